Source: an optimization exercise on an open RTL-to-GDS flow (aim: small area). Production flows keep margins and buffers that such runs may drop. In this exercise RTL edits were held to simulation tests only and were not proved equivalent to the original. Runs are listed by start time; runs that overlapped did not see each other's results, and the first one shown may already differ from the original design. The series may have gaps, and a smaller design here may also do less where the tests do not look.

`flow/config.mk`:
```
export PLATFORM = sky130hd
export DESIGN_NAME = mst_fifo_top
export DESIGN_NICKNAME = mst_fifo_top
export VERILOG_FILES = /design/flow/design.v
export SDC_FILE = /design/flow/constraint.sdc
export NUM_CORES = 4
export LEC_CHECK = 0
export CAP_MARGIN = 20
export CORE_MARGIN = 2
export CORE_UTILIZATION = 40
export SLEW_MARGIN = 20
```
`flow/constraint.sdc`:
```
create_clock -name core_clock -period 10.0 [get_ports {CLK}]
set_input_delay 2.0000 -clock core_clock [delete_from_list [all_inputs] [get_ports {CLK}]]
set_output_delay 2.0000 -clock core_clock [all_outputs]
set_load 0.01 [all_outputs]
```
`flow/design.v`:
```
module mst_fifo_io (
  input wire HRST_N,
  input wire SRST_N,
  input wire MLTCN,  
  input wire STREN,  
  input wire ERDIS,  
  input wire [3:0] MST_RD_N,	 
  input wire [3:0] MST_WR_N,    
  input wire R_OOB,
  input wire W_OOB, 
  input wire CLK,
  input wire [31:0] DATA_I,
  input wire [3:0]  BE_I,
  output wire [31:0] DATA_O,
  output wire [3:0]  BE_O,
  output wire DT_OE_N,
  output wire BE_OE_N,
  input wire RXF_N,   	 
  input wire TXE_N,
  output wire WR_N,     
  output wire SIWU_N,
  output wire RD_N,
  output wire OE_N,
  output wire [3:0] debug_sig,
  output wire [3:0] seq_err, 
  input wire [31:0] tp_data,
  input wire [3:0]  tp_be,
  input wire tp_dt_oe_n,
  input wire tp_be_oe_n,
  input wire tp_siwu_n,
  input wire tp_wr_n,      
  input wire tp_rd_n,
  input wire tp_oe_n,
  input wire [3:0] tp_debug_sig,  
  input wire [3:0] tp_seq_err, 
  output wire [31:0] tc_data,
  output wire [3:0]  tc_be,
  output wire tc_rst_n,
  output wire tc_clk,
  output wire tc_txe_n,
  output wire tc_rxf_n,
  output wire tc_mltcn,
  output wire tc_stren,
  output wire tc_erdis,  
  output wire tc_r_oob,
  output wire tc_w_oob,  
  output wire [3:0] tc_mst_rd_n,
  output wire [3:0] tc_mst_wr_n
);
  assign tc_clk 	= CLK; 
  assign tc_data  	= DATA_I;
  assign tc_be  	= BE_I;
  assign DATA_O 	= tp_data;
  assign BE_O 		= tp_be;
  assign DT_OE_N	= tp_dt_oe_n;
  assign BE_OE_N	= tp_be_oe_n;
  assign tc_txe_n 	= TXE_N;
  assign tc_rxf_n 	= RXF_N;
  assign SIWU_N  	= tp_siwu_n;
  assign WR_N 		= tp_wr_n;
  assign RD_N    	= tp_rd_n;
  assign OE_N    	= tp_oe_n;
  assign tc_rst_n 		= SRST_N & HRST_N; 
  assign tc_mltcn		= MLTCN;
  assign tc_stren		= STREN;
  assign tc_erdis		= ERDIS;  
  assign tc_r_oob		= R_OOB; 
  assign tc_w_oob		= W_OOB; 
  assign tc_mst_rd_n		= MST_RD_N;
  assign tc_mst_wr_n		= MST_WR_N;
  assign debug_sig		= tp_debug_sig;	
  assign seq_err		= tp_seq_err;
endmodule 
module mst_fifo_fsm (
  input  rst_n,
  input  clk,
  input  txe_n,
  input  rxf_n,
  input  [31:0] idata,
  input  [3:0]  ibe,
  input  mltcn,
  input  stren,
  input  r_oob,
  input  w_oob,  
  input  [3:0] mst_rd_n,
  input  [3:0] mst_wr_n,
  output  reg [31:0] odata,
  output  reg [3:0]  obe,
  output  reg dt_oe_n,
  output  reg be_oe_n,
  output  wire siwu_n,
  output  reg wr_n,    
  output  reg rd_n,
  output  reg oe_n,
  output  [3:0] tp_debug_sig,  
  output  ch0_vld,
  output  ch1_vld,
  output  ch2_vld,
  output  ch3_vld,
  output  [31:0] chk_data,
  input	  [3:0] chk_err,  
  input  [3:0] ififoafull,  
  input  [3:0] ififonempt, 
  output  ififowr,
  output  [ 1:0] ififowrid,
  output  [35:0] ififo_wdat,
  output wire prefena,
  output wire prefreq,
  output wire prefmod,
  output wire [1:0] prefchn,
  input [ 3:0]  prefnempt, 
  input [35:0]  prefdout
);
  localparam IDLE	= 4'b0001;
  localparam MTRD	= 4'b0010;
  localparam MDLE	= 4'b0100;
  localparam MTWR	= 4'b1000;
  reg [3:0] nxt_state, cur_stap1, cur_stap2, cur_stap3, cur_stap4;
  wire [3:0] cur_state;  
  assign tp_debug_sig[3:0] 	= 4'b1010; 
  assign siwu_n		= 1'b1;
  wire [3:0] imst_rd_n;
  wire [3:0] imst_wr_n;
  reg  [3:0] mst_rd_n_p1;
  reg  [3:0] mst_wr_n_p1;
  reg  [3:0] mst_rd_n_p2;
  reg  [3:0] mst_wr_n_p2;
  reg        mst_wr_n_p3;
  reg        mst_wr_n_p4;
  wire [3:0] ibuf_ful;
  wire [3:0] ibuf_nep;
  reg  [1:0] ichannel;
  reg  [36:0] remain[3:0]; 
  reg  [31:0] odata_p1;
  reg  [31:0] odata_p2;
  reg  [3:0]  obe_p1;
  reg  [3:0]  obe_p2;
  reg  rxf_n_p1;
  reg  rxf_n_p2;
  reg  txe_n_p1; 
  reg  w_oob_p1;
  reg  w_oob_p2;
  reg  r_oob_p1;
  reg  r_oob_p2;
  reg  r_oob_p3;
  reg  w_1byte;
  reg  w_1flag; 
  assign imst_rd_n = mst_rd_n_p2;
  assign imst_wr_n = mst_wr_n_p2;
  assign ibuf_ful  = ififoafull; 
  assign ibuf_nep  = ififonempt | prefnempt | {remain[3][36],remain[2][36],remain[1][36],remain[0][36]};
  reg [3:0] irxf_n;
  reg [3:0] itxe_n;
  always @ (posedge clk or negedge rst_n)
  begin
    if (~rst_n)
    begin 
      irxf_n	<=	4'hf;
      itxe_n 	<=	4'hf;
    end 
    else if (((cur_stap2 == IDLE) || (cur_stap2 == MDLE)) && (!txe_n) && wr_n)
      begin
        irxf_n    <= mltcn ? idata[15:12] : {3'b111,rxf_n}; 
        itxe_n    <= mltcn ? idata[11:8]  : {3'b111,txe_n}; 
      end
  end
  always @ (posedge clk or negedge rst_n)
  begin
    if (~rst_n)
      w_1byte <= 1'b0;
    else if (r_oob_p2 & (!r_oob_p3))
      w_1byte <= 1'b1;
    else if (w_1byte && (cur_stap1 == IDLE) && (cur_stap2 == MTWR))
      w_1byte <= 1'b0;
    else if (!r_oob_p2)
      w_1byte <= 1'b0; 
  end 
  always @ (posedge clk or negedge rst_n)
  begin
    if (~rst_n)
      w_1flag <= 1'b0;
    else if (!r_oob_p2) 
      w_1flag <= 1'b0;
    else if (w_1byte & (cur_stap2 == MTWR))
      w_1flag <= 1'b1;
  end 
  reg [3:0] ifsm_cond;
  wire r_oobe;
  assign r_oobe = r_oob_p2 | ((!mltcn) & (!wr_n) & (obe != 4'hF)); 
  always @ (posedge clk or negedge rst_n)
  begin
    if (~rst_n)
      ifsm_cond <= 4'h0;
    else if (!mltcn)
    begin
      ifsm_cond[0] <= (cur_stap1 == IDLE) & (!imst_rd_n[0]) & (!rxf_n)& (!ibuf_ful[0]); 
      ifsm_cond[1] <= (cur_state == MTRD) & ( imst_rd_n[0]  | (rxf_n  & (!rxf_n_p1))  | ibuf_ful[0]) ; 
      ifsm_cond[2] <= (cur_state == MDLE) & (!imst_wr_n[0]) & (!txe_n)& (ibuf_nep[0]  | stren | w_1byte) & (!w_1flag);
      ifsm_cond[3] <= (cur_stap3 == MTWR) & ( imst_wr_n[0]  | (txe_n  & (!txe_n_p1))  | r_oobe |
		                            ((!ififonempt[0]) & (!stren) & (!prefnempt[0]))) ; 
    end 
    else 
    begin 
      ifsm_cond[0] <= (!imst_rd_n[ichannel]) & (!irxf_n[ichannel])  & (!ibuf_ful[ichannel]) & (cur_stap3 == IDLE); 
      ifsm_cond[1] <= ( imst_rd_n[ichannel]  | (rxf_n & (!rxf_n_p1))|   ibuf_ful[ichannel]) & (cur_state == MTRD); 
      ifsm_cond[2] <= (!imst_wr_n[ichannel]) & (!itxe_n[ichannel])  & (ibuf_nep[ichannel] | stren) & (cur_stap3 == MDLE);
      ifsm_cond[3] <= ( imst_wr_n[ichannel]  | (rxf_n & (!rxf_n_p1))| 
			((!ififonempt[ichannel]) & (!stren) & (!prefnempt[ichannel]))) & (cur_stap3 == MTWR); 
    end 
  end 
  always @ (posedge clk, negedge rst_n)
  begin
    if (~rst_n) begin
      cur_stap1 <= IDLE;
      cur_stap2 <= IDLE;
      cur_stap3 <= IDLE;
      cur_stap4 <= IDLE;
    end
    else begin
      cur_stap1 <= cur_state;
      cur_stap2 <= cur_stap1; 
      cur_stap3 <= cur_stap2; 
      cur_stap4 <= cur_stap3; 
    end
  end
  assign cur_state = nxt_state;
  always @ (posedge clk, negedge rst_n) 
  begin
    if (~rst_n)
      nxt_state <= IDLE;
    else if (chk_err != 4'b0000)
      nxt_state <= MDLE;
    else 
      case (cur_state)
        IDLE : nxt_state <= ifsm_cond[0] ? MTRD : (((cur_stap4 == IDLE) & (cur_stap3 == IDLE)  & 
                                                 (cur_stap2 == IDLE) & (cur_stap1 == IDLE)) ? MDLE : IDLE); 
        MTRD : nxt_state <= ifsm_cond[1] ? MDLE : MTRD;
        MDLE : nxt_state <= ifsm_cond[2] ? MTWR : (((cur_stap4 == MDLE) & (cur_stap3 == MDLE)  & 
                                                 (cur_stap2 == MDLE) & (cur_stap1 == MDLE)) ? IDLE : MDLE); 
        MTWR : nxt_state <= (ifsm_cond[3] | (r_oobe & (!wr_n))) ? IDLE : MTWR; 
      endcase
  end
  always @ (posedge clk or negedge rst_n)
  begin 
    if (~rst_n) 
      ichannel <= 2'b00;
    else if (!mltcn)
      ichannel <= 2'b00;
    else if ((cur_stap1 == IDLE) & (cur_stap2 != IDLE))
      ichannel <= ichannel + 1'b1; 
  end 
reg  [31:0] rdata;
reg  [3:0] rbe; 
reg  rvalid;
wire [31:0] wdata;
wire [3:0] wbe; 
  always @ (posedge clk or negedge rst_n)
  begin
    if (~rst_n)
    begin 
      odata	<= 32'hFFFF_FFFF;
      obe	<=  4'hF;
    end
    else if ((cur_state == MTWR) || (cur_stap1 == MTWR)) 
      if (!mltcn) 
      begin
        odata <= r_oobe ? 32'h0000_0036 : (remain[0][36] ? remain[0][31:0]  : wdata[31:0]);
        obe   <= r_oobe ? 4'h1          : (remain[0][36] ? remain[0][35:32] : wbe);
      end 
      else 
      begin 
        if ((cur_stap1 != MTWR) | (cur_stap2 != MTWR))
        begin 
          odata[31:16] <= 16'hffff; 
          odata[15:8]  <= odata[15:8];
          odata[7:0]   <= {6'b000000,ichannel} + 1'b1; 
          obe          <= 4'h1;
        end 
        else 
        begin
          odata <= remain[ichannel][36] ? remain[ichannel][31:0]  : wdata[31:0];
          obe   <= remain[ichannel][36] ? remain[ichannel][35:32] : wbe;
        end 
      end 
    else if ((cur_state == MTRD) & mltcn)
      begin 
        odata[31:16] <= 16'hffff; 
        odata[15:8]  <= odata[15:8];
        odata[7:0]   <= {6'b000000,ichannel} + 1'b1; 
        obe	     <= 4'h0;
      end  
    else if ((cur_stap2 == IDLE) | (cur_stap2 == MDLE)) 
    begin 
      odata	<= 32'hFFFF_FFFF;
      obe	<=  4'hF;
    end
  end
  always @ (posedge clk or negedge rst_n)
  begin
    if (~rst_n)
    begin 
      rdata     <= 'b0;
      rbe	<= 'b0; 
      rvalid    <= 'b0; 
    end
    else if (cur_stap1 == MTRD)
    begin
      rdata 	<= idata;
      rbe	<= ibe;
      if (mltcn)
        rvalid	<= (rxf_n | wr_n) ? 1'b0 : 1'b1;
      else    
        rvalid 	<= (rxf_n | rd_n) ? 1'b0 : (!w_oob_p2);   
    end  
    else 
    begin 
      rdata     <= 'b0;
      rbe	<= 'b0; 
      rvalid    <= 'b0; 
    end
  end 
  always @ (posedge clk or negedge rst_n)
  begin
    if (~rst_n)
    begin 
      dt_oe_n	<= 'b1;
      be_oe_n 	<= 'b1;
      wr_n	<= 'b1;     
      rd_n	<= 'b1; 
      oe_n	<= 'b1;
    end
    else
    begin  
      if ((cur_state == IDLE) || (cur_state == MDLE)) 
      begin 
        dt_oe_n	<= mltcn; 
        be_oe_n	<= 'b0;
        wr_n	<= 'b1;     
        rd_n	<= 'b1; 
        oe_n	<= 'b1;
      end
      else if (cur_state == MTRD)
        if (!mltcn) 
        begin
          dt_oe_n 	<= 'b1;
          be_oe_n 	<= 'b1;
          wr_n		<= 'b1;     
          rd_n		<= (rxf_n_p1 | oe_n) ? 1'b1 : 1'b0; 
          oe_n		<=  rxf_n_p1         ? 1'b1 : 1'b0; 
        end
        else
        begin
          be_oe_n 	<= !(cur_stap1 == IDLE);  
          wr_n		<= (rxf_n_p1 & (!rxf_n_p2)) ? 1'b1 : ((cur_stap1 == IDLE)?  1'b0 : wr_n); 
          rd_n		<= 1'b1; 
          oe_n		<= 1'b1;  
        end
      else if (cur_state == MTWR) 
        if (!mltcn) 
        begin
      	  dt_oe_n	<= 1'b0; 
      	  be_oe_n 	<= 1'b0;
          if ((cur_stap3 == MTWR) && (cur_stap4 == MDLE)) 
            wr_n        <= 1'b0; 
          else if (((!prefnempt[0]) & (!stren)) | r_oobe | txe_n)
	    wr_n 	<= 1'b1;
      	  rd_n		<= 'b1; 
      	  oe_n		<= 'b1;
        end 
        else 
        begin 
          dt_oe_n	<= wr_n;  
          be_oe_n 	<= 1'b0;
          if (rxf_n_p1 & (!rxf_n_p2))
            wr_n	<= 1'b1;
          else if (cur_stap1 == MDLE)
            wr_n	<= 1'b0;
          else if ((!rxf_n_p1) & (((!stren) & (!prefnempt[ichannel])) | ifsm_cond[3])) 
            wr_n	<= 1'b1;
          rd_n		<= 1'b1; 
          oe_n		<= 1'b1; 
        end 
    end 
  end
  wire readburst;
  reg  readburst_p1; 
  wire rd245;
  wire rd600; 
  wire rema600;
  assign rd245 = (!mltcn) && (!txe_n) && (prefnempt[0] | stren) && (!r_oobe) && (cur_stap3 == MTWR) 
                          && (!remain[0][36]) && (!mst_wr_n_p4) && prefena;  
  assign rd600 =   mltcn  && (!wr_n) && (prefnempt[ichannel] | stren) && (cur_stap3 == MTWR); 
  assign rema600 = (!remain[ichannel][36]) & (cur_stap2 == MTWR) & (cur_stap3 != MTWR) & mltcn;
  assign readburst  = rd245 | rd600;
  always @ (posedge clk or negedge rst_n)
  begin
    if (~rst_n)
      begin
        remain[0] <= 37'd0;
        remain[1] <= 37'd0;
        remain[2] <= 37'd0;
        remain[3] <= 37'd0;
      end
    else if ((cur_stap3 == MTWR) && (cur_stap4 == MDLE) && (!mltcn))
      remain[ichannel] <= 37'd0;
    else if ((cur_stap2 == MTWR) && (cur_stap3 == MDLE) && mltcn)
      remain[ichannel] <= 37'd0;
    else if ((!wr_n & txe_n    & readburst_p1 & !mltcn)  |
             ( wr_n & rxf_n_p1 & readburst_p1 & mltcn )  | 
             (!wr_n & rxf_n_p1 & readburst_p1 & mltcn )) 
      remain[ichannel] <= {1'b1,obe_p2,odata_p2};
    else if ((!wr_n & !rxf_n_p1 & !readburst    & mltcn) |
             ( wr_n & !rxf_n_p1 &  readburst_p1 & mltcn))
      remain[ichannel] <= {1'b1,obe,odata};
  end
  always @ (posedge clk or negedge rst_n)
  begin 
    if (~rst_n) 
    begin 
      readburst_p1<= 1'b0;
      rxf_n_p1	  <= 1'b1;
      rxf_n_p2    <= 1'b1;
      txe_n_p1	  <= 1'b1;
      w_oob_p1    <= 1'b0;
      w_oob_p2    <= 1'b0;
      r_oob_p1    <= 1'b0;
      r_oob_p2    <= 1'b0;
      r_oob_p3    <= 1'b0;
      odata_p1    <= 32'h0;
      odata_p2    <= 32'h0;
      obe_p1      <= 4'h0;
      obe_p2      <= 4'h0;
      mst_rd_n_p1 <= 4'hF;
      mst_wr_n_p1 <= 4'hF;
      mst_rd_n_p2 <= 4'hF;
      mst_wr_n_p2 <= 4'hF;
      mst_wr_n_p3 <= 1'b1;
      mst_wr_n_p4 <= 1'b1;
    end 
    else
    begin 
      readburst_p1<= readburst;
      rxf_n_p1    <= rxf_n; 
      rxf_n_p2    <= rxf_n_p1;
      txe_n_p1    <= txe_n; 
      w_oob_p1    <= w_oob;		
      w_oob_p2    <= w_oob_p1;
      r_oob_p1    <= r_oob;		
      r_oob_p2    <= r_oob_p1;
      r_oob_p3    <= r_oob_p2;
      odata_p1    <= odata;
      odata_p2    <= odata_p1;
      obe_p1      <= obe;
      obe_p2      <= obe_p1;
      mst_rd_n_p1 <= mst_rd_n;
      mst_wr_n_p1 <= mst_wr_n;
      mst_rd_n_p2 <= mst_rd_n_p1;
      mst_wr_n_p2 <= mst_wr_n_p1;
      mst_wr_n_p3 <= mst_wr_n_p2[0];
      mst_wr_n_p4 <= mst_wr_n_p3;
    end 
  end
assign ch0_vld = rvalid & stren & (ichannel == 2'b00);
assign ch1_vld = rvalid & stren & (ichannel == 2'b01) & mltcn;
assign ch2_vld = rvalid & stren & (ichannel == 2'b10) & mltcn;
assign ch3_vld = rvalid & stren & (ichannel == 2'b11) & mltcn;
assign chk_data= rdata;
assign prefena = (cur_state == MTWR);
assign prefreq = readburst | rema600;
assign prefmod = stren;
assign prefchn = ichannel;
assign wdata   = prefdout[31:0];
assign wbe     = prefdout[35:32];
assign ififowr  	= rvalid & (!stren);
assign ififowrid 	= ichannel;
assign ififo_wdat 	= {rbe,rdata}; 
endmodule 
module mst_fifo_ctl #(
  parameter CAW = 3,           
  parameter AW  = CAW + 2      
  ) ( 
  input  clk,
  input  rst_n,
  input  mltcn, 
  input  fiford,    
  input  [1:0] fifordid,  
  input  fifowr,
  input  [1:0] fifowrid,     
  output reg [3:0] fifoafull,  
  output wire [3:0] fifonempt,  
  input  [35:0] fifo_din,
  output wire [35:0] fifo_dout, 
  output  wire mem_we,           
  output  wire [AW-1:0] mem_a,     
  output  wire [35:0] mem_d,	 
  input   wire [35:0] mem_q	 
  );
wire mem_re;
reg [AW-1:0] wrcnt0;
reg [CAW-1:0] wrcnt1;
reg [CAW-1:0] wrcnt2;
reg [CAW-1:0] wrcnt3;
reg [CAW-1:0] wrcnt;
reg [AW-1:0] rdcnt0;
reg [CAW-1:0] rdcnt1;
reg [CAW-1:0] rdcnt2;
reg [CAW-1:0] rdcnt3;
reg [CAW-1:0] rdcnt;
wire [AW-1:0] mem_wa;
assign      mem_wa = mltcn ? {fifowrid,wrcnt} : wrcnt0;
wire [AW-1:0] mem_ra;
assign      mem_ra = mltcn ? {fifordid,rdcnt} : rdcnt0;
always @ (*)  
  begin 
  case (fifowrid)
    2'b00: wrcnt = wrcnt0[CAW-1:0];
    2'b01: wrcnt = wrcnt1;
    2'b10: wrcnt = wrcnt2;
    2'b11: wrcnt = wrcnt3;
  endcase
  end  
always @ (*)  
  begin 
  case (fifordid)
    2'b00: rdcnt = rdcnt0[CAW-1:0];
    2'b01: rdcnt = rdcnt1;
    2'b10: rdcnt = rdcnt2;
    2'b11: rdcnt = rdcnt3;
  endcase
  end 
assign mem_a = mem_we ? mem_wa : mem_ra;
assign mem_d = fifo_din;
assign fifo_dout = mem_q; 
always @(posedge clk or negedge rst_n)
  begin
  if(!rst_n)
    wrcnt0 <= {AW{1'b0}};   
  else if (mem_we & (fifowrid == 2'b00)) 
    wrcnt0 <= wrcnt0 + 1'b1;
  end
always @(posedge clk or negedge rst_n)
  begin
  if(!rst_n)
    wrcnt1 <= {CAW{1'b0}};   
  else if (mem_we & (fifowrid == 2'b01)) 
    wrcnt1 <= wrcnt1 + 1'b1;
  end
always @(posedge clk or negedge rst_n)
  begin
  if(!rst_n)
    wrcnt2 <= {CAW{1'b0}};   
  else if (mem_we & (fifowrid == 2'b10)) 
    wrcnt2 <= wrcnt2 + 1'b1;
  end
always @(posedge clk or negedge rst_n)
  begin
  if(!rst_n)
    wrcnt3 <= {CAW{1'b0}};   
  else if (mem_we & (fifowrid == 2'b11)) 
    wrcnt3 <= wrcnt3 + 1'b1;
  end
always @(posedge clk or negedge rst_n)
  begin
  if(!rst_n)
    rdcnt0 <= {AW{1'b0}};   
  else if (mem_re & (fifordid == 2'b00)) 
    rdcnt0 <= rdcnt0 + 1'b1;
  end
always @(posedge clk or negedge rst_n)
  begin
  if(!rst_n)
    rdcnt1 <= {CAW{1'b0}};   
  else if (mem_re & (fifordid == 2'b01)) 
    rdcnt1 <= rdcnt1 + 1'b1;
  end
always @(posedge clk or negedge rst_n)
  begin
  if(!rst_n)
    rdcnt2 <= {CAW{1'b0}};   
  else if (mem_re & (fifordid == 2'b10)) 
    rdcnt2 <= rdcnt2 + 1'b1;
  end
always @(posedge clk or negedge rst_n)
  begin
  if(!rst_n)
    rdcnt3 <= {CAW{1'b0}};   
  else if (mem_re & (fifordid == 2'b11)) 
    rdcnt3 <= rdcnt3 + 1'b1;
  end
wire [3:0] fifofull;
wire full;
assign full  =   fifofull[fifowrid];
wire notempty;
assign notempty    =   fifonempt[fifordid];
assign mem_we      =   fifowr & (!full);
assign mem_re      =   fiford & (notempty);
reg [AW:0] fifolen0;
reg [CAW:0] fifolen1;
reg [CAW:0] fifolen2;
reg [CAW:0] fifolen3;
assign fifonempt[0] = |fifolen0;
assign fifonempt[1] = |fifolen1;
assign fifonempt[2] = |fifolen2;
assign fifonempt[3] = |fifolen3; 
assign fifofull[0] = mltcn ? fifolen0[CAW] : fifolen0[AW];
assign fifofull[1] = mltcn ? fifolen1[CAW] : 1'b0;
assign fifofull[2] = mltcn ? fifolen2[CAW] : 1'b0; 
assign fifofull[3] = mltcn ? fifolen3[CAW] : 1'b0; 
always @ (posedge clk or negedge rst_n)
  begin 
    if (!rst_n) 
      fifolen0 <= {(AW+1){1'b0}};
    else if (mem_we & (fifowrid == 2'b00))
      fifolen0 <= fifolen0 + 1'b1;
    else if (mem_re & (fifordid == 2'b00))
      fifolen0 <= fifolen0 - 1'b1;
  end 
always @ (posedge clk or negedge rst_n)
  begin 
    if (!rst_n) 
      fifolen1 <= {(CAW+1){1'b0}};
    else if (mem_we & (fifowrid == 2'b01))
      fifolen1 <= fifolen1 + 1'b1;
    else if (mem_re & (fifordid == 2'b01))
      fifolen1 <= fifolen1 - 1'b1;
  end 
always @ (posedge clk or negedge rst_n)
  begin 
    if (!rst_n) 
      fifolen2 <= {(CAW+1){1'b0}};
    else if (mem_we & (fifowrid == 2'b10))
      fifolen2 <= fifolen2 + 1'b1;
    else if (mem_re & (fifordid == 2'b10))
      fifolen2 <= fifolen2 - 1'b1;
  end 
always @ (posedge clk or negedge rst_n)
  begin 
    if (!rst_n) 
      fifolen3 <= {(CAW+1){1'b0}};
    else if (mem_we & (fifowrid == 2'b11))
      fifolen3 <= fifolen3 + 1'b1;
    else if (mem_re & (fifordid == 2'b11))
      fifolen3 <= fifolen3 - 1'b1;
  end 
always @ (posedge clk or negedge rst_n)
  begin 
    if (!rst_n)
      fifoafull <= 4'h0;
    else if (mltcn) 
      begin
      fifoafull[0] <= (fifolen0 >= (1 << CAW) - 5);
      fifoafull[1] <= (fifolen1 >= (1 << CAW) - 5);
      fifoafull[2] <= (fifolen2 >= (1 << CAW) - 5);
      fifoafull[3] <= (fifolen3 >= (1 << CAW) - 5);
      end
    else  
      begin
      fifoafull[0] <= (fifolen0 >= (1 << AW) - 5);
      fifoafull[1] <= 1'b0;
      fifoafull[2] <= 1'b0; 
      fifoafull[3] <= 1'b0;
      end
  end 
endmodule
module mst_sp_ram #(
  parameter AW = 5,
  parameter DW = 36
  ) (
  input  wire [AW-1:0] address,
  input  wire          clock,
  input  wire [DW-1:0] data,
  input  wire          wren,
  output wire [DW-1:0] q
);
  reg [DW-1:0] mem [0:(1<<AW)-1];
  reg [AW-1:0] addr_r;
  always @(posedge clock)
  begin
    if (wren)
      mem[address] <= data;
    addr_r <= address;
  end
  assign q = mem[addr_r];
endmodule
module mst_data_gen (
  input rst_n, 
  input clk,
  input bus16,
  input ch0_req,
  input ch1_req,
  input ch2_req,
  input ch3_req,
  output reg [31:0] ch0_dat,
  output reg [31:0] ch1_dat,
  output reg [31:0] ch2_dat,
  output reg [31:0] ch3_dat 
);
  always @ (posedge clk or negedge rst_n)
  begin
    if (!rst_n)
        ch0_dat <= 32'hFFFF_FFFF;
    else if (ch0_req)  
      if (bus16) 
            ch0_dat <= (&ch0_dat[15:0]) ? 32'h0000_0000 : {16'h0000,ch0_dat[15:0] + 1'b1};
      else  
            ch0_dat <= (&ch0_dat) ? 32'h0000_0000 : ch0_dat + 1'b1;
  end 
  always @ (posedge clk or negedge rst_n)
  begin
    if (!rst_n)
        ch1_dat <= 32'hFFFF_FFFF;
    else if (ch1_req)  
      if (bus16) 
            ch1_dat <= (&ch1_dat[15:0]) ? 32'h0000_0000 : {16'h0000,ch1_dat[15:0] + 1'b1};
      else  
            ch1_dat <= (&ch1_dat) ? 32'h0000_0000 : ch1_dat + 1'b1;
  end 
  always @ (posedge clk or negedge rst_n)
  begin
    if (!rst_n)
        ch2_dat <= 32'hFFFF_FFFF;
    else if (ch2_req)  
      if (bus16) 
            ch2_dat <= (&ch2_dat[15:0]) ? 32'h0000_0000 : {16'h0000,ch2_dat[15:0] + 1'b1};
      else  
            ch2_dat <= (&ch2_dat) ? 32'h0000_0000 : ch2_dat + 1'b1;
  end 
  always @ (posedge clk or negedge rst_n)
  begin
    if (!rst_n)
        ch3_dat <= 32'hFFFF_FFFF;
    else if (ch3_req)  
      if (bus16) 
            ch3_dat <= (&ch3_dat[15:0]) ? 32'h0000_0000 : {16'h0000,ch3_dat[15:0] + 1'b1};
      else  
            ch3_dat <= (&ch3_dat) ? 32'h0000_0000 : ch3_dat + 1'b1;
  end
endmodule 
module mst_data_chk (
  input  rst_n, 
  input  clk,
  input  bus16,
  input  erdis, 
  input  ch0_vld,
  input  ch1_vld,
  input  ch2_vld,
  input  ch3_vld,
  input  [31:0] rdata,
  output wire [3:0] seq_err 
);
  reg [31:0] cmp0_dat;
  reg [31:0] cmp1_dat;
  reg [31:0] cmp2_dat;
  reg [31:0] cmp3_dat;
  reg cmp0_err;
  reg cmp1_err;
  reg cmp2_err;
  reg cmp3_err;
  assign seq_err = {cmp3_err,cmp2_err,cmp1_err,cmp0_err} & {4{!erdis}};
  always @ (posedge clk or negedge rst_n)
  begin
    if (!rst_n)
      begin 
        cmp0_dat <= 32'h0000_0000;
        cmp0_err <= 1'b0;
      end 
    else if (ch0_vld & (!cmp0_err) & (!erdis))
      if (bus16) 
        if (rdata[15:0] == cmp0_dat[15:0])
          begin  
            cmp0_dat <= (&cmp0_dat[15:0]) ? 32'h0000_0000 : {16'h0000,cmp0_dat[15:0] + 1'b1};
            cmp0_err <= 1'b0;
          end 
        else
          begin 
            cmp0_dat <= cmp0_dat;
            cmp0_err <= 1'b1;
          end 
      else  
        if (rdata == cmp0_dat)
          begin  
            cmp0_dat <= (&cmp0_dat) ? 32'h0000_0000 : cmp0_dat + 1'b1;
            cmp0_err <= 1'b0;
          end 
        else
          begin 
            cmp0_dat <= cmp0_dat;
            cmp0_err <= 1'b1;
          end
  end 
  always @ (posedge clk or negedge rst_n)
  begin
    if (!rst_n)
      begin 
        cmp1_dat <= 32'h0000_0000;
        cmp1_err <= 1'b0;
      end 
    else if (ch1_vld & (!cmp1_err) & (!erdis)) 
      if (bus16) 
        if (rdata[15:0] == cmp1_dat[15:0])
          begin  
            cmp1_dat <= (&cmp1_dat[15:0]) ? 32'h0000_0000 : {16'h0000,cmp1_dat[15:0] + 1'b1};
            cmp1_err <= 1'b0;
          end 
        else
          begin 
            cmp1_dat <= cmp1_dat;
            cmp1_err <= 1'b1;
          end 
      else  
        if (rdata == cmp1_dat)
          begin  
            cmp1_dat <= (&cmp1_dat) ? 32'h0000_0000 : cmp1_dat + 1'b1;
            cmp1_err <= 1'b0;
          end 
        else
          begin 
            cmp1_dat <= cmp1_dat;
            cmp1_err <= 1'b1;
          end
  end 
  always @ (posedge clk or negedge rst_n)
  begin
    if (!rst_n)
      begin 
        cmp2_dat <= 32'h0000_0000;
        cmp2_err <= 1'b0;
      end 
    else if (ch2_vld & (!cmp2_err) & (!erdis)) 
      if (bus16) 
        if (rdata[15:0] == cmp2_dat[15:0])
          begin  
            cmp2_dat <= (&cmp2_dat[15:0]) ? 32'h0000_0000 : {16'h0000,cmp2_dat[15:0] + 1'b1};
            cmp2_err <= 1'b0;
          end 
        else
          begin 
            cmp2_dat <= cmp2_dat;
            cmp2_err <= 1'b1;
          end 
      else  
        if (rdata == cmp2_dat)
          begin  
            cmp2_dat <= (&cmp2_dat) ? 32'h0000_0000 : cmp2_dat + 1'b1;
            cmp2_err <= 1'b0;
          end 
        else
          begin 
            cmp2_dat <= cmp2_dat;
            cmp2_err <= 1'b1;
          end
  end 
  always @ (posedge clk or negedge rst_n)
  begin
    if (!rst_n)
      begin 
        cmp3_dat <= 32'h0000_0000;
        cmp3_err <= 1'b0;
      end 
    else if (ch3_vld & (!cmp3_err) & (!erdis)) 
      if (bus16) 
        if (rdata[15:0] == cmp3_dat[15:0])
          begin  
            cmp3_dat <= (&cmp3_dat[15:0]) ? 32'h0000_0000 : {16'h0000,cmp3_dat[15:0] + 1'b1};
            cmp3_err <= 1'b0;
          end 
        else
          begin 
            cmp3_dat <= cmp3_dat;
            cmp3_err <= 1'b1;
          end 
      else  
        if (rdata == cmp3_dat)
          begin  
            cmp3_dat <= (&cmp3_dat) ? 32'h0000_0000 : cmp3_dat + 1'b1;
            cmp3_err <= 1'b0;
          end 
        else
          begin 
            cmp3_dat <= cmp3_dat;
            cmp3_err <= 1'b1;
          end
  end 
endmodule 
module mst_pre_fet 
    (
     clk,
     rst_n,
     rxf_n,
     mltcn,
     wr_n,
     prefena,        
     prefreq,        
     prefmod,	     
     prefchn,	     
     prefnempt,      
     prefdout,       
     ififord,        
     ifnempt,        
     ififodat,       
     gen0req,         
     gen1req,         
     gen2req,         
     gen3req,         
     gen0dat,         
     gen1dat,         
     gen2dat,         
     gen3dat          
     );
parameter ADDRBIT = 2;
parameter LENGTH  = 4;
parameter WIDTH   = 36;
input clk;
input rst_n;
input rxf_n;
input mltcn;
input wr_n;
input prefena;      
input prefreq;      
input prefmod;	    
input [1:0]  prefchn;
output[3:0]  prefnempt;      
output[WIDTH -1:0]  prefdout;      
output ififord;
input [3:0] ifnempt;
input [WIDTH -1:0] ififodat; 
output gen0req;
output gen1req;
output gen2req;
output gen3req;
input[WIDTH-5:0]  gen0dat; 
input[WIDTH-5:0]  gen1dat; 
input[WIDTH-5:0]  gen2dat; 
input[WIDTH-5:0]  gen3dat; 
reg     [WIDTH-1:0]     pref_dat0 [LENGTH-1:0];
reg     [WIDTH-1:0]     pref_dat1 [LENGTH-1:0];
reg     [WIDTH-1:0]     pref_dat2 [LENGTH-1:0];
reg     [WIDTH-1:0]     pref_dat3 [LENGTH-1:0];
reg     [ADDRBIT:0]     pref_len0;
reg     [ADDRBIT:0]     pref_len1;
reg     [ADDRBIT:0]     pref_len2;
reg     [ADDRBIT:0]     pref_len3;
reg     [ADDRBIT-1:0]   wrcnt0;
reg     [ADDRBIT-1:0]   wrcnt1;
reg     [ADDRBIT-1:0]   wrcnt2;
reg     [ADDRBIT-1:0]   wrcnt3;
wire    [3:0] prefnempt; 
assign  prefnempt[0]    =   (pref_len0!={1'b0,{ADDRBIT{1'b0}}});
assign  prefnempt[1]    =   (pref_len1!={1'b0,{ADDRBIT{1'b0}}});
assign  prefnempt[2]    =   (pref_len2!={1'b0,{ADDRBIT{1'b0}}});
assign  prefnempt[3]    =   (pref_len3!={1'b0,{ADDRBIT{1'b0}}});
wire    [3:0] preffull;
assign  preffull[0]    =   (pref_len0[ADDRBIT]);
assign  preffull[1]    =   (pref_len1[ADDRBIT]);
assign  preffull[2]    =   (pref_len2[ADDRBIT]);
assign  preffull[3]    =   (pref_len3[ADDRBIT]);
wire    prefwr; 
wire    write;
assign  write       =   (prefwr & !preffull[prefchn]);
reg wr_n_p1;
always @(posedge clk or negedge rst_n)
begin
  if (~rst_n)
    wr_n_p1	<= 1'b0;
  else
    wr_n_p1 <= wr_n;
end
reg wr_start;
always @(posedge clk or negedge rst_n)
begin
  if (~rst_n)
    wr_start <= 1'b0;
  else if (!wr_n && wr_n_p1)
    wr_start <= 1'b1;
  else
    wr_start <= 1'b0;
end
wire    rd245;
wire    rd600;
assign  rd245       =   prefreq & prefnempt[prefchn];
assign  rd600       =   (!rxf_n | (wr_start & prefreq)) & prefnempt[prefchn];
wire    [ADDRBIT-1:0]   rdcnt0;
wire    [ADDRBIT-1:0]   rdcnt1;
wire    [ADDRBIT-1:0]   rdcnt2;
wire    [ADDRBIT-1:0]   rdcnt3;
assign  rdcnt0       =   wrcnt0 - pref_len0[ADDRBIT-1:0];
assign  rdcnt1       =   wrcnt1 - pref_len1[ADDRBIT-1:0];
assign  rdcnt2       =   wrcnt2 - pref_len2[ADDRBIT-1:0];
assign  rdcnt3       =   wrcnt3 - pref_len3[ADDRBIT-1:0];
integer     i;
reg [WIDTH-1:0] prefdat0 [LENGTH-1:0];
reg [WIDTH-1:0] prefdat1 [LENGTH-1:0];
reg [WIDTH-1:0] prefdat2 [LENGTH-1:0];
reg [WIDTH-1:0] prefdat3 [LENGTH-1:0];
reg [WIDTH-1:0] prefdin; 
always @(posedge clk or negedge rst_n)
begin
  if(!rst_n) 
    for(i=0; i<LENGTH; i=i+1)
    begin 
      prefdat0[i]      <= {WIDTH{1'b0}};
      prefdat1[i]      <= {WIDTH{1'b0}};
      prefdat2[i]      <= {WIDTH{1'b0}};
      prefdat3[i]      <= {WIDTH{1'b0}};
    end 
  else if(write)
    case (prefchn) 
      2'b00 :  prefdat0[wrcnt0] <= prefdin;
      2'b01 :  prefdat1[wrcnt1] <= prefdin;
      2'b10 :  prefdat2[wrcnt2] <= prefdin;
      2'b11 :  prefdat3[wrcnt3] <= prefdin;
    endcase 
end
always @(posedge clk or negedge rst_n)
begin
  if(!rst_n) 
  begin
    wrcnt0 <= {ADDRBIT{1'b0}};
    wrcnt1 <= {ADDRBIT{1'b0}};
    wrcnt2 <= {ADDRBIT{1'b0}};
    wrcnt3 <= {ADDRBIT{1'b0}};
  end 
  else if(write)
    case (prefchn)
      2'b00:  wrcnt0 <= wrcnt0 + 1'b1;
      2'b01:  wrcnt1 <= wrcnt1 + 1'b1;
      2'b10:  wrcnt2 <= wrcnt2 + 1'b1;
      2'b11:  wrcnt3 <= wrcnt3 + 1'b1;
    endcase
end  
always @(posedge clk or negedge rst_n)
begin
  if(!rst_n) pref_len0  <= {1'b0,{ADDRBIT{1'b0}}};
  else if ((prefchn == 2'b00) && !mltcn)
    case({rd245,write})
      2'b01:   pref_len0 <= pref_len0 + 1'b1;
      2'b10:   pref_len0 <= pref_len0 - 1'b1;
      default: pref_len0 <= pref_len0;
    endcase
  else if (prefchn == 2'b00)
    case({rd600,write})
      2'b01:   pref_len0 <= pref_len0 + 1'b1;
      2'b10:   pref_len0 <= pref_len0 - 1'b1;
      default: pref_len0 <= pref_len0;
    endcase
end
always @(posedge clk or negedge rst_n)
begin
  if(!rst_n) pref_len1  <= {1'b0,{ADDRBIT{1'b0}}};
  else if ((prefchn == 2'b01) && !mltcn)
    case({rd245,write})
      2'b01:   pref_len1 <= pref_len1 + 1'b1;
      2'b10:   pref_len1 <= pref_len1 - 1'b1;
      default: pref_len1 <= pref_len1;
    endcase
  else if (prefchn == 2'b01)
    case({rd600,write})
      2'b01:   pref_len1 <= pref_len1 + 1'b1;
      2'b10:   pref_len1 <= pref_len1 - 1'b1;
      default: pref_len1 <= pref_len1;
    endcase
end
always @(posedge clk or negedge rst_n)
begin
  if(!rst_n) pref_len2  <= {1'b0,{ADDRBIT{1'b0}}};
  else if ((prefchn == 2'b10) && !mltcn)
    case({rd245,write})
      2'b01:   pref_len2 <= pref_len2 + 1'b1;
      2'b10:   pref_len2 <= pref_len2 - 1'b1;
      default: pref_len2 <= pref_len2;
    endcase
  else if (prefchn == 2'b10)
    case({rd600,write})
      2'b01:   pref_len2 <= pref_len2 + 1'b1;
      2'b10:   pref_len2 <= pref_len2 - 1'b1;
      default: pref_len2 <= pref_len2;
    endcase
end
always @(posedge clk or negedge rst_n)
begin
  if(!rst_n) pref_len3  <= {1'b0,{ADDRBIT{1'b0}}};
  else if ((prefchn == 2'b11) && !mltcn)
    case({rd245,write})
      2'b01:   pref_len3 <= pref_len3 + 1'b1;
      2'b10:   pref_len3 <= pref_len3 - 1'b1;
      default: pref_len3 <= pref_len3;
    endcase
  else if (prefchn == 2'b11)
    case({rd600,write})
      2'b01:   pref_len3 <= pref_len3 + 1'b1;
      2'b10:   pref_len3 <= pref_len3 - 1'b1;
      default: pref_len3 <= pref_len3;
    endcase
end
wire [WIDTH-1:0] pref_dout[3:0];
assign pref_dout[0] = prefdat0[rdcnt0]; 
assign pref_dout[1] = prefdat1[rdcnt1]; 
assign pref_dout[2] = prefdat2[rdcnt2]; 
assign pref_dout[3] = prefdat3[rdcnt3];
wire [WIDTH-1:0] prefdout;  
assign prefdout = pref_dout[prefchn];
wire[3:0] prenotful; 
assign prenotful[0] = (pref_len0 < 3);
assign prenotful[1] = (pref_len1 < 3);
assign prenotful[2] = (pref_len2 < 3);
assign prenotful[3] = (pref_len3 < 3);
wire datareq;
wire ififord;  
assign datareq = prefena && prenotful[prefchn] && (ifnempt[prefchn] | prefmod) ;
assign ififord = datareq && (!prefmod);  
reg datareq_p1;
always @(posedge clk or negedge rst_n)
begin
  if(!rst_n) 
    datareq_p1 <= 1'b0;
  else
    datareq_p1 <= datareq; 
end
assign prefwr = datareq_p1;
always @(*)  
begin 
  if (!prefmod)
    prefdin = ififodat; 
  else 
    case (prefchn)
      2'b00: prefdin = {4'hf,gen0dat};
      2'b01: prefdin = {4'hf,gen1dat}; 
      2'b10: prefdin = {4'hf,gen2dat}; 
      2'b11: prefdin = {4'hf,gen3dat}; 
    endcase 
end 
wire gen0req;
wire gen1req;
wire gen2req;
wire gen3req;
assign gen0req = datareq & (prefchn == 2'b00) & prefmod; 
assign gen1req = datareq & (prefchn == 2'b01) & prefmod; 
assign gen2req = datareq & (prefchn == 2'b10) & prefmod; 
assign gen3req = datareq & (prefchn == 2'b11) & prefmod;
endmodule 
module mst_fifo_top (
  input wire HRST_N,
  input wire MLTCN,  
  input wire STREN,  
  input wire ERDIS,  
  input wire R_OOB,
  input wire W_OOB,  
  input wire WAKEUP_N, 
  input wire CLK,
  input wire [31:0] DATA_I,   
  input wire [3:0]  BE_I,
  output wire [31:0] DATA_O,  
  output wire [3:0]  BE_O,
  output wire DT_OE_N,        
  output wire BE_OE_N,        
  input wire RXF_N,     
  input wire TXE_N,
  output wire WR_N,     
  output wire SIWU_N,
  output wire RD_N,
  output wire OE_N,
  output wire [3:0] debug_sig,
  output wire [3:0] STRER
);
  assign debug_sig[0]   = WAKEUP_N; 
  assign debug_sig[3:1] = 3'b101;
  wire [31:0] tp_data;
  wire [3:0]  tp_be;
  wire tp_dt_oe_n;
  wire tp_be_oe_n;
  wire tp_siwu_n;
  wire tp_wr_n;      
  wire tp_rd_n;
  wire tp_oe_n;
  wire [3:0] tp_debug_sig;
  wire [3:0] tp_seq_err;
  wire [31:0] tc_data;
  wire [3:0]  tc_be;
  wire tc_rst_n;
  wire tc_clk;
  wire tc_txe_n;
  wire tc_rxf_n;
  wire tc_mltcn;
  wire tc_stren;
  wire tc_bus16;
  wire tc_erdis;
  wire tc_r_oob;
  wire tc_w_oob;
  wire [3:0] tc_mst_rd_n;
  wire [3:0] tc_mst_wr_n; 
  mst_fifo_io i0_io (
    .HRST_N	(HRST_N),
    .SRST_N	(1'b1),
    .MLTCN	(MLTCN), 
    .STREN	(STREN), 
    .ERDIS	(ERDIS), 
    .MST_RD_N	(4'h0),   
    .MST_WR_N	(4'h0), 
    .R_OOB	(R_OOB), 
    .W_OOB	(W_OOB), 
    .CLK		(CLK),
    .DATA_I	(DATA_I),
    .BE_I	(BE_I),
    .DATA_O	(DATA_O),
    .BE_O	(BE_O),
    .DT_OE_N	(DT_OE_N),
    .BE_OE_N	(BE_OE_N),
    .RXF_N	(RXF_N),   
    .TXE_N	(TXE_N),
    .WR_N	(WR_N),
    .SIWU_N	(SIWU_N),
    .RD_N	(RD_N),
    .OE_N	(OE_N),
    .debug_sig	(),  
    .seq_err	(STRER),
    .tp_data	(tp_data),
    .tp_be	(tp_be),
    .tp_dt_oe_n	(tp_dt_oe_n),
    .tp_be_oe_n	(tp_be_oe_n),
    .tp_siwu_n	(tp_siwu_n),
    .tp_wr_n	(tp_wr_n),   
    .tp_rd_n	(tp_rd_n),
    .tp_oe_n	(tp_oe_n),
    .tp_debug_sig(tp_debug_sig),
    .tp_seq_err	(tp_seq_err),
    .tc_data	(tc_data),
    .tc_be	(tc_be),
    .tc_rst_n	(tc_rst_n),
    .tc_clk	(tc_clk),
    .tc_txe_n	(tc_txe_n),
    .tc_rxf_n	(tc_rxf_n),
    .tc_mltcn	(tc_mltcn),
    .tc_stren	(tc_stren),
    .tc_erdis	(tc_erdis),
    .tc_r_oob	(tc_r_oob),
    .tc_w_oob	(tc_w_oob),
    .tc_mst_rd_n(tc_mst_rd_n),
    .tc_mst_wr_n(tc_mst_wr_n) 
  );
  wire ch0_vld;
  wire ch1_vld;
  wire ch2_vld;
  wire ch3_vld;
  wire [31:0] chk_data;
  wire ch0_req;
  wire ch1_req;
  wire ch2_req;
  wire ch3_req;
  wire [31:0] ch0_dat;
  wire [31:0] ch1_dat;
  wire [31:0] ch2_dat;
  wire [31:0] ch3_dat;
  wire ififord;
  wire ififowr;
  wire [1:0] ififowrid;
  wire [3:0] ififoafull;
  wire [3:0] ififonempt;
  wire [35:0] ififo_wdat;
  wire [35:0] ififo_rdat;
  wire prefena;
  wire prefreq;
  wire prefmod;
  wire[ 1:0]  prefchn;
  wire[ 3:0]  prefnempt;
  wire[35:0]  prefdout; 
  mst_fifo_fsm i1_fsm (
    .rst_n	(tc_rst_n),
    .clk		(tc_clk),
    .txe_n	(tc_txe_n),
    .rxf_n	(tc_rxf_n),
    .idata	(tc_data),
    .ibe		(tc_be),
    .mltcn	(tc_mltcn),
    .stren	(tc_stren),
    .r_oob	(tc_r_oob),
    .w_oob	(tc_w_oob),
    .mst_rd_n	(tc_mst_rd_n),
    .mst_wr_n	(tc_mst_wr_n), 
    .odata	(tp_data),
    .obe		(tp_be),
    .dt_oe_n(tp_dt_oe_n),
    .be_oe_n(tp_be_oe_n),
    .siwu_n	(tp_siwu_n),
    .wr_n	(tp_wr_n),
    .rd_n	(tp_rd_n),
    .oe_n	(tp_oe_n),
    .tp_debug_sig(tp_debug_sig),
    .ch0_vld	(ch0_vld),
    .ch1_vld	(ch1_vld),
    .ch2_vld	(ch2_vld),
    .ch3_vld	(ch3_vld),
    .chk_data	(chk_data),
    .chk_err	(tp_seq_err),
    .ififoafull	(ififoafull),
    .ififonempt	(ififonempt),
    .ififowr	(ififowr),
    .ififowrid	(ififowrid),
    .ififo_wdat	(ififo_wdat),
    .prefena   (prefena),
    .prefreq   (prefreq),
    .prefmod   (prefmod),
    .prefchn   (prefchn),
    .prefnempt (prefnempt),
    .prefdout  (prefdout)
  );
   mst_pre_fet i2_pref (
    .clk      (tc_clk),
    .rst_n    (tc_rst_n),
    .rxf_n    (tc_rxf_n),
    .mltcn    (tc_mltcn),
    .wr_n     (tp_wr_n),
    .prefena  (prefena),    
    .prefreq  (prefreq),    
    .prefmod  (prefmod),
    .prefchn  (prefchn),       
    .prefnempt(prefnempt),     
    .prefdout (prefdout),     
    .ififord  (ififord),
    .ifnempt  (ififonempt),    
    .ififodat (ififo_rdat),  
    .gen0req  (ch0_req),  
    .gen1req  (ch1_req), 
    .gen2req  (ch2_req),
    .gen3req  (ch3_req),
    .gen0dat  (ch0_dat),
    .gen1dat  (ch1_dat),
    .gen2dat  (ch2_dat),
    .gen3dat  (ch3_dat) 
     );
  wire chk_rst_n;
  assign chk_rst_n = (!tc_w_oob) & tc_rst_n;
  assign tc_bus16  = 1'b0;
  mst_data_chk i3_chk(
    .rst_n	(chk_rst_n),
    .clk	(tc_clk),
    .bus16	(tc_bus16),
    .erdis 	(tc_erdis), 
    .ch0_vld	(ch0_vld),
    .ch1_vld	(ch1_vld),
    .ch2_vld	(ch2_vld),
    .ch3_vld	(ch3_vld),
    .rdata	(chk_data),
    .seq_err	(tp_seq_err) 
  );
  wire gen_rst_n;
  assign gen_rst_n = (!tc_r_oob) & tc_rst_n;
  mst_data_gen i4_gen(
    .rst_n	(gen_rst_n),
    .clk	(tc_clk),
    .bus16	(tc_bus16),
    .ch0_req	(ch0_req),
    .ch1_req	(ch1_req),
    .ch2_req	(ch2_req),
    .ch3_req	(ch3_req),
    .ch0_dat	(ch0_dat),
    .ch1_dat	(ch1_dat),
    .ch2_dat	(ch2_dat),
    .ch3_dat	(ch3_dat)
  ); 
  wire mem_w;       
  wire [4:0] mem_a;
  wire [35:0] mem_d;   
  wire [35:0] mem_q; 
  mst_fifo_ctl i5_ctl(
    .clk	(tc_clk),
    .rst_n	(tc_rst_n),
    .mltcn	(tc_mltcn),
    .fiford	(ififord),
    .fifordid	(prefchn),
    .fifowr	(ififowr),
    .fifowrid	(ififowrid),
    .fifoafull	(ififoafull),
    .fifonempt	(ififonempt),
    .fifo_din	(ififo_wdat),
    .fifo_dout	(ififo_rdat), 
    .mem_we	(mem_w),
    .mem_a	(mem_a),
    .mem_d	(mem_d),
    .mem_q	(mem_q) 
    );
  mst_sp_ram i6_ram (
    .address	(mem_a),
    .clock	(tc_clk),
    .data	(mem_d),
    .wren	(mem_w),
    .q		(mem_q) 
  );
endmodule 
```
`flow/run.sh`:
```
#!/bin/bash
# synth_recipe.tcl (not shown) runs the flow's synth.tcl, then flattens the netlist and writes it again
# the make line also repeats each setting of config.mk as NAME=value (left out here)
make -C /OpenROAD-flow-scripts/flow DESIGN_CONFIG=/design/flow/config.mk WORK_HOME=/design/flow/orfs CLKGATE_MAP_FILE= SYNTH_SCRIPT=/design/flow/synth_recipe.tcl finish
```
==> results of run 1 <==
[cell type report]
class	count	area, sq um
antenna	8	20.02
clock buffer	328	6701
clock inverter	123	1277
fill	22640	140200
inverter	71	267.8
multi-input combinational	4735	35270
sequential	2413	66380
tap	3384	4234
timing repair buffer	299	2570
[flip-flops by register name (all words and copies together), names as in the netlist, 144 cells and up, named ones only]
register	count
i2_pref.prefdat1	144
i1_fsm.remain	148
i2_pref.prefdat2	144
i6_ram.mem	1152
i2_pref.prefdat0	144
i2_pref.prefdat3	144
[layer usage]
metal | routed length (microns) | GRT usage
met1 | 127600 | 0.3222
met2 | 140800 | 0.3598
met3 | 23250 | 0.03821
met4 | 8689 | 0.06626
met5 | 13 | 0
[logic make-up (layout without fill, tap and decap cells)]
family | after synthesis | in the layout | share of synthesized area
buf+inv | 564 | 821 | 0.02203
fa+ha+maj | 69 | 69 | 0.008644
compound gates | 1557 | 1557 | 0.09445
xor+xnor | 385 | 385 | 0.03352
flops | 2413 | 2413 | 0.6421
mux | 590 | 590 | 0.1060
simple gates | 2129 | 2129 | 0.09319
other cells | 2 | 13 | 0.00007266
[per-stage QoR]
| stage | instances | instance area [sq um] |
|---|---|---|
| final | 11360 | 116700 |
| after CTS | 11350 | 116700 |
| after global placement | 10900 | 108600 |
| after global routing | 11350 | 116700 |
| after detailed placement | 10900 | 108700 |
| after floorplan | 7712 | 103400 |
[Yosys cell counts (all sizes together), types with 107 or more instances]
library cell	n	share of area
dfstp	189	0.048
mux4	402	0.088
xor2	145	0.012
mux2i	169	0.016
nand2	1116	0.041
a21oi	226	0.011
xnor2	234	0.020
nand3	151	0.0073
nand4	107	0.0065
buf	136	0.0064
dfrtp	1067	0.26
nor2	327	0.012
o21ai	783	0.038
edfxtp	1152	0.33
a22o	148	0.013
clkbuf	357	0.013
[worst min path at each step]
stage | slack [ns] | end | start | cells after the start
floorplan | 0.33 | i1_fsm.obe_p2[0] | i1_fsm.obe_p1[0] | 0
global placement | 0.33 | i1_fsm.odata_p2[22] | i1_fsm.odata_p1[22] | 0
detailed placement | 0.33 | i1_fsm.odata_p2[13] | i1_fsm.odata_p1[13] | 0
CTS | 0.33 | i1_fsm.odata_p2[0] | i1_fsm.odata_p1[0] | 0
global route | 0.34 | i1_fsm.odata_p2[0] | i1_fsm.odata_p1[0] | 0
finish | 0.34 | i1_fsm.odata_p2[0] | i1_fsm.odata_p1[0] | 0
[layout by cell type (no fill, tap or decap), types with 59 or more instances in the layout]
| master | instances |
|---|---|
| sky130_fd_sc_hd__a22o_1 | 148 |
| sky130_fd_sc_hd__edfxtp_1 | 1152 |
| sky130_fd_sc_hd__nand3_1 | 151 |
| sky130_fd_sc_hd__clkdlybuf4s50_1 | 86 |
| sky130_fd_sc_hd__nor3_1 | 71 |
| sky130_fd_sc_hd__nand4_1 | 107 |
| sky130_fd_sc_hd__buf_4 | 202 |
| sky130_fd_sc_hd__dfrtp_1 | 1063 |
| sky130_fd_sc_hd__xnor2_1 | 232 |
| sky130_fd_sc_hd__nor4_1 | 69 |
| sky130_fd_sc_hd__mux4_2 | 402 |
| sky130_fd_sc_hd__a21oi_1 | 225 |
| sky130_fd_sc_hd__dfstp_2 | 189 |
| sky130_fd_sc_hd__nand2_1 | 1098 |
| sky130_fd_sc_hd__mux2i_1 | 169 |
| sky130_fd_sc_hd__xor2_1 | 144 |
| sky130_fd_sc_hd__inv_1 | 69 |
| sky130_fd_sc_hd__nor2_1 | 289 |
| sky130_fd_sc_hd__a222oi_1 | 75 |
| sky130_fd_sc_hd__clkbuf_16 | 244 |
| sky130_fd_sc_hd__and2_1 | 59 |
| sky130_fd_sc_hd__ha_1 | 60 |
| sky130_fd_sc_hd__o21ai_0 | 770 |
[critical path: stages]
cell and delay (ns):
sky130_fd_sc_hd__buf_2 0.39, sky130_fd_sc_hd__mux2i_1 0.24, sky130_fd_sc_hd__o21ai_0 0.17, sky130_fd_sc_hd__a2111oi_4 0.38
sky130_fd_sc_hd__buf_4 0.38, sky130_fd_sc_hd__mux2i_1 0.12, sky130_fd_sc_hd__o21ai_0 0.63, sky130_fd_sc_hd__nand2_1 0.70
sky130_fd_sc_hd__nor2_4 0.75, sky130_fd_sc_hd__buf_16 0.25
==> run summary, run 1 <==
Routing:
- The final routed wirelength across all metal layers is 300.3 mm.
- The number of DRC markers in iteration 0 is 7349.
- For this run, design rule violations remaining after detail routing come to 0.
- Detailed routing inserted a total of 66290 vias.
- The remaining number of nets flagged by the antenna check after routing is 0.
- Dividing the detail-routed via count by the number of cells gives 5.835.
- After detailed routing, the average wire length per cell comes to 26.43 microns.
- The first detailed-routing pass ran for 8 iterations.

Run status:
- The run finished with no timing, DRC or antenna violations.

Worst setup path:
- STA classifies the critical path endpoint as a flip-flop.
- The critical path startpoint category is a primary input.
- The capturing instance or port of the critical path is i6_ram.mem[31][2].
- The setup slack of the worst register-to-register path is 5.02 ns.
- Along the worst path, the maximum fanout reaches 28.
- In this run the critical register-to-register path is captured at i2_pref.pref_len1[2].
- The start-to-end type of the worst setup path is in2reg.
- The depth of the most critical reg-to-reg path is 16.
- Data arrives at the worst endpoint at 6.07 ns.
- The critical path launch point is MLTCN.
- The startpoint of the worst register-to-register path is i1_fsm.ichannel[0].
- The required time of the critical path is 10.57 ns.

Global route:
- The first global-routing pass estimated 447.3 mm of wire.
- The number of global-route vias before repair was 65870.
- For this run, the total global-route usage over all layers was measured as 0.2273.
- Entering global routing, the biggest net connects 177 pins.
- The number of antenna violations at the first check in global routing is 12.
- The remaining global-route overflow is 0.

STA:
- For the final routed database, the setup TNS stands at 0 ns.
- The setup violation total in the final timing report is 0.
- For this run, the top clock speed supported by timing is 181.8 MHz.
- At the pin with the least slew margin, the transition time is 1.132 ns.
- The number of pins exceeding their max-slew limit in the final report is 0.
- The final-layout worst hold slack is 0.3376 ns.
- The final-report hold violation count is 0.
- The clock arrives with 0.05227 ns of skew.
- The post-route clock period utilization is 0.5500.
- Headroom to the max-slew limit came out at 0.2382.
- Setup repair after global routing left no endpoint under its margin.
- The worst path needs 5.500 ns of the cycle, external delays included.
- The setup slack after layout is 4.500 ns.

Synth:
- In the synthesized netlist the async set-or-reset flop fraction comes to 0.5205.
- The number of unique standard cell types used by synthesis is 93.
- After synthesis, the mean cell area works out to 13.41 sq um.
- The total standard cell area after synthesis is 103400 sq um.
- The register bit count reported by yosys is 2413.
- The number of synthesized flops with an enable pin is 1152.
- In the synthesized netlist the dominant register cell turns out to be sky130_fd_sc_hd__edfxtp_1.
- The number of synthesis warnings is 11.
- The number of standard cells after synthesis is 7709.
- For this run, the register share of the synthesized area comes to 0.6421.

Cells and area:
- The utilization after layout is 0.4543.
- In the final layout, the share of cells above drive strength 1 is 0.1663.
- The final net count is 7872.
- The area added between synthesis and finish is 12.93%.

CTS:
- The cts-stage hold buffer count is 0.
- The clock latency at the later pin of the worst-skew pair is 0.89 ns.
- The number of buffers created by CTS is 237.
- The clock-pin slew reported for the worst setup and hold paths after clock tree synthesis is 0.07 ns.
- The maximum clock insertion buffer count is 3.
- The number of levels in the clock H-tree is 4.
- Gates resized during post-CTS repair numbered 0.
- The number of post-CTS setup repair buffers is 0.
- Clock tree synthesis selected as its root buffer the cell sky130_fd_sc_hd__clkbuf_16.
- The number of sinks handled by clock tree synthesis is 2413.
- TritonCTS built the clock tree.

Place:
- The count of buffers inserted at the top-level ports is 89.
- At the end of routability-driven placement, the weighted congestion stood at 0.8661.
- After legalization and detailed placement, the total HPWL measured 186.3 mm.
- The setup slack at placement is 3.547 ns.

Hold path:
- The worst hold-check path type is reg2reg.

Flow run:
- Max-cap violations in this run came to 0.

Floorplan:
- In this run the core area contains 186 standard-cell rows.
- The die covers 262500 sq um.
- The initial core utilization is 0.4023.
- Pin placement for this block handled 96 I/O pins.
- The core region is 256900 sq um.
- The height of the die is 512.3 microns.
- The width of the die is 512.3 microns.
Power of run 1 is not shown: the default activity estimate is doubtful for this run.
==> inputs of run 2 (changes only) <==
==> flow/design.v (replaced) <==
module mst_fifo_io (
  input wire HRST_N,
  input wire SRST_N,
  input wire MLTCN,  
  input wire STREN,  
  input wire ERDIS,  
  input wire [3:0] MST_RD_N,	 
  input wire [3:0] MST_WR_N,    
  input wire R_OOB,
  input wire W_OOB, 
  input wire CLK,
  input wire [31:0] DATA_I,
  input wire [3:0]  BE_I,
  output wire [31:0] DATA_O,
  output wire [3:0]  BE_O,
  output wire DT_OE_N,
  output wire BE_OE_N,
  input wire RXF_N,   	 
  input wire TXE_N,
  output wire WR_N,     
  output wire SIWU_N,
  output wire RD_N,
  output wire OE_N,
  output wire [3:0] debug_sig,
  output wire [3:0] seq_err, 
  input wire [31:0] tp_data,
  input wire [3:0]  tp_be,
  input wire tp_dt_oe_n,
  input wire tp_be_oe_n,
  input wire tp_siwu_n,
  input wire tp_wr_n,      
  input wire tp_rd_n,
  input wire tp_oe_n,
  input wire [3:0] tp_debug_sig,  
  input wire [3:0] tp_seq_err, 
  output wire [31:0] tc_data,
  output wire [3:0]  tc_be,
  output wire tc_rst_n,
  output wire tc_clk,
  output wire tc_txe_n,
  output wire tc_rxf_n,
  output wire tc_mltcn,
  output wire tc_stren,
  output wire tc_erdis,  
  output wire tc_r_oob,
  output wire tc_w_oob,  
  output wire [3:0] tc_mst_rd_n,
  output wire [3:0] tc_mst_wr_n
);
  assign tc_clk 	= CLK; 
  assign tc_data  	= DATA_I;
  assign tc_be  	= BE_I;
  assign DATA_O 	= tp_data;
  assign BE_O 		= tp_be;
  assign DT_OE_N	= tp_dt_oe_n;
  assign BE_OE_N	= tp_be_oe_n;
  assign tc_txe_n 	= TXE_N;
  assign tc_rxf_n 	= RXF_N;
  assign SIWU_N  	= tp_siwu_n;
  assign WR_N 		= tp_wr_n;
  assign RD_N    	= tp_rd_n;
  assign OE_N    	= tp_oe_n;
  assign tc_rst_n 		= SRST_N & HRST_N; 
  assign tc_mltcn		= MLTCN;
  assign tc_stren		= STREN;
  assign tc_erdis		= ERDIS;  
  assign tc_r_oob		= R_OOB; 
  assign tc_w_oob		= W_OOB; 
  assign tc_mst_rd_n		= MST_RD_N;
  assign tc_mst_wr_n		= MST_WR_N;
  assign debug_sig		= tp_debug_sig;	
  assign seq_err		= tp_seq_err;
endmodule 
module mst_fifo_fsm (
  input  rst_n,
  input  clk,
  input  txe_n,
  input  rxf_n,
  input  [31:0] idata,
  input  [3:0]  ibe,
  input  mltcn,
  input  stren,
  input  r_oob,
  input  w_oob,
  output  reg [31:0] odata,
  output  reg [3:0]  obe,
  output  reg dt_oe_n,
  output  reg be_oe_n,
  output  reg wr_n,
  output  reg rd_n,
  output  reg oe_n,
  output  rvalid_o,
  output  [1:0] chan,
  output  [31:0] chk_data,
  input	  [3:0] chk_err,
  input  [3:0] ififoafull,
  input  [3:0] ififonempt,
  output  ififowr,
  output  [35:0] ififo_wdat,
  output wire prefena,
  output wire prefreq,
  input [ 3:0]  prefnempt,
  input [35:0]  prefdout
);
  localparam IDLE	= 2'd0;
  localparam MTRD	= 2'd1;
  localparam MDLE	= 2'd2;
  localparam MTWR	= 2'd3;
  reg [1:0] nxt_state, cur_stap1, cur_stap2, cur_stap3, cur_stap4;
  wire [1:0] cur_state;
  reg  mst_p1, mst_p2, mst_p3, mst_p4;
  wire [3:0] imst_rd_n;
  wire [3:0] imst_wr_n;
  wire       mst_wr_n_p4;
  wire [3:0] ibuf_ful;
  wire [3:0] ibuf_nep;
  reg  [1:0] ichannel;
  reg  [3:0]  rem_v;
  reg  [35:0] rem_d [3:0];
  reg  [31:0] odata_p1;
  reg  [31:0] odata_p2;
  reg  [3:0]  obe_p1;
  reg  [3:0]  obe_p2;
  reg  rxf_n_p1;
  reg  rxf_n_p2;
  reg  txe_n_p1;
  reg  w_oob_p1;
  reg  w_oob_p2;
  reg  r_oob_p1;
  reg  r_oob_p2;
  reg  r_oob_p3;
  reg  w_1byte;
  reg  w_1flag;
  assign imst_rd_n = {4{mst_p2}};
  assign imst_wr_n = {4{mst_p2}};
  assign mst_wr_n_p4 = mst_p4;
  assign ibuf_ful  = ififoafull;
  assign ibuf_nep  = ififonempt | prefnempt | rem_v;
  reg [3:0] irxf_n;
  reg [3:0] itxe_n;
  always @ (posedge clk or negedge rst_n)
  begin
    if (~rst_n)
    begin
      irxf_n	<=	4'hf;
      itxe_n 	<=	4'hf;
    end
    else if (((cur_stap2 == IDLE) || (cur_stap2 == MDLE)) && (!txe_n) && wr_n)
      begin
        irxf_n    <= mltcn ? idata[15:12] : {3'b111,rxf_n};
        itxe_n    <= mltcn ? idata[11:8]  : {3'b111,txe_n};
      end
  end
  always @ (posedge clk or negedge rst_n)
  begin
    if (~rst_n)
      w_1byte <= 1'b0;
    else if (r_oob_p2 & (!r_oob_p3))
      w_1byte <= 1'b1;
    else if (w_1byte && (cur_stap1 == IDLE) && (cur_stap2 == MTWR))
      w_1byte <= 1'b0;
    else if (!r_oob_p2)
      w_1byte <= 1'b0;
  end
  always @ (posedge clk or negedge rst_n)
  begin
    if (~rst_n)
      w_1flag <= 1'b0;
    else if (!r_oob_p2)
      w_1flag <= 1'b0;
    else if (w_1byte & (cur_stap2 == MTWR))
      w_1flag <= 1'b1;
  end
  reg [3:0] ifsm_cond;
  wire r_oobe;
  assign r_oobe = r_oob_p2 | ((!mltcn) & (!wr_n) & (obe != 4'hF));
  always @ (posedge clk or negedge rst_n)
  begin
    if (~rst_n)
      ifsm_cond <= 4'h0;
    else if (!mltcn)
    begin
      ifsm_cond[0] <= (cur_stap1 == IDLE) & (!imst_rd_n[0]) & (!rxf_n)& (!ibuf_ful[0]);
      ifsm_cond[1] <= (cur_state == MTRD) & ( imst_rd_n[0]  | (rxf_n  & (!rxf_n_p1))  | ibuf_ful[0]) ;
      ifsm_cond[2] <= (cur_state == MDLE) & (!imst_wr_n[0]) & (!txe_n)& (ibuf_nep[0]  | stren | w_1byte) & (!w_1flag);
      ifsm_cond[3] <= (cur_stap3 == MTWR) & ( imst_wr_n[0]  | (txe_n  & (!txe_n_p1))  | r_oobe |
		                            ((!ififonempt[0]) & (!stren) & (!prefnempt[0]))) ;
    end
    else
    begin
      ifsm_cond[0] <= (!imst_rd_n[ichannel]) & (!irxf_n[ichannel])  & (!ibuf_ful[ichannel]) & (cur_stap3 == IDLE);
      ifsm_cond[1] <= ( imst_rd_n[ichannel]  | (rxf_n & (!rxf_n_p1))|   ibuf_ful[ichannel]) & (cur_state == MTRD);
      ifsm_cond[2] <= (!imst_wr_n[ichannel]) & (!itxe_n[ichannel])  & (ibuf_nep[ichannel] | stren) & (cur_stap3 == MDLE);
      ifsm_cond[3] <= ( imst_wr_n[ichannel]  | (rxf_n & (!rxf_n_p1))|
			((!ififonempt[ichannel]) & (!stren) & (!prefnempt[ichannel]))) & (cur_stap3 == MTWR);
    end
  end
  always @ (posedge clk, negedge rst_n)
  begin
    if (~rst_n) begin
      cur_stap1 <= IDLE;
      cur_stap2 <= IDLE;
      cur_stap3 <= IDLE;
      cur_stap4 <= IDLE;
    end
    else begin
      cur_stap1 <= cur_state;
      cur_stap2 <= cur_stap1;
      cur_stap3 <= cur_stap2;
      cur_stap4 <= cur_stap3;
    end
  end
  assign cur_state = nxt_state;
  always @ (posedge clk, negedge rst_n)
  begin
    if (~rst_n)
      nxt_state <= IDLE;
    else if (chk_err != 4'b0000)
      nxt_state <= MDLE;
    else
      case (cur_state)
        IDLE : nxt_state <= ifsm_cond[0] ? MTRD : (((cur_stap4 == IDLE) & (cur_stap3 == IDLE)  &
                                                 (cur_stap2 == IDLE) & (cur_stap1 == IDLE)) ? MDLE : IDLE);
        MTRD : nxt_state <= ifsm_cond[1] ? MDLE : MTRD;
        MDLE : nxt_state <= ifsm_cond[2] ? MTWR : (((cur_stap4 == MDLE) & (cur_stap3 == MDLE)  &
                                                 (cur_stap2 == MDLE) & (cur_stap1 == MDLE)) ? IDLE : MDLE);
        MTWR : nxt_state <= (ifsm_cond[3] | (r_oobe & (!wr_n))) ? IDLE : MTWR;
      endcase
  end
  always @ (posedge clk or negedge rst_n)
  begin
    if (~rst_n)
      ichannel <= 2'b00;
    else if (!mltcn)
      ichannel <= 2'b00;
    else if ((cur_stap1 == IDLE) & (cur_stap2 != IDLE))
      ichannel <= ichannel + 1'b1;
  end
reg  [31:0] rdata;
reg  [3:0] rbe;
reg  rvalid;
wire [31:0] wdata;
wire [3:0] wbe;
wire [36:0] remain_c = {rem_v[ichannel], rem_d[ichannel]};
  always @ (posedge clk or negedge rst_n)
  begin
    if (~rst_n)
    begin
      odata	<= 32'hFFFF_FFFF;
      obe	<=  4'hF;
    end
    else if ((cur_state == MTWR) || (cur_stap1 == MTWR))
      if (!mltcn)
      begin
        odata <= r_oobe ? 32'h0000_0036 : (remain_c[36] ? remain_c[31:0]  : wdata[31:0]);
        obe   <= r_oobe ? 4'h1          : (remain_c[36] ? remain_c[35:32] : wbe);
      end
      else
      begin
        if ((cur_stap1 != MTWR) | (cur_stap2 != MTWR))
        begin
          odata[31:16] <= 16'hffff;
          odata[15:8]  <= odata[15:8];
          odata[7:0]   <= {6'b000000,ichannel} + 1'b1;
          obe          <= 4'h1;
        end
        else
        begin
          odata <= remain_c[36] ? remain_c[31:0]  : wdata[31:0];
          obe   <= remain_c[36] ? remain_c[35:32] : wbe;
        end
      end
    else if ((cur_state == MTRD) & mltcn)
      begin
        odata[31:16] <= 16'hffff;
        odata[15:8]  <= odata[15:8];
        odata[7:0]   <= {6'b000000,ichannel} + 1'b1;
        obe	     <= 4'h0;
      end
    else if ((cur_stap2 == IDLE) | (cur_stap2 == MDLE))
    begin
      odata	<= 32'hFFFF_FFFF;
      obe	<=  4'hF;
    end
  end
  always @ (posedge clk)
  begin
    rdata <= idata;
    rbe   <= ibe;
  end
  always @ (posedge clk or negedge rst_n)
  begin
    if (~rst_n)
      rvalid    <= 'b0;
    else if (cur_stap1 == MTRD)
    begin
      if (mltcn)
        rvalid	<= (rxf_n | wr_n) ? 1'b0 : 1'b1;
      else
        rvalid 	<= (rxf_n | rd_n) ? 1'b0 : (!w_oob_p2);
    end
    else
      rvalid    <= 'b0;
  end
  always @ (posedge clk or negedge rst_n)
  begin
    if (~rst_n)
    begin
      dt_oe_n	<= 'b1;
      be_oe_n 	<= 'b1;
      wr_n	<= 'b1;
      rd_n	<= 'b1;
      oe_n	<= 'b1;
    end
    else
    begin
      if ((cur_state == IDLE) || (cur_state == MDLE))
      begin
        dt_oe_n	<= mltcn;
        be_oe_n	<= 'b0;
        wr_n	<= 'b1;
        rd_n	<= 'b1;
        oe_n	<= 'b1;
      end
      else if (cur_state == MTRD)
        if (!mltcn)
        begin
          dt_oe_n 	<= 'b1;
          be_oe_n 	<= 'b1;
          wr_n		<= 'b1;
          rd_n		<= (rxf_n_p1 | oe_n) ? 1'b1 : 1'b0;
          oe_n		<=  rxf_n_p1         ? 1'b1 : 1'b0;
        end
        else
        begin
          be_oe_n 	<= !(cur_stap1 == IDLE);
          wr_n		<= (rxf_n_p1 & (!rxf_n_p2)) ? 1'b1 : ((cur_stap1 == IDLE)?  1'b0 : wr_n);
          rd_n		<= 1'b1;
          oe_n		<= 1'b1;
        end
      else if (cur_state == MTWR)
        if (!mltcn)
        begin
      	  dt_oe_n	<= 1'b0;
      	  be_oe_n 	<= 1'b0;
          if ((cur_stap3 == MTWR) && (cur_stap4 == MDLE))
            wr_n        <= 1'b0;
          else if (((!prefnempt[0]) & (!stren)) | r_oobe | txe_n)
	    wr_n 	<= 1'b1;
      	  rd_n		<= 'b1;
      	  oe_n		<= 'b1;
        end
        else
        begin
          dt_oe_n	<= wr_n;
          be_oe_n 	<= 1'b0;
          if (rxf_n_p1 & (!rxf_n_p2))
            wr_n	<= 1'b1;
          else if (cur_stap1 == MDLE)
            wr_n	<= 1'b0;
          else if ((!rxf_n_p1) & (((!stren) & (!prefnempt[ichannel])) | ifsm_cond[3]))
            wr_n	<= 1'b1;
          rd_n		<= 1'b1;
          oe_n		<= 1'b1;
        end
    end
  end
  wire readburst;
  reg  readburst_p1;
  wire rd245;
  wire rd600;
  wire rema600;
  assign rd245 = (!mltcn) && (!txe_n) && (prefnempt[0] | stren) && (!r_oobe) && (cur_stap3 == MTWR)
                          && (!rem_v[0]) && (!mst_wr_n_p4) && prefena;
  assign rd600 =   mltcn  && (!wr_n) && (prefnempt[ichannel] | stren) && (cur_stap3 == MTWR);
  assign rema600 = (!remain_c[36]) & (cur_stap2 == MTWR) & (cur_stap3 != MTWR) & mltcn;
  assign readburst  = rd245 | rd600;
  wire rem_clr = ((cur_stap3 == MTWR) && (cur_stap4 == MDLE) && (!mltcn)) ||
                 ((cur_stap2 == MTWR) && (cur_stap3 == MDLE) && mltcn);
  wire rem_ld2 = (!wr_n & txe_n    & readburst_p1 & !mltcn)  |
                 ( wr_n & rxf_n_p1 & readburst_p1 & mltcn )  |
                 (!wr_n & rxf_n_p1 & readburst_p1 & mltcn );
  wire rem_ld1 = (!wr_n & !rxf_n_p1 & !readburst    & mltcn) |
                 ( wr_n & !rxf_n_p1 &  readburst_p1 & mltcn);
  always @ (posedge clk or negedge rst_n)
  begin
    if (~rst_n)
      rem_v <= 4'd0;
    else if (rem_clr)
      rem_v[ichannel] <= 1'b0;
    else if (rem_ld2 | rem_ld1)
      rem_v[ichannel] <= 1'b1;
  end
  always @ (posedge clk)
  begin
    if (!rem_clr & (rem_ld2 | rem_ld1))
      rem_d[ichannel] <= rem_ld2 ? {obe_p2,odata_p2} : {obe,odata};
  end
  always @ (posedge clk or negedge rst_n)
  begin
    if (~rst_n)
    begin
      readburst_p1<= 1'b0;
      rxf_n_p1	  <= 1'b1;
      rxf_n_p2    <= 1'b1;
      txe_n_p1	  <= 1'b1;
      w_oob_p1    <= 1'b0;
      w_oob_p2    <= 1'b0;
      r_oob_p1    <= 1'b0;
      r_oob_p2    <= 1'b0;
      r_oob_p3    <= 1'b0;
      mst_p1      <= 1'b1;
      mst_p2      <= 1'b1;
      mst_p3      <= 1'b1;
      mst_p4      <= 1'b1;
    end
    else
    begin
      readburst_p1<= readburst;
      rxf_n_p1    <= rxf_n;
      rxf_n_p2    <= rxf_n_p1;
      txe_n_p1    <= txe_n;
      w_oob_p1    <= w_oob;
      w_oob_p2    <= w_oob_p1;
      r_oob_p1    <= r_oob;
      r_oob_p2    <= r_oob_p1;
      r_oob_p3    <= r_oob_p2;
      mst_p1      <= 1'b0;
      mst_p2      <= mst_p1;
      mst_p3      <= mst_p2;
      mst_p4      <= mst_p3;
    end
  end
  always @ (posedge clk)
  begin
    odata_p1    <= odata;
    odata_p2    <= odata_p1;
    obe_p1      <= obe;
    obe_p2      <= obe_p1;
  end
assign rvalid_o = rvalid;
assign chan     = ichannel;
assign chk_data = rdata;
assign prefena = (cur_state == MTWR);
assign prefreq = readburst | rema600;
assign wdata   = prefdout[31:0];
assign wbe     = prefdout[35:32];
assign ififowr  	= rvalid & (!stren);
assign ififo_wdat 	= {rbe,rdata};
endmodule
module mst_fifo_ctl #(
  parameter CAW = 3,           
  parameter AW  = CAW + 2      
  ) ( 
  input  clk,
  input  rst_n,
  input  mltcn, 
  input  fiford,    
  input  [1:0] fifordid,  
  input  fifowr,
  input  [1:0] fifowrid,     
  output reg [3:0] fifoafull,  
  output wire [3:0] fifonempt,  
  input  [35:0] fifo_din,
  output wire [35:0] fifo_dout, 
  output  wire mem_we,           
  output  wire [AW-1:0] mem_a,     
  output  wire [35:0] mem_d,	 
  input   wire [35:0] mem_q	 
  );
wire mem_re;
reg [AW-1:0] wrcnt0;
reg [CAW-1:0] wrcnt1;
reg [CAW-1:0] wrcnt2;
reg [CAW-1:0] wrcnt3;
reg [CAW-1:0] wrcnt;
reg [AW-1:0] rdcnt0;
reg [CAW-1:0] rdcnt1;
reg [CAW-1:0] rdcnt2;
reg [CAW-1:0] rdcnt3;
reg [CAW-1:0] rdcnt;
wire [AW-1:0] mem_wa;
assign      mem_wa = mltcn ? {fifowrid,wrcnt} : wrcnt0;
wire [AW-1:0] mem_ra;
assign      mem_ra = mltcn ? {fifordid,rdcnt} : rdcnt0;
always @ (*)  
  begin 
  case (fifowrid)
    2'b00: wrcnt = wrcnt0[CAW-1:0];
    2'b01: wrcnt = wrcnt1;
    2'b10: wrcnt = wrcnt2;
    2'b11: wrcnt = wrcnt3;
  endcase
  end  
always @ (*)  
  begin 
  case (fifordid)
    2'b00: rdcnt = rdcnt0[CAW-1:0];
    2'b01: rdcnt = rdcnt1;
    2'b10: rdcnt = rdcnt2;
    2'b11: rdcnt = rdcnt3;
  endcase
  end 
assign mem_a = mem_we ? mem_wa : mem_ra;
assign mem_d = fifo_din;
assign fifo_dout = mem_q; 
always @(posedge clk or negedge rst_n)
  begin
  if(!rst_n)
    wrcnt0 <= {AW{1'b0}};   
  else if (mem_we & (fifowrid == 2'b00)) 
    wrcnt0 <= wrcnt0 + 1'b1;
  end
always @(posedge clk or negedge rst_n)
  begin
  if(!rst_n)
    wrcnt1 <= {CAW{1'b0}};   
  else if (mem_we & (fifowrid == 2'b01)) 
    wrcnt1 <= wrcnt1 + 1'b1;
  end
always @(posedge clk or negedge rst_n)
  begin
  if(!rst_n)
    wrcnt2 <= {CAW{1'b0}};   
  else if (mem_we & (fifowrid == 2'b10)) 
    wrcnt2 <= wrcnt2 + 1'b1;
  end
always @(posedge clk or negedge rst_n)
  begin
  if(!rst_n)
    wrcnt3 <= {CAW{1'b0}};   
  else if (mem_we & (fifowrid == 2'b11)) 
    wrcnt3 <= wrcnt3 + 1'b1;
  end
always @(posedge clk or negedge rst_n)
  begin
  if(!rst_n)
    rdcnt0 <= {AW{1'b0}};   
  else if (mem_re & (fifordid == 2'b00)) 
    rdcnt0 <= rdcnt0 + 1'b1;
  end
always @(posedge clk or negedge rst_n)
  begin
  if(!rst_n)
    rdcnt1 <= {CAW{1'b0}};   
  else if (mem_re & (fifordid == 2'b01)) 
    rdcnt1 <= rdcnt1 + 1'b1;
  end
always @(posedge clk or negedge rst_n)
  begin
  if(!rst_n)
    rdcnt2 <= {CAW{1'b0}};   
  else if (mem_re & (fifordid == 2'b10)) 
    rdcnt2 <= rdcnt2 + 1'b1;
  end
always @(posedge clk or negedge rst_n)
  begin
  if(!rst_n)
    rdcnt3 <= {CAW{1'b0}};   
  else if (mem_re & (fifordid == 2'b11)) 
    rdcnt3 <= rdcnt3 + 1'b1;
  end
wire [3:0] fifofull;
wire full;
assign full  =   fifofull[fifowrid];
wire notempty;
assign notempty    =   fifonempt[fifordid];
assign mem_we      =   fifowr & (!full);
assign mem_re      =   fiford & (notempty);
reg [AW:0] fifolen0;
reg [CAW:0] fifolen1;
reg [CAW:0] fifolen2;
reg [CAW:0] fifolen3;
assign fifonempt[0] = |fifolen0;
assign fifonempt[1] = |fifolen1;
assign fifonempt[2] = |fifolen2;
assign fifonempt[3] = |fifolen3; 
assign fifofull[0] = mltcn ? fifolen0[CAW] : fifolen0[AW];
assign fifofull[1] = mltcn ? fifolen1[CAW] : 1'b0;
assign fifofull[2] = mltcn ? fifolen2[CAW] : 1'b0; 
assign fifofull[3] = mltcn ? fifolen3[CAW] : 1'b0; 
always @ (posedge clk or negedge rst_n)
  begin 
    if (!rst_n) 
      fifolen0 <= {(AW+1){1'b0}};
    else if (mem_we & (fifowrid == 2'b00))
      fifolen0 <= fifolen0 + 1'b1;
    else if (mem_re & (fifordid == 2'b00))
      fifolen0 <= fifolen0 - 1'b1;
  end 
always @ (posedge clk or negedge rst_n)
  begin 
    if (!rst_n) 
      fifolen1 <= {(CAW+1){1'b0}};
    else if (mem_we & (fifowrid == 2'b01))
      fifolen1 <= fifolen1 + 1'b1;
    else if (mem_re & (fifordid == 2'b01))
      fifolen1 <= fifolen1 - 1'b1;
  end 
always @ (posedge clk or negedge rst_n)
  begin 
    if (!rst_n) 
      fifolen2 <= {(CAW+1){1'b0}};
    else if (mem_we & (fifowrid == 2'b10))
      fifolen2 <= fifolen2 + 1'b1;
    else if (mem_re & (fifordid == 2'b10))
      fifolen2 <= fifolen2 - 1'b1;
  end 
always @ (posedge clk or negedge rst_n)
  begin 
    if (!rst_n) 
      fifolen3 <= {(CAW+1){1'b0}};
    else if (mem_we & (fifowrid == 2'b11))
      fifolen3 <= fifolen3 + 1'b1;
    else if (mem_re & (fifordid == 2'b11))
      fifolen3 <= fifolen3 - 1'b1;
  end 
always @ (posedge clk or negedge rst_n)
  begin 
    if (!rst_n)
      fifoafull <= 4'h0;
    else if (mltcn) 
      begin
      fifoafull[0] <= (fifolen0 >= (1 << CAW) - 5);
      fifoafull[1] <= (fifolen1 >= (1 << CAW) - 5);
      fifoafull[2] <= (fifolen2 >= (1 << CAW) - 5);
      fifoafull[3] <= (fifolen3 >= (1 << CAW) - 5);
      end
    else  
      begin
      fifoafull[0] <= (fifolen0 >= (1 << AW) - 5);
      fifoafull[1] <= 1'b0;
      fifoafull[2] <= 1'b0; 
      fifoafull[3] <= 1'b0;
      end
  end 
endmodule
module mst_sp_ram #(
  parameter AW = 5,
  parameter DW = 36
  ) (
  input  wire [AW-1:0] address,
  input  wire          clock,
  input  wire [DW-1:0] data,
  input  wire          wren,
  output wire [DW-1:0] q,
  input  wire          stren,
  input  wire [1:0]    chan,
  input  wire          gen_we,
  input  wire [31:0]   gen_d,
  input  wire          chk_we,
  input  wire [31:0]   chk_d,
  output wire [31:0]   hi_q
);
  reg [DW-1:0] mem [0:(1<<AW)-1];
  reg [AW-1:0] addr_r;
  wire [3:0]    wa    = stren ? {2'b00, chan} : address[3:0];
  wire          we_lo = stren ? gen_we : (wren & !address[4]);
  wire          we_hi = stren ? chk_we : (wren &  address[4]);
  wire [DW-1:0] d_lo  = stren ? {data[DW-1:32], gen_d} : data;
  wire [DW-1:0] d_hi  = stren ? {data[DW-1:32], chk_d} : data;
  integer r;
  always @(posedge clock)
  begin
    for (r = 0; r < 16; r = r + 1)
    begin
      if (we_lo && (wa == r))
        mem[r] <= d_lo;
      if (we_hi && (wa == r))
        mem[r+16] <= d_hi;
    end
    addr_r <= address;
  end
  wire [3:0]    ra   = stren ? {2'b00, chan} : addr_r[3:0];
  wire [DW-1:0] lo_w = mem[{1'b0, ra}];
  wire [DW-1:0] hi_w = mem[{1'b1, ra}];
  assign q    = (addr_r[4] & !stren) ? hi_w : lo_w;
  assign hi_q = hi_w[31:0];
endmodule
module mst_data_gen (
  input rst_n,
  input clk,
  input req,               
  input [1:0] chan,
  input [31:0] row,        
  output [31:0] gen_val,   
  output [31:0] gen_nxt    
);
  reg [3:0] vld;
  assign gen_val = row | {32{~vld[chan]}};
  assign gen_nxt = gen_val + 1'b1;
  always @ (posedge clk or negedge rst_n)
  begin
    if (!rst_n)
      vld <= 4'h0;
    else if (req)
      vld[chan] <= 1'b1;
  end
endmodule
module mst_data_chk (
  input  rst_n,
  input  clk,
  input  erdis,
  input  vld,               
  input  [1:0] chan,
  input  [31:0] rdata,
  input  [31:0] row,        
  output upd,               
  output [31:0] cmp_nxt,
  output wire [3:0] seq_err
);
  reg [3:0] cvld;
  reg [3:0] cmp_err;
  wire [31:0] cmp_val = row & {32{cvld[chan]}};
  wire        go      = vld & !cmp_err[chan] & !erdis;
  wire        match   = (rdata == cmp_val);
  assign cmp_nxt = cmp_val + 1'b1;
  assign upd     = go & match;
  assign seq_err = cmp_err & {4{!erdis}};
  always @ (posedge clk or negedge rst_n)
  begin
    if (!rst_n)
    begin
      cvld    <= 4'h0;
      cmp_err <= 4'h0;
    end
    else if (go)
    begin
      if (match)
        cvld[chan] <= 1'b1;
      else
        cmp_err[chan] <= 1'b1;
    end
  end
endmodule
module mst_pre_fet
    (
     input clk,
     input rst_n,
     input rxf_n,
     input mltcn,
     input wr_n,
     input prefena,             
     input prefreq,             
     input prefmod,             
     input [1:0] prefchn,       
     output [3:0] prefnempt,    
     output [35:0] prefdout,    
     output ififord,            
     input [3:0] ifnempt,       
     input [35:0] prefdin,      
     output genreq              
     );
reg     [35:0]  pref_dat [15:0];
reg     [2:0]   pref_len [3:0];
reg     [1:0]   wrcnt    [3:0];
reg     [3:0]   wrapped;
wire [2:0] len_c   = pref_len[prefchn];
wire [1:0] wrcnt_c = wrcnt[prefchn];
assign  prefnempt[0]    =   (pref_len[0] != 3'd0);
assign  prefnempt[1]    =   (pref_len[1] != 3'd0);
assign  prefnempt[2]    =   (pref_len[2] != 3'd0);
assign  prefnempt[3]    =   (pref_len[3] != 3'd0);
wire    nempt_c  = (len_c != 3'd0);
wire    full_c   = len_c[2];
reg     datareq_p1;
wire    write;
assign  write       =   (datareq_p1 & !full_c);
reg wr_n_p1;
always @(posedge clk or negedge rst_n)
begin
  if (~rst_n)
    wr_n_p1	<= 1'b0;
  else
    wr_n_p1 <= wr_n;
end
reg wr_start;
always @(posedge clk or negedge rst_n)
begin
  if (~rst_n)
    wr_start <= 1'b0;
  else if (!wr_n && wr_n_p1)
    wr_start <= 1'b1;
  else
    wr_start <= 1'b0;
end
wire    rd245;
wire    rd600;
assign  rd245       =   prefreq & nempt_c;
assign  rd600       =   (!rxf_n | (wr_start & prefreq)) & nempt_c;
wire    rd          =   mltcn ? rd600 : rd245;
always @(posedge clk)
begin
  if (write)
    pref_dat[{prefchn, wrcnt_c}] <= prefdin;
end
integer i;
always @(posedge clk or negedge rst_n)
begin
  if(!rst_n)
  begin
    for (i = 0; i < 4; i = i + 1)
    begin
      wrcnt[i]    <= 2'b00;
      pref_len[i] <= 3'b000;
    end
    wrapped <= 4'h0;
  end
  else
  begin
    if (write)
    begin
      wrcnt[prefchn] <= wrcnt_c + 1'b1;
      if (wrcnt_c == 2'b11)
        wrapped[prefchn] <= 1'b1;
    end
    case ({rd, write})
      2'b01:   pref_len[prefchn] <= len_c + 1'b1;
      2'b10:   pref_len[prefchn] <= len_c - 1'b1;
      default: ;
    endcase
  end
end
wire [1:0] rdcnt_c = wrcnt_c - len_c[1:0];
assign prefdout = pref_dat[{prefchn, rdcnt_c}] & {36{wrapped[prefchn] | nempt_c}};
wire prenotful_c = (len_c < 3'd3);
wire datareq;
assign datareq = prefena && prenotful_c && (ifnempt[prefchn] | prefmod) ;
assign ififord = datareq && (!prefmod);
always @(posedge clk or negedge rst_n)
begin
  if(!rst_n)
    datareq_p1 <= 1'b0;
  else
    datareq_p1 <= datareq;
end
assign genreq = datareq & prefmod;
endmodule
module mst_fifo_top (
  input wire HRST_N,
  input wire MLTCN,  
  input wire STREN,  
  input wire ERDIS,  
  input wire R_OOB,
  input wire W_OOB,  
  input wire WAKEUP_N, 
  input wire CLK,
  input wire [31:0] DATA_I,   
  input wire [3:0]  BE_I,
  output wire [31:0] DATA_O,  
  output wire [3:0]  BE_O,
  output wire DT_OE_N,        
  output wire BE_OE_N,        
  input wire RXF_N,     
  input wire TXE_N,
  output wire WR_N,     
  output wire SIWU_N,
  output wire RD_N,
  output wire OE_N,
  output wire [3:0] debug_sig,
  output wire [3:0] STRER
);
  assign debug_sig[0]   = WAKEUP_N; 
  assign debug_sig[3:1] = 3'b101;
  wire [31:0] tp_data;
  wire [3:0]  tp_be;
  wire tp_dt_oe_n;
  wire tp_be_oe_n;
  wire tp_siwu_n;
  wire tp_wr_n;      
  wire tp_rd_n;
  wire tp_oe_n;
  wire [3:0] tp_debug_sig;
  wire [3:0] tp_seq_err;
  wire [31:0] tc_data;
  wire [3:0]  tc_be;
  wire tc_rst_n;
  wire tc_clk;
  wire tc_txe_n;
  wire tc_rxf_n;
  wire tc_mltcn;
  wire tc_stren;
  wire tc_bus16;
  wire tc_erdis;
  wire tc_r_oob;
  wire tc_w_oob;
  wire [3:0] tc_mst_rd_n;
  wire [3:0] tc_mst_wr_n; 
  mst_fifo_io i0_io (
    .HRST_N	(HRST_N),
    .SRST_N	(1'b1),
    .MLTCN	(MLTCN), 
    .STREN	(STREN), 
    .ERDIS	(ERDIS), 
    .MST_RD_N	(4'h0),   
    .MST_WR_N	(4'h0), 
    .R_OOB	(R_OOB), 
    .W_OOB	(W_OOB), 
    .CLK		(CLK),
    .DATA_I	(DATA_I),
    .BE_I	(BE_I),
    .DATA_O	(DATA_O),
    .BE_O	(BE_O),
    .DT_OE_N	(DT_OE_N),
    .BE_OE_N	(BE_OE_N),
    .RXF_N	(RXF_N),   
    .TXE_N	(TXE_N),
    .WR_N	(WR_N),
    .SIWU_N	(SIWU_N),
    .RD_N	(RD_N),
    .OE_N	(OE_N),
    .debug_sig	(),  
    .seq_err	(STRER),
    .tp_data	(tp_data),
    .tp_be	(tp_be),
    .tp_dt_oe_n	(tp_dt_oe_n),
    .tp_be_oe_n	(tp_be_oe_n),
    .tp_siwu_n	(tp_siwu_n),
    .tp_wr_n	(tp_wr_n),   
    .tp_rd_n	(tp_rd_n),
    .tp_oe_n	(tp_oe_n),
    .tp_debug_sig(tp_debug_sig),
    .tp_seq_err	(tp_seq_err),
    .tc_data	(tc_data),
    .tc_be	(tc_be),
    .tc_rst_n	(tc_rst_n),
    .tc_clk	(tc_clk),
    .tc_txe_n	(tc_txe_n),
    .tc_rxf_n	(tc_rxf_n),
    .tc_mltcn	(tc_mltcn),
    .tc_stren	(tc_stren),
    .tc_erdis	(tc_erdis),
    .tc_r_oob	(tc_r_oob),
    .tc_w_oob	(tc_w_oob),
    .tc_mst_rd_n(tc_mst_rd_n),
    .tc_mst_wr_n(tc_mst_wr_n) 
  );
  wire rvalid;
  wire [1:0] chan;
  wire [31:0] chk_data;
  wire ififord;
  wire ififowr;
  wire [3:0] ififoafull;
  wire [3:0] ififonempt;
  wire [35:0] ififo_wdat;
  wire [35:0] ififo_rdat;
  wire prefena;
  wire prefreq;
  wire[ 3:0]  prefnempt;
  wire[35:0]  prefdout;
  wire[35:0]  prefdin;
  wire        genreq;
  mst_fifo_fsm i1_fsm (
    .rst_n	(tc_rst_n),
    .clk		(tc_clk),
    .txe_n	(tc_txe_n),
    .rxf_n	(tc_rxf_n),
    .idata	(tc_data),
    .ibe		(tc_be),
    .mltcn	(tc_mltcn),
    .stren	(tc_stren),
    .r_oob	(tc_r_oob),
    .w_oob	(tc_w_oob),
    .odata	(tp_data),
    .obe		(tp_be),
    .dt_oe_n(tp_dt_oe_n),
    .be_oe_n(tp_be_oe_n),
    .wr_n	(tp_wr_n),
    .rd_n	(tp_rd_n),
    .oe_n	(tp_oe_n),
    .rvalid_o	(rvalid),
    .chan	(chan),
    .chk_data	(chk_data),
    .chk_err	(tp_seq_err),
    .ififoafull	(ififoafull),
    .ififonempt	(ififonempt),
    .ififowr	(ififowr),
    .ififo_wdat	(ififo_wdat),
    .prefena   (prefena),
    .prefreq   (prefreq),
    .prefnempt (prefnempt),
    .prefdout  (prefdout)
  );
  assign tp_siwu_n    = 1'b1;
  assign tp_debug_sig = 4'b1010;
   mst_pre_fet i2_pref (
    .clk      (tc_clk),
    .rst_n    (tc_rst_n),
    .rxf_n    (tc_rxf_n),
    .mltcn    (tc_mltcn),
    .wr_n     (tp_wr_n),
    .prefena  (prefena),
    .prefreq  (prefreq),
    .prefmod  (tc_stren),
    .prefchn  (chan),
    .prefnempt(prefnempt),
    .prefdout (prefdout),
    .ififord  (ififord),
    .ifnempt  (ififonempt),
    .prefdin  (prefdin),
    .genreq   (genreq)
     );
  wire chk_rst_n;
  assign chk_rst_n = (!tc_w_oob) & tc_rst_n;
  wire chk_upd;
  wire [31:0] chk_nxt;
  wire [31:0] chk_row;
  mst_data_chk i3_chk(
    .rst_n	(chk_rst_n),
    .clk	(tc_clk),
    .erdis 	(tc_erdis),
    .vld	(rvalid & tc_stren),
    .chan	(chan),
    .rdata	(chk_data),
    .row	(chk_row),
    .upd	(chk_upd),
    .cmp_nxt	(chk_nxt),
    .seq_err	(tp_seq_err)
  );
  wire gen_rst_n;
  assign gen_rst_n = (!tc_r_oob) & tc_rst_n;
  wire [31:0] gen_val;
  wire [31:0] gen_nxt;
  mst_data_gen i4_gen(
    .rst_n	(gen_rst_n),
    .clk	(tc_clk),
    .req	(genreq),
    .chan	(chan),
    .row	(ififo_rdat[31:0]),
    .gen_val	(gen_val),
    .gen_nxt	(gen_nxt)
  );
  assign prefdin = tc_stren ? {4'hf, gen_val} : ififo_rdat;
  wire mem_w;
  wire [4:0] mem_a;
  wire [35:0] mem_d;
  wire [35:0] mem_q;
  mst_fifo_ctl i5_ctl(
    .clk	(tc_clk),
    .rst_n	(tc_rst_n),
    .mltcn	(tc_mltcn),
    .fiford	(ififord),
    .fifordid	(chan),
    .fifowr	(ififowr),
    .fifowrid	(chan),
    .fifoafull	(ififoafull),
    .fifonempt	(ififonempt),
    .fifo_din	(ififo_wdat),
    .fifo_dout	(ififo_rdat),
    .mem_we	(mem_w),
    .mem_a	(mem_a),
    .mem_d	(mem_d),
    .mem_q	(mem_q)
    );
  mst_sp_ram i6_ram (
    .address	(mem_a),
    .clock	(tc_clk),
    .data	(mem_d),
    .wren	(mem_w),
    .q		(mem_q),
    .stren	(tc_stren),
    .chan	(chan),
    .gen_we	(genreq),
    .gen_d	(gen_nxt),
    .chk_we	(chk_upd),
    .chk_d	(chk_nxt),
    .hi_q	(chk_row)
  );
endmodule 
==> run 2 against run 1 <==
Still clean. Cell area shrank 15%. Register-to-register slack got worse by 2.2 ns. Worst setup slack got worse by 2.3 ns. Non-clock buffer count grew 13. Global-route usage up 3.1 points. Clock skew grew 0.037 ns. Die area down 16%. Fmax fell by 30%. Utilization is 0.69 points higher. Critical endpoint is now i6_ram.mem[21][24]. Largest cell class unchanged. Highest routed layer unchanged.
==> run summary, run 2 <==
CTS:
- The cell chosen for the clock root is sky130_fd_sc_hd__clkbuf_16.
- The number of levels in the clock H-tree is 4.
- In this run the post-CTS setup repair buffer count came out at 0.
- The clock latency at the later pin of the worst-skew pair is 0.91 ns.
- The number of cells upsized or downsized after cts is 0.
- In this run the deepest clock path goes through 3 buffers.
- For this design, the sink count on the clock tree is 2159.
- After clock tree synthesis, the flow added hold-fix buffers numbering 0.
- The number of clock buffers added by TritonCTS is 219.
- After clock tree synthesis, the clock-pin slew on the worst setup and hold paths is 0.07 ns.
- The TritonCTS clock tree is done.

Global route:
- Across every metal layer, demand over resource in global routing totals 0.2581.
- In the global route stage, met2 resource usage came out at 0.4053.
- The remaining global-route overflow is 0.
- The layer flagged by global routing as most heavily used is met2.
- The largest net degree at the start of global routing is 106.
- The first-pass GRT wire length is 399.7 mm.
- For this run, global-route usage on met1 was measured as 0.3331.
- For this run, global-route usage on met3 was measured as 0.05784.
- The number of global-route vias before repair is 51200.
- The number of antenna violations at the first check in global routing is 18.

Cells and area:
- More flip-flops sit in one register than any other, and that register is i6_ram.mem.
- The final layout contains 5537 nets.
- The most common cell after layout, fill and taps aside is sky130_fd_sc_hd__edfxtp_1.
- The area added between synthesis and finish is 14.60%.
- The finished layout holds 8486 standard cells, fillers aside.
- The number of flip-flops under the largest register name is 1152.
- The top cell types in the final layout, fill and taps aside, are 1872 x sky130_fd_sc_hd__edfxtp_1, 250 x sky130_fd_sc_hd__nand2_1, 224 x sky130_fd_sc_hd__mux4_2.
- Of the cells placed in the final design, the portion with a size suffix greater than 1 is 0.1956.
- The total non-filler cell area in the finished layout is 99090 sq um.
- The largest registers in the layout are i6_ram.mem (1152), i2_pref.pref_dat (576), i1_fsm.rem_d (144).
- The number of fill cells in the layout is 18310.

Routing:
- The DRC violation count after routing is 0.
- The remaining number of nets flagged by the antenna check after routing is 0.
- In the routed layout, each cell is associated on average with a via count of 6.223.
- Wires add up to 287.5 mm.
- The count of vias placed by the detailed router is 52810.
- The number of DRC markers in iteration 0 is 7678.
- The detailed-router iteration count before antenna repair is 9.
- The wire length per cell after detailed routing is 33.88 microns.

Hold path:
- The worst hold path begins at i1_fsm.w_oob_p1.
- The worst min-delay path endpoint is i1_fsm.w_oob_p2.
- Along the worst hold path, the cell count comes to 0.
- The path class of the tightest hold or removal check is reg2reg.

STA:
- In the finished design, the share of the clock period the worst path needs comes to 0.7806.
- Setup repair after global routing left no endpoint under its margin.
- The worst path in the final design needs a cycle of 7.806 ns, including I/O delays and setup.
- The relative slew slack is 0.1498.
- The final-report hold violation count is 0.
- The number of pins exceeding their max-slew limit in the final report came to 0.
- The maximum frequency from static timing analysis is 128.1 MHz.
- Setup violations remaining at the end of the flow were counted as 0.
- The transition at the pin with the smallest max-transition slack is 1.262 ns.
- Setup total negative slack on the finished layout was measured at 0 ns.
- The final-layout worst hold slack is 0.3165 ns.
- For the final database, setup skew stands at 0.08952 ns.

Synth:
- The commonest cells after synthesis are 1872 x sky130_fd_sc_hd__edfxtp_1, 252 x sky130_fd_sc_hd__nand2_1, 225 x sky130_fd_sc_hd__nor2_1.
- The compound-cell area share of the yosys netlist came to 0.09070.
- Counting flops with an async set or reset pin after synthesis yields a share of 0.08059.
- In the post-synthesis netlist, the cell with the most instances is sky130_fd_sc_hd__edfxtp_1.
- The cell count after synthesis came out at 5238.
- The share of the synthesized area in the top cell type is 0.6502.
- Synthesis instantiated 118 different standard cells from the library.
- The largest area contributor in the synthesized netlist is sky130_fd_sc_hd__edfxtp_1.
- The combinational family with the most area after synthesis is compound AO/OA/AOI/OAI gates.
- Of the total synthesized cell area, the portion taken by AND, OR, NAND and NOR gates is 0.06657.
- The fraction of the mapped netlist area in adder cells is 0.005644.
- The multiplexer area fraction after synthesis is 0.07978.
- After synthesis, the mean cell area works out to 16.51 sq um.
- For this run, the number of Yosys warnings is 9.
- For this run, the leading register cell type out of synthesis is sky130_fd_sc_hd__edfxtp_1.
- In this run, synthesis inferred 1872 flip-flops with an integrated enable.
- Ranked by total cell area, the synthesized netlist is headed by sky130_fd_sc_hd__edfxtp_1 65%, sky130_fd_sc_hd__mux4_2 5.8%, sky130_fd_sc_hd__dfrtp_1 3.4%, sky130_fd_sc_hd__dfxtp_1 2.6%, sky130_fd_sc_hd__dfstp_2 1.7%.
- Of the total synthesized cell area, the portion taken by XOR and XNOR cells is 0.009319.
- The synthesized netlist occupies a cell area of 86460 sq um.
- Of the synthesized area, sequential elements account for 0.7275.
- After synthesis the netlist holds a flip-flop and latch count of 2159.

Run status:
- The run finished with no timing, DRC or antenna violations.

Floorplan:
- The initial core utilization is 0.4025.
- The I/O pin count is 96.
- The die covers 219900 sq um.
- The area of the core is 214800 sq um.
- The floorplan has 170 rows.
- The width of the die is 468.9 microns.
- The die is 468.9 microns tall.

Worst setup path:
- The worst setup path is launched from a primary input.
- The start-to-end type of the worst setup path is in2reg.
- The critical path goes through clkbuf_8 -> or3b_1 -> nor3_4 -> a222oi_1 -> nor4b_2 -> nor2_1 -> xor2_1 -> nor4_1 -> nand4_1 -> nor4_4 -> a21oi_4 -> nor3_2 -> buf_4.
- STA classifies the critical path endpoint as a flip-flop.
- The startpoint of the worst register-to-register path is i6_ram.addr_r[1].
- Together, buffers and inverters on the worst path number 2.
- The longest individual stage delay on the worst path is 1.02 ns.
- STA puts the critical path data required time at 10.48 ns.
- The family of cells with the greatest summed delay on the critical path is simple AND/OR/NAND/NOR gates.
- The setup slack of the worst register-to-register path is 2.77 ns.
- For the worst setup path, the data arrival time is 8.29 ns.
- The largest fanout of any net on the critical path is 64.
- The endpoint identified for the worst register-to-register timing path is i6_ram.mem[21][24].
- Counting cells, the worst reg-to-reg path comes to 14.
- The largest individual stage delay along the critical path comes from the cell sky130_fd_sc_hd__a222oi_1.

Place:
- The weighted congestion reported at the end of routability-driven placement is 0.9794.
- The cell count after placement is 8070.
- The detailed-placement wirelength estimate is 179.1 mm.
- The post-place instance area is 91720 sq um.
- The count of buffers inserted at the top-level ports is 89.

Flow run:
- Across the run, the number of max-cap violations was 0.
-- run 2: cell count changes after synthesis, sizes merged, moves of 133 or more --
cell / delta
dfrtp: -949
nand2: -858
edfxtp: +720
o21ai: -572
clkbuf: -200
a22oi: +189
mux4: -178
xnor2: -173
dfstp: -133
-- run 2: worst max-delay path by stage --
| stage | endpoint | slack, ns | cells past startpoint | from |
|---|---|---|---|---|
| finish | i6_ram.mem[21][24] | 2.19 | 13 | STREN |
| global route | i6_ram.mem[20][21] | 2.19 | 13 | STREN |
| CTS | i6_ram.mem[23][13] | 2.78 | 13 | STREN |
| detailed placement | i6_ram.mem[23][27] | 1.89 | 13 | STREN |
| global placement | i6_ram.mem[23][27] | 1.45 | 13 | STREN |
| floorplan | i6_ram.mem[19][0] | 2.28 | 14 | STREN |
-- run 2: final cells by class --
cell class	instances	area, sq um	area share
Clock inverter	133	1421	0.01434
Multi-Input combinational cell	2702	22430	0.2264
Tap cell	2838	3551	0.03584
Clock buffer	277	5821	0.05874
Antenna cell	4	10.01	0.0001010
Sequential cell	2159	62930	0.6351
Inverter	61	230.2	0.002323
Timing Repair Buffer	312	2695	0.02720
-- run 2: cells by family (layout without fill, tap and decap cells) --
logic type,count (synthesis),count (layout)
fa+ha+maj,36,36
other cells,2,9
xor+xnor,92,92
buf+inv,380,783
flops,2159,2159
compound gates,1087,1087
mux,399,399
simple gates,1083,1083
-- run 2: per-stage QoR --
| step | utilization | setup WS [ns] |
|---|---|---|
| after floorplan | - | 2.281 |
| after global placement | 0.4266 | 1.445 |
| after detailed placement | 0.4270 | 1.889 |
| after CTS | 0.4607 | 2.779 |
| after global routing | 0.4612 | 2.194 |
| final | 0.4612 | 2.194 |
-- run 2: routing by layer --
layer | vias to the layer above | part of all wire
li1 | 21530 | -
met1 | 27370 | 0.37
met2 | 3216 | 0.46
met3 | 692 | 0.10
met4 | 8 | 0.062
met5 | - | 0.00022
Power of run 2 is not shown: the default activity estimate is doubtful for this run.
==> inputs of run 3 (changes only) <==
--- a/flow/design.v
+++ b/flow/design.v
@@ -383,12 +383,18 @@
   wire rem_ld1 = (!wr_n & !rxf_n_p1 & !readburst    & mltcn) |
                  ( wr_n & !rxf_n_p1 &  readburst_p1 & mltcn);
+  integer k;
   always @ (posedge clk or negedge rst_n)
   begin
     if (~rst_n)
       rem_v <= 4'd0;
-    else if (rem_clr)
-      rem_v[ichannel] <= 1'b0;
-    else if (rem_ld2 | rem_ld1)
-      rem_v[ichannel] <= 1'b1;
+    else
+      for (k = 0; k < 4; k = k + 1)
+        if (ichannel == k)
+        begin
+          if (rem_clr)
+            rem_v[k] <= 1'b0;
+          else if (rem_ld2 | rem_ld1)
+            rem_v[k] <= 1'b1;
+        end
   end
   always @ (posedge clk)
@@ -452,16 +458,16 @@
   parameter CAW = 3,           
   parameter AW  = CAW + 2      
-  ) ( 
+  ) (
   input  clk,
   input  rst_n,
-  input  mltcn, 
-  input  fiford,    
-  input  [1:0] fifordid,  
+  input  mltcn,
+  input  fiford,
+  input  [1:0] fifordid,
   input  fifowr,
-  input  [1:0] fifowrid,     
+  input  [1:0] fifowrid,
   output reg [3:0] fifoafull,  
   output wire [3:0] fifonempt,  
   input  [35:0] fifo_din,
-  output wire [35:0] fifo_dout, 
+  output wire [35:0] fifo_dout,
   output  wire mem_we,           
   output  wire [AW-1:0] mem_a,     
@@ -474,40 +480,32 @@
 reg [CAW-1:0] wrcnt2;
 reg [CAW-1:0] wrcnt3;
-reg [CAW-1:0] wrcnt;
-reg [AW-1:0] rdcnt0;
-reg [CAW-1:0] rdcnt1;
-reg [CAW-1:0] rdcnt2;
-reg [CAW-1:0] rdcnt3;
-reg [CAW-1:0] rdcnt;
-wire [AW-1:0] mem_wa;
-assign      mem_wa = mltcn ? {fifowrid,wrcnt} : wrcnt0;
-wire [AW-1:0] mem_ra;
-assign      mem_ra = mltcn ? {fifordid,rdcnt} : rdcnt0;
-always @ (*)  
-  begin 
+reg [AW:0] fifolen0;
+reg [CAW:0] fifolen1;
+reg [CAW:0] fifolen2;
+reg [CAW:0] fifolen3;
+reg [AW-1:0] wrsel;
+reg [AW-1:0] lensel;
+always @ (*)
+  begin
   case (fifowrid)
-    2'b00: wrcnt = wrcnt0[CAW-1:0];
-    2'b01: wrcnt = wrcnt1;
-    2'b10: wrcnt = wrcnt2;
-    2'b11: wrcnt = wrcnt3;
-  endcase
-  end  
-always @ (*)  
-  begin 
-  case (fifordid)
-    2'b00: rdcnt = rdcnt0[CAW-1:0];
-    2'b01: rdcnt = rdcnt1;
-    2'b10: rdcnt = rdcnt2;
-    2'b11: rdcnt = rdcnt3;
+    2'b00: begin wrsel = wrcnt0;                 lensel = fifolen0[AW-1:0];         end
+    2'b01: begin wrsel = {{(AW-CAW){1'b0}}, wrcnt1}; lensel = {{(AW-CAW-1){1'b0}}, fifolen1}; end
+    2'b10: begin wrsel = {{(AW-CAW){1'b0}}, wrcnt2}; lensel = {{(AW-CAW-1){1'b0}}, fifolen2}; end
+    2'b11: begin wrsel = {{(AW-CAW){1'b0}}, wrcnt3}; lensel = {{(AW-CAW-1){1'b0}}, fifolen3}; end
   endcase
-  end 
+  end
+wire [AW-1:0] rdsel = wrsel - lensel;
+wire [AW-1:0] mem_wa;
+assign      mem_wa = mltcn ? {fifowrid,wrsel[CAW-1:0]} : wrsel;
+wire [AW-1:0] mem_ra;
+assign      mem_ra = mltcn ? {fifordid,rdsel[CAW-1:0]} : rdsel;
 assign mem_a = mem_we ? mem_wa : mem_ra;
 assign mem_d = fifo_din;
-assign fifo_dout = mem_q; 
+assign fifo_dout = mem_q;
 always @(posedge clk or negedge rst_n)
   begin
   if(!rst_n)
-    wrcnt0 <= {AW{1'b0}};   
-  else if (mem_we & (fifowrid == 2'b00)) 
+    wrcnt0 <= {AW{1'b0}};
+  else if (mem_we & (fifowrid == 2'b00))
     wrcnt0 <= wrcnt0 + 1'b1;
   end
@@ -515,6 +513,6 @@
   begin
   if(!rst_n)
-    wrcnt1 <= {CAW{1'b0}};   
-  else if (mem_we & (fifowrid == 2'b01)) 
+    wrcnt1 <= {CAW{1'b0}};
+  else if (mem_we & (fifowrid == 2'b01))
     wrcnt1 <= wrcnt1 + 1'b1;
   end
@@ -522,6 +520,6 @@
   begin
   if(!rst_n)
-    wrcnt2 <= {CAW{1'b0}};   
-  else if (mem_we & (fifowrid == 2'b10)) 
+    wrcnt2 <= {CAW{1'b0}};
+  else if (mem_we & (fifowrid == 2'b10))
     wrcnt2 <= wrcnt2 + 1'b1;
   end
@@ -529,36 +527,8 @@
   begin
   if(!rst_n)
-    wrcnt3 <= {CAW{1'b0}};   
-  else if (mem_we & (fifowrid == 2'b11)) 
+    wrcnt3 <= {CAW{1'b0}};
+  else if (mem_we & (fifowrid == 2'b11))
     wrcnt3 <= wrcnt3 + 1'b1;
   end
-always @(posedge clk or negedge rst_n)
-  begin
-  if(!rst_n)
-    rdcnt0 <= {AW{1'b0}};   
-  else if (mem_re & (fifordid == 2'b00)) 
-    rdcnt0 <= rdcnt0 + 1'b1;
-  end
-always @(posedge clk or negedge rst_n)
-  begin
-  if(!rst_n)
-    rdcnt1 <= {CAW{1'b0}};   
-  else if (mem_re & (fifordid == 2'b01)) 
-    rdcnt1 <= rdcnt1 + 1'b1;
-  end
-always @(posedge clk or negedge rst_n)
-  begin
-  if(!rst_n)
-    rdcnt2 <= {CAW{1'b0}};   
-  else if (mem_re & (fifordid == 2'b10)) 
-    rdcnt2 <= rdcnt2 + 1'b1;
-  end
-always @(posedge clk or negedge rst_n)
-  begin
-  if(!rst_n)
-    rdcnt3 <= {CAW{1'b0}};   
-  else if (mem_re & (fifordid == 2'b11)) 
-    rdcnt3 <= rdcnt3 + 1'b1;
-  end
 wire [3:0] fifofull;
 wire full;
@@ -568,19 +538,15 @@
 assign mem_we      =   fifowr & (!full);
 assign mem_re      =   fiford & (notempty);
-reg [AW:0] fifolen0;
-reg [CAW:0] fifolen1;
-reg [CAW:0] fifolen2;
-reg [CAW:0] fifolen3;
 assign fifonempt[0] = |fifolen0;
 assign fifonempt[1] = |fifolen1;
 assign fifonempt[2] = |fifolen2;
-assign fifonempt[3] = |fifolen3; 
+assign fifonempt[3] = |fifolen3;
 assign fifofull[0] = mltcn ? fifolen0[CAW] : fifolen0[AW];
 assign fifofull[1] = mltcn ? fifolen1[CAW] : 1'b0;
-assign fifofull[2] = mltcn ? fifolen2[CAW] : 1'b0; 
-assign fifofull[3] = mltcn ? fifolen3[CAW] : 1'b0; 
+assign fifofull[2] = mltcn ? fifolen2[CAW] : 1'b0;
+assign fifofull[3] = mltcn ? fifolen3[CAW] : 1'b0;
 always @ (posedge clk or negedge rst_n)
-  begin 
-    if (!rst_n) 
+  begin
+    if (!rst_n)
       fifolen0 <= {(AW+1){1'b0}};
     else if (mem_we & (fifowrid == 2'b00))
@@ -588,8 +554,8 @@
     else if (mem_re & (fifordid == 2'b00))
       fifolen0 <= fifolen0 - 1'b1;
-  end 
+  end
 always @ (posedge clk or negedge rst_n)
-  begin 
-    if (!rst_n) 
+  begin
+    if (!rst_n)
       fifolen1 <= {(CAW+1){1'b0}};
     else if (mem_we & (fifowrid == 2'b01))
@@ -597,8 +563,8 @@
     else if (mem_re & (fifordid == 2'b01))
       fifolen1 <= fifolen1 - 1'b1;
-  end 
+  end
 always @ (posedge clk or negedge rst_n)
-  begin 
-    if (!rst_n) 
+  begin
+    if (!rst_n)
       fifolen2 <= {(CAW+1){1'b0}};
     else if (mem_we & (fifowrid == 2'b10))
@@ -606,8 +572,8 @@
     else if (mem_re & (fifordid == 2'b10))
       fifolen2 <= fifolen2 - 1'b1;
-  end 
+  end
 always @ (posedge clk or negedge rst_n)
-  begin 
-    if (!rst_n) 
+  begin
+    if (!rst_n)
       fifolen3 <= {(CAW+1){1'b0}};
     else if (mem_we & (fifowrid == 2'b11))
@@ -615,10 +581,10 @@
     else if (mem_re & (fifordid == 2'b11))
       fifolen3 <= fifolen3 - 1'b1;
-  end 
+  end
 always @ (posedge clk or negedge rst_n)
-  begin 
+  begin
     if (!rst_n)
       fifoafull <= 4'h0;
-    else if (mltcn) 
+    else if (mltcn)
       begin
       fifoafull[0] <= (fifolen0 >= (1 << CAW) - 5);
@@ -627,12 +593,12 @@
       fifoafull[3] <= (fifolen3 >= (1 << CAW) - 5);
       end
-    else  
+    else
       begin
       fifoafull[0] <= (fifolen0 >= (1 << AW) - 5);
       fifoafull[1] <= 1'b0;
-      fifoafull[2] <= 1'b0; 
+      fifoafull[2] <= 1'b0;
       fifoafull[3] <= 1'b0;
       end
-  end 
+  end
 endmodule
 module mst_sp_ram #(
@@ -648,7 +614,7 @@
   input  wire [1:0]    chan,
   input  wire          gen_we,
-  input  wire [31:0]   gen_d,
+  input  wire          gen_sel,    
+  input  wire [31:0]   gen_src,
   input  wire          chk_we,
-  input  wire [31:0]   chk_d,
   output wire [31:0]   hi_q
 );
@@ -658,6 +624,6 @@
   wire          we_lo = stren ? gen_we : (wren & !address[4]);
   wire          we_hi = stren ? chk_we : (wren &  address[4]);
-  wire [DW-1:0] d_lo  = stren ? {data[DW-1:32], gen_d} : data;
-  wire [DW-1:0] d_hi  = stren ? {data[DW-1:32], chk_d} : data;
+  wire [31:0]   base  = gen_sel ? gen_src : data[31:0];
+  wire [DW-1:0] d_w   = {data[DW-1:32], base + {31'd0, stren}};
   integer r;
   always @(posedge clock)
@@ -666,7 +632,7 @@
     begin
       if (we_lo && (wa == r))
-        mem[r] <= d_lo;
+        mem[r] <= d_w;
       if (we_hi && (wa == r))
-        mem[r+16] <= d_hi;
+        mem[r+16] <= d_w;
     end
     addr_r <= address;
@@ -683,11 +649,8 @@
   input req,               
   input [1:0] chan,
-  input [31:0] row,        
-  output [31:0] gen_val,   
-  output [31:0] gen_nxt    
+  output vld_c             
 );
   reg [3:0] vld;
-  assign gen_val = row | {32{~vld[chan]}};
-  assign gen_nxt = gen_val + 1'b1;
+  assign vld_c   = vld[chan];
   always @ (posedge clk or negedge rst_n)
   begin
@@ -707,5 +670,4 @@
   input  [31:0] row,        
   output upd,               
-  output [31:0] cmp_nxt,
   output wire [3:0] seq_err
 );
@@ -715,5 +677,4 @@
   wire        go      = vld & !cmp_err[chan] & !erdis;
   wire        match   = (rdata == cmp_val);
-  assign cmp_nxt = cmp_val + 1'b1;
   assign upd     = go & match;
   assign seq_err = cmp_err & {4{!erdis}};
@@ -823,5 +784,14 @@
 end
 wire [1:0] rdcnt_c = wrcnt_c - len_c[1:0];
-assign prefdout = pref_dat[{prefchn, rdcnt_c}] & {36{wrapped[prefchn] | nempt_c}};
+wire [3:0] rsel = {prefchn, rdcnt_c};
+wire gate = wrapped[prefchn] | nempt_c;
+reg [35:0] pd_or;
+integer k;
+always @(*) begin
+  pd_or = 36'd0;
+  for (k = 0; k < 16; k = k + 1)
+    pd_or = pd_or | (pref_dat[k] & {36{(rsel == k) & gate}});
+end
+assign prefdout = pd_or;
 wire prenotful_c = (len_c < 3'd3);
 wire datareq;
@@ -1004,5 +974,4 @@
   assign chk_rst_n = (!tc_w_oob) & tc_rst_n;
   wire chk_upd;
-  wire [31:0] chk_nxt;
   wire [31:0] chk_row;
   mst_data_chk i3_chk(
@@ -1015,11 +984,9 @@
     .row	(chk_row),
     .upd	(chk_upd),
-    .cmp_nxt	(chk_nxt),
     .seq_err	(tp_seq_err)
   );
   wire gen_rst_n;
   assign gen_rst_n = (!tc_r_oob) & tc_rst_n;
-  wire [31:0] gen_val;
-  wire [31:0] gen_nxt;
+  wire        gen_vld;
   mst_data_gen i4_gen(
     .rst_n	(gen_rst_n),
@@ -1027,9 +994,8 @@
     .req	(genreq),
     .chan	(chan),
-    .row	(ififo_rdat[31:0]),
-    .gen_val	(gen_val),
-    .gen_nxt	(gen_nxt)
+    .vld_c	(gen_vld)
   );
-  assign prefdin = tc_stren ? {4'hf, gen_val} : ififo_rdat;
+  assign prefdin = {ififo_rdat[35:32] | {4{tc_stren}},
+                    ififo_rdat[31:0]  | {32{tc_stren & !gen_vld}}};
   wire mem_w;
   wire [4:0] mem_a;
@@ -1062,7 +1028,7 @@
     .chan	(chan),
     .gen_we	(genreq),
-    .gen_d	(gen_nxt),
+    .gen_sel	(tc_stren & !rvalid),
+    .gen_src	(prefdin[31:0]),
     .chk_we	(chk_upd),
-    .chk_d	(chk_nxt),
     .hi_q	(chk_row)
   );
==> flow/flow/run.sh (new file) <==
#!/bin/bash
# Layout flow: the standard flow (standard.sh) with these changes.
#  - Synthesis is the standard flow's own script (synth_recipe.tcl) with an area-oriented
#    ABC mapping script (flow/area.abc) in place of ORFS's speed script.
#    Everything else, and every register, is as in the standard synthesis.
#  - Clock tree synthesis uses clkbuf_8 cells in clusters of up to 14 sinks
#    and 50 um, and inserts no dummy loads.
#  - Every input and output port still gets its buffer, a buf_1.
# Each tool's full output goes to a log file in this folder.
set -euo pipefail
W=$(pwd)
cat > "$W/own_synth.tcl" <<EOT
proc abc {args} {
  set i [lsearch -exact \$args -script]
  if {\$i >= 0} { set args [lreplace \$args [expr {\$i+1}] [expr {\$i+1}] $W/flow/area.abc] }
  puts "own_synth: abc \$args"
  yosys abc {*}\$args
}
source $W/synth_recipe.tcl
EOT
CTS="-sink_clustering_enable -repair_clock_nets -buf_list sky130_fd_sc_hd__clkbuf_8 -sink_clustering_size 14 -sink_clustering_max_diameter 50 -dont_use_dummy_load"
bash "$W/standard.sh" "SYNTH_SCRIPT=$W/own_synth.tcl" "CTS_ARGS=$CTS" "BUFFER_PORTS_ARGS=-buffer_cell sky130_fd_sc_hd__buf_1" finish > "$W/standard_flow.log" 2>&1
# keep the tools' own logs beside this flow's log
cp -r "$W/orfs/logs" "$W/orfs_logs" 2>/dev/null || true
==> flow/flow/area.abc (new file) <==
strash
&get -n
&fraig -x
&put
scorr
dc2
strash
dc2
strash
&get -n
&dch -f
&nf -R 1000
&put
&get -n
&dch -f
&nf -R 1000
&put
==> flow/standard.sh (new file) <==
#!/bin/bash
# synth_recipe.tcl (not shown) runs the flow's synth.tcl, then flattens the netlist and writes it again
# the make line also repeats each setting of config.mk as NAME=value (left out here)
make -C /OpenROAD-flow-scripts/flow DESIGN_CONFIG=/design/flow/config.mk WORK_HOME=/design/flow/orfs CLKGATE_MAP_FILE= SYNTH_SCRIPT=/design/flow/synth_recipe.tcl "${@:-finish}"
--- a/flow/config.mk
+++ b/flow/config.mk
@@ -8,4 +8,4 @@
 export CAP_MARGIN = 20
 export CORE_MARGIN = 2
-export CORE_UTILIZATION = 40
+export CORE_UTILIZATION = 65
 export SLEW_MARGIN = 20
removed: flow/run.sh
==> run 3 against run 2 <==
Still clean on timing, DRC and antenna. Critical path depth increased by 10. Clock skew down 0.011 ns. Wire length decreased by 21%. Cell area is 15% lower. Synthesized cell count shrank 20%. Count of clock-buffer cells in the layout fell by 95. Non-clock buffer count down 28. First-iteration DRC count grew 8.7%.
==> run summary, run 3 <==
Run status:
- The run finished with no timing, DRC or antenna violations.

Synth:
- In the synthesized netlist the async set-or-reset flop fraction comes to 0.07459.
- In the post-synthesis netlist, the biggest area contributors are sky130_fd_sc_hd__edfxtp_1 73%, sky130_fd_sc_hd__a222oi_1 5.2%, sky130_fd_sc_hd__dfrtp_1 3.4%, sky130_fd_sc_hd__dfxtp_1 2.9%, sky130_fd_sc_hd__dfstp_2 1.9%.
- The number of synthesized flops with an enable pin is 1872.
- The post-synthesis sequential area ratio is 0.8069.
- The most used flip-flop cell after synthesis is sky130_fd_sc_hd__edfxtp_1.
- The library cell with the highest instance count after synthesis is sky130_fd_sc_hd__edfxtp_1.
- After synthesis, the most frequently instantiated cells are 1872 x sky130_fd_sc_hd__edfxtp_1, 405 x sky130_fd_sc_hd__a222oi_1, 249 x sky130_fd_sc_hd__nand2_1.
- The combinational family with the most area after synthesis is compound AO/OA/AOI/OAI gates.
- The compound-cell area share of the yosys netlist is 0.1040.
- The largest area contributor in the synthesized netlist is sky130_fd_sc_hd__edfxtp_1.
- The portion of synthesized area spent on multiplexers is 0.02302.
- Yosys printed 9 warnings.
- Dividing the synthesized area by the synthesized cell count gives 18.50 sq um.
- Of the total synthesized cell area, the portion taken by AND, OR, NAND and NOR gates is 0.04650.
- The netlist uses 60 different library cells.
- Of the total synthesized cell area, the portion taken by XOR and XNOR cells is 0.009830.
- The number of standard cells after synthesis is 4191.
- In this run the cell area of the synthesized design comes to 77510 sq um.
- The fraction of the mapped netlist area in adder cells is 0.006941.
- The synthesized design contains 2145 register bits.
- The share of the synthesized area in the top cell type is 0.7252.

Cells and area:
- The fraction of layout instances using a drive strength above 1 is 0.1276.
- The area growth from synthesis to layout is 9.275%.
- In the layout the commonest cells are 1872 x sky130_fd_sc_hd__edfxtp_1, 405 x sky130_fd_sc_hd__a222oi_1, 248 x sky130_fd_sc_hd__nand2_1.
- The largest register by flop count is i6_ram.mem.
- In the final layout, the registers with the most flip-flops are i6_ram.mem (1152), i2_pref.pref_dat (576), i1_fsm.rem_d (144).
- The most common cell after layout, fill and taps aside is sky130_fd_sc_hd__edfxtp_1.
- The net count of the finished layout is 4743.
- The register with the most flip-flops in the layout has 1152 of them.

CTS:
- The number of buffers created by CTS is 182.
- The TritonCTS clock tree is done.
- The maximum clock insertion buffer count is 3.
- Post-CTS repair changed the size of 0 cells.
- The cell chosen for the clock root is sky130_fd_sc_hd__clkbuf_8.
- The H-tree generated during clock tree synthesis spans 4 levels.
- Once the clock tree was built, the setup fixing pass inserted 0 buffers.
- After clock tree synthesis, the clock-pin slew on the worst setup and hold paths is 0.08 ns.
- The clock net in this run drives a total of 2145 sinks.
- The cts-stage hold buffer count is 0.
- The clock latency at the later pin of the worst-skew pair is 0.95 ns.

Place:
- The count of buffers inserted at the top-level ports is 89.
- The weighted congestion reported at the end of routability-driven placement is 0.8871.
- The wire-length estimate of the detail-placed layout is 131.7 mm.
- Before CTS, the worst setup slack after placement is 0.8443 ns.

Routing:
- The detailed-router iteration count before antenna repair is 10.
- After the first detailed-routing iteration, the DRC count stood at 8349.
- The detail-routed via count per cell is 7.482.
- The count of vias placed by the detailed router is 46380.
- After detailed routing, the total wire length is 227.4 mm.
- The wire length per cell after detailed routing is 36.68 microns.
- For this run, design rule violations remaining after detail routing come to 0.
- The remaining number of nets flagged by the antenna check after routing is 0.

Floorplan:
- The floorplan step defined a die boundary enclosing 122000 sq um.
- The width of the die is 349.3 microns.
- The initial core utilization is 0.6556.
- The floorplan has 126 rows.
- The die is 349.3 microns tall.
- The I/O pin count is 96.
- The area of the core is 118200 sq um.

STA:
- In the final timing run, aggregate negative setup slack is 0 ns.
- The relative slew slack is 0.1946.
- Setup repair after global routing left no endpoint under its margin.
- The maximum frequency from static timing analysis is 118.3 MHz.
- Setup violations remaining at the end of the flow were counted as 0.
- The post-route clock period utilization is 0.8452.
- The setup slack after layout is 1.548 ns.
- The final-report hold violation count is 0.
- The worst clock skew on the final layout is 0.07860 ns.
- For the finished layout, the period the worst path requires is 8.452 ns.
- The number of pins exceeding their max-slew limit in the final report is 0.
- The transition at the pin with the smallest max-transition slack is 1.208 ns.

Global route:
- For this run the aggregate overflow at the end of global routing stands at 0.
- The total track usage is 0.3761.
- The first global-routing pass estimated 322.4 mm of wire.
- The number of antenna violations at the first check in global routing came to 8.
- The number of global-route vias before repair is 44740.
- Entering global routing, the biggest net connects 60 pins.

Worst setup path:
- Data on the critical path arrives at its endpoint at 9.07 ns.
- The startpoint of the worst register-to-register path is i1_fsm.ichannel[1].
- The worst setup path is launched from a primary input.
- STA classifies the critical path endpoint as a flip-flop.
- At the worst endpoint, the required time is 10.61 ns.
- The worst register-to-register path ends at i6_ram.mem[28][2].
- The setup slack of the worst register-to-register path is 1.96 ns.
- In this run the worst path has a maximum fanout of 34.
- Following the worst setup path forward leads to its endpoint at i6_ram.mem[28][2].
- The worst register-to-register path has a depth of 23.
- The worst setup path is of the in2reg kind.
- The critical path launch point is STREN.

Hold path:
- The worst hold-check path type is reg2reg.

Flow run:
- The max-cap check violation count is 0.
[run 3: final cells by class]
| cell class | count | area [sq um] |
|---|---|---|
| antenna | 8 | 20.02 |
| clock buffer | 182 | 2505 |
| fill | 7351 | 33530 |
| inverter | 45 | 168.9 |
| multi-input combinational | 1999 | 15520 |
| sequential | 2145 | 62560 |
| tap | 1536 | 1922 |
| timing repair buffer | 284 | 2012 |
[run 3: worst max-delay path, cell delays in order]
cell and delay (ns):
sky130_fd_sc_hd__buf_1 0.14, sky130_fd_sc_hd__buf_4 0.23, sky130_fd_sc_hd__clkinv_1 0.28, sky130_fd_sc_hd__nand3_1 0.38, sky130_fd_sc_hd__nor2_4 0.63, sky130_fd_sc_hd__buf_4 0.64
sky130_fd_sc_hd__buf_4 0.50, sky130_fd_sc_hd__a22oi_1 0.12, sky130_fd_sc_hd__nand2_1 0.10, sky130_fd_sc_hd__a221oi_1 0.05, sky130_fd_sc_hd__and3_1 0.23, sky130_fd_sc_hd__nand3_1 0.12
sky130_fd_sc_hd__nand2_1 0.08, sky130_fd_sc_hd__xor2_1 0.17, sky130_fd_sc_hd__nand4_1 0.29, sky130_fd_sc_hd__nor4_1 0.48, sky130_fd_sc_hd__o2111ai_1 0.63, sky130_fd_sc_hd__nor4_1 0.37
sky130_fd_sc_hd__buf_4 0.22, sky130_fd_sc_hd__a21oi_4 0.04, sky130_fd_sc_hd__buf_4 0.28, sky130_fd_sc_hd__nor2_4 0.70, sky130_fd_sc_hd__buf_12 0.28
[run 3: cells by family (layout without fill, tap and decap cells)]
group,count (synthesis),in the layout
xor gates and xnor gates,87,87
and+or+nand+nor,765,765
DFF,2145,2145
other,2,13
AOI/OAI and AO/OA,982,982
adders and majority gates,40,40
muxes,120,120
buffers and inverters,50,511
[run 3: worst min path at each step]
stage	slack [ns]	endpoint	from	cells after the start
6_report	0.33	i1_fsm.odata_p2[11]	i1_fsm.odata_p1[11]	0
5_1_grt	0.34	i1_fsm.odata_p2[11]	i1_fsm.odata_p1[11]	0
4_1_cts	0.33	i1_fsm.odata_p2[17]	i1_fsm.odata_p1[17]	0
3_5_place_dp	0.31	i1_fsm.odata_p2[23]	i1_fsm.odata_p1[23]	0
3_3_place_gp	0.31	i1_fsm.odata_p2[24]	i1_fsm.odata_p1[24]	0
2_1_floorplan	0.31	i1_fsm.obe_p2[0]	i1_fsm.obe_p1[0]	0
[run 3: metrics by stage]
stage / std cells / utilization / hold WS [ns] / instance area (sq um)
global route: 6196 / 0.7163 / 0.3359 / 84700
global placement: 6003 / 0.6939 / 0.3096 / 82040
floorplan: 4194 / - / 0.3096 / 77550
finish: 6199 / 0.7164 / 0.3309 / 84700
detailed placement: 6009 / 0.6949 / 0.3121 / 82160
CTS: 6191 / 0.7161 / 0.3312 / 84670
[run 3: routing by layer]
layer | global-route usage | share of wire | vias to the layer above
li1 | - | - | 18720
met1 | 0.5192 | 0.36 | 23340
met2 | 0.6004 | 0.47 | 3661
met3 | 0.07080 | 0.12 | 661
met4 | 0.1559 | 0.046 | 4
met5 | 0 | 0.00012 | -
Power of run 3 is not shown: the default activity estimate is doubtful for this run.
==> inputs of run 4 (changes only) <==
==> flow/run.sh (new file) <==
#!/bin/bash
# synth_recipe.tcl (not shown) runs the flow's synth.tcl, then flattens the netlist and writes it again
# the make line also repeats each setting of config.mk as NAME=value (left out here)
make -C /OpenROAD-flow-scripts/flow DESIGN_CONFIG=/design/flow/config.mk WORK_HOME=/design/flow/orfs CLKGATE_MAP_FILE= SYNTH_SCRIPT=/design/flow/synth_recipe.tcl finish
--- a/flow/config.mk
+++ b/flow/config.mk
@@ -9,3 +9,6 @@
 export CORE_MARGIN = 2
 export CORE_UTILIZATION = 65
+export CTS_BUF_LIST = sky130_fd_sc_hd__clkbuf_8
+export CTS_CLUSTER_DIAMETER = 60
+export CTS_CLUSTER_SIZE = 12
 export SLEW_MARGIN = 20
removed: flow/flow/run.sh
removed: flow/flow/area.abc
removed: flow/standard.sh
==> run 4 against run 3 <==
Global-route usage up 4.7 points. Critical path type unchanged. Sequential share of layout area down 5.4 points. Synthesized area up 8.2%. Die area up 8.1%. Register-to-register slack better by 1.0 ns. Synthesized cell count up 25%. Cell area up 7.9%. Critical path depth down 9. Utilization down 0.15 points. Largest cell class unchanged. Non-clock buffer count up 37.
==> run summary, run 4 <==
Run status:
- The run finished with no timing, DRC or antenna violations.

Global route:
- The remaining global-route overflow is 0.
- The largest net degree at the start of global routing is 86.
- The total track usage is 0.4236.
- The number of antenna violations at the first check in global routing is 16.
- The number of global-route vias before repair is 51450.
- The first global-routing pass estimated 387.8 mm of wire.

CTS:
- The clock-pin slew reported for the worst setup and hold paths after clock tree synthesis is 0.09 ns.
- The maximum clock insertion buffer count is 3.
- In this run the post-CTS setup repair buffer count came out at 0.
- The number of buffers created by CTS is 200.
- TritonCTS built the clock tree.
- The later pin in the worst-skew pair is clocked with a latency of 1.01 ns.
- The cts-stage hold buffer count is 0.
- The cell chosen for the clock root is sky130_fd_sc_hd__clkbuf_8.
- The number of sinks handled by clock tree synthesis is 2145.
- The number of cells upsized or downsized after cts is 0.
- The H-tree was split into 4 levels.

Synth:
- Dividing the synthesized area by the synthesized cell count gives 16.06 sq um.
- Among all flip-flop cells after synthesis, the most frequent one is sky130_fd_sc_hd__edfxtp_1.
- The number of unique standard cell types used by synthesis is 118.
- Of all flip-flops after synthesis, the portion carrying an async set or reset was 0.07459.
- sky130_fd_sc_hd__edfxtp_1 takes more of the synthesized area than any other cell.
- Among all cell types in the netlist, the one instantiated most often is sky130_fd_sc_hd__edfxtp_1.
- The number of standard cells after synthesis is 5224.
- The number of synthesized flops with an enable pin is 1872.
- The commonest cells after synthesis are 1872 x sky130_fd_sc_hd__edfxtp_1, 290 x sky130_fd_sc_hd__a22oi_1, 244 x sky130_fd_sc_hd__o21ai_0.
- The number of synthesis warnings is 9.
- Ranked by total cell area, the synthesized netlist is headed by sky130_fd_sc_hd__edfxtp_1 67%, sky130_fd_sc_hd__dfrtp_1 3.1%, sky130_fd_sc_hd__dfxtp_1 2.7%, sky130_fd_sc_hd__a22oi_1 2.6%, sky130_fd_sc_hd__dfstp_2 1.8%.
- After synthesis the netlist holds a flip-flop and latch count of 2145.
- The total standard cell area after synthesis is 83900 sq um.
- The share of the Yosys chip area taken by registers is 0.7456.
- The share of the synthesized area in the top cell type is 0.6700.

Floorplan:
- The width of the die is 363.3 microns.
- The height of the die is 363.3 microns.
- The die covers 132000 sq um.
- The site row count is 131.
- The initial core utilization is 0.6562.
- In this run the standard cell core region covers 127800 sq um.
- The I/O pin count is 96.

STA:
- Adding up every negative setup slack in the final design gives 0 ns.
- Setup violations remaining at the end of the flow were counted as 0.
- The number of pins exceeding their max-slew limit in the final report was 0.
- Setup repair after global routing left no endpoint under its margin.
- The post-route clock period utilization is 0.7182.
- Derived from the worst setup path, the maximum achievable clock frequency is 139.2 MHz.
- The transition at the pin with the smallest max-transition slack is 1.229 ns.
- Clock skew on the completed layout was measured at 0.06143 ns.
- The shortest period the worst path allows is 7.182 ns.
- Measured against its own limit, the worst slew margin works out to 0.1796.
- The final-report hold violation count is 0.

Routing:
- Using the TritonRoute via totals, the vias-per-cell ratio works out to 7.541.
- Summed over all layers, the routed wires come to 278.7 mm.
- The count of vias placed by the detailed router is 54520.
- The remaining number of nets flagged by the antenna check after routing is 0.
- The number of DRC markers in iteration 0 is 9182.
- The wire length per cell after detailed routing is 38.54 microns.
- After detailed routing, the number of remaining DRC violations is 0.
- The detailed-router iteration count before antenna repair is 10.

Place:
- The weighted congestion reported at the end of routability-driven placement is 0.9939.
- The detailed-placement wirelength estimate is 170.2 mm.
- During placement, the flow inserted port buffers numbering 89.

Cells and area:
- The fraction of layout instances using a drive strength above 1 is 0.1559.
- From synthesis to final layout, the design area changed by 8.945%.
- The final net count is 5505.
- The library cell used most frequently in the layout, excluding fill and tap cells, is sky130_fd_sc_hd__edfxtp_1.
- Counting flops per register, the top entry is i6_ram.mem.
- In the layout the commonest cells are 1872 x sky130_fd_sc_hd__edfxtp_1, 290 x sky130_fd_sc_hd__a22oi_1, 238 x sky130_fd_sc_hd__o21ai_0.
- The largest registers in the layout are i6_ram.mem (1152), i2_pref.pref_dat (576), i1_fsm.rem_d (144).
- After filler insertion, the fill cell instance count of the layout stands at 8235.
- The number of flip-flops under the largest register name is 1152.

Hold path:
- The cell depth of the worst min-delay path is 0.
- In this run the most critical hold path is launched from i1_fsm.obe_p1[1].
- The worst hold-check path type is reg2reg.
- The worst min-delay path endpoint is i1_fsm.obe_p2[1].

Worst setup path:
- The cell family contributing the most delay on the critical path is compound AO/OA/AOI/OAI gates.
- The capture point of the worst reg-to-reg path is i6_ram.mem[4][24].
- The most numerous cell on the critical path is sky130_fd_sc_hd__buf_4.
- The depth of the most critical reg-to-reg path is 13.
- Traced cell by cell, the critical path runs through buf_4 -> buf_4 -> nor3b_1 -> buf_4 -> and3_1 -> a2111oi_0 -> nand4_1 -> mux2_2 -> o22ai_1 -> o21ai_0 -> a211oi_2 -> a41oi_4 -> nor3_2 -> buf_4.
- STA classifies the critical path startpoint as a primary input.
- The slowest stage of the critical path belongs to the cell sky130_fd_sc_hd__a2111oi_0.
- Along the worst path, the maximum fanout reaches 51.
- The worst register-to-register path begins at i6_ram.addr_r[2].
- The capturing element type of the critical path is a flip-flop.
- Setup slack on the worst reg-to-reg path comes out at 2.96 ns.
- The buffers plus inverters on the worst setup path is 4.
- The required time of the critical path is 10.62 ns.
- The longest individual stage delay on the worst path is 0.87 ns.
- At the worst endpoint, the arrival time is 7.80 ns.
- The worst setup path is of the in2reg kind.

Flow run:
- The max-cap check violation count is 0.
## run 4: per-layer routing
metal,vias to the layer above,share of wire,global-route usage
met5,-,0.00033,0.001089
li1,21450,-,-
met4,14,0.077,0.2648
met3,1130,0.15,0.1225
met2,4936,0.43,0.6169
met1,26990,0.34,0.5681
## run 4: cells by family (layout without fill, tap and decap cells)
kind of cell / Yosys count / in the layout / share of synthesized area
mux: 198 / 198 / 0.03118
buf+inv: 382 / 717 / 0.02173
flops: 2145 / 2145 / 0.7456
fa+ha+maj: 40 / 40 / 0.006413
other cells: 2 / 11 / 0.00008951
simple gates: 990 / 990 / 0.06398
compound gates: 1390 / 1390 / 0.1230
xor+xnor: 77 / 77 / 0.008038
## run 4: final cells by class
type	count	area (sq um)	share of cell area
sequential	2145	62570	0.6846
multi-input combinational	2700	20320	0.2224
clock buffer	200	2753	0.03012
timing repair buffer	321	2731	0.02988
tap	1662	2079	0.02275
clock inverter	145	733.2	0.008022
inverter	51	191.4	0.002094
antenna	6	15.01	0.0001643
## run 4: how the worst max path moves through the flow
stage | startpoint | endpoint | slack [ns] | cells after the start
after floorplan | STREN | i6_ram.mem[24][0] | 2.39 | 14
after global placement | STREN | i6_ram.mem[29][13] | 2.27 | 12
after detailed placement | STREN | i6_ram.mem[20][13] | 2.15 | 12
after CTS | STREN | i6_ram.mem[25][13] | 3.23 | 12
after global routing | STREN | i6_ram.mem[31][1] | 2.88 | 14
final | STREN | i6_ram.mem[31][1] | 2.82 | 14
## run 4: per-stage QoR
stage	worst slack, ns	instance area, sq um	util	instances	hold slack, ns
after CTS	3.228	91350	0.7145	7221	0.3251
final	2.818	91400	0.7149	7230	0.3308
after global routing	2.881	91390	0.7148	7226	0.3355
after global placement	2.272	87760	0.6864	6873	0.3099
after detailed placement	2.146	87860	0.6872	6876	0.3121
after floorplan	2.391	83910	-	5227	0.3096
Power of run 4 is not shown: the default activity estimate is doubtful for this run.
==> inputs of run 5 (changes only) <==
--- a/flow/design.v
+++ b/flow/design.v
@@ -101,5 +101,8 @@
   output wire prefreq,
   input [ 3:0]  prefnempt,
-  input [35:0]  prefdout
+  input [35:0]  prefdout,     
+  output [3:0]  rem_valid,
+  output [3:0]  rem_we,
+  output [35:0] rem_din
 );
   localparam IDLE	= 2'd0;
@@ -117,5 +120,4 @@
   reg  [1:0] ichannel;
   reg  [3:0]  rem_v;
-  reg  [35:0] rem_d [3:0];
   reg  [31:0] odata_p1;
   reg  [31:0] odata_p2;
@@ -242,5 +244,5 @@
 wire [31:0] wdata;
 wire [3:0] wbe;
-wire [36:0] remain_c = {rem_v[ichannel], rem_d[ichannel]};
+wire        remain_v = rem_v[ichannel];
   always @ (posedge clk or negedge rst_n)
   begin
@@ -253,6 +255,6 @@
       if (!mltcn)
       begin
-        odata <= r_oobe ? 32'h0000_0036 : (remain_c[36] ? remain_c[31:0]  : wdata[31:0]);
-        obe   <= r_oobe ? 4'h1          : (remain_c[36] ? remain_c[35:32] : wbe);
+        odata <= r_oobe ? 32'h0000_0036 : wdata[31:0];
+        obe   <= r_oobe ? 4'h1          : wbe;
       end
       else
@@ -267,6 +269,6 @@
         else
         begin
-          odata <= remain_c[36] ? remain_c[31:0]  : wdata[31:0];
-          obe   <= remain_c[36] ? remain_c[35:32] : wbe;
+          odata <= wdata[31:0];
+          obe   <= wbe;
         end
       end
@@ -374,5 +376,5 @@
                           && (!rem_v[0]) && (!mst_wr_n_p4) && prefena;
   assign rd600 =   mltcn  && (!wr_n) && (prefnempt[ichannel] | stren) && (cur_stap3 == MTWR);
-  assign rema600 = (!remain_c[36]) & (cur_stap2 == MTWR) & (cur_stap3 != MTWR) & mltcn;
+  assign rema600 = (!remain_v) & (cur_stap2 == MTWR) & (cur_stap3 != MTWR) & mltcn;
   assign readburst  = rd245 | rd600;
   wire rem_clr = ((cur_stap3 == MTWR) && (cur_stap4 == MDLE) && (!mltcn)) ||
@@ -398,9 +400,13 @@
         end
   end
-  always @ (posedge clk)
-  begin
-    if (!rem_clr & (rem_ld2 | rem_ld1))
-      rem_d[ichannel] <= rem_ld2 ? {obe_p2,odata_p2} : {obe,odata};
-  end
+  genvar g;
+  generate
+    for (g = 0; g < 4; g = g + 1)
+    begin : g_rem_we
+      assign rem_we[g] = !rem_clr & (rem_ld2 | rem_ld1) & (ichannel == g);
+    end
+  endgenerate
+  assign rem_din   = rem_ld2 ? {obe_p2,odata_p2} : {obe,odata};
+  assign rem_valid = rem_v;
   always @ (posedge clk or negedge rst_n)
   begin
@@ -711,5 +717,8 @@
      input [3:0] ifnempt,       
      input [35:0] prefdin,      
-     output genreq              
+     output genreq,             
+     input [3:0]  rem_v,        
+     input [3:0]  rem_we,       
+     input [35:0] rem_din
      );
 reg     [35:0]  pref_dat [15:0];
@@ -785,5 +794,13 @@
 wire [1:0] rdcnt_c = wrcnt_c - len_c[1:0];
 wire [3:0] rsel = {prefchn, rdcnt_c};
-wire gate = wrapped[prefchn] | nempt_c;
+reg [35:0] rem_d [3:0];
+integer j;
+always @(posedge clk)
+begin
+  for (j = 0; j < 4; j = j + 1)
+    if (rem_we[j])
+      rem_d[j] <= rem_din;
+end
+wire gate = (wrapped[prefchn] | nempt_c) & !rem_v[prefchn];
 reg [35:0] pd_or;
 integer k;
@@ -792,4 +809,6 @@
   for (k = 0; k < 16; k = k + 1)
     pd_or = pd_or | (pref_dat[k] & {36{(rsel == k) & gate}});
+  for (k = 0; k < 4; k = k + 1)
+    pd_or = pd_or | (rem_d[k] & {36{(prefchn == k) & rem_v[k]}});
 end
 assign prefdout = pd_or;
@@ -921,4 +940,7 @@
   wire[35:0]  prefdin;
   wire        genreq;
+  wire [3:0]  rem_valid;
+  wire [3:0]  rem_we;
+  wire [35:0] rem_din;
   mst_fifo_fsm i1_fsm (
     .rst_n	(tc_rst_n),
@@ -950,5 +972,8 @@
     .prefreq   (prefreq),
     .prefnempt (prefnempt),
-    .prefdout  (prefdout)
+    .prefdout  (prefdout),
+    .rem_valid (rem_valid),
+    .rem_we    (rem_we),
+    .rem_din   (rem_din)
   );
   assign tp_siwu_n    = 1'b1;
@@ -969,5 +994,8 @@
     .ifnempt  (ififonempt),
     .prefdin  (prefdin),
-    .genreq   (genreq)
+    .genreq   (genreq),
+    .rem_v    (rem_valid),
+    .rem_we   (rem_we),
+    .rem_din  (rem_din)
      );
   wire chk_rst_n;
==> flow/flow/run.sh (new file) <==
#!/bin/bash
# Layout flow: the standard flow (standard.sh) with these changes.
#  - Synthesis is the standard flow's own script (synth_recipe.tcl) with an area-oriented
#    ABC mapping script (flow/area.abc) in place of ORFS's speed script.
#    Everything else, and every register, is as in the standard synthesis.
#  - Clock tree synthesis uses clkbuf_8 cells in clusters of up to 14 sinks
#    and 50 um, and inserts no dummy loads.
#  - Every input and output port still gets its buffer, a buf_1.
# Each tool's full output goes to a log file in this folder.
set -euo pipefail
W=$(pwd)
cat > "$W/own_synth.tcl" <<EOT
proc abc {args} {
  set i [lsearch -exact \$args -script]
  if {\$i >= 0} { set args [lreplace \$args [expr {\$i+1}] [expr {\$i+1}] $W/flow/area.abc] }
  puts "own_synth: abc \$args"
  yosys abc {*}\$args
}
source $W/synth_recipe.tcl
EOT
CTS="-sink_clustering_enable -repair_clock_nets -buf_list sky130_fd_sc_hd__clkbuf_8 -sink_clustering_size 14 -sink_clustering_max_diameter 50 -dont_use_dummy_load"
bash "$W/standard.sh" "SYNTH_SCRIPT=$W/own_synth.tcl" "CTS_ARGS=$CTS" "BUFFER_PORTS_ARGS=-buffer_cell sky130_fd_sc_hd__buf_1" finish > "$W/standard_flow.log" 2>&1
# keep the tools' own logs beside this flow's log
cp -r "$W/orfs/logs" "$W/orfs_logs" 2>/dev/null || true
==> flow/flow/area.abc (new file) <==
strash
&get -n
&fraig -x
&put
scorr
dc2
strash
dc2
strash
&get -n
&dch -f
&nf -R 1000
&put
&get -n
&dch -f
&nf -R 1000
&put
==> flow/standard.sh (new file) <==
#!/bin/bash
# synth_recipe.tcl (not shown) runs the flow's synth.tcl, then flattens the netlist and writes it again
# the make line also repeats each setting of config.mk as NAME=value (left out here)
make -C /OpenROAD-flow-scripts/flow DESIGN_CONFIG=/design/flow/config.mk WORK_HOME=/design/flow/orfs CLKGATE_MAP_FILE= SYNTH_SCRIPT=/design/flow/synth_recipe.tcl "${@:-finish}"
--- a/flow/config.mk
+++ b/flow/config.mk
@@ -9,6 +9,3 @@
 export CORE_MARGIN = 2
 export CORE_UTILIZATION = 65
-export CTS_BUF_LIST = sky130_fd_sc_hd__clkbuf_8
-export CTS_CLUSTER_DIAMETER = 60
-export CTS_CLUSTER_SIZE = 12
 export SLEW_MARGIN = 20
removed: flow/run.sh
==> run 5 against run 4 <==
Still clean on timing, DRC and antenna. Die area down 7.9%. Critical path depth up 15. Clock skew up 0.019 ns. Final cell count down 14%. Critical endpoint is now i6_ram.mem[6][30]. Wire length down 15%. Worst setup slack worse by 1.8 ns. Count of clock-buffer cells in the layout down 18. Global-route usage down 3.0 points. Hold slack worse by 0.047 ns. Cell area down 7.4%. First-iteration DRC count down 4.9%. Critical path type unchanged.
==> run summary, run 5 <==
Synth:
- Sorting the synthesized cells by area gives the leading types as sky130_fd_sc_hd__edfxtp_1 73%, sky130_fd_sc_hd__a222oi_1 5.4%, sky130_fd_sc_hd__dfrtp_1 3.4%, sky130_fd_sc_hd__dfxtp_1 2.9%, sky130_fd_sc_hd__dfstp_2 1.9%.
- Sorting the synthesized cells by how often they occur yields 1872 x sky130_fd_sc_hd__edfxtp_1, 418 x sky130_fd_sc_hd__a222oi_1, 231 x sky130_fd_sc_hd__nand2_1.
- The fraction of registers with async set or reset after synthesis is 0.07459.
- Yosys mapped a number of flops with a built-in enable equal to 1872.
- The register bit count reported by yosys is 2145.
- For this run, the register share of the synthesized area comes to 0.8106.
- The total standard cell area after synthesis is 77170 sq um.
- The mean instance size in the synthesized netlist is 18.46 sq um.
- In the synthesized netlist, the number of instances is 4181.
- The largest area contributor in the synthesized netlist is sky130_fd_sc_hd__edfxtp_1.
- The netlist uses 59 different library cells.
- Among all cell types in the netlist, the one instantiated most often is sky130_fd_sc_hd__edfxtp_1.
- For this run, the number of Yosys warnings is 10.
- The most used flip-flop cell after synthesis is sky130_fd_sc_hd__edfxtp_1.
- The share of the synthesized area in the top cell type is 0.7285.

Hold path:
- The min-delay analysis places its worst path in the category reg2reg.
- The worst hold path passes through 0 cells.
- The worst hold path terminates at i1_fsm.odata_p2[0].
- The worst hold path startpoint is i1_fsm.odata_p1[0].

Place:
- At the end of routability-driven placement, the weighted congestion stood at 0.9144.
- The detailed-placement wirelength estimate is 135.1 mm.
- Buffers placed on the I/O ports in this run total 89.

Worst setup path:
- The critical path startpoint category is a primary input.
- The depth of the most critical reg-to-reg path is 30.
- In this run the critical register-to-register path is launched from i1_fsm.ichannel[1].
- Setup slack on the worst reg-to-reg path comes out at 1.42 ns.
- The most numerous cell on the critical path is sky130_fd_sc_hd__nand2_1.
- The cell type of the slowest stage on the worst timing path is sky130_fd_sc_hd__xnor2_4.
- Of all nets on the critical path, the largest fanout is 32.
- The endpoint arrival time on the critical path is 9.64 ns.
- For this run, the slowest stage of the critical path takes 0.62 ns.
- The start-to-end type of the worst setup path is in2reg.
- The required time of the critical path is 10.64 ns.
- The endpoint identified for the worst register-to-register timing path is i6_ram.mem[6][30].
- The worst setup path is captured at a flip-flop.

STA:
- Across all hold checks on the routed design, the worst slack comes to 0.2838 ns.
- The worst clock skew on the final layout is 0.08062 ns.
- The setup violation total in the final timing report is 0.
- At the pin with the least slew margin, the transition time is 1.104 ns.
- The maximum frequency from static timing analysis is 111.1 MHz.
- The final-report hold violation count came to 0.
- The number of pins exceeding their max-slew limit in the final report is 0.
- In the finished design, the share of the clock period the worst path needs comes to 0.9005.
- The relative slew slack is 0.2627.
- Setup repair after global routing left no endpoint under its margin.
- The shortest period the worst path allows is 9.005 ns.

Routing:
- In this run, the number of DRC markers left after iteration 0 of detailed routing was 8735.
- Using the TritonRoute via totals, the vias-per-cell ratio works out to 7.588.
- The count of vias placed by the detailed router is 47170.
- The first detailed-routing pass ran for 10 iterations.
- For this run, design rule violations remaining after detail routing come to 0.
- The detail route stage leaves a number of antenna-violating nets equal to 0.
- The wire length per cell after detailed routing is 38.15 microns.
- Summed over all layers, the routed wires come to 237.1 mm.

Cells and area:
- The final net count is 4766.
- The number of flip-flops under the largest register name is 1152.
- Leaving out fill and tap cells, the most frequent cells in the layout are 1872 x sky130_fd_sc_hd__edfxtp_1, 418 x sky130_fd_sc_hd__a222oi_1, 230 x sky130_fd_sc_hd__nand2_1.
- The multi-input combinational cell area is 15170 sq um.
- Of the cells placed in the final design, the portion with a size suffix greater than 1 is 0.1255.
- The largest register by flop count is i6_ram.mem.
- The number of fill cells in the layout is 7393.
- The most common cell after layout, fill and taps aside is sky130_fd_sc_hd__edfxtp_1.
- Summing all flip-flop and latch instances after layout gives 62550 sq um.
- The area added between synthesis and finish is 9.693%.
- In the final layout, the registers with the most flip-flops are i6_ram.mem (1152), i2_pref.pref_dat (576), i2_pref.rem_d (144).

CTS:
- After clock tree synthesis, the repair step resized 0 gates.
- The clock latency at the later pin of the worst-skew pair is 0.96 ns.
- The cts-stage hold buffer count is 0.
- The tree built by TritonCTS fans out to 2145 sinks.
- The clock-pin slew reported for the worst setup and hold paths after clock tree synthesis is 0.09 ns.
- Buffers added to address setup during post-CTS repair amount to 0.
- Clock tree synthesis selected as its root buffer the cell sky130_fd_sc_hd__clkbuf_8.
- TritonCTS created 182 clock buffers.
- The TritonCTS clock tree is done.
- The number of levels in the clock H-tree is 4.
- The clock passes through at most 3 buffers.

Floorplan:
- The I/O pin count is 96.
- The area of the core is 117900 sq um.
- The initial utilization of the core area, before any placement, comes to 0.6544.
- The height of the die is 348.6 microns.
- The floorplan has 126 rows.
- The width of the die is 348.6 microns.
- The overall die area is 121500 sq um.

Global route:
- The number of antenna violations at the first check in global routing came to 10.
- The remaining global-route overflow is 0.
- Entering global routing, the biggest net connects 63 pins.
- For this run, the total global-route usage over all layers was measured as 0.3941.
- The number of global-route vias before repair is 45820.
- The first global-routing pass estimated 335.3 mm of wire.

Flow run:
- Max-cap violations in this run came to 0.

Run status:
- The run finished with no timing, DRC or antenna violations.
## run 5: changes by cell type after synthesis, sizes merged, moves of 68 or more
cell    change
a222oi    +358
clkbuf    -166
a22o      -105
o21ai     -170
buf       -160
and3       -68
a22oi     -133
## run 5: routing by layer
layer,share of wire,global-route usage,vias to the layer above
met4,0.053,0.1781,6
met2,0.47,0.6271,4000
li1,-,-,18760
met3,0.13,0.07493,767
met1,0.35,0.5374,23630
met5,0.00059,0.006803,-
## run 5: critical path: cells and delay by family
kind            cells  cell delay [ns]
xor+xnor            1             0.62
buf+inv             3             1.00
fa+ha+maj           2             0.51
simple gates       18             4.64
mux                 1             0.16
compound gates      4             0.65
## run 5: final cells by class
| type | instances | share of cell area |
|---|---|---|
| clock buffer | 182 | 0.02959 |
| tap | 1536 | 0.02270 |
| multi-input combinational | 1989 | 0.1793 |
| sequential | 2145 | 0.7390 |
| inverter | 45 | 0.001996 |
| antenna | 3 | 0.00008869 |
| timing repair buffer | 316 | 0.02738 |
## run 5: logic make-up after synthesis
kind of cell               Yosys count  share of synthesized area
adders and majority gates           41                   0.007134
AOI/OAI and AO/OA                 1021                     0.1105
buffers and inverters               50                   0.002675
and+or+nand+nor                    749                    0.04650
muxes                               83                    0.01231
xor gates and xnor gates            90                    0.01021
DFF                               2145                     0.8106
other                                2                 0.00009732
## run 5: worst max path at each step
stage               startpoint           endpoint  cells after the start
floorplan                STREN  i6_ram.mem[23][0]                     16
global placement         STREN  i6_ram.mem[5][30]                     29
detailed placement       STREN  i6_ram.mem[5][30]                     29
CTS                      STREN  i6_ram.mem[6][30]                     29
global route             STREN  i6_ram.mem[6][30]                     29
finish                   STREN  i6_ram.mem[6][30]                     29
## run 5: per-stage QoR
stage               worst slack, ns    util  instance area, sq um  setup TNS (ns)  cells
finish                       0.9952  0.7178                 84650               0   6216
global route                 0.4863  0.7178                 84640               0   6215
CTS                           1.125  0.7173                 84590               0   6213
detailed placement           0.1712  0.6961                 82090               0   6031
global placement             0.5437  0.6955                 82020               0   6029
floorplan                   -0.3689       -                 77190         -146.06   4184
Power of run 5 is not shown: the default activity estimate is doubtful for this run.
==> inputs of run 6 (changes only) <==
--- a/flow/flow/run.sh
+++ b/flow/flow/run.sh
@@ -4,6 +4,6 @@
 #    ABC mapping script (flow/area.abc) in place of ORFS's speed script.
 #    Everything else, and every register, is as in the standard synthesis.
-#  - Clock tree synthesis uses clkbuf_8 cells in clusters of up to 14 sinks
-#    and 50 um, and inserts no dummy loads.
+#  - Clock tree synthesis uses clkbuf_8 cells in clusters of up to 16 sinks
+#    and 55 um, and inserts no dummy loads.
 #  - Every input and output port still gets its buffer, a buf_1.
 # Each tool's full output goes to a log file in this folder.
@@ -19,5 +19,5 @@
 source $W/synth_recipe.tcl
 EOT
-CTS="-sink_clustering_enable -repair_clock_nets -buf_list sky130_fd_sc_hd__clkbuf_8 -sink_clustering_size 14 -sink_clustering_max_diameter 50 -dont_use_dummy_load"
+CTS="-sink_clustering_enable -repair_clock_nets -buf_list sky130_fd_sc_hd__clkbuf_8 -sink_clustering_size 16 -sink_clustering_max_diameter 55 -dont_use_dummy_load"
 bash "$W/standard.sh" "SYNTH_SCRIPT=$W/own_synth.tcl" "CTS_ARGS=$CTS" "BUFFER_PORTS_ARGS=-buffer_cell sky130_fd_sc_hd__buf_1" finish > "$W/standard_flow.log" 2>&1
 # keep the tools' own logs beside this flow's log
--- a/flow/flow/area.abc
+++ b/flow/flow/area.abc
@@ -16,2 +16,6 @@
 &nf -R 1000
 &put
+&get -n
+&dch -f
+&nf -R 1000
+&put
==> run 6 against run 5 <==
Via count rose by 0.28%. Hold slack gained 0.040 ns. Wire length grew 2.0%. Final cell count grew 0.14%.
==> run summary, run 6 <==
Run status:
- The run finished with no timing, DRC or antenna violations.

Synth:
- Counting instances in the post-synthesis netlist gives the leading cell types as 1872 x sky130_fd_sc_hd__edfxtp_1, 435 x sky130_fd_sc_hd__a222oi_1, 246 x sky130_fd_sc_hd__nand2_1.
- The number of standard cells after synthesis is 4179.
- By area the synthesized netlist is led by sky130_fd_sc_hd__edfxtp_1 73%, sky130_fd_sc_hd__a222oi_1 5.6%, sky130_fd_sc_hd__dfrtp_1 3.4%, sky130_fd_sc_hd__dfxtp_1 2.9%, sky130_fd_sc_hd__dfstp_2 1.9%.
- The total standard cell area after synthesis is 77120 sq um.
- The mean instance size in the synthesized netlist is 18.45 sq um.
- The number of synthesized flops with an enable pin is 1872.
- sky130_fd_sc_hd__edfxtp_1 takes more of the synthesized area than any other cell.
- After synthesis, the share of flip-flops with an asynchronous set or reset is 0.07459.
- The number of unique standard cell types used by synthesis is 58.
- Among all flip-flop cells after synthesis, the most frequent one is sky130_fd_sc_hd__edfxtp_1.
- The post-synthesis sequential area ratio is 0.8111.
- The number of synthesis warnings is 10.
- The library cell with the highest instance count after synthesis is sky130_fd_sc_hd__edfxtp_1.
- Of the post-synthesis cell area, the dominant cell type holds 0.7289.
- In this run, synthesis produced a sequential element count of 2145.

Place:
- Routability-driven placement finished with a final weighted congestion of 0.9393.
- Detailed placement finished with a half-perimeter wire length of 142.2 mm.
- Buffers placed on the I/O ports in this run total 89.

Floorplan:
- Row generation in the floorplan step produced 126 rows.
- The overall die area is 121400 sq um.
- 96 I/O pins were placed.
- The initial core utilization is 0.6540.
- The width of the die is 348.4 microns.
- Measured along the y axis, the die boundary spans 348.4 microns.
- The area of the core is 117900 sq um.

STA:
- The worst path needs 8.470 ns of the cycle, external delays included.
- The post-route clock period utilization is 0.8470.
- For the pin with the worst max-slew slack, the measured transition is 1.167 ns.
- The worst clock skew on the final layout is 0.09185 ns.
- The total negative slack for setup checks is 0 ns.
- The setup violation total in the final timing report is 0.
- The number of pins exceeding their max-slew limit in the final report is 0.
- The maximum frequency from static timing analysis is 118.1 MHz.
- The worst pin sits at a relative slew slack of 0.2220.
- Setup repair after global routing left no endpoint under its margin.
- The final-report hold violation count was 0.

Worst setup path:
- STA classifies the critical path startpoint as a primary input.
- For this run, the slowest stage of the critical path takes 0.81 ns.
- Of all nets on the critical path, the largest fanout is 32.
- Across all register-to-register paths, the minimum setup slack is 2.21 ns.
- The worst setup path is captured at a flip-flop.
- For the worst setup path, the data arrival time is 9.09 ns.
- For this design, the slowest cell found on the critical path is sky130_fd_sc_hd__o21ai_0.
- The start-to-end type of the worst setup path is in2reg.
- The most numerous cell on the critical path is sky130_fd_sc_hd__buf_4.
- At the worst endpoint, the required time is 10.62 ns.

Routing:
- The detail-routed via count per cell is 7.598.
- For this block, the initial DRC count from the detailed router was 9570.
- The wire length per cell after detailed routing is 38.86 microns.
- After detailed routing, the number of remaining DRC violations is 0.
- The pre-antenna-repair detailed-routing pass consisted of 10 iterations.
- The count of vias placed by the detailed router is 47300.
- In this run the remaining antenna-violating nets after routing total 0.
- The final routed wirelength across all metal layers is 241.9 mm.

Global route:
- The remaining global-route overflow is 0.
- The first global-routing pass estimated 336.7 mm of wire.
- Entering global routing, the biggest net connects 75 pins.
- The number of global-route vias before repair is 44760.
- The total track usage is 0.4000.
- The number of antenna violations at the first check in global routing is 13.

Cells and area:
- In the final layout, the registers with the most flip-flops are i6_ram.mem (1152), i2_pref.pref_dat (576), i2_pref.rem_d (144).
- In the final layout, the share of cells above drive strength 1 is 0.1289.
- Across the whole layout, storage elements account for 62550 sq um.
- The most common cell after layout, fill and taps aside is sky130_fd_sc_hd__edfxtp_1.
- The number of flip-flops under the largest register name is 1152.
- The area added between synthesis and finish is 9.584%.
- The largest register by flop count is i6_ram.mem.
- After the last flow step, the layout net total stands at 4773.
- In the final layout, the multi-input gates occupy 15110 sq um.
- The library cells used most frequently in the layout, excluding fill and tap cells, are 1872 x sky130_fd_sc_hd__edfxtp_1, 435 x sky130_fd_sc_hd__a222oi_1, 244 x sky130_fd_sc_hd__nand2_1.
- Counting the fill cells in the layout gives 7425.

CTS:
- The number of post-CTS setup repair buffers is 0.
- In this run, post-CTS repair resized a total of 0 instances.
- The cell sitting at the root of the clock tree is a sky130_fd_sc_hd__clkbuf_8.
- The cts-stage hold buffer count is 0.
- Clock-pin slew was measured on the worst setup and hold paths at 0.10 ns.
- The H-tree was split into 4 levels.
- In this run the deepest clock path goes through 3 buffers.
- The number of buffers created by CTS is 162.
- The clock reaches the later pin of the worst-skew pair after 0.96 ns.
- The number of sinks handled by clock tree synthesis is 2145.
- The TritonCTS clock tree is done.

Flow run:
- Max-cap violations in this run came to 0.

Hold path:
- The worst hold path belongs to the class reg2reg.
## run 6: cell count changes in the layout (fill, tap and decap cells not counted), moves of 10 or more
cell                       change
sky130_fd_sc_hd__a221oi_1     +10
sky130_fd_sc_hd__a222oi_1     +17
sky130_fd_sc_hd__a22o_1       -16
sky130_fd_sc_hd__a22oi_1      -19
sky130_fd_sc_hd__buf_4        +32
sky130_fd_sc_hd__clkbuf_8     -20
sky130_fd_sc_hd__nand2_1      +14
sky130_fd_sc_hd__nand3_1      +29
sky130_fd_sc_hd__nand4_1      -12
sky130_fd_sc_hd__nor2_1       -15
sky130_fd_sc_hd__nor2_4       +16
sky130_fd_sc_hd__nor3_2       -21
sky130_fd_sc_hd__xor2_1       -14
## run 6: stage by stage
| step | cell area (sq um) | hold slack [ns] | util | worst slack [ns] | instances |
|---|---|---|---|---|---|
| 2_1_floorplan | 77140 | 0.3096 | - | 0.007875 | 4182 |
| 3_3_place_gp | 82130 | 0.3098 | 0.6965 | 0.8755 | 6053 |
| 3_5_place_dp | 82230 | 0.3121 | 0.6973 | 1.009 | 6057 |
| 4_1_cts | 84460 | 0.3245 | 0.7162 | 1.971 | 6219 |
| 5_1_grt | 84500 | 0.3267 | 0.7165 | 1.303 | 6221 |
| 6_report | 84510 | 0.3236 | 0.7166 | 1.530 | 6225 |
## run 6: metal layers
layer | vias to the layer above | track usage | share of wire
met5 | - | 0 | 0.00033
met4 | 10 | 0.1708 | 0.050
met3 | 676 | 0.09140 | 0.14
met2 | 4210 | 0.6230 | 0.46
met1 | 23620 | 0.5529 | 0.35
li1 | 18790 | - | -
## run 6: worst max-delay path, delay by kind of cell
family / cells / cell delay, ns
AOI/OAI and AO/OA: 4 / 1.39
xor gates and xnor gates: 1 / 0.22
buffers and inverters: 4 / 1.02
and+or+nand+nor: 16 / 4.41
## run 6: area by class of cell
type | count | area share
Timing Repair Buffer | 345 | 0.02967
Multi-Input combinational cell | 1985 | 0.1788
Clock buffer | 162 | 0.02638
Antenna cell | 5 | 0.0001481
Inverter | 47 | 0.002088
Tap cell | 1536 | 0.02274
Sequential cell | 2145 | 0.7402
## run 6: cells by family (layout without fill, tap and decap cells)
group | after synthesis | count (layout) | synth area share
flip-flops | 2145 | 2145 | 0.8111
AO/OA/AOI/OAI | 1015 | 1015 | 0.1104
AND/OR/NAND/NOR | 766 | 766 | 0.04702
multiplexers | 82 | 82 | 0.01279
XOR/XNOR | 76 | 76 | 0.008632
buffers and inverters | 52 | 554 | 0.002775
adder cells (fa/ha/maj) | 41 | 41 | 0.007139
other | 2 | 10 | 0.00009739
## run 6: final timing paths
check	from	end	depth (start not counted)
worst max register to register	i1_fsm.ichannel[0]	i6_ram.mem[24][31]	26
worst min-delay path	i1_fsm.odata_p1[5]	i1_fsm.odata_p2[5]	0
min in group asynchronous	R_OOB	i4_gen.vld[0]	2
worst max-delay path	STREN	i6_ram.mem[24][31]	25
max in group asynchronous	HRST_N	i4_gen.vld[2]	4
worst min register to register	i1_fsm.odata_p1[5]	i1_fsm.odata_p2[5]	0
Power of run 6 is not shown: the default activity estimate is doubtful for this run.
==> inputs of run 7 (changes only) <==
--- a/flow/config.mk
+++ b/flow/config.mk
@@ -9,3 +9,4 @@
 export CORE_MARGIN = 2
 export CORE_UTILIZATION = 65
+export GPL_ROUTABILITY_DRIVEN = 0
 export SLEW_MARGIN = 20
==> run 7 against run 6 <==
Critical path depth up 2. Clock skew down 0.011 ns. Synthesized cell count unchanged. Sequential share of layout area about the same. Flip-flop and latch count unchanged. Count of clock-buffer cells in the layout down 1. Via count up 0.89%. Synthesized area unchanged. Final cell count about the same. Register-to-register slack worse by 0.11 ns.
==> run summary, run 7 <==
Synth:
- The largest area contributor in the synthesized netlist is sky130_fd_sc_hd__edfxtp_1.
- Ranked by instance count, the synthesized netlist is headed by 1872 x sky130_fd_sc_hd__edfxtp_1, 435 x sky130_fd_sc_hd__a222oi_1, 246 x sky130_fd_sc_hd__nand2_1.
- The library cell with the highest instance count after synthesis is sky130_fd_sc_hd__edfxtp_1.
- Counting every instance in the synthesized netlist gives 4179.
- The synthesized design contains 2145 register bits.
- The mean instance size in the synthesized netlist is 18.45 sq um.
- In the synthesized netlist the async set-or-reset flop fraction comes to 0.07459.
- The number of synthesis warnings is 10.
- In the post-synthesis netlist, the biggest area contributors are sky130_fd_sc_hd__edfxtp_1 73%, sky130_fd_sc_hd__a222oi_1 5.6%, sky130_fd_sc_hd__dfrtp_1 3.4%, sky130_fd_sc_hd__dfxtp_1 2.9%, sky130_fd_sc_hd__dfstp_2 1.9%.
- The cell area that synthesis handed to floorplanning was 77120 sq um.
- The post-synthesis sequential area ratio is 0.8111.
- The flip-flop cell with the highest count after synthesis is sky130_fd_sc_hd__edfxtp_1.
- The number of synthesized flops with an enable pin is 1872.
- Of the post-synthesis cell area, the dominant cell type holds 0.7289.
- In this run, distinct cell masters in the synthesized netlist total 58.

STA:
- Setup violations remaining at the end of the flow were counted as 0.
- In the finished design, the share of the clock period the worst path needs comes to 0.8863.
- Adding up every negative setup slack in the final design gives 0 ns.
- At the pin with the least slew margin, the transition time is 1.208 ns.
- For this run, the top clock speed supported by timing is 112.8 MHz.
- Between clock sinks in the finished design, the worst skew comes to 0.08119 ns.
- The relative slew slack is 0.1930.
- The shortest period the worst path allows is 8.863 ns.
- Setup repair after global routing left no endpoint under its margin.
- The final-report hold violation count is 0.
- The number of pins exceeding their max-slew limit in the final report was 0.

Routing:
- The DRC violation count after routing is 0.
- In this run, the number of DRC markers left after iteration 0 of detailed routing was 9829.
- The detail-routed via count per cell is 7.670.
- The detailed-router iteration count before antenna repair is 10.
- The remaining number of nets flagged by the antenna check after routing is 0.
- The routed wire length on met2 is 112.6 mm.
- The final routed wirelength across all metal layers is 244.9 mm.
- Dividing the detail-routed wire length by the instance count gives 39.35 microns.
- The routed design uses 34.91 mm of met3 wire.
- The highest metal layer with signal wires is met5.
- The routed length on met1 is 83.83 mm.
- The routed layout has 47720 vias.

Cells and area:
- The area added between synthesis and finish is 9.537%.
- In the final layout, the share of cells above drive strength 1 is 0.1284.
- The library cell used most frequently in the layout, excluding fill and tap cells, is sky130_fd_sc_hd__edfxtp_1.
- Once layout is complete, the cells apart from fillers number 6222.
- The final net count is 4770.
- The largest registers in the layout are i6_ram.mem (1152), i2_pref.pref_dat (576), i2_pref.rem_d (144).
- Counting the fill cells in the layout gives 7365.
- The largest register by flop count is i6_ram.mem.
- The number of flip-flops under the largest register name is 1152.
- The top cell types in the final layout, fill and taps aside, are 1872 x sky130_fd_sc_hd__edfxtp_1, 435 x sky130_fd_sc_hd__a222oi_1, 244 x sky130_fd_sc_hd__nand2_1.

Worst setup path:
- The required time of the critical path is 10.67 ns.
- The critical path in this run is classified as in2reg.
- The capturing element type of the critical path is a flip-flop.
- STA classifies the critical path startpoint as a primary input.
- The setup slack of the worst register-to-register path is 2.10 ns.
- The largest fanout of any net on the critical path is 32.
- STA puts the critical path data arrival time at 9.54 ns.

CTS:
- The number of buffers created by CTS is 161.
- The clock-pin slew reported for the worst setup and hold paths after clock tree synthesis is 0.10 ns.
- After clock tree synthesis, the setup repair step added 0 buffers.
- The number of gates resized after CTS was 0.
- The later pin in the worst-skew pair is clocked with a latency of 0.96 ns.
- The number of sinks handled by clock tree synthesis is 2145.
- The TritonCTS clock tree is done.
- The maximum clock insertion buffer count is 3.
- The number of levels in the clock H-tree is 4.
- The cell chosen for the clock root is sky130_fd_sc_hd__clkbuf_8.
- The cts-stage hold buffer count is 0.

Global route:
- Entering global routing, the biggest net connects 101 pins.
- The first-pass GRT wire length is 339.9 mm.
- The number of global-route vias before repair came to 45580.
- The total track usage is 0.4037.
- Global routing finished with a remaining overflow of 0.
- The number of antenna violations at the first check in global routing is 7.

Floorplan:
- For this design the top-level I/O count stands at 96.
- In this run the horizontal extent of the chip is 348.4 microns.
- The area of the core is 117900 sq um.
- The height of the die is 348.4 microns.
- The initialized floorplan defines 126 standard-cell rows.
- The die covers 121400 sq um.
- For this configuration, the core starts out at a cell density of 0.6540.

Place:
- The detailed-placement wirelength estimate is 143.5 mm.
- The number of placed instances, taps included, is 6054.
- The count of buffers inserted at the top-level ports is 89.

Run status:
- The flow ran to the end and the layout has no timing, DRC or antenna violations.

Flow run:
- The max-cap check violation count is 0.

Hold path:
- The worst hold path belongs to the class reg2reg.
==> run 7: cell counts after synthesis <==
Identical to the previous run, type by type.
==> run 7: cell families after synthesis <==
logic type	Yosys count	share of synthesized area
compound gates	1015	0.1104
xor+xnor	76	0.008632
fa+ha+maj	41	0.007139
buf+inv	52	0.002775
flops	2145	0.8111
mux	82	0.01279
other cells	2	0.00009739
simple gates	766	0.04702
==> run 7: critical path, cell delays in order <==
cell                       delay [ns]
sky130_fd_sc_hd__clkbuf_2        0.24
sky130_fd_sc_hd__o21ai_0         0.94
sky130_fd_sc_hd__nand2b_1        0.48
sky130_fd_sc_hd__nor2_4          0.83
sky130_fd_sc_hd__a222oi_1        0.22
sky130_fd_sc_hd__nand4_1         0.17
sky130_fd_sc_hd__a211o_1         0.13
sky130_fd_sc_hd__o22a_1          0.17
sky130_fd_sc_hd__mux2_1          0.14
sky130_fd_sc_hd__ha_1            0.19
sky130_fd_sc_hd__ha_2            0.24
sky130_fd_sc_hd__nand2_1         0.09
sky130_fd_sc_hd__nor3_1          0.28
sky130_fd_sc_hd__nand3_1         0.21
sky130_fd_sc_hd__nor4_1          0.56
sky130_fd_sc_hd__nand3_1         0.20
sky130_fd_sc_hd__nor2_1          0.14
sky130_fd_sc_hd__nand2_1         0.11
sky130_fd_sc_hd__nor2_1          0.16
sky130_fd_sc_hd__nand2_1         0.12
sky130_fd_sc_hd__or3_1           0.43
sky130_fd_sc_hd__nor3b_1         0.42
sky130_fd_sc_hd__nand2_1         0.10
sky130_fd_sc_hd__nor2_1          0.19
sky130_fd_sc_hd__nand3_1         0.20
sky130_fd_sc_hd__xnor2_2         0.22
sky130_fd_sc_hd__buf_4           0.34
==> run 7: layer usage <==
layer	global-route usage	vias up
met5	0	-
met4	0.1873	2
met3	0.08692	803
met2	0.6284	4263
met1	0.5554	23870
li1	-	18780
==> run 7: path summary, 6_finish.rpt <==
kind / start / to / cells after the start
min in group asynchronous: HRST_N / i1_fsm.odata[24] / 1
hold / removal: i1_fsm.odata_p1[24] / i1_fsm.odata_p2[24] / 0
setup / recovery: STREN / i6_ram.mem[26][30] / 27
setup reg to reg: i1_fsm.ichannel[0] / i6_ram.mem[28][5] / 21
max in group asynchronous: HRST_N / i3_chk.cvld[3] / 3
hold reg to reg: i1_fsm.odata_p1[24] / i1_fsm.odata_p2[24] / 0
==> run 7: stage by stage <==
stage | hold slack, ns | util | cell area, sq um | setup WS, ns
after global placement | 0.3097 | 0.6969 | 82190 | 0.7946
after detailed placement | 0.3121 | 0.6973 | 82230 | 0.6978
after floorplan | 0.3096 | - | 77140 | 0.007875
after CTS | 0.3123 | 0.7161 | 84440 | 1.610
after global routing | 0.3146 | 0.7162 | 84460 | 1.002
final | 0.3077 | 0.7163 | 84470 | 1.137
==> run 7: final cells by class <==
| type | instances | area (sq um) | share of cell area |
|---|---|---|---|
| Antenna cell | 5 | 12.51 | 0.0001481 |
| Sequential cell | 2145 | 62550 | 0.7405 |
| Clock buffer | 161 | 2216 | 0.02623 |
| Timing Repair Buffer | 343 | 2485 | 0.02942 |
| Tap cell | 1536 | 1922 | 0.02275 |
| Multi-Input combinational cell | 1985 | 15110 | 0.1789 |
| Inverter | 47 | 176.4 | 0.002089 |
Power of run 7 is not shown: the default activity estimate is doubtful for this run.
==> inputs of run 8 (changes only) <==
--- a/flow/config.mk
+++ b/flow/config.mk
@@ -8,5 +8,5 @@
 export CAP_MARGIN = 20
 export CORE_MARGIN = 2
-export CORE_UTILIZATION = 65
-export GPL_ROUTABILITY_DRIVEN = 0
+export CORE_UTILIZATION = 75
+export PLACE_DENSITY = 0.85
 export SLEW_MARGIN = 20
==> run 8 against run 7 <==
Still clean on timing, DRC and antenna. Sequential share of layout area grew 0.49 points. Count of clock-buffer cells in the layout shrank 1. Wire length shrank 4.0%. Non-clock buffer count shrank 49. Synthesized area is the same. Critical path depth is the same. First-iteration DRC count grew 22%. Register-to-register slack is essentially flat. Hold slack gained 0.014 ns. Cell area shrank 0.66%. Largest cell class unchanged. Highest routed layer unchanged.
==> run summary, run 8 <==
CTS:
- The H-tree was split into 4 levels.
- The number of sinks handled by clock tree synthesis is 2145.
- The number of buffers created by CTS is 160.
- The clock latency at the later pin of the worst-skew pair is 0.91 ns.
- In this run the deepest clock path goes through 3 buffers.
- The number of post-CTS setup repair buffers is 0.
- Hold repair after CTS inserted 0 buffers.
- After clock tree synthesis, the clock-pin slew on the worst setup and hold paths is 0.09 ns.
- Once the clock tree was built, the resizer swapped 0 gates to a different size.
- The root buffer cell chosen for the clock tree is sky130_fd_sc_hd__clkbuf_8.
- TritonCTS built the clock tree.

STA:
- The maximum frequency from static timing analysis is 115.9 MHz.
- The final-report hold violation count is 0.
- The worst clock skew on the final layout is 0.08104 ns.
- The setup violation total in the final timing report is 0.
- At the pin with the least slew margin, the transition time is 1.221 ns.
- The smallest clock period supported by the final layout is computed as 8.630 ns.
- Measured against its own limit, the worst slew margin works out to 0.1843.
- Setup slack closes at 1.370 ns.
- Setup repair after global routing left no endpoint under its margin.
- The post-route clock period utilization is 0.8630.
- The number of pins exceeding their max-slew limit in the final report is 0.
- In the final timing run, aggregate negative setup slack is 0 ns.

Synth:
- The number of synthesized flops with an enable pin is 1872.
- The compound-cell area share of the yosys netlist is 0.1104.
- Of all flip-flops after synthesis, the portion carrying an async set or reset was 0.07459.
- The Yosys step of the flow raised 10 warnings.
- The mean instance size in the synthesized netlist is 18.45 sq um.
- Of the total synthesized cell area, the portion taken by XOR and XNOR cells is 0.008632.
- Yosys attributes the largest share of cell area to sky130_fd_sc_hd__edfxtp_1 73%, sky130_fd_sc_hd__a222oi_1 5.6%, sky130_fd_sc_hd__dfrtp_1 3.4%, sky130_fd_sc_hd__dfxtp_1 2.9%, sky130_fd_sc_hd__dfstp_2 1.9%.
- After synthesis the cells add up to 77120 sq um.
- The multiplexer area fraction after synthesis is 0.01279.
- The flip-flop cell with the highest count after synthesis is sky130_fd_sc_hd__edfxtp_1.
- Counting distinct cell types in the post-synthesis netlist gives 58.
- The largest total area in the synthesized netlist belongs to sky130_fd_sc_hd__edfxtp_1.
- The post-synthesis sequential area ratio is 0.8111.
- In the post-synthesis netlist, the cell with the most instances is sky130_fd_sc_hd__edfxtp_1.
- The combinational family with the most area after synthesis is compound AO/OA/AOI/OAI gates.
- By count the netlist is led by 1872 x sky130_fd_sc_hd__edfxtp_1, 435 x sky130_fd_sc_hd__a222oi_1, 246 x sky130_fd_sc_hd__nand2_1.
- Of the total synthesized cell area, the portion taken by AND, OR, NAND and NOR gates is 0.04702.
- After technology mapping, the gate count stands at 4179.
- Of the total synthesized cell area, the portion taken by full adders, half adders and majority gates is 0.007139.
- After synthesis the netlist holds a flip-flop and latch count of 2145.
- The share of the synthesized area in the top cell type is 0.7289.

Worst setup path:
- The start-to-end type of the worst setup path is in2reg.
- The largest fanout of any net on the critical path is 32.
- The worst setup path is captured at a flip-flop.
- The setup check on the worst reg-to-reg path leaves a slack of 2.11 ns.
- The critical path startpoint category is a primary input.
- The endpoint arrival time on the critical path is 9.18 ns.
- Data on the critical path is required at its endpoint by 10.55 ns.

Cells and area:
- Leaving out fill and tap cells, the most frequent cell in the layout is sky130_fd_sc_hd__edfxtp_1.
- Of the cells placed in the final design, the portion with a size suffix greater than 1 is 0.1185.
- After filler insertion, the fill cell instance count of the layout stands at 4702.
- The register with the most flip-flops in the layout has 1152 of them.
- For this run, the share of the core covered by cells in the final layout is 0.8236.
- The finished cells cover 83920 sq um.
- The largest registers in the layout are i6_ram.mem (1152), i2_pref.pref_dat (576), i2_pref.rem_d (144).
- The library cells used most frequently in the layout, excluding fill and tap cells, are 1872 x sky130_fd_sc_hd__edfxtp_1, 435 x sky130_fd_sc_hd__a222oi_1, 244 x sky130_fd_sc_hd__nand2_1.
- The final net count is 4720.
- The area added between synthesis and finish is 8.818%.
- The largest register by flop count is i6_ram.mem.

Global route:
- The number of antenna violations at the first check in global routing is 3.
- The number of global-route vias before repair is 48190.
- The largest net degree at the start of global routing is 56.
- The first-pass GRT wire length is 332.9 mm.
- The total overflow left after global routing is 0.
- Across every metal layer, demand over resource in global routing totals 0.4487.

Routing:
- Signal routing reaches up to met5.
- Detailed routing inserted a total of 48710 vias.
- The remaining number of nets flagged by the antenna check after routing is 0.
- The final routed wirelength across all metal layers is 235.1 mm.
- The DRC violation count after routing is 0.
- Using the TritonRoute via totals, the vias-per-cell ratio works out to 8.116.
- The met3 wire length is 43.45 mm.
- The routed wire length on met2 is 103.0 mm.
- The detailed-router iteration count before antenna repair is 11.
- The wire length per cell after detailed routing is 39.16 microns.
- The number of DRC markers in iteration 0 is 11970.
- After detailed routing, the wire length on met1 is 68.70 mm.

Floorplan:
- For this configuration, the core starts out at a cell density of 0.7569.
- After floorplanning, the core was sized to cover 101900 sq um.
- In this run the core area contains 117 standard-cell rows.
- The overall die area is 105400 sq um.
- The width of the die is 324.7 microns.
- The height of the die is 324.7 microns.
- 96 I/O pins were placed.

Flow run:
- Across the run, the number of max-cap violations was 0.

Place:
- The placed instances occupy a cell area of 81610 sq um.
- The congestion estimate from routability-driven global placement came to 1.000.
- The detailed-placement wirelength estimate is 134.1 mm.
- The setup slack at placement is 0.4997 ns.
- In this run the tool buffered the top-level ports with 89 buffer cells.

Run status:
- The run finished with no timing, DRC or antenna violations.

Hold path:
- The path class of the tightest hold or removal check is reg2reg.
## run 8: critical path: stages
cell and delay, ns:
sky130_fd_sc_hd__clkbuf_2 0.24, sky130_fd_sc_hd__o21ai_0 0.58, sky130_fd_sc_hd__nand2b_1 0.40, sky130_fd_sc_hd__nor2_4 0.56, sky130_fd_sc_hd__a222oi_1 0.17, sky130_fd_sc_hd__nand4_1 0.14, sky130_fd_sc_hd__a211o_1 0.14, sky130_fd_sc_hd__o22a_1 0.18
sky130_fd_sc_hd__mux2_1 0.16, sky130_fd_sc_hd__ha_1 0.28, sky130_fd_sc_hd__ha_1 0.26, sky130_fd_sc_hd__nand2_1 0.09, sky130_fd_sc_hd__nor3_1 0.34, sky130_fd_sc_hd__nand3_1 0.26, sky130_fd_sc_hd__nor4_1 0.50, sky130_fd_sc_hd__nand3_1 0.24
sky130_fd_sc_hd__nor2_1 0.15, sky130_fd_sc_hd__nand2_1 0.09, sky130_fd_sc_hd__nor2_1 0.13, sky130_fd_sc_hd__nand2_1 0.12, sky130_fd_sc_hd__or3_1 0.47, sky130_fd_sc_hd__nor3b_1 0.25, sky130_fd_sc_hd__buf_4 0.16, sky130_fd_sc_hd__nand2_1 0.05
sky130_fd_sc_hd__nor2_1 0.25, sky130_fd_sc_hd__nand3_1 0.24, sky130_fd_sc_hd__xnor2_4 0.69
## run 8: layout make-up
type / instances / area [sq um] / area share
antenna: 3 / 7.507 / 0.00008946
clock buffer: 160 / 2202 / 0.02624
inverter: 47 / 176.4 / 0.002102
multi-input combinational: 1985 / 15130 / 0.1803
sequential: 2145 / 62550 / 0.7454
tap: 1368 / 1712 / 0.02040
timing repair buffer: 294 / 2135 / 0.02544
## run 8: cells by family (layout without fill, tap and decap cells)
logic type / after synthesis / in the layout
compound gates: 1015 / 1015
xor+xnor: 76 / 76
fa+ha+maj: 41 / 41
buf+inv: 52 / 501
flops: 2145 / 2145
mux: 82 / 82
other cells: 2 / 8
simple gates: 766 / 766
## run 8: final timing paths
| kind | cells after the start | endpoint | start |
|---|---|---|---|
| setup / recovery | 27 | i6_ram.mem[6][30] | STREN |
| hold / removal | 0 | i1_fsm.odata_p2[0] | i1_fsm.odata_p1[0] |
| setup reg to reg | 26 | i6_ram.mem[6][30] | i1_fsm.ichannel[0] |
| hold reg to reg | 0 | i1_fsm.odata_p2[0] | i1_fsm.odata_p1[0] |
| max in group asynchronous | 3 | i3_chk.cmp_err[0] | HRST_N |
| min in group asynchronous | 1 | i1_fsm.ifsm_cond[3] | HRST_N |
## run 8: metal layers
| layer | vias up | GRT usage |
|---|---|---|
| met1 | 22910 | 0.5774 |
| li1 | 18670 | - |
| met3 | 1386 | 0.1504 |
| met4 | 2 | 0.2866 |
| met5 | - | 0 |
| met2 | 5742 | 0.6674 |
## run 8: metrics by stage
step | hold WS (ns) | std cells
global placement | 0.3097 | 5831
global route | 0.3298 | 6000
detailed placement | 0.3121 | 5837
finish | 0.3220 | 6002
CTS | 0.3164 | 5997
floorplan | 0.3096 | 4182
Power of run 8 is not shown: the default activity estimate is doubtful for this run.
==> inputs of run 9 (changes only) <==
--- a/flow/config.mk
+++ b/flow/config.mk
@@ -8,5 +8,5 @@
 export CAP_MARGIN = 20
 export CORE_MARGIN = 2
-export CORE_UTILIZATION = 75
-export PLACE_DENSITY = 0.85
+export CORE_UTILIZATION = 82
+export PLACE_DENSITY = 0.9
 export SLEW_MARGIN = 20
==> run 9 against run 8 <==
Still clean on timing, DRC and antenna. Synthesized cell count unchanged. Clock skew increased by 0.020 ns. Final cell count decreased by 2.0%. Flip-flop and latch count unchanged. Die area decreased by 8.4%. Hold slack improved by 0.0016 ns. Register-to-register slack got worse by 0.92 ns. First-iteration DRC count increased by 27%. Global-route usage increased by 7.4 points. Synthesized area unchanged. Non-clock buffer count unchanged. Cell area decreased by 0.31%. Critical endpoint is now i6_ram.mem[21][31].
==> run summary, run 9 <==
STA:
- Across the routed clock network, the largest skew measured is 0.1005 ns.
- Headroom to the max-slew limit came out at 0.1435.
- Derived from the worst setup path, the maximum achievable clock frequency is 106.7 MHz.
- For the pin with the worst max-slew slack, the measured transition is 1.282 ns.
- Setup violations remaining at the end of the flow were counted as 0.
- The total negative slack for setup checks is 0 ns.
- Of the available clock period, the critical path in the final layout requires 0.9369.
- The final-report hold violation count was 0.
- Setup repair after global routing left no endpoint under its margin.
- The number of pins exceeding their max-slew limit in the final report is 0.
- The smallest clock period supported by the final layout is computed as 9.369 ns.

Place:
- The post-place instance area is 81430 sq um.
- Summed over all nets, the half-perimeter wirelength after detailed placement is 138.0 mm.
- The cell count after placement is 5724.
- The count of buffers inserted at the top-level ports is 89.
- At the end of routability-driven placement, the weighted congestion stood at 0.9763.

Cells and area:
- The post-route non-filler standard cell count is 5884.
- The library cells used most frequently in the layout, excluding fill and tap cells, are 1872 x sky130_fd_sc_hd__edfxtp_1, 435 x sky130_fd_sc_hd__a222oi_1, 245 x sky130_fd_sc_hd__nand2_1.
- The largest register by flop count is i6_ram.mem.
- The area added between synthesis and finish is 8.476%.
- The number of flip-flops under the largest register name is 1152.
- The fraction of layout instances using a drive strength above 1 is 0.1165.
- The final layout contains 4716 nets.
- The largest registers in the layout are i6_ram.mem (1152), i2_pref.pref_dat (576), i2_pref.rem_d (144).
- The most common cell after layout, fill and taps aside is sky130_fd_sc_hd__edfxtp_1.
- Once layout is done, the placed cells without fillers occupy 83650 sq um.

Synth:
- The register bit count reported by yosys is 2145.
- Measured against the total synthesized area, the mux share comes to 0.01279.
- The number of standard cells after synthesis is 4179.
- The library cell with the highest instance count after synthesis is sky130_fd_sc_hd__edfxtp_1.
- For this run, asynchronously set or reset flops after synthesis account for 0.07459.
- Yosys printed 10 warnings.
- The fraction of the mapped netlist area in adder cells is 0.007139.
- The commonest cells after synthesis are 1872 x sky130_fd_sc_hd__edfxtp_1, 435 x sky130_fd_sc_hd__a222oi_1, 246 x sky130_fd_sc_hd__nand2_1.
- The largest total area in the synthesized netlist belongs to sky130_fd_sc_hd__edfxtp_1.
- The combinational family with the most area after synthesis is compound AO/OA/AOI/OAI gates.
- Of the total synthesized cell area, the portion taken by XOR and XNOR cells is 0.008632.
- The share of the Yosys chip area taken by registers is 0.8111.
- The simple-gate area share of the yosys netlist is 0.04702.
- The mean instance size in the synthesized netlist is 18.45 sq um.
- The number of unique standard cell types used by synthesis is 58.
- The share of the synthesized area in the top cell type is 0.7289.
- Ranked by total cell area, the synthesized netlist is headed by sky130_fd_sc_hd__edfxtp_1 73%, sky130_fd_sc_hd__a222oi_1 5.6%, sky130_fd_sc_hd__dfrtp_1 3.4%, sky130_fd_sc_hd__dfxtp_1 2.9%, sky130_fd_sc_hd__dfstp_2 1.9%.
- Counting flops with a built-in enable in the synthesized netlist gives 1872.
- The compound-cell area share of the yosys netlist is 0.1104.
- The most used flip-flop cell after synthesis is sky130_fd_sc_hd__edfxtp_1.
- The total standard cell area after synthesis is 77120 sq um.

Worst setup path:
- The endpoint identified for the worst register-to-register timing path is i6_ram.mem[21][31].
- The buffers plus inverters on the worst setup path is 2.
- The cell type of the slowest stage on the worst timing path is sky130_fd_sc_hd__nor2_4.
- The critical path launch point is STREN.
- The largest fanout of any net on the critical path is 32.
- The setup slack of the worst register-to-register path is 1.19 ns.
- Counting stages on the worst path, the most repeated cell is sky130_fd_sc_hd__nand3_1.
- The startpoint of the worst register-to-register path is i1_fsm.ichannel[0].
- The start-to-end type of the worst setup path is in2reg.
- The endpoint arrival time on the critical path is 9.97 ns.
- The required time of the critical path is 10.60 ns.
- The family of cells with the greatest summed delay on the critical path is simple AND/OR/NAND/NOR gates.
- The critical path startpoint category is a primary input.
- The depth of the most critical reg-to-reg path is 27.
- The worst setup path is captured at a flip-flop.
- The total number of cells along the worst setup path is 25.
- Following the worst setup path forward leads to its endpoint at i6_ram.mem[21][31].
- For this run, the slowest stage of the critical path takes 0.70 ns.

CTS:
- The clock passes through at most 3 buffers.
- The TritonCTS clock tree is done.
- The number of sinks handled by clock tree synthesis is 2145.
- After clock tree synthesis, the clock-pin slew on the worst setup and hold paths is 0.10 ns.
- Buffers inserted to repair hold after CTS numbered 0.
- The cell chosen for the clock root is sky130_fd_sc_hd__clkbuf_8.
- Post-CTS timing repair inserted 0 buffers for setup.
- After clock tree synthesis, the repair step resized 0 gates.
- The number of levels in the clock H-tree is 4.
- In this run, CTS created clock tree buffers numbering 156.
- The clock latency at the later pin of the worst-skew pair is 0.92 ns.

Global route:
- The number of antenna violations at the first check in global routing is 8.
- The first-pass GRT wire length is 353.0 mm.
- The largest net degree at the start of global routing is 55.
- In the global route stage, overall resource usage came out at 0.5223.
- The number of global-route vias before repair is 51090.
- The total overflow left after global routing is 0.

Hold path:
- The worst hold path passes through 0 cells.
- The worst hold path begins at i1_fsm.odata_p1[30].
- The worst hold-check path type is reg2reg.

Routing:
- The remaining number of nets flagged by the antenna check after routing is 0.
- In this run, the number of DRC markers left after iteration 0 of detailed routing was 15250.
- Using the TritonRoute via totals, the vias-per-cell ratio works out to 8.730.
- The first TritonRoute pass finished after 30 iterations.
- Wires add up to 251.1 mm.
- The DRC violation count after routing is 0.
- The wire length per cell after detailed routing is 42.68 microns.
- The count of vias placed by the detailed router is 51370.

Floorplan:
- The area of the core is 93330 sq um.
- The initial utilization of the core area, before any placement, comes to 0.8263.
- From left edge to right edge, the die measures 310.7 microns.
- From bottom edge to top edge, the die measures 310.7 microns.
- The overall die area is 96510 sq um.
- The site row count is 112.
- The I/O pin count is 96.

Flow run:
- The max-cap check violation count is 0.

Run status:
- The run finished with no timing, DRC or antenna violations.
## run 9: cell counts after synthesis
No cell type changed its count.
## run 9: routing by layer
metal / share of wire / track usage / vias up
met1: 0.27 / 0.6336 / 23470
met4: 0.10 / 0.3789 / 10
li1: - / - / 18660
met2: 0.43 / 0.7568 / 7150
met5: 0.00053 / 0.01482 / -
met3: 0.20 / 0.2263 / 2083
## run 9: worst reg2reg max path, stage by stage, from the launching register on
cell and delay (ns):
sky130_fd_sc_hd__dfrtp_1 0.38, sky130_fd_sc_hd__clkinv_1 0.56, sky130_fd_sc_hd__nand2_1 0.28, sky130_fd_sc_hd__o21ai_0 0.23
sky130_fd_sc_hd__nand2b_1 0.42, sky130_fd_sc_hd__nor2_4 0.29, sky130_fd_sc_hd__buf_12 0.33, sky130_fd_sc_hd__a222oi_1 0.23
sky130_fd_sc_hd__nand3_1 0.22, sky130_fd_sc_hd__a21oi_1 0.09, sky130_fd_sc_hd__nand4_1 0.17, sky130_fd_sc_hd__o22a_1 0.24
sky130_fd_sc_hd__mux2_1 0.36, sky130_fd_sc_hd__nand3_1 0.23, sky130_fd_sc_hd__or2_0 0.29, sky130_fd_sc_hd__nor3b_1 0.43
sky130_fd_sc_hd__nand3b_1 0.27, sky130_fd_sc_hd__nor3_1 0.44, sky130_fd_sc_hd__nand2_1 0.16, sky130_fd_sc_hd__or3_1 0.41
sky130_fd_sc_hd__nor3b_1 0.65, sky130_fd_sc_hd__nand3_1 0.23, sky130_fd_sc_hd__nor3_1 0.42, sky130_fd_sc_hd__nand3_1 0.20
sky130_fd_sc_hd__nor2_1 0.23, sky130_fd_sc_hd__nand4_1 0.28, sky130_fd_sc_hd__xor2_1 0.24, sky130_fd_sc_hd__buf_4 0.24
## run 9: final cells by class
cell class | count | area (sq um)
Fill cell | 3197 | 9677
Tap cell | 1254 | 1569
Timing Repair Buffer | 294 | 2132
Inverter | 47 | 176.4
Antenna cell | 3 | 7.507
Clock buffer | 156 | 2147
Sequential cell | 2145 | 62550
Multi-Input combinational cell | 1985 | 15070
## run 9: worst min-delay path by stage
stage | endpoint | slack (ns)
floorplan | i1_fsm.obe_p2[0] | 0.31
global placement | i1_fsm.odata_p2[27] | 0.31
detailed placement | i1_fsm.odata_p2[19] | 0.31
CTS | i1_fsm.odata_p2[30] | 0.32
global route | i1_fsm.odata_p2[30] | 0.33
finish | i1_fsm.odata_p2[30] | 0.32
## run 9: metrics by stage
step	worst slack [ns]	utilization	hold slack [ns]
global placement	1.066	0.8721	0.3098
global route	0.5873	0.8963	0.3342
detailed placement	0.5671	0.8725	0.3121
finish	0.6312	0.8963	0.3236
CTS	1.372	0.8955	0.3205
floorplan	0.007875	-	0.3096
## run 9: logic make-up (layout without fill, tap and decap cells)
group / count (synthesis) / after routing
DFF: 2145 / 2145
AOI/OAI and AO/OA: 1015 / 1015
and+or+nand+nor: 766 / 766
muxes: 82 / 82
xor gates and xnor gates: 76 / 76
buffers and inverters: 52 / 497
adders and majority gates: 41 / 41
other: 2 / 8
Power of run 9 is not shown: the default activity estimate is doubtful for this run.

-- static timing again, ports no longer ideal --
Ports are ideal in the flow. The routed layouts listed here were re-timed in OpenROAD. Step 1, drivers: a clkbuf_16 drives CLK and a buf_2 each remaining input, both assumed. Step 2 moves the port delays by t, midway between the first and last clock arrival at a register: inputs arrive t later, outputs are due t later. That takes back most of the time a late clock gives input paths. a / b / c = no drivers / after step 1 / after step 2; a / b = the first two.
run | t (ns) | setup slack, ns | worst setup path at the end | worst slew at a driven data input, ns | pins driven straight from the clock port
run 1 | 0.951 | 4.500 / 4.563 / 3.613 | input to register | 0.06 | 1
run 2 | 0.952 | 2.194 / 2.243 / 1.291 | input to register | 0.06 | 1
run 3 | 0.990 | 1.548 / 1.591 / 0.601 | input to register | 0.06 | 1
run 4 | 1.061 | 2.818 / 2.858 / 1.797 | input to register | 0.06 | 1
run 5 | 1.003 | 0.995 / 1.043 / 0.040 | input to register | 0.06 | 1
run 6 | 0.986 | 1.530 / 1.575 / 0.589 | input to register | 0.06 | 1
run 7 | 0.994 | 1.137 / 1.195 / 0.201 | input to register | 0.06 | 1
run 8 | 0.945 | 1.370 / 1.419 / 0.474 | input to register | 0.07 | 1
run 9 | 0.944 | 0.631 / 0.664 / -0.280 | input to register | 0.06 | 1
With both steps, setup timing fails in run 9, where it was met with ideal ports. The setup slack of run 4, which loses most, moves by +0.040 ns with the drivers and by -1.021 ns with both steps.
